From an optimization exercise on the open Yosys and OpenROAD flow, aimed at small area, a short achievable clock period and few clock cycles per item; shortcuts taken in it are not production practice. Where RTL was checked, it was by simulation tests only, not by an equivalence proof against the original. Runs are listed by start time; runs that overlapped did not see each other's results, and the first one shown may already differ from the original design. Not every run is shown, and edits may drop behaviour that the tests do not exercise. The RTL of runs 4, 5, 7 to 10, 13 to 16, 18, 29 and 30 was laid out without a check of its function. Power and IR drop assume default switching activity.

[design/flow/run.sh]
#!/bin/bash
# synth_recipe.tcl (not shown) runs the flow's synth.tcl, then flattens the netlist and writes it again
# the make line also repeats each setting of config.mk as NAME=value (left out here)
make -C /OpenROAD-flow-scripts/flow DESIGN_CONFIG=/design/flow/config.mk WORK_HOME=/design/flow/orfs CLKGATE_MAP_FILE= SYNTH_SCRIPT=/design/flow/synth_recipe.tcl finish
[design/flow/config.mk]
export PLATFORM = sky130hd
export DESIGN_NAME = SME
export DESIGN_NICKNAME = SME
export VERILOG_FILES = /design/flow/design.v
export SDC_FILE = /design/flow/constraint.sdc
export NUM_CORES = 4
export LEC_CHECK = 0
export CAP_MARGIN = 20
export CORE_MARGIN = 2
export CORE_UTILIZATION = 40
export SLEW_MARGIN = 20
[design/flow/constraint.sdc]
create_clock -name core_clock -period 8.0 [get_ports {clk}]
set_input_delay 1.6000 -clock core_clock [delete_from_list [all_inputs] [get_ports {clk}]]
set_output_delay 1.6000 -clock core_clock [all_outputs]
set_load 0.01 [all_outputs]
[design/flow/design.v]
module SME ( clk, reset, chardata, isstring, ispattern, valid, match, match_index);
input clk;
input reset;
input [7:0] chardata;
input isstring;
input ispattern;
output valid;
output match;
output [4:0] match_index;
reg [7:0] strbuf[0:31];
reg [7:0] pattern[0:7];
reg match;
reg valid;
reg valid_temp;
reg match_temp;
reg match_done;
reg star_flag;
reg match_t;
reg [4:0] match_index;
reg [2:0] state;
reg [2:0] n_state;
reg [5:0] string_cnt;			 
reg [5:0] string_cnt_temp;
reg [3:0] pattern_cnt;			 
reg [5:0] star_index;			 
reg [3:0] star_pat;			 
reg [5:0] string_index_temp;		 
reg [5:0] string_index;			
reg [3:0] pattern_index;		
wire [5:0] str_len = string_cnt_temp + 6'd1;
wire [7:0] cur_pat = pattern[pattern_index[2:0]];
wire [7:0] cur_str = strbuf[string_index[4:0]];
wire [7:0] prev_str = strbuf[string_index[4:0] - 5'd1];
wire       in_str  = (string_index < str_len);
wire       pat_end = (pattern_index == pattern_cnt);
reg        step_ok;
parameter IDLE = 3'b000;
parameter STR  = 3'b001;
parameter PAT  = 3'b010;
parameter DEC  = 3'b011;
parameter OUT  = 3'b100;
integer i;
always@(posedge clk or posedge reset) begin
    if(reset) begin
       state <= IDLE; 
    end
    else begin
       state <= n_state;
    end
end
always@(*) begin
    case(state) 
         IDLE: begin
                  if(isstring) n_state = STR;
                  else if (ispattern) n_state = PAT;
                  else n_state = state;             
         end      
         STR: begin
                  if(ispattern) n_state = PAT;
                  else n_state = state;
         end      
         PAT: begin  
                  if(!ispattern) n_state = DEC; 
                  else n_state = state;
         end
         DEC: begin 
                 if(match_done) n_state = OUT;
                 else n_state = state;
         end
         OUT: begin
         		if(!valid_temp) n_state = IDLE;
                 else n_state = state;
         end
         default: n_state = state;
    endcase
end
always @(posedge clk or posedge reset) begin
	if (reset) begin
		string_cnt <= 0;
	end
	else begin
		case(n_state)
			STR: begin
				if (isstring) begin
					string_cnt <= string_cnt + 1;
				end
				else begin
					string_cnt <= string_cnt;
				end
			end
			OUT: begin
					string_cnt <= 0;
				 end 
			default: begin
				string_cnt <= string_cnt;
			end				
		endcase
	end
end
always @(posedge clk or posedge reset) begin
	if (reset) begin
		string_cnt_temp <= 0;
	end
	else if (isstring) begin
	    string_cnt_temp <= string_cnt;
	end
	else begin
		string_cnt_temp <= string_cnt_temp;
	end
end
always @(posedge clk or posedge reset) begin
	if (reset) begin
		pattern_cnt <= 0;
	end
	else begin
		case(n_state)
			PAT: begin
				if (ispattern) begin
					pattern_cnt <= pattern_cnt + 1;
				end
				else begin
					pattern_cnt <= pattern_cnt;
				end
			end
			OUT: pattern_cnt <= 0;
			default: pattern_cnt <= pattern_cnt;
		endcase
	end
end
always @(posedge clk or posedge reset) begin
	if (reset) begin
		for(i = 0; i <8; i=i+1) begin
			pattern[i] <= 8'b0;
		end		
    end
    else begin
    	case(n_state)
    		PAT: begin
    			if (ispattern) begin
    				pattern[pattern_cnt] <= chardata;
    			end
    			else begin
    				pattern[pattern_cnt] <= pattern[pattern_cnt];		
    			end
    		end
    		default: begin
    			for(i = 0; i < 8; i= i + 1) begin
					pattern[i] <= pattern[i];
				end
    		end
    	endcase
    end
end
always @(posedge clk or posedge reset) begin
	if (reset) begin
		for(i = 0; i <32; i=i+1)begin
			strbuf[i] <= 8'b0;
		end
	end
	else begin
		case(n_state)
			STR: begin
    			if (isstring) begin
    				strbuf[string_cnt] <= chardata; 
    			end
    			else begin
    				strbuf[string_cnt] <= strbuf[string_cnt];
    			end
    		end
    		default: begin
    			for(i = 0; i < 32; i = i + 1)begin
					strbuf[i] <= strbuf[i];
				end
    		end
		endcase
	end
end
always @(*) begin
	case (cur_pat)
		8'h5E:   step_ok = (string_index == 0) || (prev_str == 8'h20);
		8'h24:   step_ok = !in_str || (cur_str == 8'h20);
		8'h2E:   step_ok = in_str;
		default: step_ok = in_str && (cur_str == cur_pat);
	endcase
end
always @(posedge clk or posedge reset) begin
	if (reset) begin
		string_index <= 0;
		pattern_index <= 0;
		string_index_temp <= 0;
		star_flag <= 0;
		star_index <= 0;
		star_pat <= 0;
		match_done <= 0;
		match_temp <= 0;
		match_index <= 0;
	end
	else begin
		case(state)
			PAT: begin
				pattern_index <= 0;
				string_index <= 0;
				string_index_temp <= 0;
				star_flag <= 0;
				star_index <= 0;
				star_pat <= 0;
				match_done <= 0;
				match_temp <= 0;
				match_index <= 0;
			end
			DEC: begin
				if (match_done) begin
					pattern_index <= pattern_index;
				end
				else if (pat_end) begin
					match_done <= 1;
					match_temp <= 1;
					match_index <= string_index_temp[4:0];
				end
				else if (cur_pat == 8'h2A) begin
					star_flag <= 1;
					star_pat <= pattern_index;
					star_index <= string_index;
					pattern_index <= pattern_index + 1;
				end
				else if (step_ok) begin
					pattern_index <= pattern_index + 1;
					if (cur_pat != 8'h5E && cur_pat != 8'h24)
						string_index <= string_index + 1;
				end
				else if (star_flag && star_index < str_len) begin
					star_index <= star_index + 1;
					string_index <= star_index + 1;
					pattern_index <= star_pat + 1;
				end
				else if (string_index_temp + 1 >= str_len) begin
					match_done <= 1;
					match_temp <= 0;
				end
				else begin
					string_index_temp <= string_index_temp + 1;
					string_index <= string_index_temp + 1;
					pattern_index <= 0;
					star_flag <= 0;
				end
			end
			default: begin
				string_index <= string_index;
			end
		endcase
	end
end
always @(posedge clk or posedge reset) begin
	if (reset) begin
		match_t  <= 0;
		valid_temp <= 0;
	end
	else begin
		case(state)
			OUT: begin
				valid_temp <= 1;
				match_t <= match_temp;			
			end 
			default: begin
				valid_temp <= 0;
				match_t <= 0;
			end 
		endcase
	end
end
always @(posedge clk or posedge reset) begin
	if (reset) begin
		valid <= 0;
		match <= 0;
	end
	else  begin
		valid <= valid_temp;
		match <= match_t;
	end
end
endmodule
==> results of run 1 <==
==> worst max-delay path: cells and delay by family, from the launching register on <==
family                     cells  cell delay (ns)
and+or+nand+nor                4             1.87
buffers and inverters          2             0.56
DFF                            1             0.57
xor gates and xnor gates       1             0.09
muxes                          1             0.37
adders and majority gates      1             0.82
AOI/OAI and AO/OA              5             1.94
==> synthesized netlist by cell type, drive strengths merged (45+ instances only) <==
| cell | number |
|---|---|
| nand2 | 441 |
| dfrtp | 377 |
| o21ai | 355 |
| nor2 | 162 |
| clkbuf | 142 |
| a22oi | 96 |
| a21oi | 89 |
| nand3 | 74 |
| a221oi | 52 |
| buf | 52 |
| mux2i | 51 |
| a22o | 49 |
| ha | 45 |
==> metal layers <==
metal,track usage [%],vias up,wire length (um)
li1,-,9646,-
met1,60.8,11860,55300
met2,58.8,1764,50800
met3,18.0,408,17400
met4,20.4,10,7330
met5,0,-,98
==> sequential cells by signal, summed over array words and instances (netlist names) <==
register           flops
star_pat               4
strbuf               256
pattern_cnt            4
valid                  1
pattern               64
string_cnt_temp        6
star_index             6
pattern_index          4
match                  1
string_index           6
match_index            5
match_temp             1
match_t                1
match_done             1
star_flag              1
valid_temp             1
string_cnt             6
string_index_temp      6
state                  3
==> worst paths after layout <==
path	startpoint	endpoint	slack, ns	cells after the start
worst max-delay path	string_index[1]	pattern_index[2]	1.65	14
worst min-delay path	match_t	match	0.35	0
worst max register to register	string_index[1]	pattern_index[2]	1.65	14
worst min register to register	match_t	match	0.35	0
max in group asynchronous	reset	strbuf[20][2]	5.10	4
min in group asynchronous	reset	match_index[3]	1.34	2
==> through the flow <==
| step | hold slack, ns | util (%) | area [um2] | instances |
|---|---|---|---|---|
| after CTS | 0.350 | 44.6 | 25000 | 3333 |
| after global placement | 0.332 | 42.1 | 23600 | 3255 |
| after global routing | 0.351 | 44.6 | 25100 | 3334 |
| after floorplan | 0.331 | - | 22600 | 2599 |
| final | 0.348 | 44.7 | 25100 | 3344 |
| after detailed placement | 0.338 | 42.1 | 23600 | 3255 |
==> final cells by class <==
cell class                 instances  share of cell area [%]
timing repair buffer              95                    3.27
tap                              756                    3.77
multi-input combinational       1997                    49.2
clock buffer                      57                    4.70
sequential                       377                    37.6
antenna                           10                  0.0998
inverter                          31                   0.479
clock inverter                    21                   0.883
==> cell families after synthesis <==
| kind of cell | share of synthesized area [%] |
|---|---|
| flip-flops | 41.7 |
| AO/OA/AOI/OAI | 27.2 |
| XOR/XNOR | 1.23 |
| AND/OR/NAND/NOR | 19.0 |
| adder cells (fa/ha/maj) | 2.49 |
| multiplexers | 4.25 |
| buffers and inverters | 4.16 |
==> power by group <==
part	internal (mW)	total, mW	leakage, nW	switching, mW
Combinational	1.14	4.01	4.47	2.88
Clock	1.12	2.00	0.695	0.883
Sequential	2.23	2.85	5.15	0.615
==> summary.txt, run 1 <==
register bit count reported by yosys 377; Peak Freq 0.158 GHz; initial antenna violation count 12; Crit-path slowest cell o311ai_0; Power Dens Cells 353 mW/mm2; 1st-iter DRT viols 3,449; CTS tree yes; Remaining Overflow, GRT 0; Synth area leader dfrtp_1; Starting Density 40.3%; final antenna-violating net count 0; largest net degree at the start of global routing 176; dpl hpwl 97.5 mm; Post-Syn Nets 2,656; most common flop cell mapped by yosys dfrtp_1; share of post-route cells with drive strength above 1 9.39%; wire per inst 39.1 um; Max-Cap Viols 0; Cell variety after synth 98; fillers 5,513; static leakage 10.3 nW; sequential share of the synthesized area 41.7%; Post-route DRC 0; Clock Tree Root clkbuf_16; Least-Margin Pin Slew 1.26 ns; Critical Path End Type flop; Syn. warnings 3; commonest cells after routing, fill and taps aside nand2_1, dfrtp_1, o21ai_0; DR vias/cell 7.08; routed wire length 131 mm; P&R area growth vs syn 10.9%; VDD IR max 289 uV; Post-CTS Setup Bufs 0; worst-path fanout max 39; port bufs 18; worst-path cell chain inv_1 -> ha_1 -> nor3b_4 -> xnor2_2 -> buf_4 -> o311ai_0 -> a41oi_1 -> a221o_1 -> nor4_1 -> a32oi_2 -> nand3_4 -> or2_1 -> mux2_1 -> o22ai_1; Fin. Hold Viols 0; post-synthesis async set-or-reset flop share 100%; critical path type flop to flop; Synth top area share 41.7%; slowest stage delay, CP 1.03 ns; status complete, no violations; final setup fails 0; DIE WIDTH 242 um; Final Total Pwr 8.86 mW; Post-synth EDFFs 0; hold_buf cts 0; clock skew 0.0227 ns; Slew HR 16.0%; pre-CTS setup slack 1.94 ns; Nets 2,602; Cell Area, Synth 0.0226 mm2; row count 87; Final min period 6.35 ns; largest cells by area after synthesis dfrtp_1, o21ai_0, nand2_1, a22oi_1, nor2_1; total track usage 43.8%; # IOs 19; RD Place Congestion 1.13; most common cell after layout, fill and taps aside nand2_1; area of the multi-input gates 0.0123 mm2; Syn Inst Count 2,599; height of the chip 242 um; vias in the first global route 21,768; worst hold-check path type flop to flop; Register Area 0.00944 mm2; Core Area 0.0562 mm2; final worst setup slack 1.65 ns; setup_tns 0 ns; Worst EP arrival 6.85 ns; cts repair resizes 0; DR pass1 iterations 10; global-route wire length before repair 180 mm; RSZ-0062 raised after global routing no; Inserted Clock Buffers 43; Tcrit/Tclk final 79.3%; CTS clk-pin slew, worst paths 0.06 ns; Skew-Pair Late Insertion Delay 0.61 ns; WP data required 8.50 ns; Slew Viols, Final 0; Setup crit start kind flop; Sink Count 377; mean post-synth cell area 8.70 um2; via count 23,688; H-tree levels 2; clk buf depth 3; die area 0.0585 mm2
Testbench counts, summed over its fixed seeds: cycles 461,340, items 8,000.
==> run 2: changes to the inputs <==
==> design/flow/design.v (replaced) <==
module SME ( clk, reset, chardata, isstring, ispattern, valid, match, match_index);
input clk;
input reset;
input [7:0] chardata;
input isstring;
input ispattern;
output valid;
output match;
output [4:0] match_index;
reg valid;
reg match;
reg [4:0] match_index;
reg  [7:0] c_q;         
reg        lit_q, dot_q, car_q, dol_q, star_q;
reg        str_q, str_q2;
reg        pat_q, pat_q2;
wire in_car  = (chardata == 8'h5E);
wire in_dol  = (chardata == 8'h24);
wire in_dot  = (chardata == 8'h2E);
wire in_star = (chardata == 8'h2A);
always @(posedge clk) begin
	c_q    <= (in_car | in_dol) ? 8'h20 : chardata;
	lit_q  <= !(in_car | in_dol | in_dot | in_star);
	dot_q  <= in_dot;
	car_q  <= in_car;
	dol_q  <= in_dol;
	star_q <= in_star;
end
always @(posedge clk or posedge reset) begin
	if (reset) begin
		str_q  <= 1'b0;
		str_q2 <= 1'b0;
		pat_q  <= 1'b0;
		pat_q2 <= 1'b0;
	end else begin
		str_q  <= isstring;
		str_q2 <= str_q;
		pat_q  <= ispattern;
		pat_q2 <= pat_q;
	end
end
reg [7:0] s [0:31];
reg [5:0] len;           
integer n;
always @(posedge clk) begin
	if (str_q) begin
		for (n = 0; n < 31; n = n + 1)
			s[n] <= s[n+1];
		s[31] <= c_q;
		len <= str_q2 ? len + 6'd1 : 6'd1;
	end
end
wire [5:0] lo = 6'd32 - len;
reg  [31:0] v;
integer j;
always @(*) begin
	for (j = 0; j < 32; j = j + 1)
		v[j] = (j >= lo);
end
reg [31:0] eq;
always @(*) begin
	for (j = 0; j < 32; j = j + 1)
		eq[j] = (s[j] == c_q);
end
reg  [32:0] m;
reg  [4:0]  base;        
reg         starred;
wire        first  = !pat_q2;
wire [32:0] m_eff  = first ? {1'b0, v} : m;
wire [4:0]  b_eff  = first ? len[4:0] : base;
reg [32:0] pre;
always @(*) begin
	pre[0] = m_eff[0];
	for (j = 1; j < 33; j = j + 1)
		pre[j] = pre[j-1] | m_eff[j];
end
reg [4:0] fs;
always @(*) begin
	fs = 5'd0;
	for (j = 31; j >= 0; j = j - 1)
		if (m_eff[j]) fs = j;
end
wire [4:0] cand = fs + b_eff;
reg [32:0] m_nxt;
always @(*) begin
	m_nxt[0] = (car_q & v[0]) |
	           (dol_q & m_eff[0] & eq[0]) |
	           (star_q & pre[0]);
	for (j = 1; j < 32; j = j + 1)
		m_nxt[j] = ((lit_q | dot_q) & m_eff[j-1] & (dot_q | eq[j-1])) |
		           (car_q & v[j] & (!v[j-1] | eq[j-1])) |
		           (dol_q & m_eff[j] & eq[j]) |
		           (star_q & pre[j]);
	m_nxt[32] = ((lit_q | dot_q) & m_eff[31] & (dot_q | eq[31])) |
	            (dol_q & m_eff[32]) |
	            (star_q & pre[32]);
end
always @(posedge clk) begin
	if (pat_q) begin
		m    <= m_nxt;
		base <= (lit_q | dot_q) ? b_eff - 5'd1 : b_eff;
	end
end
always @(posedge clk or posedge reset) begin
	if (reset)
		starred <= 1'b0;
	else
		starred <= pat_q & (starred | star_q);
end
always @(posedge clk) begin
	if (!starred)
		match_index <= cand;
end
always @(posedge clk or posedge reset) begin
	if (reset) begin
		valid <= 1'b0;
	end else begin
		valid <= pat_q2 & !pat_q;
	end
end
always @(posedge clk) begin
	match <= |m;
end
endmodule
==> run 2 against run 1 <==
Clock-buffer cell count decreased by 5. Sequential power decreased by 28%. Highest routed layer unchanged. Critical path depth increased by 3. First-iteration DRC count decreased by 69%. Power decreased by 53%. Area after synthesis decreased by 28%. Global-route usage decreased by 25 points. Routed wire length decreased by 71%.
==> summary.txt, run 2 <==
final worst setup slack 2.56 ns; Worst Path Buf+Inv 3; hold_buf cts 0; Post-CTS Setup Bufs 0; largest registers s (256), m (33), c_q (8); status complete, no violations; dpl hpwl 25.9 mm; Slew HR 30.8%; Commonest cells post-synth edfxtp_1, xnor2_1, nor2_1; 1st-iter DRT viols 1,070; Min-Delay Startpoint s[10][4]; Post-route DRC 0; Syn. warnings 2; Tcrit/Tclk final 68.0%; critical path type flop to flop; worst-path cell chain inv_1 -> ha_1 -> and2b_1 -> nor3_1 -> o21ai_0 -> a211oi_1 -> o211ai_1 -> a21o_1 -> a21oi_1 -> ha_1 -> inv_1 -> fa_1 -> inv_1 -> a21o_1 -> a21oi_1 -> xnor2_1 -> xnor2_1; cts repair resizes 0; Cell variety after synth 89; RSZ-0062 raised after global routing no; wire per inst 20.3 um; worst hold-check path type flop to flop; # diodes 0; clk buf depth 3; Clock Tree Root clkbuf_16; Final min period 5.44 ns; commonest cells after routing, fill and taps aside edfxtp_1, xnor2_1, nor2_1; Crit-path slowest cell nor3_1; # IOs 19; height of the chip 206 um; routed wire length 38.6 mm; CTS tree yes; largest cells by area after synthesis edfxtp_1, xnor2_1, nand4_1, xor2_1, nor2_1; Synth top area share 56.0%; Starting Density 40.3%; post-synthesis async set-or-reset flop share 1.85%; Inserted Clock Buffers 37; Synth area leader edfxtp_1; H-tree levels 2; final setup fails 0; DR vias/cell 5.68; Nets 1,359; dominant cell by count in the synthesized netlist edfxtp_1; most common flop cell mapped by yosys edfxtp_1; initial antenna violation count 1; DR pass1 iterations 5; Power Dens Cells 228 mW/mm2; port bufs 18; pre-CTS setup slack 2.64 ns; most frequent CP cell inv_1; setup_tns 0 ns; Reg power frac 49.3%; Post-Syn Nets 1,358; Least-Margin Pin Slew 1.04 ns; Fin. Hold Viols 0; Clock Power Share 39.5%; Cell Area, Synth 0.0164 mm2; Crit path max-delay family compound AO/OA/AOI/OAI gates; Sink Count 325; mean post-synth cell area 12.3 um2; Final Total Pwr 4.17 mW; CTS clk-pin slew, worst paths 0.06 ns; Core Area 0.0406 mm2; Post-synth EDFFs 305; Int Power 3.14 mW; Remaining Overflow, GRT 0; vias in the first global route 10,969; Syn Inst Count 1,336; final antenna-violating net count 0; Combinational Power Share 11.3%; VDD IR max 125 uV; die area 0.0426 mm2; static leakage 6.01 nW; RD Place Congestion 0.915; Slew Viols, Final 0; via count 10,771; worst r2r src len[0]; Skew-Pair Late Insertion Delay 0.55 ns; share of post-route cells with drive strength above 1 8.13%; WP data required 8.27 ns; global-route wire length before repair 61.5 mm; P&R area growth vs syn 11.5%; sw power 1.03 mW; Biggest register s; CP Launch Point len[0]; row count 74; Largest register FFs 256; Critical Path End Type flop; Max-Cap Viols 0; Setup crit start kind flop; register bit count reported by yosys 325; clock skew 0.0223 ns; Worst EP arrival 5.71 ns; worst-path fanout max 25; Peak Freq 0.184 GHz; largest net degree at the start of global routing 192; sequential share of the synthesized area 58.6%; DIE WIDTH 206 um; slowest stage delay, CP 0.86 ns; Sw Ratio 24.7%; most common cell after layout, fill and taps aside edfxtp_1; total track usage 18.4%
[run 2: cell count changes in the layout (fill, tap and decap cells not counted), moves of 46 or more]
cell	delta
nor2_1	-69
a22o_1	-46
xnor2_1	+217
edfxtp_1	+305
dfrtp_1	-370
mux2i_1	-46
a22oi_1	-87
o21ai_0	-305
a221oi_1	-48
nand3_1	-58
buf_4	-51
nand2_1	-365
[run 2: path summary, 6_finish.rpt]
kind	end	slack, ns	cells past startpoint
hold / removal	s[9][4]	0.46	0
setup / recovery	match_index[4]	2.56	17
setup reg to reg	match_index[4]	2.56	17
hold reg to reg	s[9][4]	0.46	0
max in group asynchronous	str_q	6.51	2
min in group asynchronous	starred	1.27	2
[run 2: metal layers]
layer	vias up	global-route usage, %	routed length, um
li1	4994	-	-
met1	5342	24.0	16900
met2	353	31.0	18500
met3	80	3.23	2000
met4	2	6.22	1140
met5	-	0	13
[run 2: cell families (layout without fill, tap and decap cells)]
logic type | count (synthesis) | after routing | share of synthesized area (%)
multiplexers | 5 | 5 | 0.306
AND/OR/NAND/NOR | 339 | 339 | 11.0
buffers and inverters | 108 | 137 | 2.77
adder cells (fa/ha/maj) | 11 | 11 | 0.872
flip-flops | 325 | 325 | 58.6
AO/OA/AOI/OAI | 277 | 277 | 12.0
XOR/XNOR | 271 | 271 | 14.5
[run 2: per-stage QoR]
step	cells	cell area [um2]	utilization [%]	hold WS, ns
floorplan	1336	16400	-	0.406
global placement	1830	17100	42.0	0.450
detailed placement	1830	17100	42.0	0.454
CTS	1897	18200	44.9	0.465
global route	1897	18200	44.9	0.468
finish	1897	18200	44.9	0.462
[run 2: final cells by class]
type                            count  area (um2)
Clock buffer                       52        1020
Inverter                           30         113
Multi-Input combinational cell    903        6320
Clock inverter                     15         161
Sequential cell                   325        9600
Tap cell                          532         666
Timing Repair Buffer               40         358
Fill cell                        3690       22400
[run 2: power groups by stage]
| stage | sequential [mW] | combinational (mW) | clock [mW] |
|---|---|---|---|
| 6_report | 2.05 | 0.470 | 1.65 |
| 4_1_cts | 2.05 | 0.472 | 1.69 |
| 2_1_floorplan | 2.10 | 0.322 | 0 |
| 3_3_place_gp | 2.09 | 0.467 | 0 |
| 5_1_grt | 2.07 | 0.515 | 1.76 |
| 3_5_place_dp | 2.09 | 0.470 | 0 |
[run 2: worst register-to-register path: stages (launching register included)]
cell	delay, ns
edfxtp_1	0.71
inv_1	0.17
ha_1	0.54
and2b_1	0.44
nor3_1	0.86
o21ai_0	0.35
a211oi_1	0.33
o211ai_1	0.15
a21o_1	0.21
a21oi_1	0.23
ha_1	0.23
inv_1	0.06
fa_1	0.39
inv_1	0.07
a21o_1	0.10
a21oi_1	0.07
xnor2_1	0.14
xnor2_1	0.14
Testbench counts for the RTL of run 2, summed over its fixed seeds: cycles 114,566, items 8,000.
==> run 3: changes to the inputs <==
--- a/design/flow/design.v
+++ b/design/flow/design.v
@@ -52,3 +52,4 @@
 end
-wire [5:0] lo = 6'd32 - len;
+wire [5:0] len_nxt = str_q ? (str_q2 ? len + 6'd1 : 6'd1) : len;
+wire [5:0] lo = 6'd32 - len_nxt;
 reg  [31:0] v;
@@ -67,10 +68,7 @@
 reg         starred;
-wire        first  = !pat_q2;
-wire [32:0] m_eff  = first ? {1'b0, v} : m;
-wire [4:0]  b_eff  = first ? len[4:0] : base;
 reg [32:0] pre;
 always @(*) begin
-	pre[0] = m_eff[0];
+	pre[0] = m[0];
 	for (j = 1; j < 33; j = j + 1)
-		pre[j] = pre[j-1] | m_eff[j];
+		pre[j] = pre[j-1] | m[j];
 end
@@ -80,17 +78,17 @@
 	for (j = 31; j >= 0; j = j - 1)
-		if (m_eff[j]) fs = j;
+		if (m[j]) fs = j;
 end
-wire [4:0] cand = fs + b_eff;
+wire [4:0] cand = fs + base;
 reg [32:0] m_nxt;
 always @(*) begin
-	m_nxt[0] = (car_q & v[0]) |
-	           (dol_q & m_eff[0] & eq[0]) |
+	m_nxt[0] = (car_q & m[0]) |
+	           (dol_q & m[0] & eq[0]) |
 	           (star_q & pre[0]);
 	for (j = 1; j < 32; j = j + 1)
-		m_nxt[j] = ((lit_q | dot_q) & m_eff[j-1] & (dot_q | eq[j-1])) |
-		           (car_q & v[j] & (!v[j-1] | eq[j-1])) |
-		           (dol_q & m_eff[j] & eq[j]) |
+		m_nxt[j] = ((lit_q | dot_q) & m[j-1] & (dot_q | eq[j-1])) |
+		           (car_q & m[j] & (!m[j-1] | eq[j-1])) |
+		           (dol_q & m[j] & eq[j]) |
 		           (star_q & pre[j]);
-	m_nxt[32] = ((lit_q | dot_q) & m_eff[31] & (dot_q | eq[31])) |
-	            (dol_q & m_eff[32]) |
+	m_nxt[32] = ((lit_q | dot_q) & m[31] & (dot_q | eq[31])) |
+	            (dol_q & m[32]) |
 	            (star_q & pre[32]);
@@ -100,3 +98,6 @@
 		m    <= m_nxt;
-		base <= (lit_q | dot_q) ? b_eff - 5'd1 : b_eff;
+		base <= (lit_q | dot_q) ? base - 5'd1 : base;
+	end else begin
+		m    <= {1'b0, v};
+		base <= len_nxt[4:0];
 	end
--- a/design/flow/config.mk
+++ b/design/flow/config.mk
@@ -7,2 +7,3 @@
 export LEC_CHECK = 0
+export ABC_CLOCK_PERIOD_IN_PS = 3000
 export CAP_MARGIN = 20
@@ -10,2 +11,3 @@
 export CORE_UTILIZATION = 40
+export SETUP_SLACK_MARGIN = 5
 export SLEW_MARGIN = 20
==> run 3 against run 2 <==
Final cell count is 6.9% lower. Clock skew shrank 0.0047 ns. Setup slack better by 2.5 ns. Register-to-register slack better by 2.5 ns. Global-route usage down 1.5 points. Clock power down 7%. Non-clock buffer count rose by 2. Fmax up 88%. Synthesized cell count fell by 8.7%. Critical path depth is 2 lower. Critical path type unchanged. Highest routed layer is now met4.
==> summary.txt, run 3 <==
status complete, no violations; dominant cell by count in the synthesized netlist edfxtp_1; slowest stage delay, CP 0.36 ns; final core utilization 45.9%; pre-CTS setup slack 4.32 ns; worst hold-check path type flop to flop; Tcrit/Tclk final 36.1%; Reg2Reg Setup Slack 5.11 ns; height of the chip 199 um; initial antenna violation count 0; Worst Path Buf+Inv 2; most common flop cell mapped by yosys edfxtp_1; final worst setup slack 5.11 ns; global-route wire length before repair 52.5 mm; Largest register FFs 256; sequential share of the synthesized area 60.2%; Crit-path slowest cell fa_2; Max-Cap Viols 0; Least-Margin Pin Slew 1.15 ns; Clock Tree Root clkbuf_16; critical path type flop to flop; R2R depth 15; final antenna-violating net count 0; Critical Path End Type flop; 1st-iter DRT viols 640; Sink Count 325; RD Place Congestion 0.885; Post-synth EDFFs 266; register bit count reported by yosys 325; placed cell area 0.0160 mm2; largest net degree at the start of global routing 84; Post-Syn Nets 1,243; RSZ-0062 raised after global routing yes; dpl hpwl 21.4 mm; Synth area leader edfxtp_1; wire per inst 19.0 um; CTS clk-pin slew, worst paths 0.06 ns; vias in the first global route 9,425; Remaining Overflow, GRT 0; Min-Delay Startpoint s[16][6]; # IOs 19; design area 0.0173 mm2; Cell Area, Synth 0.0153 mm2; most common cell after layout, fill and taps aside edfxtp_1; total track usage 17.0%; row count 71; CTS tree yes; Cell variety after synth 77; die area 0.0398 mm2; mean post-synth cell area 12.5 um2; Inserted Clock Buffers 35; VDD IR max 164 uV; Slew HR 23.3%; hold path cells 0; worst-path cell chain nor2b_1 -> o21ai_1 -> a21oi_1 -> o21ai_1 -> a21oi_2 -> o221ai_2 -> a221oi_2 -> ha_2 -> inv_1 -> fa_2 -> inv_1 -> a21o_1 -> a21oi_2 -> xor2_1 -> xnor2_1; Power Dens Cells 244 mW/mm2; final setup fails 0; largest cells by area after synthesis edfxtp_1, xnor2_1, dfxtp_1, nand4_1, o21ai_0; clock skew 0.0176 ns; Starting Density 40.5%; Syn. warnings 2; Post-route DRC 0; commonest cells after routing, fill and taps aside edfxtp_1, xnor2_1, o21ai_0; Hold Path End s[15][6]; hold_buf cts 0; Setup crit start kind flop; fillers 3,394; reg2reg end match_index[4]; via count 9,529; Synth top area share 52.3%; worst-path fanout max 3; DR pass1 iterations 9; DR vias/cell 5.40; Core Area 0.0377 mm2; share of post-route cells with drive strength above 1 10.8%; worst r2r src m[31]; P&R area growth vs syn 13.2%; Syn Inst Count 1,220; Final min period 2.89 ns; post-synthesis async set-or-reset flop share 1.85%; Nets 1,253; setup_tns 0 ns; H-tree levels 2; Skew-Pair Late Insertion Delay 0.52 ns; Commonest cells post-synth edfxtp_1, xnor2_1, o21ai_0; Worst EP arrival 3.14 ns; Fin. Hold Viols 0; largest registers s (256), m (33), c_q (8); Peak Freq 0.346 GHz; # diodes 0; static leakage 5.52 nW; Biggest register s; Slew Viols, Final 0; Crit path max-delay family compound AO/OA/AOI/OAI gates; DIE WIDTH 199 um; WP data required 8.25 ns; clk buf depth 3; port bufs 18; routed wire length 33.6 mm
-- run 3: how the worst max path moves through the flow --
stage               start              to  cells after the start
CTS                 m[24]  match_index[4]                     10
detailed placement  str_q           m[14]                      9
finish              m[31]  match_index[4]                     15
global route        m[31]  match_index[4]                     15
floorplan           str_q           m[18]                      9
global placement    str_q            m[4]                      9
-- run 3: repair_timing --
action,CTS,global route
buffers inserted,1,8
gates cloned,0,1
resized for setup,22,13
setup endpoints to repair,40,11
pin swaps,4,11
-- run 3: through the flow --
step                      power (mW)  hold slack, ns  cells
after floorplan                 2.51           0.352   1220
after global placement          2.67           0.449   1694
after detailed placement        2.68           0.446   1694
after CTS                       4.23           0.465   1757
after global routing            4.40           0.473   1766
final                           4.21           0.460   1766
-- run 3: cell type report --
cell class	instances	area, um2	share of cell area, %
Multi-Input combinational cell	786	5770	33.4
Clock buffer	54	1050	6.07
Tap cell	511	639	3.70
Sequential cell	325	9220	53.3
Inverter	40	163	0.941
Clock inverter	8	35.0	0.203
Timing Repair Buffer	42	404	2.34
-- run 3: kinds of logic (layout without fill, tap and decap cells) --
| group | Yosys count | after routing | share of synthesized area (%) |
|---|---|---|---|
| AO/OA/AOI/OAI | 247 | 247 | 10.7 |
| buffers and inverters | 109 | 144 | 3.11 |
| XOR/XNOR | 266 | 266 | 15.4 |
| flip-flops | 325 | 325 | 60.2 |
| AND/OR/NAND/NOR | 259 | 259 | 9.45 |
| multiplexers | 3 | 3 | 0.197 |
| adder cells (fa/ha/maj) | 11 | 11 | 0.950 |
-- run 3: layer usage --
metal | vias up | GRT usage [%] | part of all wire, %
li1 | 4536 | - | -
met1 | 4703 | 22.8 | 45
met2 | 240 | 27.9 | 48
met3 | 50 | 3.21 | 4.8
met4 | 0 | 5.02 | 2.2
met5 | - | 0 | 0
-- run 3: report_power, final --
group	leakage, nW	switching, mW	internal [mW]
Sequential	3.12	0.108	1.97
Combinational	1.86	0.334	0.258
Clock	0.532	0.636	0.901
Testbench counts for the RTL of run 3, summed over its fixed seeds: cycles 114,566, items 8,000.
==> run 4: changes to the inputs <==
==> design/flow/design.v (replaced) <==
module SME ( clk, reset, chardata, isstring, ispattern, valid, match, match_index);
input clk;
input reset;
input [7:0] chardata;
input isstring;
input ispattern;
output valid;
output match;
output [4:0] match_index;
reg valid;
reg match;
reg [4:0] match_index;
reg str_q;               
reg pat_q;               
reg starred;             
wire is_car  = (chardata == 8'h5E);
wire is_dol  = (chardata == 8'h24);
wire is_dot  = (chardata == 8'h2E);
wire is_star = (chardata == 8'h2A);
wire is_lit  = !(is_car | is_dol | is_dot | is_star);
always @(posedge clk or posedge reset) begin
	if (reset) begin
		str_q   <= 1'b0;
		pat_q   <= 1'b0;
		starred <= 1'b0;
		valid   <= 1'b0;
	end else begin
		str_q   <= isstring;
		pat_q   <= ispattern;
		starred <= ispattern & (starred | is_star);
		valid   <= pat_q & !ispattern;
	end
end
reg [7:0] s [0:31];
reg [5:0] len;           
integer n;
wire [5:0] len_nxt = isstring ? (str_q ? len + 6'd1 : 6'd1) : len;
always @(posedge clk) begin
	if (isstring) begin
		for (n = 0; n < 31; n = n + 1)
			s[n] <= s[n+1];
		s[31] <= chardata;
	end
	len <= len_nxt;
end
wire [5:0] lo = 6'd32 - len_nxt;
reg  [31:0] v;
integer j;
always @(*) begin
	for (j = 0; j < 32; j = j + 1)
		v[j] = (j >= lo);
end
reg [31:0] eq, sp;
always @(*) begin
	for (j = 0; j < 32; j = j + 1) begin
		eq[j] = (s[j] == chardata);
		sp[j] = (s[j] == 8'h20);
	end
end
reg  [32:0] m;
reg  [4:0]  base;        
reg [32:0] pre;
always @(*) begin
	pre[0] = m[0];
	for (j = 1; j < 33; j = j + 1)
		pre[j] = pre[j-1] | m[j];
end
reg [4:0] fs;
always @(*) begin
	fs = 5'd0;
	for (j = 31; j >= 0; j = j - 1)
		if (m[j]) fs = j;
end
wire [4:0] cand = fs + base;
reg [32:0] m_nxt;
always @(*) begin
	m_nxt[0] = (is_car & m[0]) |
	           (is_dol & m[0] & sp[0]) |
	           (is_star & pre[0]);
	for (j = 1; j < 32; j = j + 1)
		m_nxt[j] = (is_dot & m[j-1]) |
		           (is_lit & m[j-1] & eq[j-1]) |
		           (is_car & m[j] & (!m[j-1] | sp[j-1])) |
		           (is_dol & m[j] & sp[j]) |
		           (is_star & pre[j]);
	m_nxt[32] = (is_dot & m[31]) |
	            (is_lit & m[31] & eq[31]) |
	            (is_dol & m[32]) |
	            (is_star & pre[32]);
end
always @(posedge clk) begin
	if (ispattern) begin
		m    <= m_nxt;
		base <= (is_lit | is_dot) ? base - 5'd1 : base;
	end else begin
		m    <= {1'b0, v};
		base <= len_nxt[4:0];
	end
end
always @(posedge clk) begin
	match <= |m;
	if (!starred)
		match_index <= cand;
end
endmodule
--- a/design/flow/config.mk
+++ b/design/flow/config.mk
@@ -7,3 +7,2 @@
 export LEC_CHECK = 0
-export ABC_CLOCK_PERIOD_IN_PS = 3000
 export CAP_MARGIN = 20
==> run 4 against run 3 <==
First-iteration DRC count rose by 98%. Final cell count up 8.3%. Setup slack worse by 0.19 ns. Power is 10% higher. Routed wire length grew 38%. Largest power group unchanged. Still clean. Utilization is 4.8 points higher. Fmax fell by 6.0%. Final area is 11% higher.
==> summary.txt, run 4 <==
DR pass1 iterations 8; fillers 3,229; reg2reg end match_index[4]; Post-Syn Nets 1,285; Power Dens Cells 243 mW/mm2; VDD IR max 159 uV; Tcrit/Tclk final 38.4%; Skew-Pair Late Insertion Delay 0.55 ns; RSZ-0062 raised after global routing yes; Clock Tree Root clkbuf_16; final worst setup slack 4.92 ns; WP data required 8.42 ns; Nets 1,399; CTS tree yes; clk buf depth 3; Syn. warnings 2; sequential share of the synthesized area 57.7%; clock skew 0.0311 ns; 1st-iter DRT viols 1,269; worst r2r src m[30]; Reg2Reg Setup Slack 5.02 ns; vias in the first global route 11,095; Slew HR 41.8%; worst hold-check path type flop to flop; wire per inst 24.2 um; Cell variety after synth 83; CTS clk-pin slew, worst paths 0.06 ns; row count 71; Int Power 3.33 mW; Fin. Hold Viols 0; R2R depth 14; Worst Path Buf+Inv 2; routed wire length 46.3 mm; Max-Cap Viols 0; H-tree levels 2; Register Area 0.00889 mm2; setup_tns 0 ns; DR vias/cell 5.98; Reg power frac 44.3%; Remaining Overflow, GRT 0; static leakage 6.29 nW; hold_buf cts 0; hold path cells 1; most common cell after layout, fill and taps aside edfxtp_1; port bufs 18; final setup fails 0; commonest cells after routing, fill and taps aside edfxtp_1, xnor2_1, buf_4; Peak Freq 0.325 GHz; most frequent CP cell buf_16; final antenna-violating net count 0; Inserted Clock Buffers 37; Final min period 3.08 ns; die area 0.0401 mm2; Final Total Pwr 4.65 mW; initial antenna violation count 0; Min-Delay Startpoint pat_q; Syn Inst Count 1,263; Cell Area, Synth 0.0154 mm2; placed cell area 0.0161 mm2; critical path type input port to flop; Starting Density 40.8%; Least-Margin Pin Slew 0.865 ns; Largest register FFs 256; Synth area leader edfxtp_1; Crit-path slowest cell or4b_4; # diodes 0; Core Area 0.0378 mm2; P&R area growth vs syn 24.1%; Worst EP arrival 3.49 ns; worst-path fanout max 6; # IOs 19; height of the chip 200 um; design area 0.0191 mm2; pre-CTS setup slack 3.40 ns; Sw Ratio 28.5%; Sink Count 310; most common flop cell mapped by yosys edfxtp_1; area of the multi-input gates 0.00677 mm2; via count 11,441; Slew Viols, Final 0; mean post-synth cell area 12.2 um2; dpl hpwl 27.5 mm; slowest stage delay, CP 0.63 ns; Clock Power Share 36.1%; Biggest register s; Hold Path End valid; dominant cell by count in the synthesized netlist edfxtp_1; total track usage 22.1%; Combinational Power Share 19.6%; register bit count reported by yosys 310; DIE WIDTH 200 um; Setup crit start kind input port; Post-synth EDFFs 266; global-route wire length before repair 68.0 mm; share of post-route cells with drive strength above 1 19.3%; worst-path cell chain buf_16 -> buf_16 -> or4b_4 -> a21oi_4 -> or2b_4 -> o31ai_1 -> a221oi_2 -> o21ai_1; status complete, no violations; largest registers s (256), m (33), len (6); sw power 1.33 mW; RD Place Congestion 0.910; Post-route DRC 0; largest net degree at the start of global routing 90; post-synthesis async set-or-reset flop share 1.29%; Synth top area share 51.9%; Critical Path End Type flop; largest cells by area after synthesis edfxtp_1, xnor2_1, dfxtp_1, nand4_1, nor4_1; Crit path max-delay family simple AND/OR/NAND/NOR gates; Commonest cells post-synth edfxtp_1, xnor2_1, nand4_1
[run 4: cell count changes in the layout (fill, tap and decap cells not counted), moves of 10 or more]
cell	change
a222oi_1	-10
buf_12	+12
buf_4	+60
inv_1	-12
nor4_1	+38
nor4b_1	+30
o21ai_0	-31
o21ai_1	+14
o31ai_1	-13
[run 4: cells by family (layout without fill, tap and decap cells)]
family,after synthesis,after routing,share of synthesized area (%)
buf+inv,80,213,2.49
simple gates,364,370,13.9
flops,310,310,57.7
fa+ha+maj,10,10,0.861
compound gates,227,227,9.51
xor+xnor,267,267,15.2
mux,5,5,0.333
[run 4: repair_timing]
action / CTS / global route
resized for setup: 102 / 71
endpoints found under the setup margin: 43 / 40
cloned: 10 / 5
pin swaps: 25 / 25
setup buffers: 37 / 49
[run 4: worst register-to-register path, delay by kind of cell, from the launching register on]
family / cells / cell delay, ns
flops: 1 / 0.36
simple gates: 1 / 0.15
xor+xnor: 2 / 0.28
buf+inv: 2 / 0.11
compound gates: 7 / 1.18
fa+ha+maj: 2 / 0.62
[run 4: per-layer routing]
| layer | part of all wire, % | GRT usage (%) | vias up |
|---|---|---|---|
| li1 | - | - | 5037 |
| met1 | 41 | 29.6 | 5693 |
| met2 | 46 | 35.4 | 576 |
| met3 | 9.6 | 5.30 | 135 |
| met4 | 3.3 | 6.88 | 0 |
| met5 | 0 | 0 | - |
[run 4: worst max path at each step]
stage / from / endpoint / slack, ns / cells after the start
3_3_place_gp: chardata[6] / m[11] / 3.45 / 9
2_1_floorplan: isstring / m[11] / 4.58 / 10
5_1_grt: chardata[6] / m[27] / 4.91 / 9
3_5_place_dp: chardata[6] / m[11] / 3.40 / 9
6_report: chardata[6] / m[16] / 4.92 / 8
4_1_cts: chardata[4] / m[23] / 5.00 / 10
[run 4: power groups by stage]
stage / Clock (mW) / Combinational [mW] / Sequential, mW
2_1_floorplan: 0 / 0.494 / 2.04
4_1_cts: 1.71 / 0.824 / 2.05
3_3_place_gp: 0 / 0.712 / 2.08
3_5_place_dp: 0 / 0.718 / 2.08
6_report: 1.68 / 0.913 / 2.06
5_1_grt: 1.77 / 0.969 / 2.08
[run 4: stage by stage]
step | instances | util, % | hold slack, ns
final | 1913 | 50.6 | 0.461
after global routing | 1913 | 50.6 | 0.497
after CTS | 1859 | 48.6 | 0.467
after detailed placement | 1748 | 42.7 | 0.453
after global placement | 1748 | 42.7 | 0.444
after floorplan | 1263 | - | 0.415
[run 4: final cells by class]
type / count / area share (%)
Clock buffer: 51 / 5.28
Clock inverter: 13 / 0.962
Inverter: 20 / 0.393
Multi-Input combinational cell: 879 / 35.4
Sequential cell: 310 / 46.5
Tap cell: 511 / 3.34
Timing Repair Buffer: 129 / 8.12
==> run 5: changes to the inputs <==
--- a/design/flow/config.mk
+++ b/design/flow/config.mk
@@ -9,3 +9,3 @@
 export CORE_MARGIN = 2
-export CORE_UTILIZATION = 40
+export CORE_UTILIZATION = 60
 export SETUP_SLACK_MARGIN = 5
==> run 5 against run 4 <==
First-iteration DRC count down 0.63%. Register-to-register slack better by 0.08 ns. Fmax up 0.25%. Largest cell class unchanged. Largest power group unchanged.
==> summary.txt, run 5 <==
status complete, no violations; Syn. warnings 2; # IOs 19; Fin. Hold Viols 0; H-tree levels 2; P&R area growth vs syn 21.2%; Starting Density 61.2%; placed cell area 0.0159 mm2; via count 11,442; port bufs 18; final core utilization 74.1%; Cell variety after synth 83; clk buf depth 3; Critical Path End Type flop; Clock Tree Root clkbuf_16; critical path type input port to flop; total track usage 33.1%; CTS tree yes; Post-Syn Nets 1,285; Slew Viols, Final 0; Register Area 0.00891 mm2; R2R depth 13; Peak Freq 0.326 GHz; Least-Margin Pin Slew 1.05 ns; hold path cells 1; # diodes 0; hold_buf cts 0; Final min period 3.07 ns; height of the chip 164 um; Setup crit start kind input port; commonest cells after routing, fill and taps aside edfxtp_1, xnor2_1, nand4_1; sequential share of the synthesized area 57.7%; VDD IR max 239 uV; Max-Cap Viols 0; most common cell after layout, fill and taps aside edfxtp_1; most common flop cell mapped by yosys edfxtp_1; Synth area leader edfxtp_1; Tcrit/Tclk final 38.3%; area of the multi-input gates 0.00680 mm2; RD Place Congestion 0.939; Cell Area, Synth 0.0154 mm2; CTS clk-pin slew, worst paths 0.06 ns; dpl hpwl 26.8 mm; Power Dens Cells 239 mW/mm2; worst-path fanout max 13; WP data required 8.40 ns; setup_tns 0 ns; dominant cell by count in the synthesized netlist edfxtp_1; row count 58; Post-route DRC 0; Skew-Pair Late Insertion Delay 0.53 ns; vias in the first global route 10,969; routed wire length 44.7 mm; Largest register FFs 256; final antenna-violating net count 0; DIE WIDTH 164 um; DR pass1 iterations 6; Nets 1,369; global-route wire length before repair 66.1 mm; Sink Count 310; 1st-iter DRT viols 1,261; wire per inst 26.3 um; Core Area 0.0252 mm2; design area 0.0187 mm2; Worst EP arrival 3.46 ns; post-synthesis async set-or-reset flop share 1.29%; largest net degree at the start of global routing 86; Syn Inst Count 1,263; clock skew 0.0157 ns; final setup fails 0; initial antenna violation count 4; largest cells by area after synthesis edfxtp_1, xnor2_1, dfxtp_1, nand4_1, nor4_1; worst hold-check path type flop to flop; Slew HR 29.8%; fillers 1,628; Commonest cells post-synth edfxtp_1, xnor2_1, nand4_1; RSZ-0062 raised after global routing yes; largest registers s (256), m (33), len (6); Synth top area share 51.9%; Post-synth EDFFs 266; Remaining Overflow, GRT 0; register bit count reported by yosys 310; Biggest register s; static leakage 6.12 nW; Inserted Clock Buffers 34; die area 0.0270 mm2; share of post-route cells with drive strength above 1 18.8%; DR vias/cell 6.73; mean post-synth cell area 12.2 um2
run 5: cell type report:
type                       count  area share (%)
sequential                   310            47.7
multi-input combinational    878            36.5
timing repair buffer         103            7.59
clock buffer                  48            5.24
tap                          330            2.21
inverter                      20           0.402
clock inverter                10           0.375
run 5: metrics by stage:
step	cells	power (mW)	hold slack, ns	setup slack, ns
floorplan	1263	2.54	0.415	4.58
global placement	1565	2.78	0.466	3.44
detailed placement	1565	2.79	0.476	3.34
CTS	1672	4.37	0.490	4.92
global route	1699	4.59	0.498	4.87
finish	1699	4.46	0.490	4.93
run 5: kinds of logic (layout without fill, tap and decap cells):
family / after synthesis / count (layout) / share of synthesized area (%)
AO/OA/AOI/OAI: 227 / 227 / 9.51
multiplexers: 5 / 5 / 0.333
adder cells (fa/ha/maj): 10 / 10 / 0.861
buffers and inverters: 80 / 181 / 2.49
flip-flops: 310 / 310 / 57.7
XOR/XNOR: 267 / 267 / 15.2
AND/OR/NAND/NOR: 364 / 369 / 13.9
run 5: power by group:
part / internal [mW] / switching [mW] / leakage, nW
Clock: 0.880 / 0.624 / 0.515
Sequential: 1.91 / 0.149 / 3.00
Combinational: 0.387 / 0.503 / 2.61
Total: 3.18 / 1.27 / 6.12
run 5: per-layer routing:
metal	wire [um]	track usage (%)	vias to the layer above	share of wire, %
met4	1810	12.2	2	4.0
met1	17600	45.7	5634	39
li1	-	-	4970	-
met3	4990	7.30	141	11
met2	20300	51.8	695	45
met5	13	0	-	0.029
run 5: worst max-delay path, cell delays in order:
cell and delay, ns:
buf_16 0.14, or4b_4 0.58, buf_12 0.16, a21oi_4 0.18, or2b_4 0.24, buf_12 0.13
o31ai_4 0.05, a221oi_2 0.28, o21ai_1 0.09
run 5: what timing repair did:
item	in CTS	in global routing
endpoints found under the setup margin	125	41
gates cloned	13	3
pin swaps	38	44
buffers inserted	36	23
endpoints found under the hold margin	0	0
gates resized for setup	126	66
run 5: path summary, 6_finish.rpt:
check | to | from | slack, ns
max in group asynchronous | str_q | reset | 6.57
min reg2reg | valid | pat_q | 0.49
min | valid | pat_q | 0.49
max | m[16] | chardata[6] | 4.93
max reg2reg | match_index[4] | m[24] | 5.10
min in group asynchronous | valid | reset | 1.27
==> run 6: changes to the inputs <==
==> design/flow/design.v: back to that of run 3 <==
--- a/design/flow/config.mk
+++ b/design/flow/config.mk
@@ -9,3 +9,3 @@
 export CORE_MARGIN = 2
-export CORE_UTILIZATION = 60
+export CORE_UTILIZATION = 40
 export SETUP_SLACK_MARGIN = 5
==> run 6 against run 5 <==
Still clean. Sequential cell count up 15. Clock power up 3%. Non-clock buffer count down 61. Critical path type is now flop to flop. Critical endpoint is now match_index[4].
==> summary.txt, run 6 <==
largest registers s (256), m (33), c_q (8); static leakage 5.52 nW; global-route wire length before repair 52.5 mm; Post-Syn Nets 1,243; Cell Area, Synth 0.0153 mm2; Min-Delay Startpoint s[16][6]; final setup fails 0; clock skew 0.0176 ns; # diodes 0; Core Area 0.0377 mm2; port bufs 18; 1st-iter DRT viols 640; initial antenna violation count 0; largest net degree at the start of global routing 84; Max-Cap Viols 0; Inserted Clock Buffers 35; VDD IR max 164 uV; slowest stage delay, CP 0.36 ns; final antenna-violating net count 0; total track usage 17.0%; Setup crit start kind flop; Syn. warnings 2; Fin. Hold Viols 0; Remaining Overflow, GRT 0; Commonest cells post-synth edfxtp_1, xnor2_1, o21ai_0; final worst setup slack 5.11 ns; worst-path cell chain nor2b_1 -> o21ai_1 -> a21oi_1 -> o21ai_1 -> a21oi_2 -> o221ai_2 -> a221oi_2 -> ha_2 -> inv_1 -> fa_2 -> inv_1 -> a21o_1 -> a21oi_2 -> xor2_1 -> xnor2_1; via count 9,529; DR vias/cell 5.40; P&R area growth vs syn 13.2%; CTS tree yes; design area 0.0173 mm2; Least-Margin Pin Slew 1.15 ns; R2R depth 15; CTS clk-pin slew, worst paths 0.06 ns; dpl hpwl 21.4 mm; Sink Count 325; Largest register FFs 256; sequential share of the synthesized area 60.2%; Cell variety after synth 77; DIE WIDTH 199 um; pre-CTS setup slack 4.32 ns; placed cell area 0.0160 mm2; Post-synth EDFFs 266; status complete, no violations; Syn Inst Count 1,220; most common flop cell mapped by yosys edfxtp_1; commonest cells after routing, fill and taps aside edfxtp_1, xnor2_1, o21ai_0; RSZ-0062 raised after global routing yes; Peak Freq 0.346 GHz; most common cell after layout, fill and taps aside edfxtp_1; share of post-route cells with drive strength above 1 10.8%; die area 0.0398 mm2; largest cells by area after synthesis edfxtp_1, xnor2_1, dfxtp_1, nand4_1, o21ai_0; register bit count reported by yosys 325; worst r2r src m[31]; hold path cells 0; Slew HR 23.3%; H-tree levels 2; Crit-path slowest cell fa_2; Synth area leader edfxtp_1; critical path type flop to flop; WP data required 8.25 ns; worst hold-check path type flop to flop; Starting Density 40.5%; fillers 3,394; reg2reg end match_index[4]; Biggest register s; clk buf depth 3; vias in the first global route 9,425; Synth top area share 52.3%; Reg2Reg Setup Slack 5.11 ns; # IOs 19; worst-path fanout max 3; DR pass1 iterations 9; post-synthesis async set-or-reset flop share 1.85%; Min Hold Slack 0.460 ns; RD Place Congestion 0.885; wire per inst 19.0 um; row count 71; Final Total Pwr 4.21 mW; Hold Path End s[15][6]; Tcrit/Tclk final 36.1%; Worst EP arrival 3.14 ns; Skew-Pair Late Insertion Delay 0.52 ns; Final min period 2.89 ns; Post-route DRC 0; routed wire length 33.6 mm; dominant cell by count in the synthesized netlist edfxtp_1; mean post-synth cell area 12.5 um2; Slew Viols, Final 0; height of the chip 199 um; Nets 1,253; Power Dens Cells 244 mW/mm2; Critical Path End Type flop; Clock Tree Root clkbuf_16; setup_tns 0 ns
==> run 6: cell count changes in the layout (fill, tap and decap cells not counted), sizes merged, moves of 10 or more <==
cell	previous run	this run
a31oi	19	8
nor3	29	16
o21ai	61	76
nor4	51	13
buf	83	23
dfxtp	40	53
inv	20	39
a222oi	0	10
nor4b	32	2
==> run 6: through the flow <==
| step | instances | utilization, % |
|---|---|---|
| 2_1_floorplan | 1220 | - |
| 3_3_place_gp | 1694 | 42.5 |
| 3_5_place_dp | 1694 | 42.5 |
| 4_1_cts | 1757 | 45.6 |
| 5_1_grt | 1766 | 45.9 |
| 6_report | 1766 | 45.9 |
==> run 6: cells by family after synthesis <==
kind of cell,count (synthesis),share of synthesized area (%)
adders and majority gates,11,0.950
buffers and inverters,109,3.11
xor gates and xnor gates,266,15.4
and+or+nand+nor,259,9.45
DFF,325,60.2
AOI/OAI and AO/OA,247,10.7
muxes,3,0.197
==> run 6: report_power, final <==
part | leakage [nW] | switching (mW) | internal (mW) | total, mW
Clock | 0.532 | 0.636 | 0.901 | 1.54
Sequential | 3.12 | 0.108 | 1.97 | 2.08
Combinational | 1.86 | 0.334 | 0.258 | 0.592
==> run 6: layout make-up <==
class | instances | area, um2 | area share, %
Tap cell | 511 | 639 | 3.70
Inverter | 40 | 163 | 0.941
Sequential cell | 325 | 9220 | 53.3
Clock inverter | 8 | 35.0 | 0.203
Timing Repair Buffer | 42 | 404 | 2.34
Clock buffer | 54 | 1050 | 6.07
Multi-Input combinational cell | 786 | 5770 | 33.4
==> run 6: how the worst max path moves through the flow <==
stage	start	depth (start not counted)	slack [ns]	endpoint
finish	m[31]	15	5.11	match_index[4]
global route	m[31]	15	4.98	match_index[4]
CTS	m[24]	10	5.00	match_index[4]
detailed placement	str_q	9	4.32	m[14]
global placement	str_q	9	4.40	m[4]
floorplan	str_q	9	4.07	m[18]
==> run 6: worst max-delay path: cells and delay by family (launching register included) <==
kind	cells	cell delay, ns
AOI/OAI and AO/OA	8	1.18
xor gates and xnor gates	2	0.28
adders and majority gates	2	0.58
buffers and inverters	2	0.12
DFF	1	0.34
and+or+nand+nor	1	0.13
==> run 6: what timing repair did <==
action                                  in CTS  in global routing
endpoints found under the hold margin        0                  0
cloned                                       0                  1
endpoints found under the setup margin      40                 11
hold buffers                                 0                  0
buffers inserted                             1                  8
gates resized for setup                     22                 13
pin swaps                                    4                 11
==> run 6: layer usage <==
layer  global-route usage, %  vias to the layer above  share of wire (%)
met3                    3.21                       50                4.8
met2                    27.9                      240                 48
met4                    5.02                        0                2.2
met1                    22.8                     4703                 45
li1                        -                     4536                  -
met5                       0                        -                  0
Testbench counts for the RTL of run 6, summed over its fixed seeds: cycles 114,566, items 8,000.
==> run 7: changes to the inputs <==
==> design/flow/design.v (replaced) <==
module SME ( clk, reset, chardata, isstring, ispattern, valid, match, match_index);
input clk;
input reset;
input [7:0] chardata;
input isstring;
input ispattern;
output valid;
output match;
output [4:0] match_index;
reg valid;
reg match;
reg [4:0] match_index;
reg [7:0] s [0:31];
reg [5:0] len;           
reg       str_q;         
integer n;
always @(posedge clk) begin
	if (isstring) begin
		for (n = 0; n < 31; n = n + 1)
			s[n] <= s[n+1];
		s[31] <= chardata;
		len <= str_q ? len + 6'd1 : 6'd1;
	end
end
wire in_car  = (chardata == 8'h5E);
wire in_dol  = (chardata == 8'h24);
wire in_dot  = (chardata == 8'h2E);
wire in_star = (chardata == 8'h2A);
wire [7:0] c_eff = (in_car | in_dol) ? 8'h20 : chardata;
reg [31:0] eq_q;         
reg        lit_q, dot_q, car_q, dol_q, star_q;
reg        pat_q;        
integer j;
always @(posedge clk) begin
	for (j = 0; j < 32; j = j + 1)
		eq_q[j] <= (s[j] == c_eff);
	lit_q  <= !(in_car | in_dol | in_dot | in_star);
	dot_q  <= in_dot;
	car_q  <= in_car;
	dol_q  <= in_dol;
	star_q <= in_star;
end
reg  [32:0] m;
reg  [4:0]  base;        
reg         starred;     
wire [5:0] lo = 6'd32 - len;
reg  [31:0] v;           
always @(*) begin
	for (j = 0; j < 32; j = j + 1)
		v[j] = (j >= lo);
end
reg [32:0] pre;
always @(*) begin
	pre[0] = m[0];
	for (j = 1; j < 33; j = j + 1)
		pre[j] = pre[j-1] | m[j];
end
reg [32:0] m_nxt;
always @(*) begin
	m_nxt[0] = (car_q & m[0]) |
	           (dol_q & m[0] & eq_q[0]) |
	           (star_q & pre[0]);
	for (j = 1; j < 32; j = j + 1)
		m_nxt[j] = (dot_q & m[j-1]) |
		           (lit_q & m[j-1] & eq_q[j-1]) |
		           (car_q & m[j] & (!m[j-1] | eq_q[j-1])) |
		           (dol_q & m[j] & eq_q[j]) |
		           (star_q & pre[j]);
	m_nxt[32] = (dot_q & m[31]) |
	            (lit_q & m[31] & eq_q[31]) |
	            (dol_q & m[32]) |
	            (star_q & pre[32]);
end
wire [4:0] base_nxt = (lit_q | dot_q) ? base - 5'd1 : base;
reg [4:0] fs;
always @(*) begin
	fs = 5'd0;
	for (j = 31; j >= 0; j = j - 1)
		if (m_nxt[j]) fs = j;
end
always @(posedge clk) begin
	if (pat_q) begin
		m    <= m_nxt;
		base <= base_nxt;
	end else begin
		m    <= {1'b0, v};
		base <= len[4:0];
	end
end
always @(posedge clk or posedge reset) begin
	if (reset) begin
		str_q   <= 1'b0;
		pat_q   <= 1'b0;
		starred <= 1'b0;
		valid   <= 1'b0;
	end else begin
		str_q   <= isstring;
		pat_q   <= ispattern;
		starred <= pat_q & (starred | star_q);
		valid   <= pat_q & !ispattern;
	end
end
always @(posedge clk) begin
	match <= |m_nxt;
	if (!starred)
		match_index <= fs + base_nxt;
end
endmodule
==> run 7 against run 6 <==
Still clean on timing, DRC and antenna. First-iteration DRC count grew 36%. Global-route usage is 1.8 points higher. Via count increased by 7.8%. Critical path depth rose by 1. Utilization rose by 3.6 points. Sequential power is 5% higher. Sequential cell count is 22 higher. Non-clock buffer count is 42 higher. Area after synthesis is 3.0% higher. Routed wire length is 18% higher. Final cell count increased by 6.5%. Final area rose by 11%. Largest cell class unchanged.
==> summary.txt, run 7 <==
die area 0.0409 mm2; H-tree levels 2; Remaining Overflow, GRT 0; main combinational cell family by area after synthesis XOR/XNOR gates; Nets 1,354; WP data required 8.27 ns; largest cells by area after synthesis edfxtp_1, xnor2_1, dfxtp_1, xor2_1, a21oi_1; critical path type flop to flop; Tcrit/Tclk final 52.5%; Min-Delay Startpoint s[19][7]; Reg2Reg Setup Slack 3.80 ns; 1st-iter DRT viols 870; status complete, no violations; port bufs 18; worst-path fanout max 6; Biggest register s; VDD IR max 228 uV; post-synthesis async set-or-reset flop share 1.15%; setup_tns 0 ns; Worst Path Buf+Inv 2; static leakage 6.76 nW; Commonest cells post-synth edfxtp_1, xnor2_1, dfxtp_1; hold path cells 0; Critical Path End Type flop; most common flop cell mapped by yosys edfxtp_1; sequential share of the synthesized area 61.3%; routed wire length 39.6 mm; Slew Viols, Final 0; CTS tree yes; Hold Path End s[18][7]; commonest cells after routing, fill and taps aside edfxtp_1, xnor2_1, dfxtp_1; Clock Tree Root clkbuf_16; slowest stage delay, CP 0.64 ns; Setup crit start kind flop; initial antenna violation count 0; Fin. Hold Viols 0; CTS clk-pin slew, worst paths 0.06 ns; # diodes 0; largest registers s (256), m (33), eq_q (32); simple-gate share of the synthesized area 10.4%; row count 72; Crit-path slowest cell or4_4; pre-CTS setup slack 3.46 ns; reg2reg end match_index[4]; Least-Margin Pin Slew 0.863 ns; R2R depth 16; most frequent CP cell a211oi_2; dpl hpwl 23.0 mm; wire per inst 21.0 um; Final min period 4.20 ns; most common cell after layout, fill and taps aside edfxtp_1; DR pass1 iterations 5; worst r2r src m[0]; Synth top area share 51.0%; Worst EP arrival 4.48 ns; clk buf depth 3; Min Hold Slack 0.464 ns; Slew HR 42.4%; final worst setup slack 3.80 ns; # IOs 19; largest net degree at the start of global routing 197; worst hold-check path type flop to flop; Cell variety after synth 67; vias in the first global route 10,048; height of the chip 202 um; dominant cell by count in the synthesized netlist edfxtp_1; adder-cell share of the synthesized area 0.843%; Post-route DRC 0; Post-Syn Nets 1,300; Cell Area, Synth 0.0157 mm2; Power Dens Cells 247 mW/mm2; Sink Count 347; hold_buf cts 0; placed insts 1,755; fin cells 1,880; RSZ-0062 raised after global routing yes; Syn Inst Count 1,278; via count 10,269; RD Place Congestion 0.897; fillers 3,376; Syn. warnings 2; design area 0.0192 mm2; Compound-Gate Fraction of Synth Area 9.61%; Core Area 0.0387 mm2; Final Total Pwr 4.74 mW; placed cell area 0.0167 mm2; Post-synth EDFFs 267; Largest register FFs 256; final antenna-violating net count 0; Inserted Clock Buffers 38; total track usage 18.8%; DIE WIDTH 202 um; Max-Cap Viols 0; Skew-Pair Late Insertion Delay 0.55 ns; mean post-synth cell area 12.3 um2; final core utilization 49.5%; Crit path max-delay family simple AND/OR/NAND/NOR gates; register bit count reported by yosys 347; share of post-route cells with drive strength above 1 17.8%; P&R area growth vs syn 21.9%; multiplexer share of the synthesized area 0.0636%; final setup fails 0; Peak Freq 0.238 GHz; clock skew 0.0246 ns; Post-Synth XOR/XNOR Area 15.3%; Synth area leader edfxtp_1; DR vias/cell 5.46; global-route wire length before repair 59.7 mm; Starting Density 40.6%; worst-path cell chain or3_4 -> or4_4 -> o31ai_4 -> or3b_4 -> a311o_1 -> a211oi_2 -> nor4_2 -> a211oi_2 -> ha_2 -> inv_2 -> fa_2 -> inv_1 -> a21o_1 -> a21oi_2 -> xor2_1 -> xnor2_1
run 7: changes by cell type after synthesis, moves of 16 or more:
cell / delta
nand3_1: +31
xor2_1: +52
xnor2_1: -41
buf_2: -35
a21oi_1: +17
o21ai_0: -27
nor2_1: -17
dfxtp_1: +23
nand4_1: -31
a21o_1: +22
clkbuf_1: +27
nor3_1: +32
buf_1: +16
run 7: kinds of logic (layout without fill, tap and decap cells):
family | Yosys count | after routing
fa+ha+maj | 10 | 10
compound gates | 231 | 231
xor+xnor | 275 | 275
simple gates | 314 | 316
flops | 347 | 347
mux | 1 | 1
buf+inv | 100 | 182
run 7: final cells by class:
type | count | area, um2 | share of cell area (%)
multi-input combinational | 833 | 6390 | 33.3
clock buffer | 54 | 1130 | 5.91
timing repair buffer | 84 | 1040 | 5.40
sequential | 347 | 9650 | 50.4
inverter | 28 | 105 | 0.548
tap | 518 | 648 | 3.38
clock inverter | 16 | 203 | 1.06
run 7: power breakdown:
part           switching, mW  internal [mW]  total, mW
sequential             0.103           2.08       2.18
combinational          0.382          0.336      0.717
clock                  0.721           1.12       1.84
run 7: per-layer routing:
| layer | up-vias | track usage, % | part of all wire (%) |
|---|---|---|---|
| li1 | 4755 | - | - |
| met1 | 5151 | 25.7 | 45 |
| met2 | 303 | 31.5 | 49 |
| met3 | 60 | 2.64 | 4.7 |
| met4 | 0 | 4.87 | 2.0 |
| met5 | - | 0 | 0 |
run 7: worst max path at each step:
stage | startpoint | endpoint | slack, ns | cells after the start
floorplan | m[2] | match_index[4] | 4.03 | 18
global placement | chardata[7] | eq_q[24] | 3.50 | 7
detailed placement | chardata[7] | eq_q[19] | 3.46 | 7
CTS | m[5] | match_index[4] | 3.82 | 16
global route | m[5] | match_index[4] | 3.66 | 16
finish | m[0] | match_index[4] | 3.80 | 16
run 7: timing repair:
action                     CTS  global route
setup endpoints to repair   40            51
gates cloned                 6             3
resized for setup           95            50
buffers inserted            29            16
pin swaps                   29            25
run 7: worst register-to-register path, stage by stage (launching register included):
cell and delay, ns:
dfxtp_2 0.32, or3_4 0.39, or4_4 0.64, o31ai_4 0.23
or3b_4 0.41, a311o_1 0.29, a211oi_2 0.29, nor4_2 0.07
a211oi_2 0.17, ha_2 0.22, inv_2 0.04, fa_2 0.36
inv_1 0.07, a21o_1 0.12, a21oi_2 0.05, xor2_1 0.14
xnor2_1 0.13
==> run 8: changes to the inputs <==
--- a/design/flow/design.v
+++ b/design/flow/design.v
@@ -74,2 +74,3 @@
 wire [4:0] base_nxt = (lit_q | dot_q) ? base - 5'd1 : base;
+wire [32:0] m_res = star_q ? m : m_nxt;
 reg [4:0] fs;
@@ -78,3 +79,3 @@
 	for (j = 31; j >= 0; j = j - 1)
-		if (m_nxt[j]) fs = j;
+		if (m_res[j]) fs = j;
 end
@@ -103,3 +104,3 @@
 always @(posedge clk) begin
-	match <= |m_nxt;
+	match <= |m_res;
 	if (!starred)
==> run 8 against run 7 <==
Fmax increased by 18%. Combinational power decreased by 8.2%. First-iteration DRC count increased by 19%. Via count increased by 13%. Register-to-register slack improved by 0.65 ns. Highest routed layer unchanged. Final cell count increased by 8.7%. Final area increased by 3.8%. Setup slack improved by 0.65 ns. Still clean. Power decreased by 3.5%. Die area increased by 6.1%. Area after synthesis increased by 6.2%.
==> summary.txt, run 8 <==
Reg2Reg Setup Slack 4.45 ns; DR vias/cell 5.65; Final Total Pwr 4.58 mW; worst-path fanout max 4; Slew Viols, Final 0; Synth area leader edfxtp_1; Largest register FFs 256; hold_buf cts 0; Remaining Overflow, GRT 0; sequential share of the synthesized area 57.7%; Syn Inst Count 1,442; via count 11,557; Commonest cells post-synth edfxtp_1, xnor2_1, nand2_1; largest net degree at the start of global routing 157; DIE WIDTH 208 um; # diodes 0; Critical Path End Type flop; Biggest register s; fillers 3,627; pre-CTS setup slack 3.33 ns; VDD IR max 151 uV; final antenna-violating net count 0; status complete, no violations; post-synthesis async set-or-reset flop share 1.15%; mean post-synth cell area 11.6 um2; worst hold-check path type flop to flop; RD Place Congestion 0.920; # IOs 19; Sink Count 347; Nets 1,503; Tcrit/Tclk final 44.4%; static leakage 6.94 nW; Power Dens Cells 230 mW/mm2; Syn. warnings 2; fin cells 2,044; Core Area 0.0410 mm2; most common flop cell mapped by yosys edfxtp_1; final setup fails 0; placed insts 1,912; final core utilization 48.5%; routed wire length 44.1 mm; row count 74; critical path type flop to flop; initial antenna violation count 0; WP data required 8.31 ns; Setup crit start kind flop; commonest cells after routing, fill and taps aside edfxtp_1, xnor2_1, nand2_1; Post-Syn Nets 1,464; vias in the first global route 11,269; Peak Freq 0.282 GHz; RSZ-0062 raised after global routing yes; dominant cell by count in the synthesized netlist edfxtp_1; Cell Area, Synth 0.0167 mm2; Synth top area share 48.0%; Final min period 3.55 ns; Crit path max-delay family compound AO/OA/AOI/OAI gates; Clock Tree Root clkbuf_16; global-route wire length before repair 65.5 mm; slowest stage delay, CP 0.42 ns; total track usage 19.5%; Slew HR 39.5%; height of the chip 208 um; clock skew 0.0370 ns; Least-Margin Pin Slew 0.908 ns; Fin. Hold Viols 0; most common cell after layout, fill and taps aside edfxtp_1; design area 0.0199 mm2; wire per inst 21.6 um; Starting Density 40.7%; worst-path cell chain buf_16 -> or3b_1 -> a222oi_1 -> nor2b_1 -> o311a_1 -> o32a_1 -> nand2_2 -> ha_4 -> inv_2 -> fa_2 -> inv_1 -> a21o_1 -> a21oi_2 -> xor2_1 -> xnor2_1; final worst setup slack 4.45 ns; Inserted Clock Buffers 39; clk buf depth 3; H-tree levels 2; DR pass1 iterations 5; Cell variety after synth 73; register bit count reported by yosys 347; Skew-Pair Late Insertion Delay 0.58 ns; Post-synth EDFFs 267; Max-Cap Viols 0; largest cells by area after synthesis edfxtp_1, xnor2_1, dfxtp_1, xor2_1, a21oi_1; setup_tns 0 ns; CTS tree yes; 1st-iter DRT viols 1,034; Post-route DRC 0; placed cell area 0.0174 mm2; die area 0.0434 mm2; largest registers s (256), m (33), eq_q (32); Crit-path slowest cell a222oi_1; port bufs 18; Worst Path Buf+Inv 3; Min Hold Slack 0.452 ns; P&R area growth vs syn 19.1%; share of post-route cells with drive strength above 1 14.7%; dpl hpwl 25.5 mm; CTS clk-pin slew, worst paths 0.06 ns; Worst EP arrival 3.86 ns
-- run 8: changes by cell type in the layout (fill, tap and decap cells not counted), sizes merged, moves of 7 or more --
cell	previous run	this run
nor2	38	54
a211oi	6	14
nand2	61	91
nand3	49	58
or3	11	4
buf	69	76
a21oi	68	81
nor2b	5	25
nand2b	16	9
a31oi	7	16
-- run 8: routing by layer --
metal | global-route usage, % | up-vias | part of all wire (%) | routed length (um)
met5 | 0 | - | 0 | 0
li1 | - | 5342 | - | -
met4 | 6.03 | 0 | 2.8 | 1240
met3 | 3.62 | 98 | 6.4 | 2810
met2 | 31.9 | 430 | 47 | 20800
met1 | 26.4 | 5687 | 44 | 19200
-- run 8: logic make-up (layout without fill, tap and decap cells) --
group / after synthesis / in the layout / synth area share [%]
AND/OR/NAND/NOR: 385 / 385 / 12.0
flip-flops: 347 / 347 / 57.7
AO/OA/AOI/OAI: 294 / 294 / 11.7
XOR/XNOR: 275 / 275 / 14.4
buffers and inverters: 128 / 198 / 3.18
adder cells (fa/ha/maj): 10 / 10 / 0.794
multiplexers: 3 / 3 / 0.195
-- run 8: area by class of cell --
| class | count | area, um2 | area share, % |
|---|---|---|---|
| Multi-Input combinational cell | 967 | 7000 | 35.2 |
| Clock buffer | 59 | 1070 | 5.39 |
| Inverter | 33 | 135 | 0.679 |
| Sequential cell | 347 | 9650 | 48.5 |
| Timing Repair inverter | 1 | 7.51 | 0.0377 |
| Clock inverter | 13 | 146 | 0.736 |
| Tap cell | 532 | 666 | 3.35 |
| Timing Repair Buffer | 92 | 1210 | 6.07 |
-- run 8: where the power goes --
part           switching [mW]  internal [mW]  total (mW)
registers               0.110           2.08        2.19
clock network           0.733          0.996        1.73
logic                   0.349          0.309       0.658
-- run 8: worst paths after layout --
path,from,to,cells after the start
worst max-delay path,dot_q,match_index[4],15
worst min-delay path,s[9][6],s[8][6],0
worst max register to register,dot_q,match_index[4],15
worst min register to register,s[9][6],s[8][6],0
max in group asynchronous,reset,pat_q,2
min in group asynchronous,reset,starred,2
-- run 8: timing repair --
item | 4_1_cts | 5_1_grt
endpoints found under the hold margin | 0 | 0
pin swaps | 39 | 36
buffers inserted | 35 | 13
endpoints found under the setup margin | 53 | 45
cloned | 8 | 4
resized for setup | 100 | 63
==> run 9: changes to the inputs <==
--- a/design/flow/design.v
+++ b/design/flow/design.v
@@ -28,3 +28,2 @@
 wire in_star = (chardata == 8'h2A);
-wire [7:0] c_eff = (in_car | in_dol) ? 8'h20 : chardata;
 reg [31:0] eq_q;         
@@ -35,3 +34,3 @@
 	for (j = 0; j < 32; j = j + 1)
-		eq_q[j] <= (s[j] == c_eff);
+		eq_q[j] <= (s[j] == chardata);
 	lit_q  <= !(in_car | in_dol | in_dot | in_star);
@@ -51,2 +50,7 @@
 end
+reg [31:0] sp;
+always @(*) begin
+	for (j = 0; j < 32; j = j + 1)
+		sp[j] = (s[j] == 8'h20);
+end
 reg [32:0] pre;
@@ -60,3 +64,3 @@
 	m_nxt[0] = (car_q & m[0]) |
-	           (dol_q & m[0] & eq_q[0]) |
+	           (dol_q & m[0] & sp[0]) |
 	           (star_q & pre[0]);
@@ -65,4 +69,4 @@
 		           (lit_q & m[j-1] & eq_q[j-1]) |
-		           (car_q & m[j] & (!m[j-1] | eq_q[j-1])) |
-		           (dol_q & m[j] & eq_q[j]) |
+		           (car_q & m[j] & (!m[j-1] | sp[j-1])) |
+		           (dol_q & m[j] & sp[j]) |
 		           (star_q & pre[j]);
==> run 9 against run 8 <==
Via count fell by 3.5%. Utilization shrank 2.3 points. Clock power fell by 5%. Die area decreased by 0.26%. Power shrank 8.0%. Sequential cell count unchanged. Register-to-register slack got worse by 0.20 ns. Synthesized cell count shrank 2.4%. Global-route usage shrank 1.4 points. Fmax fell by 5.3%. Routed wire length shrank 9.2%. Area after synthesis fell by 0.26%. Critical endpoint is now match_index[3]. Largest cell class unchanged.
==> summary.txt, run 9 <==
Remaining Overflow, GRT 0; Post-route DRC 0; area of the multi-input gates 0.00682 mm2; Biggest register s; Post-Syn Nets 1,429; share of post-route cells with drive strength above 1 12.3%; status complete, no violations; clock skew 0.0153 ns; pre-CTS setup slack 3.70 ns; most frequent CP cell buf_4; Setup crit start kind flop; hold path cells 0; design area 0.0189 mm2; P&R area growth vs syn 13.6%; Peak Freq 0.267 GHz; placed insts 1,905; R2R depth 14; Syn Inst Count 1,407; Power Dens Cells 223 mW/mm2; DIE WIDTH 208 um; RD Place Congestion 0.859; Syn. warnings 2; routed wl met2 18.9 mm; die area 0.0433 mm2; largest cells by area after synthesis edfxtp_1, xnor2_1, dfxtp_1, nand4_1, a21oi_1; largest net degree at the start of global routing 140; final worst setup slack 4.25 ns; CTS tree yes; via count 11,158; fin cells 1,993; dominant cell by count in the synthesized netlist xnor2_1; Register Area 0.00965 mm2; Least-Margin Pin Slew 0.995 ns; initial antenna violation count 0; height of the chip 208 um; DR vias/cell 5.60; Fin. Hold Viols 0; largest registers s (256), m (33), eq_q (32); critical path type flop to flop; met3 routed WL 1.99 mm; highest metal used met4; most common flop cell mapped by yosys edfxtp_1; # diodes 0; final antenna-violating net count 0; Final min period 3.75 ns; setup_tns 0 ns; global-route wire length before repair 63.1 mm; placed cell area 0.0174 mm2; sequential share of the synthesized area 57.9%; post-synthesis async set-or-reset flop share 1.15%; Starting Density 40.7%; Commonest cells post-synth xnor2_1, edfxtp_1, nor2_1; Sink Count 347; VDD IR max 145 uV; DR pass1 iterations 5; Core Area 0.0409 mm2; row count 74; Worst EP arrival 4.02 ns; Tcrit/Tclk final 46.8%; worst hold-check path type flop to flop; register bit count reported by yosys 347; worst-path cell chain or4_4 -> or3b_4 -> o31ai_4 -> a32o_2 -> o211ai_2 -> a221o_1 -> a211oi_2 -> buf_4 -> buf_4 -> o21ai_1 -> ha_1 -> a21o_1 -> a21oi_2 -> xnor2_1; WP data required 8.27 ns; Slew HR 33.7%; static leakage 6.35 nW; final setup fails 0; commonest cells after routing, fill and taps aside xnor2_1, edfxtp_1, nor2_1; CTS clk-pin slew, worst paths 0.06 ns; 1st-iter DRT viols 803; Post-synth EDFFs 267; mean post-synth cell area 11.8 um2; vias in the first global route 11,345; Inserted Clock Buffers 37; Slew Viols, Final 0; total track usage 18.1%; Skew-Pair Late Insertion Delay 0.52 ns; fillers 3,709; Critical Path End Type flop; Cell variety after synth 80; port bufs 18; Synth area leader edfxtp_1; routed wire length 40.0 mm; worst-path fanout max 4; Max-Cap Viols 0; Met1 Wirelength 18.3 mm; Largest register FFs 256; Clock Tree Root clkbuf_16; Synth top area share 48.1%; most common cell after layout, fill and taps aside xnor2_1; Nets 1,457; slowest stage delay, CP 0.56 ns; H-tree levels 2; Crit-path slowest cell or4_4; dpl hpwl 25.4 mm; Cell Area, Synth 0.0167 mm2; wire per inst 20.1 um; RSZ-0062 raised after global routing yes; # IOs 19; clk buf depth 3
[run 9: layout make-up]
type,count,share of cell area (%)
flip-flops and latches,347,51.0
multi-input cells,955,36.1
clock buffers,48,5.38
well taps,532,3.52
repair buffers,57,2.49
inverters,36,0.754
clock inverters,17,0.721
repair inverters,1,0.0397
[run 9: logic make-up (layout without fill, tap and decap cells)]
logic type / Yosys count / count (layout) / synth area share [%]
DFF: 347 / 347 / 57.9
muxes: 2 / 2 / 0.120
xor gates and xnor gates: 275 / 275 / 14.5
adders and majority gates: 10 / 10 / 0.796
and+or+nand+nor: 384 / 384 / 12.7
AOI/OAI and AO/OA: 284 / 284 / 11.6
buffers and inverters: 105 / 159 / 2.49
[run 9: through the flow]
step,hold WS (ns),total power [mW],util (%)
final,0.488,4.21,46.2
after global routing,0.502,4.37,46.2
after CTS,0.491,4.23,45.7
after detailed placement,0.476,2.60,42.4
after global placement,0.472,2.59,42.4
after floorplan,0.463,2.44,-
[run 9: path summary, 6_finish.rpt]
path / endpoint / startpoint / slack (ns)
setup / recovery: match_index[3] / m[9] / 4.25
hold / removal: s[21][0] / s[22][0] / 0.49
setup reg to reg: match_index[3] / m[9] / 4.25
hold reg to reg: s[21][0] / s[22][0] / 0.49
max in group asynchronous: starred / reset / 6.56
min in group asynchronous: str_q / reset / 1.28
[run 9: where the power goes]
group | switching [mW] | internal, mW
Combinational | 0.224 | 0.177
Sequential | 0.104 | 2.07
Clock | 0.681 | 0.959
[run 9: timing repair]
item / 4_1_cts / 5_1_grt
gates resized for setup: 30 / 35
pin swaps: 14 / 16
buffers inserted: 14 / 8
hold buffers: 0 / 0
endpoints found under the setup margin: 12 / 9
endpoints found under the hold margin: 0 / 0
cloned: 1 / 0
[run 9: worst max-delay path: cells and delay by family, from the launching register on]
family	cells	cell delay, ns
AND/OR/NAND/NOR	2	0.99
buffers and inverters	2	0.24
adder cells (fa/ha/maj)	1	0.27
XOR/XNOR	1	0.09
AO/OA/AOI/OAI	8	1.60
flip-flops	1	0.32
[run 9: metal layers]
layer	up-vias	global-route usage (%)
li1	5297	-
met1	5547	25.1
met2	249	29.7
met3	65	3.08
met4	0	4.48
met5	-	0
==> run 10: changes to the inputs <==
--- a/design/flow/design.v
+++ b/design/flow/design.v
@@ -56,6 +56,9 @@
 reg [32:0] pre;
+integer d;
 always @(*) begin
-	pre[0] = m[0];
-	for (j = 1; j < 33; j = j + 1)
-		pre[j] = pre[j-1] | m[j];
+	pre = m;
+	for (d = 0; d < 6; d = d + 1)
+		for (j = 0; j < 33; j = j + 1)
+			if ((j >> d) & 1)
+				pre[j] = pre[j] | pre[((j >> d) << d) - 1];
 end
@@ -78,8 +81,26 @@
 wire [4:0] base_nxt = (lit_q | dot_q) ? base - 5'd1 : base;
-wire [32:0] m_res = star_q ? m : m_nxt;
-reg [4:0] fs;
+reg [32:0] x;
 always @(*) begin
-	fs = 5'd0;
-	for (j = 31; j >= 0; j = j - 1)
-		if (m_res[j]) fs = j;
+	for (j = 0; j < 32; j = j + 1)
+		x[j] = m[j] & ((lit_q & eq_q[j]) | dot_q | (dol_q & sp[j]) | star_q |
+		               (car_q & (j == 0 || !m[j-1] || sp[j-1])));
+	x[32] = m[32] & (dol_q | star_q);
+end
+reg [31:0] px, first;
+reg [4:0]  fs;
+always @(*) begin
+	px = x[31:0];
+	for (d = 0; d < 5; d = d + 1)
+		for (j = 0; j < 32; j = j + 1)
+			if ((j >> d) & 1)
+				px[j] = px[j] | px[((j >> d) << d) - 1];
+	first[0] = x[0];
+	for (j = 1; j < 32; j = j + 1)
+		first[j] = x[j] & !px[j-1];
+	for (d = 0; d < 5; d = d + 1) begin
+		fs[d] = 1'b0;
+		for (j = 0; j < 32; j = j + 1)
+			if ((j >> d) & 1)
+				fs[d] = fs[d] | first[j];
+	end
 end
@@ -108,5 +129,5 @@
 always @(posedge clk) begin
-	match <= |m_res;
+	match <= |x;
 	if (!starred)
-		match_index <= fs + base_nxt;
+		match_index <= fs + base;
 end
==> run 10 against run 9 <==
Still clean on timing, DRC and antenna. Clock power increased by 14%. Die area increased by 0.54%. Routed wire length increased by 9.6%. Register-to-register slack about the same. Synthesized cell count increased by 0.14%. Setup slack about the same. Final cell count increased by 1.6%. Largest power group unchanged.
==> summary.txt, run 10 <==
setup_tns 0 ns; Commonest cells post-synth edfxtp_1, xnor2_1, nand2_1; clk buf depth 3; DR pass1 iterations 8; Slew Viols, Final 0; Least-Margin Pin Slew 0.905 ns; routed wire length 43.9 mm; static leakage 6.75 nW; DR vias/cell 5.83; Inserted Clock Buffers 38; most common flop cell mapped by yosys edfxtp_1; status complete, no violations; Min-Delay Startpoint s[8][5]; Peak Freq 0.267 GHz; register bit count reported by yosys 347; Nets 1,486; Cell Area, Synth 0.0167 mm2; Max-Cap Viols 0; Core Area 0.0411 mm2; # IOs 19; mean post-synth cell area 11.9 um2; height of the chip 209 um; vias in the first global route 11,674; worst-path fanout max 3; CTS clk-pin slew, worst paths 0.06 ns; port bufs 18; P&R area growth vs syn 20.1%; hold_buf cts 0; Crit path max-delay family compound AO/OA/AOI/OAI gates; Biggest register s; global-route wire length before repair 66.4 mm; Post-synth EDFFs 272; worst r2r src s[26][3]; VDD IR max 182 uV; Cell variety after synth 77; fillers 3,644; initial antenna violation count 1; total track usage 19.5%; Synth top area share 48.8%; worst hold-check path type flop to flop; Clock Tree Root clkbuf_16; Largest register FFs 256; sequential share of the synthesized area 57.9%; Worst EP arrival 4.01 ns; die area 0.0435 mm2; largest registers s (256), m (33), eq_q (32); Post-Syn Nets 1,432; Critical Path End Type flop; critical path type flop to flop; RSZ-0062 raised after global routing yes; wire per inst 21.7 um; Remaining Overflow, GRT 0; H-tree levels 2; Tcrit/Tclk final 46.8%; CTS tree yes; Worst Path Buf+Inv 1; slowest stage delay, CP 0.44 ns; clock skew 0.0115 ns; Setup crit start kind flop; most common cell after layout, fill and taps aside edfxtp_1; DIE WIDTH 209 um; WP data required 8.26 ns; Sink Count 347; final setup fails 0; share of post-route cells with drive strength above 1 17.3%; 1st-iter DRT viols 1,185; row count 74; Post-route DRC 0; Power Dens Cells 222 mW/mm2; largest cells by area after synthesis edfxtp_1, xnor2_1, dfxtp_1, nand4_1, a21oi_1; RD Place Congestion 0.956; post-synthesis async set-or-reset flop share 1.15%; final antenna-violating net count 0; Syn. warnings 4; via count 11,809; worst-path cell chain nor4_4 -> buf_4 -> and4_1 -> a311oi_2 -> a22o_1 -> a31o_2 -> a32o_1 -> a221o_1 -> ha_2 -> fa_2 -> a21o_1 -> a21oi_2 -> xor2_1 -> xnor2_1; Slew HR 39.7%; commonest cells after routing, fill and taps aside edfxtp_1, xnor2_1, nand2_1; Crit-path slowest cell edfxtp_1; Fin. Hold Viols 0; largest net degree at the start of global routing 155; Starting Density 40.7%; # diodes 0; CP Launch Point s[26][3]; dominant cell by count in the synthesized netlist edfxtp_1; Synth area leader edfxtp_1; Final Total Pwr 4.47 mW; Skew-Pair Late Insertion Delay 0.54 ns; Final min period 3.75 ns; Syn Inst Count 1,409; final core utilization 48.9%; dpl hpwl 26.7 mm
[run 10: cell count changes after synthesis, sizes merged, moves of 6 or more]
cell | previous run | this run
a21o | 27 | 11
nor2 | 93 | 77
inv | 36 | 23
a21boi | 3 | 15
nor4b | 18 | 27
a211o | 6 | 14
buf | 17 | 25
a221o | 8 | 1
a31oi | 20 | 27
o22ai | 3 | 10
clkbuf | 52 | 46
[run 10: path summary, 6_finish.rpt]
path,end,slack (ns),depth (start not counted)
min in group asynchronous,valid,1.27,2
max,match_index[4],4.25,14
min reg2reg,s[7][5],0.49,0
max reg2reg,match_index[4],4.25,14
max in group asynchronous,str_q,6.55,2
min,s[7][5],0.49,0
[run 10: worst register-to-register path, delay by kind of cell (launching register included)]
kind / cells / cell delay [ns]
AOI/OAI and AO/OA: 7 / 1.43
xor gates and xnor gates: 2 / 0.27
adders and majority gates: 2 / 0.55
buffers and inverters: 1 / 0.18
DFF: 1 / 0.44
and+or+nand+nor: 2 / 0.60
[run 10: kinds of logic (layout without fill, tap and decap cells)]
| family | count (synthesis) | after routing | synth area share (%) |
|---|---|---|---|
| and+or+nand+nor | 390 | 390 | 13.0 |
| DFF | 347 | 347 | 57.9 |
| AOI/OAI and AO/OA | 291 | 291 | 11.7 |
| xor gates and xnor gates | 273 | 273 | 14.3 |
| buffers and inverters | 96 | 180 | 2.20 |
| adders and majority gates | 11 | 11 | 0.867 |
| muxes | 1 | 1 | 0.0598 |
[run 10: repair_timing]
item,in CTS,in global routing
gates resized for setup,83,56
setup buffers,24,22
pin swaps,15,23
cloned,1,2
setup endpoints to repair,10,10
hold endpoints to repair,0,0
[run 10: layout make-up]
cell class	count	area (um2)	area share, %
inverter	25	98.8	0.492
tap	532	666	3.31
clock buffer	48	1080	5.38
clock inverter	22	260	1.29
timing repair buffer	85	772	3.84
multi-input combinational	966	7540	37.5
sequential	347	9690	48.2
[run 10: stage by stage]
stage	hold WS, ns	area (um2)	setup WS [ns]	cells
finish	0.486	20100	4.25	2025
global route	0.510	20100	4.10	2025
CTS	0.491	19600	4.28	2001
detailed placement	0.478	17600	3.85	1906
global placement	0.479	17600	3.93	1906
floorplan	0.460	16900	4.50	1409
[run 10: where the power goes]
| group | leakage (nW) | internal, mW | switching (mW) |
|---|---|---|---|
| clock network | 0.665 | 1.15 | 0.722 |
| registers | 3.30 | 2.07 | 0.119 |
| logic | 2.78 | 0.184 | 0.224 |
| total | 6.75 | 3.41 | 1.06 |
[run 10: per-layer routing]
| layer | routed length, um | vias up | part of all wire, % | track usage, % |
|---|---|---|---|---|
| met5 | 0 | - | 0 | 0 |
| met4 | 816 | 0 | 1.9 | 5.20 |
| met3 | 2800 | 76 | 6.4 | 3.68 |
| met2 | 20400 | 393 | 47 | 31.4 |
| met1 | 19800 | 5925 | 45 | 27.1 |
| li1 | - | 5415 | - | - |
==> run 11: changes to the inputs <==
==> design/flow/design.v: back to that of run 3 <==
==> design/flow/flow/run.sh (new file) <==
#!/bin/bash
set -euo pipefail
bash standard.sh SETUP_SLACK_MARGIN=5.4 finish > make_finish.log 2>&1
==> design/flow/standard.sh (new file) <==
#!/bin/bash
# synth_recipe.tcl (not shown) runs the flow's synth.tcl, then flattens the netlist and writes it again
# the make line also repeats each setting of config.mk as NAME=value (left out here)
make -C /OpenROAD-flow-scripts/flow DESIGN_CONFIG=/design/flow/config.mk WORK_HOME=/design/flow/orfs CLKGATE_MAP_FILE= SYNTH_SCRIPT=/design/flow/synth_recipe.tcl "${@:-finish}"
--- a/design/flow/config.mk
+++ b/design/flow/config.mk
@@ -10,3 +10,4 @@
 export CORE_UTILIZATION = 40
-export SETUP_SLACK_MARGIN = 5
+export CTS_CLUSTER_DIAMETER = 120
+export CTS_CLUSTER_SIZE = 24
 export SLEW_MARGIN = 20
removed: design/flow/run.sh
==> run 11 against run 10 <==
Still clean. Global-route usage shrank 2.7 points. Final area is 16% lower. Clock-buffer cell count fell by 20. Synthesized cell count shrank 13%. Via count is 19% lower. Non-clock buffer count down 40. Fmax rose by 32%. Power fell by 19%. Area after synthesis decreased by 8.8%. Sequential power down 5%. Clock skew rose by 0.014 ns. Critical path type unchanged. Largest power group unchanged.
==> summary.txt, run 11 <==
Skew-Pair Late Insertion Delay 0.53 ns; dominant cell by count in the synthesized netlist edfxtp_1; CTS tree yes; Syn Inst Count 1,220; row count 71; Critical Path End Type flop; Max-Cap Viols 0; RD Place Congestion 0.865; Biggest register s; share of post-route cells with drive strength above 1 11.7%; clock skew 0.0258 ns; Nets 1,239; reg2reg end match_index[4]; pre-CTS setup slack 4.79 ns; Commonest cells post-synth edfxtp_1, xnor2_1, o21ai_0; initial antenna violation count 0; critical path type flop to flop; clk buf depth 3; placed cell area 0.0160 mm2; largest net degree at the start of global routing 72; placed insts 1,694; VDD IR max 134 uV; design area 0.0168 mm2; Setup crit start kind flop; H-tree levels 1; register bit count reported by yosys 325; Clock Tree Root clkbuf_16; most frequent CP cell a21oi_2; Min-Delay Startpoint s[23][0]; Inserted Clock Buffers 17; final setup fails 0; Cell variety after synth 77; final antenna-violating net count 0; most common cell after layout, fill and taps aside edfxtp_1; worst-path cell chain nor2b_4 -> o21ai_2 -> a21oi_2 -> o21ai_2 -> a21oi_2 -> o221ai_2 -> a221oi_2 -> ha_2 -> inv_2 -> fa_2 -> inv_2 -> a21o_1 -> a21oi_2 -> xor2_1 -> xnor2_1; Remaining Overflow, GRT 0; largest cells by area after synthesis edfxtp_1, xnor2_1, dfxtp_1, nand4_1, o21ai_0; Peak Freq 0.353 GHz; Post-synth EDFFs 266; slowest stage delay, CP 0.37 ns; hold path cells 0; # IOs 19; Fin. Hold Viols 0; Post-route DRC 0; RSZ-0062 raised after global routing yes; R2R depth 15; Power Dens Cells 216 mW/mm2; global-route wire length before repair 52.5 mm; DR vias/cell 5.50; port bufs 18; # diodes 0; post-synthesis async set-or-reset flop share 1.85%; Slew HR 37.4%; P&R area growth vs syn 10.1%; DIE WIDTH 199 um; Tcrit/Tclk final 35.5%; Syn. warnings 2; worst hold-check path type flop to flop; DR pass1 iterations 5; worst r2r src m[31]; largest registers s (256), m (33), c_q (8); dpl hpwl 21.6 mm; wire per inst 19.4 um; Sink Count 325; static leakage 5.27 nW; Largest register FFs 256; final worst setup slack 5.16 ns; Starting Density 40.5%; WP data required 8.25 ns; total track usage 16.8%; vias in the first global route 9,411; height of the chip 199 um; Slew Viols, Final 0; status complete, no violations; CTS clk-pin slew, worst paths 0.11 ns; Crit-path slowest cell dfxtp_2; fin cells 1,738; mean post-synth cell area 12.5 um2; Final min period 2.84 ns; fillers 3,517; via count 9,554; Min Hold Slack 0.460 ns; commonest cells after routing, fill and taps aside edfxtp_1, xnor2_1, o21ai_0; Reg2Reg Setup Slack 5.16 ns; worst-path fanout max 3; routed wire length 33.7 mm; Synth area leader edfxtp_1; setup_tns 0 ns; Worst EP arrival 3.09 ns; Synth top area share 52.3%; die area 0.0398 mm2; final core utilization 44.6%; Cell Area, Synth 0.0153 mm2; 1st-iter DRT viols 728; Final Total Pwr 3.64 mW; hold_buf cts 0; Core Area 0.0377 mm2; most common flop cell mapped by yosys edfxtp_1; Least-Margin Pin Slew 0.937 ns; sequential share of the synthesized area 60.2%; Hold Path End s[22][0]; Post-Syn Nets 1,243
run 11: changes by cell type in the layout (fill, tap and decap cells not counted), sizes merged, moves of 14 or more:
cell	change
inv	+16
dfxtp	-18
xnor2	-18
clkbuf	-22
nand2	-27
nor4	-14
a31oi	-19
nor2	-19
o21ai	+21
nor4b	-25
clkinv	-15
buf	-39
a21oi	-16
a21boi	-14
run 11: worst max path at each step:
stage / cells after the start / to / start / slack (ns)
2_1_floorplan: 9 / m[18] / str_q / 4.07
3_3_place_gp: 6 / c_q[2] / chardata[4] / 4.85
3_5_place_dp: 8 / m[4] / str_q / 4.79
4_1_cts: 15 / match_index[4] / m[31] / 5.16
5_1_grt: 15 / match_index[4] / m[31] / 5.00
6_report: 15 / match_index[4] / m[31] / 5.16
run 11: metal layers:
metal | share of wire, % | track usage (%) | wire [um] | vias to the layer above
met1 | 46 | 23.2 | 15500 | 4836
met5 | 0 | 0 | 0 | -
li1 | - | - | - | 4495
met3 | 3.3 | 1.79 | 1100 | 42
met4 | 2.0 | 4.22 | 671 | 0
met2 | 49 | 28.5 | 16400 | 181
run 11: cell families (layout without fill, tap and decap cells):
logic type               Yosys count  after routing  synth area share [%]
AND/OR/NAND/NOR                  259            260                  9.45
adder cells (fa/ha/maj)           11             11                 0.950
buffers and inverters            109            115                  3.11
AO/OA/AOI/OAI                    247            247                  10.7
multiplexers                       3              3                 0.197
flip-flops                       325            325                  60.2
XOR/XNOR                         266            266                  15.4
run 11: worst max-delay path: cells and delay by family, from the launching register on:
family	cells	cell delay (ns)
adder cells (fa/ha/maj)	2	0.57
AND/OR/NAND/NOR	1	0.15
flip-flops	1	0.37
AO/OA/AOI/OAI	8	1.09
buffers and inverters	2	0.09
XOR/XNOR	2	0.28
run 11: area by class of cell:
| type | instances | area [um2] | share of cell area, % |
|---|---|---|---|
| Multi-Input combinational cell | 787 | 5880 | 35.0 |
| Sequential cell | 325 | 9230 | 54.9 |
| Clock inverter | 2 | 25.0 | 0.149 |
| Clock buffer | 28 | 467 | 2.78 |
| Tap cell | 511 | 639 | 3.80 |
| Timing Repair Buffer | 45 | 403 | 2.40 |
| Inverter | 40 | 163 | 0.968 |
run 11: what timing repair did:
action	in CTS	in global routing
setup buffers	8	5
gates cloned	1	0
setup endpoints to repair	118	39
endpoints found under the hold margin	0	0
pin swaps	15	19
resized for setup	54	28
run 11: where the power goes:
part           switching [mW]  internal (mW)
combinational           0.346          0.263
clock                   0.536          0.411
sequential              0.109           1.97
total                   0.990           2.65
Testbench counts for the RTL of run 11, summed over its fixed seeds: cycles 114,566, items 8,000.
==> run 12: changes to the inputs <==
==> design/flow/run.sh (new file) <==
#!/bin/bash
# synth_recipe.tcl (not shown) runs the flow's synth.tcl, then flattens the netlist and writes it again
# the make line also repeats each setting of config.mk as NAME=value (left out here)
make -C /OpenROAD-flow-scripts/flow DESIGN_CONFIG=/design/flow/config.mk WORK_HOME=/design/flow/orfs CLKGATE_MAP_FILE= SYNTH_SCRIPT=/design/flow/synth_recipe.tcl finish
--- a/design/flow/config.mk
+++ b/design/flow/config.mk
@@ -9,5 +9,6 @@
 export CORE_MARGIN = 2
-export CORE_UTILIZATION = 40
+export CORE_UTILIZATION = 60
 export CTS_CLUSTER_DIAMETER = 120
 export CTS_CLUSTER_SIZE = 24
+export SETUP_SLACK_MARGIN = 5
 export SLEW_MARGIN = 20
removed: design/flow/flow/run.sh
removed: design/flow/standard.sh
==> run 12 against run 11 <==
Still clean. Area after synthesis stayed put. Sequential power is essentially flat. Clock skew decreased by 0.0016 ns. Die area fell by 33%. Final area down 2.4%. Register-to-register slack got worse by 0.12 ns. Power down 1.3%. Largest power group unchanged.
==> summary.txt, run 12 <==
P&R area growth vs syn 7.46%; row count 58; share of post-route cells with drive strength above 1 8.44%; wire per inst 21.1 um; Synth area leader edfxtp_1; Synth top area share 52.3%; Inserted Clock Buffers 17; Reg2Reg Setup Slack 5.04 ns; routed wire length 32.7 mm; Least-Margin Pin Slew 1.05 ns; Min-Delay Startpoint s[19][3]; DR pass1 iterations 6; most common cell after layout, fill and taps aside edfxtp_1; Peak Freq 0.338 GHz; Post-synth EDFFs 266; 1st-iter DRT viols 1,027; hold path cells 0; Hold Path End s[18][3]; # IOs 19; Final min period 2.96 ns; worst hold-check path type flop to flop; WP data required 8.26 ns; sequential share of the synthesized area 60.2%; Setup crit start kind flop; static leakage 5.20 nW; R2R depth 10; Syn. warnings 2; # diodes 0; via count 9,424; critical path type flop to flop; commonest cells after routing, fill and taps aside edfxtp_1, xnor2_1, o21ai_0; initial antenna violation count 0; Syn Inst Count 1,220; status complete, no violations; largest cells by area after synthesis edfxtp_1, xnor2_1, dfxtp_1, nand4_1, o21ai_0; DR vias/cell 6.08; final core utilization 65.4%; Slew HR 30.0%; final setup fails 0; VDD IR max 175 uV; global-route wire length before repair 51.3 mm; Skew-Pair Late Insertion Delay 0.52 ns; Cell variety after synth 77; register bit count reported by yosys 325; pre-CTS setup slack 4.71 ns; post-synthesis async set-or-reset flop share 1.85%; RD Place Congestion 0.904; Starting Density 60.8%; total track usage 24.7%; mean post-synth cell area 12.5 um2; Critical Path End Type flop; H-tree levels 1; Clock Tree Root clkbuf_16; largest registers s (256), m (33), c_q (8); Fin. Hold Viols 0; Post-Syn Nets 1,243; placed cell area 0.0158 mm2; CTS tree yes; Slew Viols, Final 0; worst r2r src m[24]; Commonest cells post-synth edfxtp_1, xnor2_1, o21ai_0; fillers 1,871; clock skew 0.0242 ns; hold_buf cts 0; Post-route DRC 0; design area 0.0164 mm2; Core Area 0.0251 mm2; worst-path fanout max 5; clk buf depth 3; Power Dens Cells 219 mW/mm2; height of the chip 164 um; setup_tns 0 ns; Cell Area, Synth 0.0153 mm2; reg2reg end match_index[4]; largest net degree at the start of global routing 85; Remaining Overflow, GRT 0; most common flop cell mapped by yosys edfxtp_1; Final Total Pwr 3.59 mW; port bufs 18; Sink Count 325; Worst EP arrival 3.22 ns; DIE WIDTH 164 um; vias in the first global route 9,160; Tcrit/Tclk final 36.9%; Max-Cap Viols 0; RSZ-0062 raised after global routing yes; die area 0.0267 mm2; CTS clk-pin slew, worst paths 0.10 ns; Biggest register s; dpl hpwl 20.9 mm; Largest register FFs 256; final worst setup slack 5.04 ns; Nets 1,233; dominant cell by count in the synthesized netlist edfxtp_1; final antenna-violating net count 0
==> run 12: changes by cell type in the layout (fill, tap and decap cells not counted), moves of 4 or more <==
| cell | previous run | this run |
|---|---|---|
| dlygate4sd2_1 | 0 | 6 |
| a21oi_2 | 5 | 1 |
| dfxtp_2 | 16 | 12 |
| a21oi_1 | 45 | 49 |
| buf_2 | 6 | 0 |
| dfxtp_1 | 35 | 41 |
| buf_6 | 4 | 0 |
==> run 12: cell type report <==
class | count | area, um2 | share of cell area, %
Timing Repair Buffer | 40 | 373 | 2.27
Sequential cell | 325 | 9220 | 56.2
Clock inverter | 2 | 25.0 | 0.152
Multi-Input combinational cell | 786 | 5750 | 35.1
Clock buffer | 28 | 467 | 2.84
Tap cell | 330 | 413 | 2.52
Inverter | 40 | 163 | 0.991
==> run 12: kinds of logic after synthesis <==
family	count (synthesis)	share of synthesized area [%]
AND/OR/NAND/NOR	259	9.45
buffers and inverters	109	3.11
AO/OA/AOI/OAI	247	10.7
flip-flops	325	60.2
multiplexers	3	0.197
adder cells (fa/ha/maj)	11	0.950
XOR/XNOR	266	15.4
==> run 12: critical path, cell delays in order (launching register included) <==
cell and delay, ns:
dfxtp_1 0.37, nor4_1 0.54, a2111oi_0 0.22, o21ai_0 0.34, nand2_1 0.11, a21oi_1 0.23, ha_1 0.30, a21o_1 0.17
a21oi_1 0.16, xor2_1 0.18, xnor2_1 0.09
==> run 12: report_power, final <==
part           total [mW]  switching (mW)  internal (mW)
Sequential           2.07           0.104           1.97
Clock               0.937           0.526          0.411
Combinational       0.577           0.330          0.246
==> run 12: metal layers <==
| layer | wire, um | up-vias | track usage (%) | part of all wire [%] |
|---|---|---|---|---|
| met1 | 14500 | 4642 | 34.5 | 44 |
| met5 | 0 | - | 0 | 0 |
| li1 | - | 4480 | - | - |
| met3 | 1740 | 37 | 3.53 | 5.3 |
| met2 | 16000 | 265 | 41.8 | 49 |
| met4 | 482 | 0 | 4.90 | 1.5 |
==> run 12: how the worst max path moves through the flow <==
stage                 from        endpoint  slack, ns  cells past startpoint
2_1_floorplan        str_q           m[18]       4.07                      9
3_3_place_gp   chardata[4]          c_q[2]       4.76                      6
3_5_place_dp   chardata[4]          c_q[2]       4.71                      6
4_1_cts              m[31]  match_index[4]       4.84                     15
5_1_grt              m[31]  match_index[4]       4.98                     15
6_report             m[24]  match_index[4]       5.04                     10
==> run 12: repair_timing <==
item / CTS / global route
setup endpoints to repair: 31 / 13
cloned: 0 / 0
gates resized for setup: 7 / 16
buffers inserted: 1 / 4
pin swaps: 0 / 6
==> run 12: per-stage QoR <==
| stage | cells | hold slack, ns |
|---|---|---|
| floorplan | 1220 | 0.352 |
| detailed placement | 1516 | 0.455 |
| global placement | 1516 | 0.450 |
| global route | 1551 | 0.474 |
| finish | 1551 | 0.469 |
| CTS | 1547 | 0.466 |
==> run 13: changes to the inputs <==
--- a/design/flow/design.v
+++ b/design/flow/design.v
@@ -74,9 +74,38 @@
 end
-reg [4:0] fs;
+reg [15:0] a2; reg [7:0] a4; reg [3:0] a8; reg [1:0] a16;
+reg [31:0] i1;  reg [31:0] i2; reg [31:0] i4; reg [31:0] i8; reg [4:0] fs;
 always @(*) begin
-	fs = 5'd0;
-	for (j = 31; j >= 0; j = j - 1)
-		if (m[j]) fs = j;
+	i1 = 32'd0; i2 = 32'd0; i4 = 32'd0; i8 = 32'd0;
+	for (j = 0; j < 16; j = j + 1) begin             
+		a2[j] = m[2*j] | m[2*j+1];
+		i1[j] = !m[2*j] & m[2*j+1];
+	end
+	for (j = 0; j < 8; j = j + 1) begin              
+		a4[j] = a2[2*j] | a2[2*j+1];
+		i2[2*j]   = a2[2*j] ? i1[2*j] : i1[2*j+1];
+		i2[2*j+1] = !a2[2*j] & a2[2*j+1];
+	end
+	for (j = 0; j < 4; j = j + 1) begin              
+		a8[j] = a4[2*j] | a4[2*j+1];
+		i4[3*j]   = a4[2*j] ? i2[4*j]   : i2[4*j+2];
+		i4[3*j+1] = a4[2*j] ? i2[4*j+1] : i2[4*j+3];
+		i4[3*j+2] = !a4[2*j] & a4[2*j+1];
+	end
+	for (j = 0; j < 2; j = j + 1) begin              
+		a16[j] = a8[2*j] | a8[2*j+1];
+		i8[4*j]   = a8[2*j] ? i4[6*j]   : i4[6*j+3];
+		i8[4*j+1] = a8[2*j] ? i4[6*j+1] : i4[6*j+4];
+		i8[4*j+2] = a8[2*j] ? i4[6*j+2] : i4[6*j+5];
+		i8[4*j+3] = !a8[2*j] & a8[2*j+1];
+	end
+	fs[0] = a16[0] ? i8[0] : i8[4];
+	fs[1] = a16[0] ? i8[1] : i8[5];
+	fs[2] = a16[0] ? i8[2] : i8[6];
+	fs[3] = a16[0] ? i8[3] : i8[7];
+	fs[4] = !a16[0] & a16[1];
 end
-wire [4:0] cand = fs + base;
+wire [2:0] lo_sum = {1'b0, fs[1:0]} + {1'b0, base[1:0]};
+wire [2:0] hi0 = fs[4:2] + base[4:2];
+wire [2:0] hi1 = fs[4:2] + base[4:2] + 3'd1;
+wire [4:0] cand = {lo_sum[2] ? hi1 : hi0, lo_sum[1:0]};
 reg [32:0] m_nxt;
==> design/flow/flow/run.sh (new file) <==
#!/bin/bash
set -euo pipefail
bash standard.sh SETUP_SLACK_MARGIN=5.4 finish > make_finish.log 2>&1
==> design/flow/standard.sh (new file) <==
#!/bin/bash
# synth_recipe.tcl (not shown) runs the flow's synth.tcl, then flattens the netlist and writes it again
# the make line also repeats each setting of config.mk as NAME=value (left out here)
make -C /OpenROAD-flow-scripts/flow DESIGN_CONFIG=/design/flow/config.mk WORK_HOME=/design/flow/orfs CLKGATE_MAP_FILE= SYNTH_SCRIPT=/design/flow/synth_recipe.tcl "${@:-finish}"
--- a/design/flow/config.mk
+++ b/design/flow/config.mk
@@ -9,6 +9,5 @@
 export CORE_MARGIN = 2
-export CORE_UTILIZATION = 60
+export CORE_UTILIZATION = 40
 export CTS_CLUSTER_DIAMETER = 120
 export CTS_CLUSTER_SIZE = 24
-export SETUP_SLACK_MARGIN = 5
 export SLEW_MARGIN = 20
removed: design/flow/run.sh
==> run 13 against run 12 <==
Still clean on timing, DRC and antenna. Via count increased by 0.35%. Clock-buffer cell count unchanged. Non-clock buffer count increased by 26. Critical path type unchanged. Largest cell class unchanged.
==> summary.txt, run 13 <==
static leakage 5.51 nW; Reg2Reg Setup Slack 4.97 ns; largest registers s (256), m (33), c_q (8); critical path type flop to flop; WP data required 8.27 ns; P&R area growth vs syn 12.3%; Fin. Hold Viols 0; commonest cells after routing, fill and taps aside edfxtp_1, xnor2_1, nand2_1; Sw Ratio 29.5%; via count 9,457; hold_buf cts 0; mean post-synth cell area 12.5 um2; routed wire length 33.0 mm; Largest register FFs 256; Min-Delay Startpoint s[11][0]; Peak Freq 0.330 GHz; Worst EP arrival 3.30 ns; CTS tree yes; # diodes 0; RD Place Congestion 0.881; Tcrit/Tclk final 37.8%; initial antenna violation count 0; largest net degree at the start of global routing 82; Post-Syn Nets 1,227; total track usage 16.5%; Least-Margin Pin Slew 1.02 ns; status complete, no violations; dpl hpwl 21.0 mm; worst r2r src m[24]; vias in the first global route 8,919; dominant cell by count in the synthesized netlist edfxtp_1; Nets 1,248; Commonest cells post-synth edfxtp_1, xnor2_1, nand2_1; register bit count reported by yosys 325; clock skew 0.0202 ns; Final min period 3.03 ns; Reg power frac 54.3%; Sink Count 325; final antenna-violating net count 0; worst hold-check path type flop to flop; Cell variety after synth 68; Core Area 0.0368 mm2; Setup crit start kind flop; Post-route DRC 0; DIE WIDTH 198 um; worst-path fanout max 2; Max-Cap Viols 0; post-synthesis async set-or-reset flop share 1.85%; Combinational Power Share 21.9%; Power Dens Cells 235 mW/mm2; share of post-route cells with drive strength above 1 12.7%; global-route wire length before repair 50.5 mm; height of the chip 198 um; sequential share of the synthesized area 61.2%; Remaining Overflow, GRT 0; wire per inst 19.4 um; RSZ-0062 raised after global routing yes; final setup fails 0; Inserted Clock Buffers 17; DR pass1 iterations 6; Skew-Pair Late Insertion Delay 0.52 ns; Hold Path End s[10][0]; Synth top area share 53.2%; Syn Inst Count 1,205; port bufs 18; Starting Density 40.9%; largest cells by area after synthesis edfxtp_1, xnor2_1, dfxtp_1, nand4_1, nand2_1; 1st-iter DRT viols 814; reg2reg end match_index[4]; Syn. warnings 2; CTS clk-pin slew, worst paths 0.10 ns; Clock Tree Root clkbuf_16; Post-synth EDFFs 266; sw power 1.17 mW; Critical Path End Type flop; Int Power 2.79 mW; most common flop cell mapped by yosys edfxtp_1; most common cell after layout, fill and taps aside edfxtp_1; Cell Area, Synth 0.0150 mm2; hold path cells 0; R2R depth 14; Slew HR 31.8%; VDD IR max 130 uV; die area 0.0391 mm2; H-tree levels 1; row count 70; Synth area leader edfxtp_1; Slew Viols, Final 0; # IOs 19; setup_tns 0 ns; DR vias/cell 5.55; Final Total Pwr 3.96 mW; clk buf depth 3; Biggest register s; Clock Power Share 23.8%
[run 13: area by class of cell]
cell class              count  area [um2]
clock buffers              28         467
repair inverters            1        5.00
repair buffers             66         574
well taps                 468         586
flip-flops and latches    325        9250
clock inverters             2        25.0
multi-input cells         782        5840
fillers                  3285       19900
inverters                  33         133
[run 13: cells by family after synthesis]
kind of cell,Yosys count,share of synthesized area [%]
buffers and inverters,99,2.51
AO/OA/AOI/OAI,202,9.24
adder cells (fa/ha/maj),10,0.933
multiplexers,6,0.408
flip-flops,325,61.2
AND/OR/NAND/NOR,294,10.0
XOR/XNOR,269,15.7
[run 13: worst max-delay path: stages (launching register included)]
cell and delay (ns):
dfxtp_4 0.37, or4_4 0.53, o21ai_2 0.15, nand2_1 0.07
nand2_1 0.08, nand2_1 0.06, a21oi_2 0.24, ha_2 0.21
inv_1 0.04, fa_1 0.49, inv_1 0.05, ha_1 0.18
nand2_1 0.07, xnor2_1 0.13, xnor2_1 0.09
[run 13: worst max path at each step]
| stage | startpoint | to | slack (ns) | depth (start not counted) |
|---|---|---|---|---|
| floorplan | str_q | m[5] | 3.73 | 12 |
| global placement | str_q | m[18] | 4.60 | 8 |
| detailed placement | str_q | m[18] | 4.53 | 8 |
| CTS | m[24] | match_index[4] | 5.02 | 14 |
| global route | m[27] | match_index[4] | 4.90 | 14 |
| finish | m[24] | match_index[4] | 4.97 | 14 |
[run 13: power by group through the flow]
stage,Sequential [mW],Combinational [mW],Clock (mW)
global route,2.17,0.942,1.03
floorplan,2.15,0.542,0
global placement,2.17,0.724,0
CTS,2.14,0.807,0.978
finish,2.15,0.866,0.944
detailed placement,2.18,0.733,0
[run 13: routing by layer]
metal	track usage (%)	vias to the layer above	share of wire, %
met3	2.57	24	5.8
li1	-	4461	-
met5	0	-	0
met2	25.6	230	45
met4	2.62	0	0.94
met1	25.0	4742	48
[run 13: stage by stage]
| stage | util [%] | instance area [um2] | setup slack (ns) | cells | hold WS, ns |
|---|---|---|---|---|---|
| after floorplan | - | 15200 | 3.73 | 1205 | 0.352 |
| after global placement | 42.9 | 15800 | 4.60 | 1641 | 0.444 |
| after detailed placement | 42.9 | 15800 | 4.53 | 1641 | 0.452 |
| after CTS | 45.0 | 16600 | 5.02 | 1683 | 0.467 |
| after global routing | 45.9 | 16900 | 4.90 | 1705 | 0.475 |
| final | 45.9 | 16900 | 4.97 | 1705 | 0.462 |
[run 13: what timing repair did]
action | in CTS | in global routing
endpoints found under the setup margin | 132 | 46
pin swaps | 10 | 19
setup buffers | 12 | 19
gates resized for setup | 69 | 33
gates cloned | 0 | 3
==> run 14: changes to the inputs <==
==> design/flow/run.sh (new file) <==
#!/bin/bash
# synth_recipe.tcl (not shown) runs the flow's synth.tcl, then flattens the netlist and writes it again
# the make line also repeats each setting of config.mk as NAME=value (left out here)
make -C /OpenROAD-flow-scripts/flow DESIGN_CONFIG=/design/flow/config.mk WORK_HOME=/design/flow/orfs CLKGATE_MAP_FILE= SYNTH_SCRIPT=/design/flow/synth_recipe.tcl finish
--- a/design/flow/config.mk
+++ b/design/flow/config.mk
@@ -12,2 +12,3 @@
 export CTS_CLUSTER_SIZE = 24
+export SETUP_SLACK_MARGIN = 5
 export SLEW_MARGIN = 20
removed: design/flow/flow/run.sh
removed: design/flow/standard.sh
==> run 14 against run 13 <==
Largest cell class unchanged. Setup slack improved by 0.081 ns. Final cell count decreased by 1.9%. Die area unchanged. Global-route usage decreased by 0.22 points. Non-clock buffer count decreased by 29. Clock skew about the same.
==> summary.txt, run 14 <==
status complete, no violations; Met1 Wirelength 15.3 mm; highest metal used met4; P&R area growth vs syn 9.28%; Cell Area, Synth 0.0150 mm2; post-synthesis async set-or-reset flop share 1.85%; share of post-route cells with drive strength above 1 7.30%; Skew-Pair Late Insertion Delay 0.52 ns; final antenna-violating net count 0; DIE WIDTH 198 um; # IOs 19; Post-route DRC 0; pre-CTS setup slack 4.68 ns; area of the multi-input gates 0.00565 mm2; Sink Count 325; final core utilization 44.6%; Critical Path End Type flop; die area 0.0391 mm2; 1st-iter DRT viols 907; worst-path fanout max 5; Tcrit/Tclk final 36.8%; static leakage 5.30 nW; Least-Margin Pin Slew 1.07 ns; most common flop cell mapped by yosys edfxtp_1; Syn. warnings 2; Biggest register s; mean post-synth cell area 12.5 um2; setup_tns 0 ns; final setup fails 0; final worst setup slack 5.05 ns; CTS clk-pin slew, worst paths 0.10 ns; routed wire length 31.9 mm; largest registers s (256), m (33), c_q (8); worst hold-check path type flop to flop; Fin. Hold Viols 0; Max-Cap Viols 0; RSZ-0062 raised after global routing yes; design area 0.0164 mm2; most frequent CP cell nand2_1; initial antenna violation count 0; placed cell area 0.0158 mm2; Remaining Overflow, GRT 0; vias in the first global route 8,950; slowest stage delay, CP 0.55 ns; register bit count reported by yosys 325; Clock Tree Root clkbuf_16; largest net degree at the start of global routing 89; Syn Inst Count 1,205; Slew HR 28.5%; via count 9,231; DR vias/cell 5.52; dominant cell by count in the synthesized netlist edfxtp_1; H-tree levels 1; Starting Density 40.9%; WP data required 8.27 ns; Post-synth EDFFs 266; Cell variety after synth 68; most common cell after layout, fill and taps aside edfxtp_1; DR pass1 iterations 5; critical path type flop to flop; Worst EP arrival 3.22 ns; met3 routed WL 1.82 mm; sequential share of the synthesized area 61.2%; CTS tree yes; Register Area 0.00923 mm2; Core Area 0.0368 mm2; Setup crit start kind flop; RD Place Congestion 0.890; height of the chip 198 um; clk buf depth 3; Largest register FFs 256; global-route wire length before repair 50.1 mm; Inserted Clock Buffers 17; Min-Delay Startpoint s[11][7]; hold path cells 0; Final min period 2.95 ns; # diodes 0; Slew Viols, Final 0; hold_buf cts 0; CP Launch Point m[25]; VDD IR max 121 uV; Synth area leader edfxtp_1; worst-path cell chain or4_4 -> o21ai_2 -> nand2_1 -> nand2_1 -> nand2_1 -> a21oi_2 -> ha_2 -> inv_1 -> fa_1 -> inv_1 -> ha_1 -> nand2_1 -> xnor2_1 -> xnor2_1; routed wl met2 14.4 mm; commonest cells after routing, fill and taps aside edfxtp_1, xnor2_1, nand2_1; dpl hpwl 20.8 mm; worst r2r src m[25]; Peak Freq 0.339 GHz; R2R depth 14; largest cells by area after synthesis edfxtp_1, xnor2_1, dfxtp_1, nand4_1, nand2_1; Commonest cells post-synth edfxtp_1, xnor2_1, nand2_1; Final Total Pwr 3.85 mW; port bufs 18; total track usage 16.3%; Post-Syn Nets 1,227; Nets 1,217; fillers 3,318; row count 70; Crit-path slowest cell or4_4; clock skew 0.0200 ns; wire per inst 19.1 um; Synth top area share 53.2%; Power Dens Cells 234 mW/mm2
[run 14: cell types whose count changed in the layout (fill, tap and decap cells not counted), sizes merged]
cell           delta
clkinvlp          -2
xor2              -1
dlygate4sd2       +5
clkdlybuf4s50     +3
dlymetal6s2s      -1
buf              -36
[run 14: final cells by class]
class	count	area share, %
Clock buffer	28	2.84
Clock inverter	1	0.0991
Inverter	33	0.785
Multi-Input combinational cell	781	34.4
Sequential cell	325	56.2
Tap cell	468	3.57
Timing Repair Buffer	37	2.12
[run 14: power by group]
part	switching [mW]	leakage (nW)	internal (mW)
registers	0.153	3.12	2.00
clock network	0.529	0.229	0.408
logic	0.440	1.95	0.319
total	1.12	5.30	2.73
[run 14: metrics by stage]
stage	hold WS, ns	instances
floorplan	0.352	1205
global route	0.477	1673
detailed placement	0.456	1640
global placement	0.444	1640
CTS	0.469	1670
finish	0.470	1673
[run 14: critical path: cells and delay by family, from the launching register on]
| family | cells | cell delay, ns |
|---|---|---|
| adder cells (fa/ha/maj) | 3 | 0.86 |
| AND/OR/NAND/NOR | 5 | 0.84 |
| flip-flops | 1 | 0.38 |
| AO/OA/AOI/OAI | 2 | 0.33 |
| XOR/XNOR | 2 | 0.22 |
| buffers and inverters | 2 | 0.09 |
[run 14: path summary, 6_finish.rpt]
check / to / slack (ns)
min: s[10][7] / 0.47
max reg2reg: match_index[4] / 5.05
min in group asynchronous: str_q2 / 1.30
max: match_index[4] / 5.05
min reg2reg: s[10][7] / 0.47
max in group asynchronous: str_q / 6.49
[run 14: routing by layer]
metal	global-route usage, %	vias up
li1	-	4384
met1	24.1	4587
met2	25.5	234
met3	2.71	26
met4	3.20	0
met5	0	-
[run 14: cells by family after synthesis]
logic type	share of synthesized area [%]
muxes	0.408
buffers and inverters	2.51
DFF	61.2
AOI/OAI and AO/OA	9.24
xor gates and xnor gates	15.7
and+or+nand+nor	10.0
adders and majority gates	0.933
[run 14: timing repair]
item                                    in CTS  in global routing
setup buffers                                1                  3
pin swaps                                    3                  3
endpoints found under the setup margin      35                 22
resized for setup                           20                 14
gates cloned                                 0                  0
==> run 15: changes to the inputs <==
--- a/design/flow/design.v
+++ b/design/flow/design.v
@@ -74,2 +74,9 @@
 end
+reg [32:0] x;
+always @(*) begin
+	for (j = 0; j < 32; j = j + 1)
+		x[j] = m[j] & ((lit_q & eq[j]) | dot_q | (dol_q & eq[j]) | star_q |
+		               (car_q & (j == 0 || !m[j-1] || eq[j-1])));
+	x[32] = m[32] & (dol_q | star_q);
+end
 reg [15:0] a2; reg [7:0] a4; reg [3:0] a8; reg [1:0] a16;
@@ -79,4 +86,4 @@
 	for (j = 0; j < 16; j = j + 1) begin             
-		a2[j] = m[2*j] | m[2*j+1];
-		i1[j] = !m[2*j] & m[2*j+1];
+		a2[j] = x[2*j] | x[2*j+1];
+		i1[j] = !x[2*j] & x[2*j+1];
 	end
@@ -106,6 +113,2 @@
 end
-wire [2:0] lo_sum = {1'b0, fs[1:0]} + {1'b0, base[1:0]};
-wire [2:0] hi0 = fs[4:2] + base[4:2];
-wire [2:0] hi1 = fs[4:2] + base[4:2] + 3'd1;
-wire [4:0] cand = {lo_sum[2] ? hi1 : hi0, lo_sum[1:0]};
 reg [32:0] m_nxt;
@@ -133,10 +136,23 @@
 end
+reg [4:0] fsq, bq;
+reg       starred2;
+always @(posedge clk) begin
+	fsq <= fs;
+	bq  <= base;
+end
+wire [2:0] lo_sum = {1'b0, fsq[1:0]} + {1'b0, bq[1:0]};
+wire [2:0] hi0 = fsq[4:2] + bq[4:2];
+wire [2:0] hi1 = fsq[4:2] + bq[4:2] + 3'd1;
+wire [4:0] cand = {lo_sum[2] ? hi1 : hi0, lo_sum[1:0]};
 always @(posedge clk or posedge reset) begin
-	if (reset)
-		starred <= 1'b0;
-	else
-		starred <= pat_q & (starred | star_q);
+	if (reset) begin
+		starred  <= 1'b0;
+		starred2 <= 1'b0;
+	end else begin
+		starred  <= pat_q & (starred | star_q);
+		starred2 <= starred;
+	end
 end
 always @(posedge clk) begin
-	if (!starred)
+	if (!starred2)
 		match_index <= cand;
==> design/flow/flow/run.sh (new file) <==
#!/bin/bash
set -euo pipefail
bash standard.sh SETUP_SLACK_MARGIN=5.4 finish > make_finish.log 2>&1
==> design/flow/standard.sh (new file) <==
#!/bin/bash
# synth_recipe.tcl (not shown) runs the flow's synth.tcl, then flattens the netlist and writes it again
# the make line also repeats each setting of config.mk as NAME=value (left out here)
make -C /OpenROAD-flow-scripts/flow DESIGN_CONFIG=/design/flow/config.mk WORK_HOME=/design/flow/orfs CLKGATE_MAP_FILE= SYNTH_SCRIPT=/design/flow/synth_recipe.tcl "${@:-finish}"
--- a/design/flow/config.mk
+++ b/design/flow/config.mk
@@ -12,3 +12,2 @@
 export CTS_CLUSTER_SIZE = 24
-export SETUP_SLACK_MARGIN = 5
 export SLEW_MARGIN = 20
removed: design/flow/run.sh
==> run 15 against run 14 <==
Final area increased by 17%. Clock-buffer cell count increased by 1. Global-route usage increased by 3.5 points. Critical endpoint is now fsq[1]. Still clean on timing, DRC and antenna. Final cell count increased by 15%. Critical path type unchanged. Largest cell class unchanged. Sequential share of layout area decreased by 6.7 points.
==> summary.txt, run 15 <==
row count 73; Skew-Pair Late Insertion Delay 0.53 ns; Syn Inst Count 1,289; via count 10,693; clk buf depth 3; Post-route DRC 0; largest registers s (256), m (33), c_q (8); final setup fails 0; initial antenna violation count 0; routed wire length 42.3 mm; Inserted Clock Buffers 17; Synth area leader edfxtp_1; RSZ-0062 raised after global routing yes; Combinational Power Share 17.9%; Peak Freq 0.371 GHz; Biggest register s; vias in the first global route 10,333; Slew HR 31.1%; Commonest cells post-synth edfxtp_1, xor2_1, xnor2_1; DR vias/cell 5.57; Core Area 0.0397 mm2; Cell Area, Synth 0.0161 mm2; Post-synth EDFFs 266; most common cell after layout, fill and taps aside edfxtp_1; RD Place Congestion 0.875; Fin. Hold Viols 0; Int Power 2.74 mW; Clock Tree Root clkbuf_16; post-synthesis async set-or-reset flop share 2.08%; Slew Viols, Final 0; share of post-route cells with drive strength above 1 21.0%; wire per inst 22.0 um; placed insts 1,790; setup_tns 0 ns; Setup crit start kind flop; Power Dens Cells 198 mW/mm2; P&R area growth vs syn 18.9%; final worst setup slack 5.31 ns; sw power 1.05 mW; Final min period 2.69 ns; most common flop cell mapped by yosys edfxtp_1; clock skew 0.0199 ns; Reg power frac 56.8%; WP data required 8.45 ns; DIE WIDTH 205 um; port bufs 18; die area 0.0418 mm2; sequential share of the synthesized area 58.6%; design area 0.0191 mm2; dominant cell by count in the synthesized netlist edfxtp_1; largest cells by area after synthesis edfxtp_1, xor2_1, dfxtp_1, xnor2_1, o21ai_0; # diodes 0; Clock Power Share 25.4%; Post-Syn Nets 1,311; Syn. warnings 4; static leakage 6.70 nW; H-tree levels 1; Critical Path End Type flop; fin cells 1,920; pre-CTS setup slack 4.31 ns; Min Hold Slack 0.392 ns; Sw Ratio 27.7%; Worst EP arrival 3.14 ns; VDD IR max 147 uV; Cell variety after synth 89; total track usage 19.8%; placed cell area 0.0167 mm2; CTS clk-pin slew, worst paths 0.10 ns; final antenna-violating net count 0; # IOs 19; 1st-iter DRT viols 833; Largest register FFs 256; largest net degree at the start of global routing 83; Starting Density 40.5%; worst hold-check path type flop to flop; Sink Count 336; height of the chip 205 um; Tcrit/Tclk final 33.7%; register bit count reported by yosys 336; status complete, no violations; worst-path fanout max 8; Synth top area share 49.6%; commonest cells after routing, fill and taps aside edfxtp_1, xor2_1, xnor2_1; critical path type flop to flop; CTS tree yes; global-route wire length before repair 63.2 mm; Least-Margin Pin Slew 1.03 ns; fillers 3,495; Max-Cap Viols 0; dpl hpwl 23.3 mm; Nets 1,407; mean post-synth cell area 12.5 um2; Remaining Overflow, GRT 0; DR pass1 iterations 5
run 15: layout make-up:
type / count / area [um2] / area share (%)
flip-flops and latches: 336 / 9470 / 49.5
multi-input cells: 853 / 6710 / 35.1
repair buffers: 138 / 1660 / 8.70
well taps: 525 / 657 / 3.43
clock buffers: 29 / 470 / 2.46
inverters: 38 / 158 / 0.824
repair inverters: 1 / 7.51 / 0.0392
run 15: per-stage QoR:
step                power (mW)  utilization, %
floorplan                 2.56               -
global placement          2.70            42.0
detailed placement        2.71            42.0
CTS                       3.74            46.4
global route              3.93            48.2
finish                    3.79            48.2
run 15: worst max-delay path, cell delays in order, from the launching register on:
cell and delay (ns):
dfxtp_4 0.38, buf_12 0.14, buf_8 0.13, xor2_2 0.16
nor4_2 0.09, a31oi_1 0.24, o2111ai_2 0.16, a22o_1 0.29
or4b_4 0.59, a211oi_2 0.27, o21ai_2 0.10, o31ai_1 0.06
run 15: worst paths after layout:
path                          from  endpoint  slack [ns]  depth (start not counted)
max in group asynchronous    reset     str_q        6.38                          2
min                        starred  starred2        0.39                          0
max reg2reg                 c_q[4]    fsq[1]        5.31                         11
min in group asynchronous    reset     str_q        1.33                          2
max                         c_q[4]    fsq[1]        5.31                         11
min reg2reg                starred  starred2        0.39                          0
run 15: power groups by stage:
| stage | registers [mW] | logic [mW] | clock network [mW] |
|---|---|---|---|
| 2_1_floorplan | 2.17 | 0.388 | 0 |
| 3_3_place_gp | 2.19 | 0.512 | 0 |
| 3_5_place_dp | 2.19 | 0.518 | 0 |
| 4_1_cts | 2.15 | 0.615 | 0.980 |
| 5_1_grt | 2.17 | 0.729 | 1.04 |
| 6_report | 2.15 | 0.677 | 0.961 |
run 15: kinds of logic after synthesis:
group	after synthesis	share of synthesized area, %
flip-flops	336	58.6
multiplexers	2	0.132
adder cells (fa/ha/maj)	10	0.871
buffers and inverters	100	4.05
AO/OA/AOI/OAI	291	12.2
XOR/XNOR	272	14.9
AND/OR/NAND/NOR	278	9.32
run 15: what timing repair did:
action | CTS | global route
endpoints found under the setup margin | 135 | 79
setup buffers | 54 | 37
pin swaps | 22 | 37
cloned | 10 | 0
hold buffers | 0 | 0
gates resized for setup | 121 | 87
run 15: per-layer routing:
metal	global-route usage [%]	wire length (um)	vias up
li1	-	-	4936
met1	26.3	18200	5298
met2	34.0	20600	378
met3	2.37	2110	81
met4	5.95	1300	0
met5	0	0	-
==> run 16: changes to the inputs <==
==> design/flow/run.sh (new file) <==
#!/bin/bash
# synth_recipe.tcl (not shown) runs the flow's synth.tcl, then flattens the netlist and writes it again
# the make line also repeats each setting of config.mk as NAME=value (left out here)
make -C /OpenROAD-flow-scripts/flow DESIGN_CONFIG=/design/flow/config.mk WORK_HOME=/design/flow/orfs CLKGATE_MAP_FILE= SYNTH_SCRIPT=/design/flow/synth_recipe.tcl finish
--- a/design/flow/config.mk
+++ b/design/flow/config.mk
@@ -12,2 +12,3 @@
 export CTS_CLUSTER_SIZE = 24
+export SETUP_SLACK_MARGIN = 5
 export SLEW_MARGIN = 20
removed: design/flow/flow/run.sh
removed: design/flow/standard.sh
==> run 16 against run 15 <==
Power down 3.8%. Clock-buffer cell count unchanged. Clock skew grew 0.012 ns. Critical endpoint is now m[29]. Critical path depth down 2. Critical path type unchanged. Hold slack improved by 0.0078 ns. Area after synthesis stayed put. First-iteration DRC count shrank 5.3%. Still clean on timing, DRC and antenna. Non-clock buffer count down 98. Fmax shrank 7.4%.
==> summary.txt, run 16 <==
status complete, no violations; Cell variety after synth 89; Inserted Clock Buffers 17; wire per inst 19.5 um; Biggest register s; most common flop cell mapped by yosys edfxtp_1; DIE WIDTH 205 um; CTS tree yes; vias in the first global route 9,877; Slew Viols, Final 0; Final Total Pwr 3.65 mW; setup_tns 0 ns; Clock Tree Root clkbuf_16; worst r2r src m[8]; Skew-Pair Late Insertion Delay 0.53 ns; Largest register FFs 256; worst-path fanout max 6; Starting Density 40.5%; Register Area 0.00944 mm2; Least-Margin Pin Slew 0.988 ns; sequential share of the synthesized area 58.6%; CP Launch Point m[8]; CTS clk-pin slew, worst paths 0.10 ns; Tcrit/Tclk final 36.4%; Synth area leader edfxtp_1; row count 73; final setup fails 0; 1st-iter DRT viols 789; Syn. warnings 4; die area 0.0418 mm2; critical path type flop to flop; R2R depth 9; Worst EP arrival 3.30 ns; post-synthesis async set-or-reset flop share 2.08%; H-tree levels 1; global-route wire length before repair 56.5 mm; commonest cells after routing, fill and taps aside edfxtp_1, xor2_1, xnor2_1; Post-synth EDFFs 266; Peak Freq 0.344 GHz; VDD IR max 123 uV; Setup crit start kind flop; DR pass1 iterations 5; port bufs 18; P&R area growth vs syn 7.95%; Nets 1,308; Final min period 2.91 ns; dpl hpwl 23.2 mm; Fin. Hold Viols 0; Critical Path End Type flop; via count 9,981; dominant cell by count in the synthesized netlist edfxtp_1; largest cells by area after synthesis edfxtp_1, xor2_1, dfxtp_1, xnor2_1, o21ai_0; largest registers s (256), m (33), c_q (8); Post-route DRC 0; # diodes 0; Core Area 0.0397 mm2; RD Place Congestion 0.894; total track usage 17.1%; routed wire length 35.5 mm; RSZ-0062 raised after global routing yes; fillers 3,669; largest net degree at the start of global routing 85; mean post-synth cell area 12.5 um2; final antenna-violating net count 0; register bit count reported by yosys 336; # IOs 19; Synth top area share 49.6%; DR vias/cell 5.48; area of the multi-input gates 0.00620 mm2; Sink Count 336; Commonest cells post-synth edfxtp_1, xor2_1, xnor2_1; Cell Area, Synth 0.0161 mm2; worst hold-check path type flop to flop; Reg2Reg Setup Slack 5.09 ns; reg2reg end m[29]; Syn Inst Count 1,289; Power Dens Cells 210 mW/mm2; height of the chip 205 um; crit path to m[29]; Max-Cap Viols 0; Remaining Overflow, GRT 0; Post-Syn Nets 1,311; Slew HR 34.1%; share of post-route cells with drive strength above 1 9.18%; clk buf depth 3; WP data required 8.39 ns; hold_buf cts 0; initial antenna violation count 0; clock skew 0.0322 ns; static leakage 5.93 nW; most common cell after layout, fill and taps aside edfxtp_1
==> run 16: critical path, cell delays in order, from the launching register on <==
cell	delay (ns)
dfxtp_1	0.38
nor4_2	0.36
nand4b_1	0.30
nand4b_4	0.27
nand4b_1	0.34
nor4_4	0.37
nand3_2	0.12
or3_4	0.37
a21oi_4	0.18
a221oi_1	0.10
==> run 16: cells by family (layout without fill, tap and decap cells) <==
logic type / count (synthesis) / in the layout / share of synthesized area, %
multiplexers: 2 / 2 / 0.132
AO/OA/AOI/OAI: 291 / 291 / 12.2
flip-flops: 336 / 336 / 58.6
XOR/XNOR: 272 / 272 / 14.9
adder cells (fa/ha/maj): 10 / 10 / 0.871
buffers and inverters: 100 / 107 / 4.05
AND/OR/NAND/NOR: 278 / 278 / 9.32
==> run 16: stage by stage <==
stage | worst slack [ns] | hold slack [ns] | utilization (%) | instance area [um2] | instances
floorplan | 3.90 | 0.352 | - | 16200 | 1289
global placement | 4.65 | 0.374 | 42.0 | 16700 | 1788
detailed placement | 4.66 | 0.375 | 42.0 | 16700 | 1788
CTS | 5.00 | 0.402 | 43.3 | 17200 | 1818
global route | 4.95 | 0.408 | 43.7 | 17400 | 1821
finish | 5.09 | 0.400 | 43.7 | 17400 | 1821
==> run 16: final cells by class <==
cell class,instances,area share (%)
Tap cell,525,3.78
Multi-Input combinational cell,853,35.7
Inverter,38,0.929
Sequential cell,336,54.4
Timing Repair Buffer,40,2.50
Clock buffer,29,2.71
==> run 16: report_power, final <==
group / switching [mW] / leakage [nW] / internal (mW)
registers: 0.109 / 3.22 / 2.04
logic: 0.331 / 2.48 / 0.222
clock network: 0.543 / 0.224 / 0.406
total: 0.982 / 5.93 / 2.66
==> run 16: timing repair <==
action,in CTS,in global routing
buffers inserted,1,3
endpoints found under the setup margin,94,19
resized for setup,15,39
pin swaps,0,4
==> run 16: worst min-delay path by stage <==
stage	depth (start not counted)	from	to	slack (ns)
floorplan	0	pat_q	pat_q2	0.35
global placement	0	base[4]	bq[4]	0.37
finish	0	starred	starred2	0.40
detailed placement	0	starred	starred2	0.38
CTS	0	starred	starred2	0.40
global route	0	starred	starred2	0.41
==> run 16: metal layers <==
layer	vias to the layer above	share of wire (%)	track usage (%)
li1	4712	-	-
met1	4967	45	23.4
met2	254	48	29.1
met3	48	4.1	1.61
met4	0	2.6	4.63
met5	-	0	0
==> run 17: changes to the inputs <==
--- a/design/flow/design.v
+++ b/design/flow/design.v
@@ -74,41 +74,9 @@
 end
-reg [32:0] x;
+reg [4:0] fs;
 always @(*) begin
-	for (j = 0; j < 32; j = j + 1)
-		x[j] = m[j] & ((lit_q & eq[j]) | dot_q | (dol_q & eq[j]) | star_q |
-		               (car_q & (j == 0 || !m[j-1] || eq[j-1])));
-	x[32] = m[32] & (dol_q | star_q);
+	fs = 5'd0;
+	for (j = 31; j >= 0; j = j - 1)
+		if (m[j]) fs = j;
 end
-reg [15:0] a2; reg [7:0] a4; reg [3:0] a8; reg [1:0] a16;
-reg [31:0] i1;  reg [31:0] i2; reg [31:0] i4; reg [31:0] i8; reg [4:0] fs;
-always @(*) begin
-	i1 = 32'd0; i2 = 32'd0; i4 = 32'd0; i8 = 32'd0;
-	for (j = 0; j < 16; j = j + 1) begin             
-		a2[j] = x[2*j] | x[2*j+1];
-		i1[j] = !x[2*j] & x[2*j+1];
-	end
-	for (j = 0; j < 8; j = j + 1) begin              
-		a4[j] = a2[2*j] | a2[2*j+1];
-		i2[2*j]   = a2[2*j] ? i1[2*j] : i1[2*j+1];
-		i2[2*j+1] = !a2[2*j] & a2[2*j+1];
-	end
-	for (j = 0; j < 4; j = j + 1) begin              
-		a8[j] = a4[2*j] | a4[2*j+1];
-		i4[3*j]   = a4[2*j] ? i2[4*j]   : i2[4*j+2];
-		i4[3*j+1] = a4[2*j] ? i2[4*j+1] : i2[4*j+3];
-		i4[3*j+2] = !a4[2*j] & a4[2*j+1];
-	end
-	for (j = 0; j < 2; j = j + 1) begin              
-		a16[j] = a8[2*j] | a8[2*j+1];
-		i8[4*j]   = a8[2*j] ? i4[6*j]   : i4[6*j+3];
-		i8[4*j+1] = a8[2*j] ? i4[6*j+1] : i4[6*j+4];
-		i8[4*j+2] = a8[2*j] ? i4[6*j+2] : i4[6*j+5];
-		i8[4*j+3] = !a8[2*j] & a8[2*j+1];
-	end
-	fs[0] = a16[0] ? i8[0] : i8[4];
-	fs[1] = a16[0] ? i8[1] : i8[5];
-	fs[2] = a16[0] ? i8[2] : i8[6];
-	fs[3] = a16[0] ? i8[3] : i8[7];
-	fs[4] = !a16[0] & a16[1];
-end
+wire [4:0] cand = fs + base;
 reg [32:0] m_nxt;
@@ -136,23 +104,10 @@
 end
-reg [4:0] fsq, bq;
-reg       starred2;
-always @(posedge clk) begin
-	fsq <= fs;
-	bq  <= base;
-end
-wire [2:0] lo_sum = {1'b0, fsq[1:0]} + {1'b0, bq[1:0]};
-wire [2:0] hi0 = fsq[4:2] + bq[4:2];
-wire [2:0] hi1 = fsq[4:2] + bq[4:2] + 3'd1;
-wire [4:0] cand = {lo_sum[2] ? hi1 : hi0, lo_sum[1:0]};
 always @(posedge clk or posedge reset) begin
-	if (reset) begin
-		starred  <= 1'b0;
-		starred2 <= 1'b0;
-	end else begin
-		starred  <= pat_q & (starred | star_q);
-		starred2 <= starred;
-	end
+	if (reset)
+		starred <= 1'b0;
+	else
+		starred <= pat_q & (starred | star_q);
 end
 always @(posedge clk) begin
-	if (!starred2)
+	if (!starred)
 		match_index <= cand;
==> run 17 against run 16 <==
Area after synthesis is 5.1% lower. Global-route usage shrank 0.65 points. Hold slack gained 0.068 ns. Highest routed layer unchanged.
==> summary.txt, run 17 <==
CTS clk-pin slew, worst paths 0.10 ns; Cell Area, Synth 0.0153 mm2; row count 71; global-route wire length before repair 51.5 mm; routed wire length 33.0 mm; largest registers s (256), m (33), c_q (8); Post-route DRC 0; clk buf depth 3; vias in the first global route 9,197; Starting Density 40.5%; largest cells by area after synthesis edfxtp_1, xnor2_1, dfxtp_1, nand4_1, o21ai_0; P&R area growth vs syn 8.88%; Remaining Overflow, GRT 0; Commonest cells post-synth edfxtp_1, xnor2_1, o21ai_0; Cell variety after synth 77; setup_tns 0 ns; Least-Margin Pin Slew 1.14 ns; DIE WIDTH 199 um; Nets 1,229; largest net degree at the start of global routing 84; DR pass1 iterations 6; VDD IR max 145 uV; Critical Path End Type flop; Max-Cap Viols 0; critical path type flop to flop; dpl hpwl 21.4 mm; status complete, no violations; Final min period 2.90 ns; Min Hold Slack 0.468 ns; worst-path fanout max 3; worst hold-check path type flop to flop; fillers 3,455; Largest register FFs 256; Post-synth EDFFs 266; final setup fails 0; share of post-route cells with drive strength above 1 8.22%; Synth area leader edfxtp_1; die area 0.0398 mm2; RD Place Congestion 0.885; CTS tree yes; port bufs 18; most common cell after layout, fill and taps aside edfxtp_1; clock skew 0.0180 ns; final antenna-violating net count 0; RSZ-0062 raised after global routing yes; mean post-synth cell area 12.5 um2; static leakage 5.18 nW; total track usage 16.5%; Slew Viols, Final 0; Post-Syn Nets 1,243; Final Total Pwr 3.59 mW; Inserted Clock Buffers 17; Core Area 0.0377 mm2; WP data required 8.26 ns; via count 9,437; 1st-iter DRT viols 776; dominant cell by count in the synthesized netlist edfxtp_1; Slew HR 24.1%; post-synthesis async set-or-reset flop share 1.85%; Biggest register s; hold_buf cts 0; Fin. Hold Viols 0; Skew-Pair Late Insertion Delay 0.51 ns; sequential share of the synthesized area 60.2%; H-tree levels 1; height of the chip 199 um; Synth top area share 52.3%; DR vias/cell 5.46; Tcrit/Tclk final 36.2%; wire per inst 19.1 um; Peak Freq 0.345 GHz; Power Dens Cells 216 mW/mm2; Clock Tree Root clkbuf_16; register bit count reported by yosys 325; # diodes 0; most common flop cell mapped by yosys edfxtp_1; Syn. warnings 2; Setup crit start kind flop; Syn Inst Count 1,220; Worst EP arrival 3.15 ns; initial antenna violation count 0; commonest cells after routing, fill and taps aside edfxtp_1, xnor2_1, o21ai_0; Sink Count 325; # IOs 19
run 17: cell types whose count changed after synthesis, moves of 10 or more:
| cell | change |
|---|---|
| xor2_1 | -131 |
| xnor2_1 | +124 |
| nand4_1 | +38 |
| buf_2 | +35 |
| nor4_1 | -27 |
| nand2_1 | -26 |
| buf_6 | -18 |
| a21oi_1 | -11 |
| a31oi_1 | -10 |
| dfxtp_1 | -10 |
run 17: area by class of cell:
| type | instances | area (um2) | area share, % |
|---|---|---|---|
| clock buffer | 28 | 467 | 2.81 |
| clock inverter | 1 | 16.3 | 0.0978 |
| inverter | 40 | 163 | 0.978 |
| multi-input combinational | 786 | 5770 | 34.7 |
| sequential | 325 | 9220 | 55.4 |
| tap | 511 | 639 | 3.85 |
| timing repair buffer | 36 | 355 | 2.14 |
run 17: power by group:
group	switching (mW)	total, mW	internal [mW]	leakage (nW)
combinational	0.329	0.578	0.249	1.83
clock	0.528	0.937	0.408	0.229
sequential	0.108	2.08	1.97	3.12
run 17: stage by stage:
stage          utilization [%]  setup WS [ns]  instance area (um2)  cells
5_1_grt                   44.1           4.95                16600   1727
4_1_cts                   44.0           5.01                16600   1724
3_5_place_dp              42.5           4.32                16000   1694
2_1_floorplan                -           4.07                15400   1220
6_report                  44.1           5.10                16600   1727
3_3_place_gp              42.5           4.40                16000   1694
run 17: worst paths after layout:
| path | start | endpoint | slack (ns) | depth (start not counted) |
|---|---|---|---|---|
| worst max-delay path | m[31] | match_index[4] | 5.10 | 15 |
| worst min-delay path | pat_q2 | valid | 0.47 | 1 |
| worst max register to register | m[31] | match_index[4] | 5.10 | 15 |
| worst min register to register | pat_q2 | valid | 0.47 | 1 |
| max in group asynchronous | reset | str_q | 6.51 | 2 |
| min in group asynchronous | reset | str_q | 1.29 | 2 |
run 17: kinds of logic (layout without fill, tap and decap cells):
family                     after synthesis  after routing  synth area share, %
buffers and inverters                  109            105                 3.11
and+or+nand+nor                        259            259                 9.45
DFF                                    325            325                 60.2
muxes                                    3              3                0.197
xor gates and xnor gates               266            266                 15.4
AOI/OAI and AO/OA                      247            247                 10.7
adders and majority gates               11             11                0.950
run 17: worst max-delay path: stages, from the launching register on:
cell and delay, ns:
dfxtp_2 0.35, nor2b_1 0.12, o21ai_0 0.08, a21oi_1 0.16, o21ai_1 0.10, a21oi_2 0.22
o221ai_2 0.17, a221oi_2 0.29, ha_2 0.22, inv_1 0.05, fa_2 0.35, inv_1 0.06
a21o_1 0.11, a21oi_1 0.07, xor2_1 0.15, xnor2_1 0.13
run 17: repair_timing:
action	in CTS	in global routing
setup endpoints to repair	41	11
buffers inserted	1	2
cloned	0	1
gates resized for setup	21	10
pin swaps	2	5
run 17: per-layer routing:
metal	track usage, %	up-vias	part of all wire [%]
met5	0	-	0
li1	-	4474	-
met2	27.6	236	48
met4	4.06	0	2.2
met1	22.6	4691	45
met3	2.14	36	4.2
Testbench counts for the RTL of run 17, summed over its fixed seeds: cycles 114,566, items 8,000.
==> run 18: changes to the inputs <==
==> design/flow/design.v (replaced) <==
module SME ( clk, reset, chardata, isstring, ispattern, valid, match, match_index);
input clk;
input reset;
input [7:0] chardata;
input isstring;
input ispattern;
output valid;
output match;
output [4:0] match_index;
reg valid;
reg match;
reg [4:0] match_index;
reg [7:0] s [0:31];
reg [5:0] len;           
reg       str_q;         
integer n;
always @(posedge clk) begin
	if (isstring) begin
		for (n = 0; n < 31; n = n + 1)
			s[n] <= s[n+1];
		s[31] <= chardata;
		len <= str_q ? len + 6'd1 : 6'd1;
	end
end
wire in_car  = (chardata == 8'h5E);
wire in_dol  = (chardata == 8'h24);
wire in_dot  = (chardata == 8'h2E);
wire in_star = (chardata == 8'h2A);
wire [7:0] c_eff = (in_car | in_dol) ? 8'h20 : chardata;
reg [31:0] eq_q;         
reg        lit_q, dot_q, car_q, dol_q, star_q;
reg        pat_q;        
integer j;
always @(posedge clk) begin
	for (j = 0; j < 32; j = j + 1)
		eq_q[j] <= (s[j] == c_eff);
	lit_q  <= !(in_car | in_dol | in_dot | in_star);
	dot_q  <= in_dot;
	car_q  <= in_car;
	dol_q  <= in_dol;
	star_q <= in_star;
end
reg  [32:0] m;
reg  [4:0]  base;        
reg         starred;     
wire [5:0] lo = 6'd32 - len;
reg  [31:0] v;           
always @(*) begin
	for (j = 0; j < 32; j = j + 1)
		v[j] = (j >= lo);
end
reg [32:0] pre;
always @(*) begin
	pre[0] = m[0];
	for (j = 1; j < 33; j = j + 1)
		pre[j] = pre[j-1] | m[j];
end
wire [4:0] base_nxt = (lit_q | dot_q) ? base - 5'd1 : base;
reg [32:0] x;
always @(*) begin
	for (j = 0; j < 32; j = j + 1)
		x[j] = m[j] & ((lit_q & eq_q[j]) | dot_q | (dol_q & eq_q[j]) | star_q |
		               (car_q & (j == 0 || !m[j-1] || eq_q[j-1])));
	x[32] = m[32] & (dol_q | star_q);
end
wire        cons  = lit_q | dot_q;
wire [32:0] m_nxt = cons ? {x[31:0], 1'b0} : star_q ? pre : x;
reg [15:0] a2; reg [7:0] a4; reg [3:0] a8; reg [1:0] a16;
reg [31:0] i1;  reg [31:0] i2; reg [31:0] i4; reg [31:0] i8; reg [4:0] fs;
always @(*) begin
	i1 = 32'd0; i2 = 32'd0; i4 = 32'd0; i8 = 32'd0;
	for (j = 0; j < 16; j = j + 1) begin             
		a2[j] = x[2*j] | x[2*j+1];
		i1[j] = !x[2*j] & x[2*j+1];
	end
	for (j = 0; j < 8; j = j + 1) begin              
		a4[j] = a2[2*j] | a2[2*j+1];
		i2[2*j]   = a2[2*j] ? i1[2*j] : i1[2*j+1];
		i2[2*j+1] = !a2[2*j] & a2[2*j+1];
	end
	for (j = 0; j < 4; j = j + 1) begin              
		a8[j] = a4[2*j] | a4[2*j+1];
		i4[3*j]   = a4[2*j] ? i2[4*j]   : i2[4*j+2];
		i4[3*j+1] = a4[2*j] ? i2[4*j+1] : i2[4*j+3];
		i4[3*j+2] = !a4[2*j] & a4[2*j+1];
	end
	for (j = 0; j < 2; j = j + 1) begin              
		a16[j] = a8[2*j] | a8[2*j+1];
		i8[4*j]   = a8[2*j] ? i4[6*j]   : i4[6*j+3];
		i8[4*j+1] = a8[2*j] ? i4[6*j+1] : i4[6*j+4];
		i8[4*j+2] = a8[2*j] ? i4[6*j+2] : i4[6*j+5];
		i8[4*j+3] = !a8[2*j] & a8[2*j+1];
	end
	fs[0] = a16[0] ? i8[0] : i8[4];
	fs[1] = a16[0] ? i8[1] : i8[5];
	fs[2] = a16[0] ? i8[2] : i8[6];
	fs[3] = a16[0] ? i8[3] : i8[7];
	fs[4] = !a16[0] & a16[1];
end
wire [2:0] lo_sum = {1'b0, fs[1:0]} + {1'b0, base[1:0]};
wire [2:0] hi0 = fs[4:2] + base[4:2];
wire [2:0] hi1 = fs[4:2] + base[4:2] + 3'd1;
wire [4:0] cand = {lo_sum[2] ? hi1 : hi0, lo_sum[1:0]};
always @(posedge clk) begin
	if (pat_q) begin
		m    <= m_nxt;
		base <= base_nxt;
	end else begin
		m    <= {1'b0, v};
		base <= len[4:0];
	end
end
always @(posedge clk or posedge reset) begin
	if (reset) begin
		str_q   <= 1'b0;
		pat_q   <= 1'b0;
		starred <= 1'b0;
		valid   <= 1'b0;
	end else begin
		str_q   <= isstring;
		pat_q   <= ispattern;
		starred <= pat_q & (starred | star_q);
		valid   <= pat_q & !ispattern;
	end
end
always @(posedge clk) begin
	match <= |x;
	if (!starred)
		match_index <= cand;
end
endmodule
==> run 18 against run 17 <==
Area after synthesis is 2.7% higher. Global-route usage up 1.2 points. Final cell count is 6.6% higher.
==> summary.txt, run 18 <==
fin cells 1,841; VDD IR max 132 uV; highest metal used met4; commonest cells after routing, fill and taps aside edfxtp_1, xnor2_1, nand2_1; Final min period 3.52 ns; critical path type flop to flop; DR vias/cell 5.54; DIE WIDTH 202 um; Synth area leader edfxtp_1; status complete, no violations; register bit count reported by yosys 347; Power Dens Cells 193 mW/mm2; clock skew 0.0348 ns; Max-Cap Viols 0; CTS tree yes; final setup fails 0; Core Area 0.0386 mm2; Synth top area share 52.3%; WP data required 8.30 ns; wire per inst 20.4 um; mean post-synth cell area 12.6 um2; routed wire length 37.5 mm; 1st-iter DRT viols 1,076; Worst EP arrival 3.82 ns; global-route wire length before repair 56.1 mm; Slew Viols, Final 0; initial antenna violation count 0; Reg2Reg Setup Slack 4.48 ns; port bufs 18; Sink Count 347; pre-CTS setup slack 3.24 ns; Post-Syn Nets 1,270; Syn. warnings 4; vias in the first global route 9,639; Cell variety after synth 67; Critical Path End Type flop; largest cells by area after synthesis edfxtp_1, xnor2_1, dfxtp_1, xor2_1, o211ai_1; # diodes 0; RD Place Congestion 0.905; height of the chip 202 um; CTS clk-pin slew, worst paths 0.11 ns; Fin. Hold Viols 0; Syn Inst Count 1,248; worst-path fanout max 5; reg2reg end match_index[3]; met3 routed WL 2.33 mm; largest net degree at the start of global routing 178; Skew-Pair Late Insertion Delay 0.53 ns; setup_tns 0 ns; Largest register FFs 256; H-tree levels 1; sequential share of the synthesized area 61.8%; hold_buf cts 0; Least-Margin Pin Slew 1.02 ns; Post-synth EDFFs 273; post-synthesis async set-or-reset flop share 1.15%; fillers 3,384; worst r2r src lit_q; Biggest register s; hold path cells 0; P&R area growth vs syn 18.2%; Hold Path End s[1][5]; Met1 Wirelength 17.1 mm; Min-Delay Startpoint s[2][5]; DR pass1 iterations 8; Clock Tree Root clkbuf_16; largest registers s (256), m (33), eq_q (32); dominant cell by count in the synthesized netlist edfxtp_1; Inserted Clock Buffers 18; total track usage 17.6%; R2R depth 15; Nets 1,333; most common flop cell mapped by yosys edfxtp_1; Cell Area, Synth 0.0157 mm2; Tcrit/Tclk final 44.0%; clk buf depth 3; Starting Density 40.6%; # IOs 19; routed wl met2 17.3 mm; dpl hpwl 21.8 mm; die area 0.0408 mm2; share of post-route cells with drive strength above 1 17.2%; placed insts 1,733; worst hold-check path type flop to flop; static leakage 6.34 nW; most common cell after layout, fill and taps aside edfxtp_1; Post-route DRC 0; final worst setup slack 4.48 ns; Peak Freq 0.284 GHz; Commonest cells post-synth edfxtp_1, xnor2_1, nand2_1; RSZ-0062 raised after global routing yes; Setup crit start kind flop; row count 72; via count 10,204; Remaining Overflow, GRT 0; Slew HR 31.8%; final antenna-violating net count 0
-- run 18: layout make-up --
cell class                 instances  area (um2)  share of cell area [%]
clock inverter                     2        15.0                  0.0810
timing repair buffer             102        1230                    6.64
multi-input combinational        823        6340                    34.2
tap                              518         648                    3.50
sequential                       347        9710                    52.4
clock buffer                      30         517                    2.79
inverter                          19        71.3                   0.385
-- run 18: repair_timing --
item / 4_1_cts / 5_1_grt
cloned: 8 / 7
buffers inserted: 32 / 29
pin swaps: 43 / 51
setup endpoints to repair: 45 / 41
resized for setup: 94 / 61
-- run 18: how the worst max path moves through the flow --
stage / slack (ns) / endpoint / startpoint / cells past startpoint
2_1_floorplan: 4.39 / match_index[3] / dol_q / 14
3_3_place_gp: 3.38 / eq_q[0] / chardata[5] / 8
3_5_place_dp: 3.24 / eq_q[1] / chardata[5] / 8
4_1_cts: 4.30 / match_index[3] / lit_q / 14
5_1_grt: 4.34 / match_index[4] / star_q / 17
6_report: 4.48 / match_index[3] / lit_q / 15
-- run 18: logic make-up (layout without fill, tap and decap cells) --
family          after synthesis  count (layout)  share of synthesized area [%]
xor+xnor                    275             275                           15.4
compound gates              212             212                           9.02
simple gates                321             325                           10.8
fa+ha+maj                    10              10                          0.893
buf+inv                      82             153                           2.07
mux                           1               1                         0.0718
flops                       347             347                           61.8
-- run 18: critical path: stages, from the launching register on --
cell	delay, ns
dfxtp_4	0.36
buf_12	0.12
or2_4	0.25
buf_6	0.14
a21oi_4	0.14
a21boi_2	0.09
or4_4	0.56
nor4_4	0.19
a21oi_2	0.09
o21a_1	0.20
ha_2	0.18
inv_2	0.05
fa_1	0.39
inv_2	0.09
ha_4	0.19
mux2_4	0.24
-- run 18: metal layers --
metal	vias up	global-route usage, %
met2	364	28.1
met5	-	0
met1	5107	25.8
met4	0	3.73
li1	4675	-
met3	58	2.35
-- run 18: where the power goes --
group	leakage, nW	switching (mW)	internal, mW
Sequential	3.30	0.0841	2.06
Clock	0.256	0.570	0.452
Combinational	2.78	0.218	0.193
-- run 18: metrics by stage --
stage	instance area, um2	hold slack (ns)	utilization, %	power [mW]
6_report	18500	0.466	48.0	3.58
5_1_grt	18500	0.483	48.0	3.72
4_1_cts	17900	0.468	46.4	3.59
3_5_place_dp	16600	0.454	43.0	2.54
3_3_place_gp	16600	0.448	43.0	2.53
2_1_floorplan	16100	0.448	-	2.42
==> run 19: changes to the inputs <==
==> design/flow/design.v: back to that of run 3 <==
--- a/design/flow/config.mk
+++ b/design/flow/config.mk
@@ -10,4 +10,5 @@
 export CORE_UTILIZATION = 40
-export CTS_CLUSTER_DIAMETER = 120
-export CTS_CLUSTER_SIZE = 24
+export CTS_BUF_LIST = sky130_fd_sc_hd__clkbuf_8
+export CTS_CLUSTER_DIAMETER = 100
+export CTS_CLUSTER_SIZE = 16
 export SETUP_SLACK_MARGIN = 5
==> run 19 against run 18 <==
First-iteration DRC count fell by 32%. Sequential power is 3% lower. Critical path type is now flop to output pin. Highest routed layer unchanged. Still clean on timing, DRC and antenna. Clock-buffer cell count is 5 lower. Register-to-register slack better by 0.62 ns.
==> summary.txt, run 19 <==
worst-path fanout max 1; commonest cells after routing, fill and taps aside edfxtp_1, xnor2_1, o21ai_0; row count 71; fillers 3,462; via count 9,420; height of the chip 199 um; Least-Margin Pin Slew 1.12 ns; H-tree levels 1; DR vias/cell 5.41; routed wire length 32.9 mm; Core Area 0.0377 mm2; Commonest cells post-synth edfxtp_1, xnor2_1, o21ai_0; Cell Area, Synth 0.0153 mm2; Slew HR 25.3%; RD Place Congestion 0.885; Peak Freq 0.343 GHz; Inserted Clock Buffers 24; vias in the first global route 9,287; largest registers s (256), m (33), c_q (8); Slew Viols, Final 0; Synth area leader edfxtp_1; 1st-iter DRT viols 731; dpl hpwl 21.4 mm; Combinational Power Share 16.5%; VDD IR max 145 uV; dominant cell by count in the synthesized netlist edfxtp_1; share of post-route cells with drive strength above 1 8.77%; CTS tree yes; post-synthesis async set-or-reset flop share 1.85%; main combinational cell family by area after synthesis XOR/XNOR gates; setup_tns 0 ns; Reg power frac 59.7%; Crit-path slowest cell edfxtp_1; Syn. warnings 2; Sw Ratio 27.8%; P&R area growth vs syn 8.50%; Post-Syn Nets 1,243; clock skew 0.0226 ns; global-route wire length before repair 51.8 mm; Final min period 2.91 ns; final setup fails 0; worst-path cell chain dlygate4sd2_1; final antenna-violating net count 0; Setup crit start kind flop; Post-route DRC 0; DR pass1 iterations 7; Worst EP arrival 1.31 ns; clk buf depth 3; Int Power 2.52 mW; register bit count reported by yosys 325; mean post-synth cell area 12.5 um2; die area 0.0398 mm2; Sink Count 325; Cell variety after synth 77; Worst Path Buf+Inv 1; DIE WIDTH 199 um; Clock Power Share 23.8%; RSZ-0062 raised after global routing yes; Syn Inst Count 1,220; simple-gate share of the synthesized area 9.45%; fin cells 1,742; Remaining Overflow, GRT 0; placed insts 1,694; Post-synth EDFFs 266; Compound-Gate Fraction of Synth Area 10.7%; Tcrit/Tclk final 36.4%; Largest register FFs 256; initial antenna violation count 0; Biggest register s; # diodes 0; Synth top area share 52.3%; Skew-Pair Late Insertion Delay 0.59 ns; most common flop cell mapped by yosys edfxtp_1; WP data required 6.40 ns; Critical Path End Type output pin; Register Area 0.00922 mm2; CTS clk-pin slew, worst paths 0.10 ns; port bufs 18; Crit path max-delay family flip-flops; Fin. Hold Viols 0; Starting Density 40.5%; largest net degree at the start of global routing 84; adder-cell share of the synthesized area 0.950%; sequential share of the synthesized area 60.2%; sw power 969 uW; area of the multi-input gates 0.00577 mm2; most common cell after layout, fill and taps aside edfxtp_1; Clock Tree Root clkbuf_8; Nets 1,236; critical path type flop to output pin; # IOs 19; Post-Synth XOR/XNOR Area 15.4%; Power Dens Cells 210 mW/mm2; total track usage 16.6%; multiplexer share of the synthesized area 0.197%; status complete, no violations; wire per inst 18.9 um; largest cells by area after synthesis edfxtp_1, xnor2_1, dfxtp_1, nand4_1, o21ai_0; slowest stage delay, CP 0.43 ns; worst hold-check path type flop to flop; Max-Cap Viols 0; static leakage 5.23 nW
[run 19: changes by cell type after synthesis, sizes merged, moves of 23 or more]
| cell | change |
|---|---|
| buf | +25 |
| nand2 | -23 |
| nand3 | -27 |
| nand4 | +35 |
| nor2 | +24 |
| nor2b | -28 |
| nor3 | -26 |
| o211ai | -45 |
| xnor2 | +42 |
| xor2 | -51 |
[run 19: path summary, 6_finish.rpt]
| path | start | to | slack, ns | depth (start not counted) |
|---|---|---|---|---|
| max | match_index[1] | match_index[1] | 5.09 | 1 |
| min | s[21][3] | s[20][3] | 0.46 | 0 |
| max reg2reg | m[31] | match_index[4] | 5.10 | 15 |
| min reg2reg | s[21][3] | s[20][3] | 0.46 | 0 |
| max in group asynchronous | reset | str_q | 6.57 | 2 |
| min in group asynchronous | reset | pat_q2 | 1.22 | 2 |
[run 19: power by group through the flow]
stage                     registers [mW]  clock network [mW]  logic (mW)
after floorplan                     2.10                   0       0.410
after CTS                           2.08               0.865       0.571
after global routing                2.09               0.925       0.639
after global placement              2.11                   0       0.558
final                               2.08               0.829       0.577
after detailed placement            2.11                   0       0.563
[run 19: timing repair]
item	4_1_cts	5_1_grt
setup endpoints to repair	42	10
resized for setup	22	9
endpoints found under the hold margin	0	0
gates cloned	0	1
setup buffers	1	2
hold buffers	0	0
pin swaps	2	6
[run 19: layout make-up]
type / count / share of cell area, %
clock inverter: 19 / 0.506
multi-input combinational: 786 / 34.8
timing repair buffer: 36 / 2.12
tap: 511 / 3.86
inverter: 40 / 0.982
sequential: 325 / 55.6
clock buffer: 25 / 2.08
[run 19: logic make-up (layout without fill, tap and decap cells)]
family | count (synthesis) | in the layout
and+or+nand+nor | 259 | 259
adders and majority gates | 11 | 11
AOI/OAI and AO/OA | 247 | 247
muxes | 3 | 3
xor gates and xnor gates | 266 | 266
buffers and inverters | 109 | 120
DFF | 325 | 325
[run 19: layer usage]
layer | vias to the layer above | wire length (um) | track usage (%)
li1 | 4487 | - | -
met1 | 4687 | 15100 | 22.8
met2 | 209 | 15900 | 27.7
met3 | 37 | 1350 | 2.72
met4 | 0 | 516 | 3.18
met5 | - | 0 | 0
[run 19: stage by stage]
step	cell area, um2	hold WS, ns	setup WS, ns	power, mW	util, %
floorplan	15400	0.352	4.07	2.51	-
global placement	16000	0.449	4.40	2.67	42.5
detailed placement	16000	0.446	4.32	2.68	42.5
CTS	16500	0.460	5.03	3.51	43.8
global route	16600	0.454	4.96	3.66	44.0
finish	16600	0.455	5.09	3.48	44.0
Testbench counts for the RTL of run 19, summed over its fixed seeds: cycles 114,566, items 8,000.
==> run 20: changes to the inputs <==
==> design/flow/flow/run.sh (new file) <==
#!/bin/bash
set -euo pipefail
bash standard.sh SETUP_SLACK_MARGIN=5.3 finish > make_finish.log 2>&1
==> design/flow/standard.sh (new file) <==
#!/bin/bash
# synth_recipe.tcl (not shown) runs the flow's synth.tcl, then flattens the netlist and writes it again
# the make line also repeats each setting of config.mk as NAME=value (left out here)
make -C /OpenROAD-flow-scripts/flow DESIGN_CONFIG=/design/flow/config.mk WORK_HOME=/design/flow/orfs CLKGATE_MAP_FILE= SYNTH_SCRIPT=/design/flow/synth_recipe.tcl "${@:-finish}"
--- a/design/flow/config.mk
+++ b/design/flow/config.mk
@@ -10,6 +10,4 @@
 export CORE_UTILIZATION = 40
-export CTS_BUF_LIST = sky130_fd_sc_hd__clkbuf_8
-export CTS_CLUSTER_DIAMETER = 100
-export CTS_CLUSTER_SIZE = 16
-export SETUP_SLACK_MARGIN = 5
+export CTS_CLUSTER_DIAMETER = 120
+export CTS_CLUSTER_SIZE = 24
 export SLEW_MARGIN = 20
removed: design/flow/run.sh
==> run 20 against run 19 <==
Via count up 0.84%. Register-to-register slack about the same. Area after synthesis stayed put. Routed wire length grew 1.5%. Utilization is 0.57 points higher. First-iteration DRC count down 0.55%. Sequential share of layout area is 0.69 points lower. Highest routed layer unchanged. Clock power increased by 13%. Largest cell class unchanged. Final area rose by 1.3%.
==> summary.txt, run 20 <==
status complete, no violations; Post-route DRC 0; Starting Density 40.5%; commonest cells after routing, fill and taps aside edfxtp_1, xnor2_1, o21ai_0; Inserted Clock Buffers 17; fillers 3,455; setup_tns 0 ns; routed wire length 33.4 mm; # diodes 0; Crit path max-delay family compound AO/OA/AOI/OAI gates; share of post-route cells with drive strength above 1 10.9%; DR pass1 iterations 7; DIE WIDTH 199 um; Remaining Overflow, GRT 0; Nets 1,243; most common cell after layout, fill and taps aside edfxtp_1; Clock Tree Root clkbuf_16; clk buf depth 3; height of the chip 199 um; worst hold-check path type flop to flop; Largest register FFs 256; Post-synth EDFFs 266; via count 9,499; slowest stage delay, CP 0.37 ns; total track usage 16.7%; design area 0.0168 mm2; Biggest register s; critical path type flop to flop; worst r2r src m[31]; 1st-iter DRT viols 727; clock skew 0.0195 ns; Least-Margin Pin Slew 1.14 ns; Crit-path slowest cell dfxtp_2; global-route wire length before repair 52.1 mm; placed insts 1,694; register bit count reported by yosys 325; fin cells 1,741; worst-path fanout max 3; R2R depth 15; RD Place Congestion 0.885; Worst Path Buf+Inv 2; Final Total Pwr 3.62 mW; CTS clk-pin slew, worst paths 0.10 ns; H-tree levels 1; Commonest cells post-synth edfxtp_1, xnor2_1, o21ai_0; sequential share of the synthesized area 60.2%; worst-path cell chain nor2b_1 -> o21ai_1 -> a21oi_1 -> o21ai_1 -> a21oi_2 -> o221ai_2 -> a221oi_2 -> ha_2 -> inv_2 -> fa_2 -> inv_2 -> a21o_1 -> a21oi_2 -> xor2_1 -> xnor2_1; static leakage 5.26 nW; Cell Area, Synth 0.0153 mm2; WP data required 8.26 ns; Syn. warnings 2; P&R area growth vs syn 9.90%; Worst EP arrival 3.16 ns; # IOs 19; row count 71; Cell variety after synth 77; Synth top area share 52.3%; Skew-Pair Late Insertion Delay 0.52 ns; final core utilization 44.6%; VDD IR max 146 uV; vias in the first global route 9,235; RSZ-0062 raised after global routing yes; Max-Cap Viols 0; Reg2Reg Setup Slack 5.10 ns; largest cells by area after synthesis edfxtp_1, xnor2_1, dfxtp_1, nand4_1, o21ai_0; dominant cell by count in the synthesized netlist edfxtp_1; Peak Freq 0.344 GHz; Post-Syn Nets 1,243; Syn Inst Count 1,220; hold path cells 0; port bufs 18; dpl hpwl 21.4 mm; Fin. Hold Viols 0; placed cell area 0.0160 mm2; initial antenna violation count 0; CP Launch Point m[31]; Synth area leader edfxtp_1; Min-Delay Startpoint s[16][6]; Sink Count 325; final setup fails 0; Critical Path End Type flop; die area 0.0398 mm2; DR vias/cell 5.46; Tcrit/Tclk final 36.3%; Crit. path cell count 15; post-synthesis async set-or-reset flop share 1.85%; wire per inst 19.2 um; Slew Viols, Final 0; CTS tree yes; Core Area 0.0377 mm2; Slew HR 23.8%; Final min period 2.90 ns; most common flop cell mapped by yosys edfxtp_1; largest registers s (256), m (33), c_q (8); final antenna-violating net count 0; largest net degree at the start of global routing 84; Setup crit start kind flop; mean post-synth cell area 12.5 um2; Power Dens Cells 216 mW/mm2
## run 20: cell counts after synthesis
Identical to the previous run, type by type.
## run 20: area by class of cell
type                    instances  area [um2]  area share [%]
flip-flops and latches        325        9220            54.9
inverters                      40         163           0.969
multi-input cells             786        5820            34.7
clock inverters                 1        16.3          0.0969
repair buffers                 50         458            2.73
clock buffers                  28         467            2.78
well taps                     511         639            3.81
## run 20: repair_timing
item,in CTS,in global routing
gates cloned,1,0
pin swaps,15,16
gates resized for setup,62,6
setup buffers,7,10
hold buffers,0,0
endpoints found under the setup margin,116,17
## run 20: logic make-up (layout without fill, tap and decap cells)
kind of cell	Yosys count	in the layout	share of synthesized area, %
fa+ha+maj	11	11	0.950
buf+inv	109	119	3.11
xor+xnor	266	266	15.4
flops	325	325	60.2
simple gates	259	259	9.45
mux	3	3	0.197
compound gates	247	247	10.7
## run 20: worst reg2reg max path, delay by kind of cell (launching register included)
| family | cells | cell delay [ns] |
|---|---|---|
| AO/OA/AOI/OAI | 8 | 1.21 |
| XOR/XNOR | 2 | 0.27 |
| adder cells (fa/ha/maj) | 2 | 0.57 |
| buffers and inverters | 2 | 0.09 |
| flip-flops | 1 | 0.37 |
| AND/OR/NAND/NOR | 1 | 0.13 |
## run 20: per-layer routing
layer | up-vias | wire length, um | GRT usage, %
li1 | 4500 | - | -
met3 | 37 | 1390 | 1.97
met5 | - | 0 | 0
met4 | 0 | 631 | 3.57
met2 | 215 | 16200 | 28.4
met1 | 4747 | 15100 | 23.0
## run 20: final timing paths
kind,to
setup / recovery,match_index[4]
hold / removal,s[15][6]
setup reg to reg,match_index[4]
hold reg to reg,s[15][6]
max in group asynchronous,str_q
min in group asynchronous,str_q
## run 20: where the power goes
part / internal (mW) / switching, mW / leakage [nW]
sequential: 1.97 / 0.106 / 3.12
combinational: 0.263 / 0.340 / 1.91
clock: 0.408 / 0.530 / 0.229
## run 20: stage by stage
| stage | setup slack (ns) | hold WS [ns] |
|---|---|---|
| final | 5.10 | 0.466 |
| after global routing | 4.98 | 0.473 |
| after CTS | 5.11 | 0.468 |
| after detailed placement | 4.32 | 0.446 |
| after global placement | 4.40 | 0.449 |
| after floorplan | 4.07 | 0.352 |
==> run 21: changes to the inputs <==
--- a/design/flow/design.v
+++ b/design/flow/design.v
@@ -13,3 +13,3 @@
 reg  [7:0] c_q;         
-reg        lit_q, dot_q, car_q, dol_q, star_q;
+reg        dot_q, car_q, dol_q, star_q;
 reg        str_q, str_q2;
@@ -22,3 +22,2 @@
 	c_q    <= (in_car | in_dol) ? 8'h20 : chardata;
-	lit_q  <= !(in_car | in_dol | in_dot | in_star);
 	dot_q  <= in_dot;
@@ -41,4 +40,5 @@
 end
+wire lit_q = !(dot_q | car_q | dol_q | star_q);
 reg [7:0] s [0:31];
-reg [5:0] len;           
+reg [4:0] len;           
 integer n;
@@ -49,7 +49,7 @@
 		s[31] <= c_q;
-		len <= str_q2 ? len + 6'd1 : 6'd1;
+		len <= str_q2 ? len + 5'd1 : 5'd1;
 	end
 end
-wire [5:0] len_nxt = str_q ? (str_q2 ? len + 6'd1 : 6'd1) : len;
-wire [5:0] lo = 6'd32 - len_nxt;
+wire [4:0] len_nxt = str_q ? (str_q2 ? len + 5'd1 : 5'd1) : len;
+wire [4:0] lo = 5'd0 - len_nxt;      
 reg  [31:0] v;
@@ -101,3 +101,3 @@
 		m    <= {1'b0, v};
-		base <= len_nxt[4:0];
+		base <= len_nxt;
 	end
==> design/flow/run.sh (new file) <==
#!/bin/bash
# synth_recipe.tcl (not shown) runs the flow's synth.tcl, then flattens the netlist and writes it again
# the make line also repeats each setting of config.mk as NAME=value (left out here)
make -C /OpenROAD-flow-scripts/flow DESIGN_CONFIG=/design/flow/config.mk WORK_HOME=/design/flow/orfs CLKGATE_MAP_FILE= SYNTH_SCRIPT=/design/flow/synth_recipe.tcl finish
--- a/design/flow/config.mk
+++ b/design/flow/config.mk
@@ -12,2 +12,3 @@
 export CTS_CLUSTER_SIZE = 24
+export SETUP_SLACK_MARGIN = 5
 export SLEW_MARGIN = 20
removed: design/flow/flow/run.sh
removed: design/flow/standard.sh
==> run 21 against run 20 <==
Fmax fell by 2.5%. Die area decreased by 2.4%. Register-to-register slack worse by 0.08 ns. Critical endpoint unchanged. Largest cell class unchanged. Utilization is 0.30 points lower. Non-clock buffer count fell by 14.
==> summary.txt, run 21 <==
mean post-synth cell area 12.8 um2; Worst EP arrival 3.25 ns; area of the multi-input gates 0.00549 mm2; Power Dens Cells 224 mW/mm2; Tcrit/Tclk final 37.2%; critical path type flop to flop; design area 0.0162 mm2; final worst setup slack 5.02 ns; Core Area 0.0366 mm2; DIE WIDTH 197 um; H-tree levels 1; Cell Area, Synth 0.0149 mm2; Worst Path Buf+Inv 1; Slew HR 38.2%; Hold Path End s[20][3]; RSZ-0062 raised after global routing yes; VDD IR max 111 uV; Final Total Pwr 3.63 mW; Post-route DRC 0; most frequent CP cell a21oi_1; Crit-path slowest cell or4_4; Fin. Hold Viols 0; worst hold-check path type flop to flop; Syn. warnings 2; Nets 1,176; post-synthesis async set-or-reset flop share 1.86%; 1st-iter DRT viols 620; Sink Count 323; Least-Margin Pin Slew 0.927 ns; WP data required 8.27 ns; largest cells by area after synthesis edfxtp_1, xnor2_1, dfxtp_1, nand4_1, nand2_1; CTS clk-pin slew, worst paths 0.10 ns; port bufs 18; largest registers s (256), m (33), c_q (8); die area 0.0388 mm2; # IOs 19; Inserted Clock Buffers 17; # diodes 0; static leakage 5.24 nW; Final min period 2.98 ns; Peak Freq 0.336 GHz; fillers 3,332; Post-Syn Nets 1,186; Synth top area share 53.6%; Synth area leader edfxtp_1; via count 8,816; Skew-Pair Late Insertion Delay 0.53 ns; dominant cell by count in the synthesized netlist edfxtp_1; largest net degree at the start of global routing 86; Post-synth EDFFs 266; slowest stage delay, CP 0.52 ns; row count 70; reg2reg end match_index[4]; final core utilization 44.3%; DR vias/cell 5.40; commonest cells after routing, fill and taps aside edfxtp_1, xnor2_1, nand4_1; worst-path cell chain nor2_1 -> o311ai_2 -> a311oi_1 -> o31ai_1 -> a21oi_1 -> or4_4 -> fa_2 -> inv_1 -> a21o_1 -> a21oi_1 -> xor2_1 -> xnor2_1; hold path cells 0; Setup crit start kind flop; worst r2r src m[30]; clock skew 0.0167 ns; final setup fails 0; total track usage 16.0%; setup_tns 0 ns; final antenna-violating net count 0; R2R depth 12; share of post-route cells with drive strength above 1 7.64%; global-route wire length before repair 49.6 mm; Biggest register s; Reg2Reg Setup Slack 5.02 ns; Starting Density 40.7%; register bit count reported by yosys 323; Cell variety after synth 71; Syn Inst Count 1,164; clk buf depth 3; most common flop cell mapped by yosys edfxtp_1; Clock Tree Root clkbuf_16; most common cell after layout, fill and taps aside edfxtp_1; CTS tree yes; sequential share of the synthesized area 61.5%; pre-CTS setup slack 4.90 ns; Min-Delay Startpoint s[21][3]; worst-path fanout max 5; hold_buf cts 0; P&R area growth vs syn 8.71%; height of the chip 197 um; Max-Cap Viols 0; routed wire length 30.9 mm; placed cell area 0.0157 mm2; DR pass1 iterations 5; Register Area 0.00918 mm2; initial antenna violation count 0; status complete, no violations; vias in the first global route 8,917; RD Place Congestion 0.815; Commonest cells post-synth edfxtp_1, xnor2_1, nand4_1; dpl hpwl 19.9 mm; Largest register FFs 256; wire per inst 18.9 um; Slew Viols, Final 0; Crit path max-delay family compound AO/OA/AOI/OAI gates; Remaining Overflow, GRT 0; Critical Path End Type flop
[run 21: cell types whose count changed after synthesis, sizes merged, moves of 9 or more]
| cell | previous run | this run |
|---|---|---|
| xor2 | 19 | 4 |
| a222oi | 10 | 0 |
| o22ai | 14 | 2 |
| o211ai | 7 | 22 |
| o31ai | 20 | 2 |
| xnor2 | 247 | 263 |
| o32a | 0 | 10 |
| o21ai | 76 | 51 |
| a21oi | 51 | 42 |
| o211a | 0 | 14 |
[run 21: stage by stage]
| step | cells | hold slack, ns |
|---|---|---|
| 3_3_place_gp | 1601 | 0.450 |
| 5_1_grt | 1633 | 0.480 |
| 2_1_floorplan | 1164 | 0.349 |
| 6_report | 1633 | 0.464 |
| 3_5_place_dp | 1601 | 0.450 |
| 4_1_cts | 1632 | 0.465 |
[run 21: logic make-up after synthesis]
logic type	after synthesis	synth area share, %
AO/OA/AOI/OAI	199	9.17
XOR/XNOR	267	15.7
adder cells (fa/ha/maj)	10	0.890
buffers and inverters	103	2.85
flip-flops	323	61.5
multiplexers	4	0.277
AND/OR/NAND/NOR	258	9.61
[run 21: worst max path at each step]
stage / start / end / slack [ns] / cells after the start
2_1_floorplan: str_q / m[12] / 3.99 / 9
3_3_place_gp: m[30] / match_index[4] / 4.91 / 12
3_5_place_dp: m[30] / match_index[4] / 4.90 / 12
4_1_cts: m[30] / match_index[4] / 4.95 / 12
5_1_grt: m[30] / match_index[4] / 4.86 / 12
6_report: m[30] / match_index[4] / 5.02 / 12
[run 21: what timing repair did]
| action | 4_1_cts | 5_1_grt |
|---|---|---|
| endpoints found under the setup margin | 8 | 87 |
| gates resized for setup | 11 | 3 |
| pin swaps | 3 | 3 |
| setup buffers | 1 | 1 |
[run 21: final cells by class]
cell class / count / share of cell area [%]
Sequential cell: 323 / 56.6
Multi-Input combinational cell: 738 / 33.9
Tap cell: 468 / 3.61
Clock buffer: 28 / 2.88
Timing Repair Buffer: 36 / 1.94
Inverter: 38 / 0.911
Clock inverter: 2 / 0.154
[run 21: layer usage]
metal,wire length (um),vias up,track usage [%]
met2,15100,168,27.6
met1,14000,4383,21.3
met5,0,-,0
met3,1090,42,2.24
met4,706,0,4.26
li1,-,4223,-
[run 21: report_power, final]
part	switching [mW]	leakage (nW)	total, mW	internal, mW
logic	0.345	1.89	0.604	0.259
registers	0.108	3.11	2.08	1.97
clock network	0.536	0.234	0.948	0.412
total	0.989	5.24	3.63	2.64
Testbench counts for the RTL of run 21, summed over its fixed seeds: cycles 114,566, items 8,000.
==> run 22: changes to the inputs <==
--- a/design/flow/config.mk
+++ b/design/flow/config.mk
@@ -14 +14,2 @@
 export SLEW_MARGIN = 20
+export TNS_END_PERCENT = 5
==> run 22 against run 21 <==
Critical endpoint is now match_index[4]. Sequential cell count unchanged. Die area stayed put. Routed wire length barely moved. Hold slack lost 0.0076 ns. Power down 0.10%. Final cell count increased by 0.31%. Clock skew rose by 0.0094 ns. Non-clock buffer count rose by 5. Global-route usage barely moved. Combinational power barely moved. Highest routed layer unchanged. Final area up 0.28%. Setup slack got worse by 0.011 ns.
==> summary.txt, run 22 <==
final worst setup slack 5.01 ns; Inserted Clock Buffers 17; clk buf depth 3; hold_buf cts 0; Final min period 2.99 ns; most common flop cell mapped by yosys edfxtp_1; Least-Margin Pin Slew 1.05 ns; most common cell after layout, fill and taps aside edfxtp_1; Post-Syn Nets 1,186; Remaining Overflow, GRT 0; worst-path fanout max 1; DIE WIDTH 197 um; Largest register FFs 256; Setup crit start kind flop; CTS tree yes; Biggest register s; Syn Inst Count 1,164; P&R area growth vs syn 9.02%; Worst EP arrival 1.39 ns; Syn. warnings 2; worst hold-check path type flop to flop; Reg2Reg Setup Slack 5.05 ns; routed wire length 30.8 mm; clock skew 0.0260 ns; dominant cell by count in the synthesized netlist edfxtp_1; Slew Viols, Final 0; register bit count reported by yosys 323; 1st-iter DRT viols 531; # IOs 19; dpl hpwl 20.0 mm; WP data required 6.40 ns; Synth top area share 53.6%; Nets 1,181; RSZ-0062 raised after global routing yes; final core utilization 44.4%; Peak Freq 0.334 GHz; setup_tns 0 ns; fin cells 1,638; post-synthesis async set-or-reset flop share 1.86%; share of post-route cells with drive strength above 1 7.95%; global-route wire length before repair 49.8 mm; Post-route DRC 0; Fin. Hold Viols 0; H-tree levels 1; worst-path cell chain clkdlybuf4s50_1; placed cell area 0.0156 mm2; via count 8,798; slowest stage delay, CP 0.53 ns; row count 70; Tcrit/Tclk final 37.4%; # diodes 0; Worst Path Buf+Inv 1; critical path type flop to output pin; Starting Density 40.7%; Commonest cells post-synth edfxtp_1, xnor2_1, nand4_1; largest net degree at the start of global routing 84; sequential share of the synthesized area 61.5%; Skew-Pair Late Insertion Delay 0.53 ns; Core Area 0.0366 mm2; wire per inst 18.8 um; Crit-path slowest cell clkdlybuf4s50_1; Slew HR 30.2%; Min Hold Slack 0.457 ns; placed insts 1,601; Final Total Pwr 3.62 mW; R2R depth 7; static leakage 5.25 nW; commonest cells after routing, fill and taps aside edfxtp_1, xnor2_1, nand4_1; RD Place Congestion 0.877; Crit. path cell count 1; DR pass1 iterations 8; initial antenna violation count 0; design area 0.0162 mm2; Post-synth EDFFs 266; VDD IR max 106 uV; largest registers s (256), m (33), c_q (8); final antenna-violating net count 0; vias in the first global route 8,909; hold path cells 0; Cell Area, Synth 0.0149 mm2; CTS clk-pin slew, worst paths 0.10 ns; port bufs 18; Power Dens Cells 223 mW/mm2; Synth area leader edfxtp_1; height of the chip 197 um; mean post-synth cell area 12.8 um2; DR vias/cell 5.37; die area 0.0388 mm2; final setup fails 0; Max-Cap Viols 0; Clock Tree Root clkbuf_16; Cell variety after synth 71; Critical Path End Type output pin; largest cells by area after synthesis edfxtp_1, xnor2_1, dfxtp_1, nand4_1, nand2_1; Crit path max-delay family buffers and inverters; pre-CTS setup slack 4.32 ns; total track usage 16.1%; Sink Count 323; status complete, no violations
## run 22: worst register-to-register path, cell delays in order (launching register included)
cell	delay, ns
dfrtp_4	0.63
buf_16	0.36
nand2b_1	0.16
and3_1	0.38
nand2_1	0.30
nor4b_1	0.40
o21ai_1	0.27
o311ai_1	0.36
## run 22: kinds of logic (layout without fill, tap and decap cells)
| family | count (synthesis) | after routing | share of synthesized area (%) |
|---|---|---|---|
| DFF | 323 | 323 | 61.5 |
| buffers and inverters | 103 | 109 | 2.85 |
| muxes | 4 | 4 | 0.277 |
| AOI/OAI and AO/OA | 199 | 199 | 9.17 |
| and+or+nand+nor | 258 | 258 | 9.61 |
| adders and majority gates | 10 | 10 | 0.890 |
| xor gates and xnor gates | 267 | 267 | 15.7 |
## run 22: final timing paths
path	start	endpoint
max in group asynchronous	reset	str_q
min in group asynchronous	reset	str_q2
worst min register to register	s[20][4]	s[19][4]
worst max register to register	str_q	m[2]
worst min-delay path	s[20][4]	s[19][4]
worst max-delay path	match_index[4]	match_index[4]
## run 22: per-layer routing
metal  part of all wire, %  routed length (um)  track usage [%]
met2                    51               15600             28.8
met5                     0                   0                0
met3                   3.0                 929             1.88
met1                    45               13800             21.1
met4                   1.8                 556             3.26
## run 22: repair_timing
action / CTS / global route
hold endpoints to repair: 0 / 0
buffers inserted: 3 / 4
gates resized for setup: 9 / 12
endpoints found under the setup margin: 38 / 28
pin swaps: 3 / 5
## run 22: power by group
part	internal [mW]	switching (mW)
combinational	0.277	0.327
sequential	1.97	0.111
clock	0.410	0.532
total	2.65	0.969
## run 22: layout make-up
cell class              instances  area [um2]
clock buffers                  28         467
clock inverters                 2        25.0
fillers                      3314       20400
inverters                      38         145
multi-input cells             738        5460
flip-flops and latches        323        9180
well taps                     468         586
repair buffers                 41         380
==> run 23: changes to the inputs <==
==> design/flow/flow/run.sh (new file) <==
#!/bin/bash
set -euo pipefail
bash standard.sh SETUP_SLACK_MARGIN=5.4 finish > make_finish.log 2>&1
==> design/flow/standard.sh (new file) <==
#!/bin/bash
# synth_recipe.tcl (not shown) runs the flow's synth.tcl, then flattens the netlist and writes it again
# the make line also repeats each setting of config.mk as NAME=value (left out here)
make -C /OpenROAD-flow-scripts/flow DESIGN_CONFIG=/design/flow/config.mk WORK_HOME=/design/flow/orfs CLKGATE_MAP_FILE= SYNTH_SCRIPT=/design/flow/synth_recipe.tcl "${@:-finish}"
--- a/design/flow/config.mk
+++ b/design/flow/config.mk
@@ -12,3 +12,2 @@
 export CTS_CLUSTER_SIZE = 24
-export SETUP_SLACK_MARGIN = 5
 export SLEW_MARGIN = 20
removed: design/flow/run.sh
==> run 23 against run 22 <==
Sequential cell count is the same. Non-clock buffer count grew 7. Power grew 0.46%. Clock power is essentially flat. Synthesized cell count is the same. Hold slack is essentially flat. Routed wire length grew 1.8%. Clock-buffer cell count is the same. Fmax grew 4.3%. Clock skew is essentially flat. Area after synthesis is the same. Largest cell class unchanged. Largest power group unchanged.
==> summary.txt, run 23 <==
wire per inst 19.1 um; RSZ-0062 raised after global routing yes; Power Dens Cells 222 mW/mm2; Sink Count 323; largest cells by area after synthesis edfxtp_1, xnor2_1, dfxtp_1, nand4_1, nand2_1; critical path type flop to flop; Skew-Pair Late Insertion Delay 0.53 ns; CTS clk-pin slew, worst paths 0.10 ns; Syn. warnings 2; Min Hold Slack 0.456 ns; via count 8,892; largest registers s (256), m (33), c_q (8); Starting Density 40.7%; Int Power 2.66 mW; VDD IR max 107 uV; clock skew 0.0261 ns; RD Place Congestion 0.877; Post-route DRC 0; dominant cell by count in the synthesized netlist edfxtp_1; static leakage 5.32 nW; Reg2Reg Setup Slack 5.13 ns; die area 0.0388 mm2; Biggest register s; fillers 3,307; Clock Tree Root clkbuf_16; routed wire length 31.4 mm; Post-synth EDFFs 266; worst-path fanout max 6; Combinational Power Share 17.0%; sequential share of the synthesized area 61.5%; DR pass1 iterations 5; Nets 1,188; Remaining Overflow, GRT 0; port bufs 18; Peak Freq 0.349 GHz; placed cell area 0.0156 mm2; vias in the first global route 8,980; height of the chip 197 um; hold_buf cts 0; # IOs 19; total track usage 16.3%; Largest register FFs 256; share of post-route cells with drive strength above 1 9.69%; Setup crit start kind flop; 1st-iter DRT viols 471; Slew HR 30.0%; status complete, no violations; Inserted Clock Buffers 17; Cell variety after synth 71; DR vias/cell 5.41; Clock Power Share 25.9%; final antenna-violating net count 0; Least-Margin Pin Slew 1.05 ns; DIE WIDTH 197 um; setup_tns 0 ns; clk buf depth 3; Commonest cells post-synth edfxtp_1, xnor2_1, nand4_1; design area 0.0164 mm2; commonest cells after routing, fill and taps aside edfxtp_1, xnor2_1, nand4_1; WP data required 8.26 ns; Synth area leader edfxtp_1; row count 70; worst hold-check path type flop to flop; final setup fails 0; initial antenna violation count 0; mean post-synth cell area 12.8 um2; Max-Cap Viols 0; R2R depth 11; Register Area 0.00919 mm2; Post-Syn Nets 1,186; Core Area 0.0366 mm2; Reg power frac 57.1%; Worst EP arrival 3.13 ns; Fin. Hold Viols 0; most common flop cell mapped by yosys edfxtp_1; global-route wire length before repair 50.3 mm; dpl hpwl 20.0 mm; Tcrit/Tclk final 35.9%; Cell Area, Synth 0.0149 mm2; # diodes 0; largest net degree at the start of global routing 84; Syn Inst Count 1,164; CTS tree yes; most common cell after layout, fill and taps aside edfxtp_1; post-synthesis async set-or-reset flop share 1.86%; hold path cells 0; sw power 983 uW; Synth top area share 53.6%; Sw Ratio 27.0%; final core utilization 44.8%; Final min period 2.87 ns; H-tree levels 1; P&R area growth vs syn 10.1%; area of the multi-input gates 0.00554 mm2; Slew Viols, Final 0; Critical Path End Type flop; register bit count reported by yosys 323
## run 23: cell count changes in the layout (fill, tap and decap cells not counted), moves of 2 or more
| cell | change |
|---|---|
| buf_4 | +5 |
| a21oi_2 | +3 |
| a21oi_1 | -3 |
| nor4_1 | -3 |
| dfxtp_1 | -2 |
| nor4_2 | +2 |
| dlygate4sd2_1 | +6 |
| clkdlybuf4s50_1 | -7 |
## run 23: kinds of logic after synthesis
group                      after synthesis  synth area share [%]
AOI/OAI and AO/OA                      199                  9.17
adders and majority gates               10                 0.890
DFF                                    323                  61.5
buffers and inverters                  103                  2.85
muxes                                    4                 0.277
and+or+nand+nor                        258                  9.61
xor gates and xnor gates               267                  15.7
## run 23: final timing paths
check	endpoint	from
hold / removal	s[19][4]	s[20][4]
hold reg to reg	s[19][4]	s[20][4]
setup / recovery	match_index[4]	m[29]
setup reg to reg	match_index[4]	m[29]
max in group asynchronous	str_q	reset
min in group asynchronous	str_q	reset
## run 23: final cells by class
type | instances | share of cell area [%]
inverter | 38 | 0.885
multi-input combinational | 738 | 33.7
clock buffer | 28 | 2.85
sequential | 323 | 56.0
timing repair buffer | 48 | 2.78
clock inverter | 2 | 0.153
tap | 468 | 3.57
## run 23: routing by layer
metal,vias up,part of all wire (%),global-route usage (%)
met3,34,3.2,1.86
met1,4471,44,21.4
li1,4241,-,-
met2,146,51,29.3
met4,0,1.7,3.15
met5,-,0,0
## run 23: what timing repair did
item                                    4_1_cts  5_1_grt
endpoints found under the setup margin      207       40
buffers inserted                              7        6
pin swaps                                     6       17
hold endpoints to repair                      0        0
resized for setup                            23       26
cloned                                        1        0
## run 23: per-stage QoR
step           instances  worst slack [ns]  power [mW]
5_1_grt             1645              5.02        3.80
6_report            1645              5.13        3.64
2_1_floorplan       1164              3.99        2.52
3_3_place_gp        1601              4.41        2.67
4_1_cts             1639              4.99        3.64
3_5_place_dp        1601              4.32        2.68
## run 23: worst max-delay path, cell delays in order, from the launching register on
cell      delay, ns
dfxtp_4        0.39
o311ai_4       0.26
a311oi_2       0.15
o31ai_2        0.28
a21oi_2        0.13
or4_4          0.51
fa_2           0.39
inv_2          0.05
a21o_1         0.11
a21oi_2        0.05
xor2_1         0.16
xnor2_1        0.12
## run 23: power by group through the flow
| stage | Clock [mW] | Combinational (mW) | Sequential [mW] |
|---|---|---|---|
| 6_report | 0.943 | 0.620 | 2.08 |
| 5_1_grt | 1.03 | 0.682 | 2.10 |
| 4_1_cts | 0.977 | 0.591 | 2.08 |
| 3_5_place_dp | 0 | 0.565 | 2.12 |
| 3_3_place_gp | 0 | 0.556 | 2.11 |
| 2_1_floorplan | 0 | 0.415 | 2.10 |
==> run 24: changes to the inputs <==
==> design/flow/flow/run.sh (replaced) <==
#!/bin/bash
set -euo pipefail
bash standard.sh SETUP_SLACK_MARGIN=6.0 finish > make_finish.log 2>&1
==> run 24 against run 23 <==
Largest cell class unchanged. Setup slack improved by 0.13 ns. Still clean. Final area increased by 1.3%. Power increased by 1.8%. Hold slack improved by 0.0076 ns. First-iteration DRC count increased by 28%. Largest power group unchanged.
==> summary.txt, run 24 <==
port bufs 18; final core utilization 45.4%; Combinational Power Share 18.8%; Sw Ratio 27.2%; H-tree levels 1; R2R depth 10; largest registers s (256), m (33), c_q (8); Tcrit/Tclk final 34.3%; DIE WIDTH 197 um; Min Hold Slack 0.464 ns; Cell variety after synth 71; DR pass1 iterations 5; worst r2r src m[8]; Int Power 2.70 mW; Hold Path End s[17][6]; worst-path fanout max 6; P&R area growth vs syn 11.5%; Min-Delay Startpoint s[18][6]; critical path type flop to flop; clk buf depth 3; Syn. warnings 2; VDD IR max 125 uV; Sink Count 323; largest cells by area after synthesis edfxtp_1, xnor2_1, dfxtp_1, nand4_1, nand2_1; hold_buf cts 0; # IOs 19; global-route wire length before repair 50.4 mm; Peak Freq 0.365 GHz; Post-route DRC 0; status complete, no violations; Least-Margin Pin Slew 1.06 ns; dpl hpwl 19.8 mm; WP data required 8.27 ns; sw power 1.01 mW; Syn Inst Count 1,164; Nets 1,205; height of the chip 197 um; Post-synth EDFFs 266; sequential share of the synthesized area 61.5%; # diodes 0; RSZ-0062 raised after global routing yes; Critical Path End Type flop; Clock Power Share 25.2%; setup_tns 0 ns; most common flop cell mapped by yosys edfxtp_1; commonest cells after routing, fill and taps aside edfxtp_1, xnor2_1, nand4_1; Worst EP arrival 3.01 ns; final antenna-violating net count 0; Reg2Reg Setup Slack 5.26 ns; share of post-route cells with drive strength above 1 13.1%; Biggest register s; most common cell after layout, fill and taps aside edfxtp_1; Skew-Pair Late Insertion Delay 0.52 ns; fillers 3,262; wire per inst 18.9 um; Reg power frac 56.0%; mean post-synth cell area 12.8 um2; Cell Area, Synth 0.0149 mm2; via count 9,059; Largest register FFs 256; dominant cell by count in the synthesized netlist edfxtp_1; CTS tree yes; Fin. Hold Viols 0; final setup fails 0; Slew Viols, Final 0; Final min period 2.74 ns; Core Area 0.0366 mm2; Max-Cap Viols 0; DR vias/cell 5.45; largest net degree at the start of global routing 85; Synth area leader edfxtp_1; Commonest cells post-synth edfxtp_1, xnor2_1, nand4_1; row count 70; RD Place Congestion 0.825; Clock Tree Root clkbuf_16; Starting Density 40.7%; Synth top area share 53.6%; Remaining Overflow, GRT 0; Post-Syn Nets 1,186; initial antenna violation count 0; worst hold-check path type flop to flop; register bit count reported by yosys 323; die area 0.0388 mm2; Inserted Clock Buffers 17; hold path cells 0; 1st-iter DRT viols 603; post-synthesis async set-or-reset flop share 1.86%; reg2reg end match_index[4]; Setup crit start kind flop; static leakage 5.41 nW; total track usage 16.3%; Power Dens Cells 223 mW/mm2; Slew HR 29.3%; clock skew 0.0279 ns; routed wire length 31.4 mm; CTS clk-pin slew, worst paths 0.10 ns; vias in the first global route 9,164
==> run 24: cell count changes in the layout (fill, tap and decap cells not counted), moves of 4 or more <==
cell | before | now
buf_4 | 26 | 36
buf_6 | 1 | 8
buf_2 | 0 | 6
dlygate4sd2_1 | 6 | 0
dfxtp_1 | 36 | 31
dfxtp_2 | 12 | 17
a21oi_2 | 5 | 1
==> run 24: how the worst max path moves through the flow <==
stage                     startpoint              to  slack [ns]  cells after the start
after CTS                      m[31]  match_index[4]        5.23                     12
after global routing           m[28]  match_index[4]        5.14                     11
final                           m[8]  match_index[4]        5.26                     10
after detailed placement       str_q           m[12]        4.76                      8
after floorplan                str_q           m[12]        3.99                      9
after global placement         str_q           m[12]        4.84                      8
==> run 24: cell type report <==
cell class / instances / area [um2] / share of cell area (%)
clock buffers: 28 / 467 / 2.81
clock inverters: 1 / 16.3 / 0.0979
repair buffers: 65 / 566 / 3.40
multi-input cells: 738 / 5640 / 33.9
flip-flops and latches: 323 / 9200 / 55.3
inverters: 38 / 150 / 0.903
well taps: 468 / 586 / 3.52
==> run 24: logic make-up after synthesis <==
group | after synthesis | synth area share, %
flops | 323 | 61.5
compound gates | 199 | 9.17
simple gates | 258 | 9.61
mux | 4 | 0.277
fa+ha+maj | 10 | 0.890
xor+xnor | 267 | 15.7
buf+inv | 103 | 2.85
==> run 24: what timing repair did <==
item / in CTS / in global routing
setup buffers: 30 / 1
cloned: 0 / 0
pin swaps: 24 / 6
setup endpoints to repair: 229 / 229
gates resized for setup: 87 / 21
endpoints found under the hold margin: 0 / 0
==> run 24: per-stage QoR <==
stage               area [um2]  setup slack [ns]  cells  power, mW
floorplan                15000              3.99   1164       2.52
global placement         15600              4.84   1601       2.69
detailed placement       15600              4.76   1601       2.70
CTS                      16600              5.23   1660       3.73
global route             16600              5.14   1661       3.87
finish                   16600              5.26   1661       3.71
==> run 24: power groups by stage <==
stage          clock network (mW)  logic, mW  registers, mW
6_report                    0.934      0.696           2.08
5_1_grt                      1.02      0.757           2.10
2_1_floorplan                   0      0.415           2.10
4_1_cts                     0.966      0.686           2.08
3_5_place_dp                    0      0.581           2.12
3_3_place_gp                    0      0.577           2.11
==> run 24: routing by layer <==
metal  global-route usage, %  vias to the layer above  routed length [um]
met5                       0                        -                   0
met4                    4.51                        0                 780
met3                    2.17                       53                1120
met2                    28.6                      162               15600
met1                    21.1                     4566               13900
li1                        -                     4278                   -
==> run 24: worst max-delay path, stage by stage, from the launching register on <==
cell and delay [ns]:
dfxtp_1 0.39, or2_2 0.36, a211oi_2 0.23, nor3_1 0.09
or4_4 0.51, fa_2 0.39, inv_2 0.06, a21o_1 0.11
a21oi_1 0.07, xor2_1 0.17, xnor2_1 0.12
==> run 25: changes to the inputs <==
==> design/flow/flow/run.sh (replaced) <==
#!/bin/bash
set -euo pipefail
bash standard.sh SETUP_SLACK_MARGIN=6.3 finish > make_finish.log 2>&1
==> run 25 against run 24 <==
Still clean on timing, DRC and antenna. Global-route usage up 0.31 points. Clock-buffer cell count is the same. Area after synthesis stayed put. Die area is the same. Hold slack worse by 0.0068 ns. Sequential power about the same. Via count up 0.36%. Critical path depth is 9 lower. Utilization increased by 0.35 points. Register-to-register slack worse by 0.08 ns. Sequential share of layout area fell by 0.41 points.
==> summary.txt, run 25 <==
share of post-route cells with drive strength above 1 12.1%; wire per inst 19.7 um; WP data required 6.40 ns; row count 70; status complete, no violations; VDD IR max 106 uV; H-tree levels 1; Setup crit start kind flop; dpl hpwl 20.3 mm; DIE WIDTH 197 um; largest cells by area after synthesis edfxtp_1, xnor2_1, dfxtp_1, nand4_1, nand2_1; Peak Freq 0.354 GHz; Worst Path Buf+Inv 1; commonest cells after routing, fill and taps aside edfxtp_1, xnor2_1, nand4_1; Final min period 2.83 ns; Worst EP arrival 1.23 ns; CTS clk-pin slew, worst paths 0.10 ns; RSZ-0062 raised after global routing yes; worst-path cell chain dlygate4sd2_1; routed wl met2 16.1 mm; mean post-synth cell area 12.8 um2; hold_buf cts 0; CTS tree yes; 1st-iter DRT viols 701; die area 0.0388 mm2; clk buf depth 3; slowest stage delay, CP 0.41 ns; most common cell after layout, fill and taps aside edfxtp_1; critical path type flop to output pin; Post-synth EDFFs 266; Cell variety after synth 71; DR vias/cell 5.45; # IOs 19; clock skew 0.0300 ns; port bufs 18; Starting Density 40.7%; fillers 3,264; Remaining Overflow, GRT 0; Min Hold Slack 0.457 ns; DR pass1 iterations 5; Critical Path End Type output pin; register bit count reported by yosys 323; worst-path fanout max 1; Met1 Wirelength 14.9 mm; Syn Inst Count 1,164; RD Place Congestion 0.810; Reg power frac 55.4%; routed wire length 32.8 mm; Least-Margin Pin Slew 0.734 ns; via count 9,092; Combinational Power Share 19.0%; Commonest cells post-synth edfxtp_1, xnor2_1, nand4_1; R2R depth 10; setup_tns 0 ns; Sw Ratio 27.4%; Skew-Pair Late Insertion Delay 0.53 ns; largest registers s (256), m (33), c_q (8); Crit. path cell count 1; Inserted Clock Buffers 17; Post-Syn Nets 1,186; highest metal used met4; final setup fails 0; Clock Power Share 25.6%; total track usage 16.6%; worst hold-check path type flop to flop; Largest register FFs 256; Synth top area share 53.6%; final antenna-violating net count 0; Clock Tree Root clkbuf_16; Int Power 2.72 mW; Sink Count 323; Synth area leader edfxtp_1; Core Area 0.0366 mm2; Max-Cap Viols 0; most common flop cell mapped by yosys edfxtp_1; initial antenna violation count 0; vias in the first global route 8,871; Power Dens Cells 224 mW/mm2; global-route wire length before repair 50.6 mm; sw power 1.03 mW; Slew Viols, Final 0; Tcrit/Tclk final 35.3%; dominant cell by count in the synthesized netlist edfxtp_1; Post-route DRC 0; Biggest register s; static leakage 5.47 nW; # diodes 0; largest net degree at the start of global routing 81; Crit path max-delay family flip-flops; met3 routed WL 1.14 mm; sequential share of the synthesized area 61.5%; Cell Area, Synth 0.0149 mm2; post-synthesis async set-or-reset flop share 1.86%; P&R area growth vs syn 12.4%; Syn. warnings 2; Crit-path slowest cell edfxtp_1; height of the chip 197 um; Fin. Hold Viols 0; hold path cells 0; Slew HR 51.0%; Nets 1,210
-- run 25: cell families (layout without fill, tap and decap cells) --
family                   after synthesis  in the layout  share of synthesized area [%]
AND/OR/NAND/NOR                      258            258                           9.61
buffers and inverters                103            137                           2.85
flip-flops                           323            323                           61.5
adder cells (fa/ha/maj)               10             10                          0.890
AO/OA/AOI/OAI                        199            199                           9.17
multiplexers                           4              4                          0.277
XOR/XNOR                             267            268                           15.7
-- run 25: worst reg2reg max path, cell delays in order (launching register included) --
cell      delay (ns)
dfxtp_1         0.40
or2_2           0.36
a211oi_1        0.33
nor3_1          0.11
or4_4           0.44
fa_2            0.37
inv_1           0.06
a21o_1          0.11
a21oi_2         0.05
xor2_1          0.16
xnor2_1         0.13
-- run 25: area by class of cell --
type	count	area, um2	share of cell area, %
Clock buffer	28	477	2.85
Clock inverter	2	25.0	0.149
Inverter	38	150	0.896
Multi-Input combinational cell	739	5630	33.6
Sequential cell	323	9200	54.9
Tap cell	468	586	3.50
Timing Repair Buffer	69	684	4.09
-- run 25: worst paths after layout --
check                                     from        endpoint  slack (ns)
worst max-delay path            match_index[4]  match_index[4]        5.17
worst min-delay path                  s[22][7]        s[21][7]        0.46
worst max register to register            m[8]  match_index[4]        5.18
worst min register to register        s[22][7]        s[21][7]        0.46
max in group asynchronous                reset           str_q        6.46
min in group asynchronous                reset          str_q2        1.28
-- run 25: repair_timing --
| item | in CTS | in global routing |
|---|---|---|
| buffers inserted | 5 | 29 |
| resized for setup | 24 | 63 |
| gates cloned | 1 | 1 |
| setup endpoints to repair | 281 | 141 |
| pin swaps | 11 | 20 |
-- run 25: layer usage --
| layer | vias up | global-route usage, % |
|---|---|---|
| met5 | - | 0 |
| met4 | 0 | 3.37 |
| met3 | 44 | 1.67 |
| met2 | 197 | 28.8 |
| met1 | 4562 | 22.6 |
| li1 | 4289 | - |
-- run 25: power groups by stage --
stage	registers, mW	clock network (mW)	logic [mW]
2_1_floorplan	2.10	0	0.415
6_report	2.08	0.959	0.710
3_5_place_dp	2.11	0	0.583
5_1_grt	2.09	1.04	0.769
3_3_place_gp	2.11	0	0.580
4_1_cts	2.07	0.985	0.600
-- run 25: stage by stage --
| stage | instance area (um2) | util [%] | total power, mW | worst slack [ns] | instances |
|---|---|---|---|---|---|
| after floorplan | 15000 | - | 2.52 | 3.99 | 1164 |
| after global placement | 15600 | 42.6 | 2.69 | 4.85 | 1601 |
| after detailed placement | 15600 | 42.6 | 2.70 | 4.82 | 1601 |
| after CTS | 16200 | 44.4 | 3.66 | 5.03 | 1637 |
| after global routing | 16700 | 45.7 | 3.90 | 5.09 | 1667 |
| final | 16700 | 45.7 | 3.75 | 5.17 | 1667 |
==> run 26: changes to the inputs <==
==> design/flow/flow/run.sh (replaced) <==
#!/bin/bash
set -euo pipefail
bash standard.sh SETUP_SLACK_MARGIN=5.7 finish > make_finish.log 2>&1
==> run 26 against run 25 <==
Routed wire length fell by 5.0%. Still clean on timing, DRC and antenna. Global-route usage fell by 0.48 points. Fmax rose by 2.8%. Power fell by 2.2%. Final area fell by 2.3%. Setup slack improved by 0.077 ns. Clock skew fell by 0.0012 ns. Critical path depth rose by 9. Utilization fell by 1.0 points. Clock-buffer cell count did not move. Critical path type is now flop to flop.
==> summary.txt, run 26 <==
static leakage 5.32 nW; final setup fails 0; WP data required 8.27 ns; Cell variety after synth 71; Syn. warnings 2; CTS clk-pin slew, worst paths 0.10 ns; Worst EP arrival 3.02 ns; VDD IR max 124 uV; clk buf depth 3; DR vias/cell 5.48; via count 9,048; Max-Cap Viols 0; global-route wire length before repair 49.8 mm; design area 0.0164 mm2; Final min period 2.75 ns; wire per inst 18.9 um; dominant cell by count in the synthesized netlist edfxtp_1; Setup crit start kind flop; sequential share of the synthesized area 61.5%; Tcrit/Tclk final 34.4%; worst-path cell chain or2_2 -> a211oi_2 -> nor3_1 -> or4_4 -> fa_2 -> inv_2 -> a21o_1 -> a21oi_1 -> xor2_1 -> xnor2_1; row count 70; Skew-Pair Late Insertion Delay 0.52 ns; total track usage 16.1%; dpl hpwl 19.8 mm; worst-path fanout max 6; Reg2Reg Setup Slack 5.25 ns; Nets 1,194; largest net degree at the start of global routing 85; setup_tns 0 ns; initial antenna violation count 0; Critical Path End Type flop; Clock Tree Root clkbuf_16; largest cells by area after synthesis edfxtp_1, xnor2_1, dfxtp_1, nand4_1, nand2_1; Post-synth EDFFs 266; Slew HR 30.0%; DR pass1 iterations 4; RSZ-0062 raised after global routing yes; final antenna-violating net count 0; # IOs 19; routed wire length 31.2 mm; CTS tree yes; Post-route DRC 0; Slew Viols, Final 0; Syn Inst Count 1,164; Peak Freq 0.364 GHz; critical path type flop to flop; Crit-path slowest cell or4_4; P&R area growth vs syn 9.84%; hold_buf cts 0; # diodes 0; 1st-iter DRT viols 615; Post-Syn Nets 1,186; mean post-synth cell area 12.8 um2; multiplexer share of the synthesized area 0.277%; Synth top area share 53.6%; die area 0.0388 mm2; placed cell area 0.0156 mm2; Starting Density 40.7%; adder-cell share of the synthesized area 0.890%; height of the chip 197 um; Least-Margin Pin Slew 1.05 ns; Post-Synth XOR/XNOR Area 15.7%; Cell Area, Synth 0.0149 mm2; Compound-Gate Fraction of Synth Area 9.17%; Power Dens Cells 224 mW/mm2; Inserted Clock Buffers 17; most common cell after layout, fill and taps aside edfxtp_1; H-tree levels 1; vias in the first global route 9,115; status complete, no violations; register bit count reported by yosys 323; Biggest register s; Commonest cells post-synth edfxtp_1, xnor2_1, nand4_1; port bufs 18; Synth area leader edfxtp_1; post-synthesis async set-or-reset flop share 1.86%; Sink Count 323; fillers 3,280; worst hold-check path type flop to flop; Fin. Hold Viols 0; largest registers s (256), m (33), c_q (8); Core Area 0.0366 mm2; Remaining Overflow, GRT 0; RD Place Congestion 0.825; clock skew 0.0288 ns; commonest cells after routing, fill and taps aside edfxtp_1, xnor2_1, nand4_1; slowest stage delay, CP 0.51 ns; simple-gate share of the synthesized area 9.61%; most common flop cell mapped by yosys edfxtp_1; main combinational cell family by area after synthesis XOR/XNOR gates; Min Hold Slack 0.463 ns; share of post-route cells with drive strength above 1 10.5%; Largest register FFs 256; DIE WIDTH 197 um
==> run 26: cell count changes in the layout (fill, tap and decap cells not counted), moves of 3 or more <==
cell           previous run  this run
buf_6                    10         1
dlygate4sd2_1             7         0
buf_2                     0         6
dfxtp_2                  11        14
dfxtp_4                   5         2
==> run 26: timing repair <==
action	in CTS	in global routing
buffers inserted	18	2
pin swaps	10	7
setup endpoints to repair	134	137
resized for setup	48	17
==> run 26: critical path, delay by kind of cell, from the launching register on <==
| family | cells | cell delay (ns) |
|---|---|---|
| and+or+nand+nor | 3 | 0.96 |
| AOI/OAI and AO/OA | 3 | 0.41 |
| DFF | 1 | 0.40 |
| adders and majority gates | 1 | 0.39 |
| xor gates and xnor gates | 2 | 0.29 |
| buffers and inverters | 1 | 0.06 |
==> run 26: routing by layer <==
metal,wire (um),global-route usage [%],vias up,share of wire [%]
met3,1230,2.22,56,3.9
met2,15400,28.2,203,50
met1,13700,20.9,4530,44
li1,-,-,4259,-
met5,0,0,-,0
met4,808,4.71,0,2.6
==> run 26: worst paths after layout <==
path | start | to | depth (start not counted)
setup / recovery | m[8] | match_index[4] | 10
hold / removal | s[18][6] | s[17][6] | 0
setup reg to reg | m[8] | match_index[4] | 10
hold reg to reg | s[18][6] | s[17][6] | 0
max in group asynchronous | reset | str_q | 2
min in group asynchronous | reset | pat_q | 2
==> run 26: report_power, final <==
| part | total [mW] | switching [mW] | internal, mW |
|---|---|---|---|
| Sequential | 2.08 | 0.108 | 1.97 |
| Combinational | 0.654 | 0.358 | 0.296 |
| Clock | 0.932 | 0.524 | 0.408 |
==> run 26: kinds of logic (layout without fill, tap and decap cells) <==
kind of cell / Yosys count / count (layout)
fa+ha+maj: 10 / 10
mux: 4 / 4
buf+inv: 103 / 121
simple gates: 258 / 258
xor+xnor: 267 / 267
compound gates: 199 / 199
flops: 323 / 323
==> run 26: area by class of cell <==
class / instances / area (um2) / area share, %
Sequential cell: 323 / 9190 / 56.1
Multi-Input combinational cell: 738 / 5520 / 33.7
Tap cell: 468 / 586 / 3.58
Clock buffer: 28 / 467 / 2.85
Timing Repair Buffer: 54 / 444 / 2.71
Inverter: 38 / 145 / 0.887
Clock inverter: 1 / 16.3 / 0.0994
==> run 26: through the flow <==
| stage | total power, mW | util [%] | setup slack [ns] | std cells |
|---|---|---|---|---|
| floorplan | 2.52 | - | 3.99 | 1164 |
| CTS | 3.69 | 44.5 | 5.23 | 1648 |
| finish | 3.66 | 44.7 | 5.25 | 1650 |
| detailed placement | 2.70 | 42.6 | 4.76 | 1601 |
| global placement | 2.69 | 42.6 | 4.84 | 1601 |
| global route | 3.82 | 44.7 | 5.13 | 1650 |
==> run 27: changes to the inputs <==
--- a/design/flow/config.mk
+++ b/design/flow/config.mk
@@ -13,2 +13,2 @@
 export SLEW_MARGIN = 20
-export TNS_END_PERCENT = 5
+export TNS_END_PERCENT = 0
==> run 27 against run 26 <==
Critical path depth shrank 9. Die area is the same. Fmax shrank 1.9%. Sequential cell count is the same. Clock skew shrank 0.013 ns. Clock-buffer cell count is the same. First-iteration DRC count grew 15%. Hold slack lost 0.0018 ns. Register-to-register slack lost 0.04 ns. Via count shrank 1.5%. Non-clock buffer count shrank 13.
==> summary.txt, run 27 <==
status complete, no violations; Post-Synth XOR/XNOR Area 15.7%; Final Total Pwr 3.62 mW; Cell Area, Synth 0.0149 mm2; # IOs 19; Tcrit/Tclk final 35.0%; fin cells 1,638; vias in the first global route 9,005; largest cells by area after synthesis edfxtp_1, xnor2_1, dfxtp_1, nand4_1, nand2_1; RD Place Congestion 0.828; Post-Syn Nets 1,186; Inserted Clock Buffers 17; Cell variety after synth 71; DR vias/cell 5.44; Slew Viols, Final 0; initial antenna violation count 0; CTS clk-pin slew, worst paths 0.09 ns; largest net degree at the start of global routing 85; 1st-iter DRT viols 705; Sink Count 323; DR pass1 iterations 5; Slew HR 30.0%; # diodes 0; adder-cell share of the synthesized area 0.890%; Synth area leader edfxtp_1; Max-Cap Viols 0; Post-route DRC 0; Power Dens Cells 223 mW/mm2; Skew-Pair Late Insertion Delay 0.52 ns; die area 0.0388 mm2; most common flop cell mapped by yosys edfxtp_1; multiplexer share of the synthesized area 0.277%; main combinational cell family by area after synthesis XOR/XNOR gates; worst hold-check path type flop to flop; height of the chip 197 um; Worst EP arrival 1.20 ns; mean post-synth cell area 12.8 um2; simple-gate share of the synthesized area 9.61%; commonest cells after routing, fill and taps aside edfxtp_1, xnor2_1, nand4_1; critical path type flop to output pin; Remaining Overflow, GRT 0; static leakage 5.26 nW; Clock Tree Root clkbuf_16; Commonest cells post-synth edfxtp_1, xnor2_1, nand4_1; largest registers s (256), m (33), c_q (8); Least-Margin Pin Slew 1.05 ns; row count 70; via count 8,915; H-tree levels 1; sequential share of the synthesized area 61.5%; total track usage 16.1%; clk buf depth 3; fillers 3,333; Crit path max-delay family flip-flops; post-synthesis async set-or-reset flop share 1.86%; slowest stage delay, CP 0.39 ns; Syn. warnings 2; routed wire length 30.8 mm; Nets 1,181; Final min period 2.80 ns; Setup crit start kind flop; Post-synth EDFFs 266; Starting Density 40.7%; worst-path fanout max 1; Synth top area share 53.6%; port bufs 18; Largest register FFs 256; share of post-route cells with drive strength above 1 8.89%; final setup fails 0; DIE WIDTH 197 um; P&R area growth vs syn 9.03%; worst-path cell chain dlygate4sd2_1; dpl hpwl 19.8 mm; Critical Path End Type output pin; clock skew 0.0153 ns; WP data required 6.40 ns; setup_tns 0 ns; placed insts 1,601; Worst Path Buf+Inv 1; Crit-path slowest cell edfxtp_1; most common cell after layout, fill and taps aside edfxtp_1; Fin. Hold Viols 0; Compound-Gate Fraction of Synth Area 9.17%; wire per inst 18.8 um; VDD IR max 116 uV; global-route wire length before repair 49.8 mm; Core Area 0.0366 mm2; register bit count reported by yosys 323; Syn Inst Count 1,164; Peak Freq 0.357 GHz; RSZ-0062 raised after global routing yes; CTS tree yes; dominant cell by count in the synthesized netlist edfxtp_1; Biggest register s; final antenna-violating net count 0
## run 27: area by class of cell
type                       instances  area, um2  area share [%]
sequential                       323       9190            56.5
tap                              468        586            3.60
clock buffer                      28        467            2.87
timing repair buffer              41        357            2.19
clock inverter                     2       25.0           0.154
inverter                          38        143           0.878
multi-input combinational        738       5480            33.7
## run 27: logic make-up after synthesis
family | count (synthesis)
multiplexers | 4
buffers and inverters | 103
AND/OR/NAND/NOR | 258
XOR/XNOR | 267
flip-flops | 323
adder cells (fa/ha/maj) | 10
AO/OA/AOI/OAI | 199
## run 27: where the power goes
part / leakage (nW) / switching [mW] / total (mW) / internal (mW)
clock: 0.234 / 0.534 / 0.947 / 0.412
combinational: 1.92 / 0.337 / 0.599 / 0.262
sequential: 3.11 / 0.110 / 2.08 / 1.97
## run 27: routing by layer
layer | GRT usage [%] | share of wire, %
met1 | 21.5 | 46
met2 | 27.9 | 49
met3 | 1.93 | 3.1
met4 | 3.93 | 2.0
met5 | 0 | 0
## run 27: repair_timing
action / in CTS / in global routing
resized for setup: 17 / 28
cloned: 0 / 0
pin swaps: 11 / 14
endpoints found under the setup margin: 127 / 130
setup buffers: 5 / 2
hold buffers: 0 / 0
## run 27: path summary, 6_finish.rpt
| check | slack [ns] | cells after the start | start | endpoint |
|---|---|---|---|---|
| setup / recovery | 5.20 | 1 | match_index[1] | match_index[1] |
| hold / removal | 0.46 | 0 | s[19][3] | s[18][3] |
| setup reg to reg | 5.21 | 10 | m[8] | match_index[4] |
| hold reg to reg | 0.46 | 0 | s[19][3] | s[18][3] |
| max in group asynchronous | 6.49 | 2 | reset | str_q |
| min in group asynchronous | 1.29 | 2 | reset | str_q2 |
## run 27: metrics by stage
stage | area, um2 | hold WS, ns | setup WS, ns | utilization, %
2_1_floorplan | 14900 | 0.349 | 3.99 | -
3_3_place_gp | 15600 | 0.442 | 4.93 | 42.5
3_5_place_dp | 15600 | 0.456 | 4.86 | 42.5
4_1_cts | 16100 | 0.463 | 5.05 | 44.1
5_1_grt | 16200 | 0.477 | 5.05 | 44.4
6_report | 16200 | 0.462 | 5.20 | 44.4
==> run 28: changes to the inputs <==
--- a/design/flow/config.mk
+++ b/design/flow/config.mk
@@ -9,3 +9,3 @@
 export CORE_MARGIN = 2
-export CORE_UTILIZATION = 40
+export CORE_UTILIZATION = 50
 export CTS_CLUSTER_DIAMETER = 120
@@ -13,2 +13,2 @@
 export SLEW_MARGIN = 20
-export TNS_END_PERCENT = 0
+export TNS_END_PERCENT = 5
==> run 28 against run 27 <==
Global-route usage up 4.2 points. Still clean. Hold slack better by 0.0089 ns. Synthesized cell count unchanged. Critical path type is now flop to flop. Register-to-register slack worse by 0.09 ns. Fmax down 2.8%. Clock power down 2%.
==> summary.txt, run 28 <==
Post-synth EDFFs 266; Synth top area share 53.6%; Commonest cells post-synth edfxtp_1, xnor2_1, nand4_1; DR vias/cell 5.65; static leakage 5.42 nW; height of the chip 177 um; commonest cells after routing, fill and taps aside edfxtp_1, xnor2_1, nand4_1; Combinational Power Share 18.4%; sequential share of the synthesized area 61.5%; Starting Density 50.6%; hold_buf cts 0; Setup crit start kind flop; Reg2Reg Setup Slack 5.12 ns; Fin. Hold Viols 0; area of the multi-input gates 0.00558 mm2; Slew HR 47.1%; H-tree levels 1; Clock Power Share 25.2%; global-route wire length before repair 49.6 mm; via count 8,942; sw power 993 uW; Int Power 2.69 mW; mean post-synth cell area 12.8 um2; row count 63; largest registers s (256), m (33), c_q (8); Reg power frac 56.4%; final worst setup slack 5.12 ns; Max-Cap Viols 0; P&R area growth vs syn 10.9%; clock skew 0.0205 ns; Post-Syn Nets 1,186; setup_tns 0 ns; post-synthesis async set-or-reset flop share 1.86%; Synth area leader edfxtp_1; Sink Count 323; most common flop cell mapped by yosys edfxtp_1; worst-path fanout max 4; final antenna-violating net count 0; die area 0.0312 mm2; Final min period 2.88 ns; wire per inst 20.0 um; pre-CTS setup slack 4.14 ns; initial antenna violation count 0; worst hold-check path type flop to flop; final setup fails 0; CTS clk-pin slew, worst paths 0.11 ns; largest net degree at the start of global routing 80; fillers 2,436; DIE WIDTH 177 um; total track usage 20.3%; critical path type flop to flop; # diodes 0; Biggest register s; clk buf depth 3; dpl hpwl 19.7 mm; Peak Freq 0.347 GHz; Syn Inst Count 1,164; Nets 1,206; RSZ-0062 raised after global routing yes; # IOs 19; RD Place Congestion 0.835; Cell variety after synth 71; Inserted Clock Buffers 17; dominant cell by count in the synthesized netlist edfxtp_1; Clock Tree Root clkbuf_16; register bit count reported by yosys 323; VDD IR max 166 uV; Skew-Pair Late Insertion Delay 0.52 ns; Power Dens Cells 223 mW/mm2; Remaining Overflow, GRT 0; Core Area 0.0295 mm2; CTS tree yes; Syn. warnings 2; Final Total Pwr 3.68 mW; Register Area 0.00918 mm2; largest cells by area after synthesis edfxtp_1, xnor2_1, dfxtp_1, nand4_1, nand2_1; vias in the first global route 8,865; Least-Margin Pin Slew 0.793 ns; Post-route DRC 0; share of post-route cells with drive strength above 1 11.5%; WP data required 8.26 ns; Sw Ratio 27.0%; Critical Path End Type flop; Tcrit/Tclk final 36.0%; port bufs 18; Largest register FFs 256; Cell Area, Synth 0.0149 mm2; Worst EP arrival 3.14 ns; Slew Viols, Final 0; DR pass1 iterations 7; routed wire length 31.7 mm; most common cell after layout, fill and taps aside edfxtp_1; status complete, no violations; 1st-iter DRT viols 656
run 28: cell counts after synthesis:
No cell type changed its count.
run 28: metal layers:
| layer | GRT usage (%) | part of all wire [%] | vias up | wire length (um) |
|---|---|---|---|---|
| met5 | 0 | 0 | - | 0 |
| met3 | 2.26 | 3.4 | 37 | 1090 |
| met4 | 4.44 | 2.2 | 0 | 686 |
| met2 | 34.6 | 48 | 181 | 15400 |
| met1 | 28.2 | 46 | 4433 | 14600 |
| li1 | - | - | 4291 | - |
run 28: cell type report:
class                           count  share of cell area [%]
Tap cell                          390                    2.95
Clock inverter                      1                  0.0984
Timing Repair Buffer               66                    3.86
Clock buffer                       28                    2.82
Sequential cell                   323                    55.6
Multi-Input combinational cell    738                    33.8
Inverter                           38                   0.931
run 28: final timing paths:
| check | end | from | depth (start not counted) |
|---|---|---|---|
| worst min register to register | s[22][5] | s[23][5] | 0 |
| min in group asynchronous | starred | reset | 2 |
| worst max-delay path | match_index[4] | m[28] | 11 |
| worst max register to register | match_index[4] | m[28] | 11 |
| worst min-delay path | s[22][5] | s[23][5] | 0 |
| max in group asynchronous | str_q | reset | 2 |
run 28: cell families (layout without fill, tap and decap cells):
logic type	after synthesis	after routing	share of synthesized area [%]
flops	323	323	61.5
simple gates	258	258	9.61
mux	4	4	0.277
buf+inv	103	133	2.85
compound gates	199	199	9.17
xor+xnor	267	267	15.7
fa+ha+maj	10	10	0.890
run 28: timing repair:
item,CTS,global route
setup buffers,6,24
resized for setup,26,45
cloned,1,0
pin swaps,8,16
setup endpoints to repair,247,104
run 28: stage by stage:
| step | util (%) | hold WS (ns) | area (um2) | instances |
|---|---|---|---|---|
| 2_1_floorplan | - | 0.349 | 15000 | 1164 |
| 3_3_place_gp | 52.6 | 0.449 | 15500 | 1524 |
| 3_5_place_dp | 52.6 | 0.453 | 15500 | 1524 |
| 4_1_cts | 54.9 | 0.468 | 16200 | 1560 |
| 5_1_grt | 56.1 | 0.475 | 16500 | 1584 |
| 6_report | 56.1 | 0.471 | 16500 | 1584 |
run 28: power by group through the flow:
stage | logic [mW] | clock network [mW] | registers (mW)
4_1_cts | 0.595 | 0.960 | 2.08
6_report | 0.679 | 0.928 | 2.08
2_1_floorplan | 0.415 | 0 | 2.10
5_1_grt | 0.741 | 1.01 | 2.09
3_5_place_dp | 0.572 | 0 | 2.12
3_3_place_gp | 0.570 | 0 | 2.11
run 28: critical path, cell delays in order (launching register included):
cell and delay (ns):
dfxtp_4 0.38, o311ai_4 0.30, a311oi_2 0.15, o31ai_2 0.28
a21oi_2 0.13, or4_4 0.51, fa_2 0.38, inv_2 0.06
a21o_1 0.12, a21oi_2 0.06, xor2_1 0.14, xnor2_1 0.13
==> run 29: changes to the inputs <==
--- a/design/flow/design.v
+++ b/design/flow/design.v
@@ -74,9 +74,38 @@
 end
-reg [4:0] fs;
+reg [15:0] a2; reg [7:0] a4; reg [3:0] a8; reg [1:0] a16;
+reg [31:0] i1;  reg [31:0] i2; reg [31:0] i4; reg [31:0] i8; reg [4:0] fs;
 always @(*) begin
-	fs = 5'd0;
-	for (j = 31; j >= 0; j = j - 1)
-		if (m[j]) fs = j;
+	i1 = 32'd0; i2 = 32'd0; i4 = 32'd0; i8 = 32'd0;
+	for (j = 0; j < 16; j = j + 1) begin             
+		a2[j] = m[2*j] | m[2*j+1];
+		i1[j] = !m[2*j] & m[2*j+1];
+	end
+	for (j = 0; j < 8; j = j + 1) begin              
+		a4[j] = a2[2*j] | a2[2*j+1];
+		i2[2*j]   = a2[2*j] ? i1[2*j] : i1[2*j+1];
+		i2[2*j+1] = !a2[2*j] & a2[2*j+1];
+	end
+	for (j = 0; j < 4; j = j + 1) begin              
+		a8[j] = a4[2*j] | a4[2*j+1];
+		i4[3*j]   = a4[2*j] ? i2[4*j]   : i2[4*j+2];
+		i4[3*j+1] = a4[2*j] ? i2[4*j+1] : i2[4*j+3];
+		i4[3*j+2] = !a4[2*j] & a4[2*j+1];
+	end
+	for (j = 0; j < 2; j = j + 1) begin              
+		a16[j] = a8[2*j] | a8[2*j+1];
+		i8[4*j]   = a8[2*j] ? i4[6*j]   : i4[6*j+3];
+		i8[4*j+1] = a8[2*j] ? i4[6*j+1] : i4[6*j+4];
+		i8[4*j+2] = a8[2*j] ? i4[6*j+2] : i4[6*j+5];
+		i8[4*j+3] = !a8[2*j] & a8[2*j+1];
+	end
+	fs[0] = a16[0] ? i8[0] : i8[4];
+	fs[1] = a16[0] ? i8[1] : i8[5];
+	fs[2] = a16[0] ? i8[2] : i8[6];
+	fs[3] = a16[0] ? i8[3] : i8[7];
+	fs[4] = !a16[0] & a16[1];
 end
-wire [4:0] cand = fs + base;
+wire [2:0] lo_sum = {1'b0, fs[1:0]} + {1'b0, base[1:0]};
+wire [2:0] hi0 = fs[4:2] + base[4:2];
+wire [2:0] hi1 = fs[4:2] + base[4:2] + 3'd1;
+wire [4:0] cand = {lo_sum[2] ? hi1 : hi0, lo_sum[1:0]};
 reg [32:0] m_nxt;
--- a/design/flow/config.mk
+++ b/design/flow/config.mk
@@ -9,3 +9,3 @@
 export CORE_MARGIN = 2
-export CORE_UTILIZATION = 50
+export CORE_UTILIZATION = 40
 export CTS_CLUSTER_DIAMETER = 120
==> run 29 against run 28 <==
Largest power group unchanged. Register-to-register slack better by 0.08 ns. Combinational power decreased by 9.3%. Final area decreased by 0.25%. Hold slack worse by 0.017 ns. Sequential share of layout area grew 0.14 points.
==> summary.txt, run 29 <==
Final min period 2.80 ns; placed insts 1,604; initial antenna violation count 0; setup_tns 0 ns; largest net degree at the start of global routing 93; Remaining Overflow, GRT 0; fin cells 1,658; H-tree levels 1; Inserted Clock Buffers 17; die area 0.0388 mm2; Cell variety after synth 74; Slew Viols, Final 0; Post-route DRC 0; Min Hold Slack 0.453 ns; Skew-Pair Late Insertion Delay 0.53 ns; Largest register FFs 256; Core Area 0.0366 mm2; post-synthesis async set-or-reset flop share 1.86%; largest registers s (256), m (33), c_q (8); most common cell after layout, fill and taps aside edfxtp_1; worst-path fanout max 3; WP data required 8.26 ns; total track usage 16.3%; Reg power frac 57.0%; Slew HR 40.8%; clk buf depth 3; VDD IR max 182 uV; final core utilization 45.0%; Synth area leader edfxtp_1; 1st-iter DRT viols 594; Synth top area share 53.6%; static leakage 5.30 nW; # diodes 0; Syn Inst Count 1,169; DR vias/cell 5.44; Fin. Hold Viols 0; fillers 3,346; DR pass1 iterations 5; dominant cell by count in the synthesized netlist edfxtp_1; Register Area 0.00918 mm2; placed cell area 0.0155 mm2; Nets 1,202; largest cells by area after synthesis edfxtp_1, xnor2_1, dfxtp_1, nand4_1, o21ai_0; design area 0.0165 mm2; final worst setup slack 5.20 ns; Worst EP arrival 3.06 ns; final antenna-violating net count 0; CTS tree yes; Peak Freq 0.357 GHz; Sw Ratio 26.4%; Setup crit start kind flop; vias in the first global route 8,870; status complete, no violations; Final Total Pwr 3.61 mW; most common flop cell mapped by yosys edfxtp_1; Starting Density 40.7%; P&R area growth vs syn 10.6%; Post-Syn Nets 1,191; critical path type flop to flop; clock skew 0.0300 ns; final setup fails 0; Tcrit/Tclk final 35.0%; Max-Cap Viols 0; RD Place Congestion 0.862; pre-CTS setup slack 4.91 ns; Critical Path End Type flop; Power Dens Cells 219 mW/mm2; Biggest register s; height of the chip 197 um; Sink Count 323; register bit count reported by yosys 323; Syn. warnings 2; Clock Power Share 26.0%; sw power 954 uW; dpl hpwl 20.0 mm; Cell Area, Synth 0.0149 mm2; CTS clk-pin slew, worst paths 0.11 ns; Post-synth EDFFs 266; worst hold-check path type flop to flop; mean post-synth cell area 12.7 um2; RSZ-0062 raised after global routing yes; sequential share of the synthesized area 61.5%; area of the multi-input gates 0.00551 mm2; global-route wire length before repair 50.2 mm; via count 9,019; routed wire length 31.4 mm; port bufs 18; # IOs 19; Combinational Power Share 17.1%; Commonest cells post-synth edfxtp_1, xnor2_1, nand4_1; wire per inst 18.9 um; Clock Tree Root clkbuf_16; DIE WIDTH 197 um; Int Power 2.65 mW; share of post-route cells with drive strength above 1 10.7%; Least-Margin Pin Slew 0.889 ns; row count 70; commonest cells after routing, fill and taps aside edfxtp_1, xnor2_1, nand4_1
## run 29: cell count changes in the layout (fill, tap and decap cells not counted), moves of 7 or more
cell,previous run,this run
a21oi_1,37,27
a221oi_1,3,11
a2bb2oi_1,0,7
buf_4,37,28
nand2_1,53,44
nand3_1,11,18
nor2_1,52,59
o211ai_1,22,29
o21ai_0,39,46
o21ai_1,12,2
o32a_1,10,2
xnor2_1,261,251
xor2_1,3,12
## run 29: what timing repair did
action | CTS | global route
pin swaps | 8 | 6
setup endpoints to repair | 144 | 145
gates resized for setup | 48 | 22
setup buffers | 7 | 18
hold buffers | 0 | 0
## run 29: cell type report
class | instances | share of cell area, %
flip-flops and latches | 323 | 55.7
multi-input cells | 742 | 33.4
well taps | 468 | 3.55
repair buffers | 59 | 3.49
clock buffers | 28 | 2.83
inverters | 37 | 0.880
clock inverters | 1 | 0.0987
## run 29: kinds of logic after synthesis
| group | synth area share (%) |
|---|---|
| muxes | 0.210 |
| DFF | 61.5 |
| buffers and inverters | 2.94 |
| and+or+nand+nor | 8.75 |
| xor gates and xnor gates | 15.7 |
| AOI/OAI and AO/OA | 10.0 |
| adders and majority gates | 0.940 |
## run 29: per-layer routing
layer / up-vias / track usage [%] / routed length (um)
li1: 4311 / - / -
met1: 4492 / 22.8 / 14500
met2: 178 / 26.8 / 14900
met3: 38 / 2.00 / 1150
met4: 0 / 4.37 / 767
met5: - / 0 / 0
## run 29: final timing paths
kind	start	to	slack, ns	cells past startpoint
worst max-delay path	m[20]	match_index[4]	5.20	13
worst max register to register	m[20]	match_index[4]	5.20	13
worst min-delay path	s[23][6]	s[22][6]	0.45	0
min in group asynchronous	reset	pat_q	1.30	2
max in group asynchronous	reset	str_q	6.45	2
worst min register to register	s[23][6]	s[22][6]	0.45	0
## run 29: power groups by stage
stage | sequential [mW] | clock (mW) | combinational (mW)
4_1_cts | 2.06 | 0.969 | 0.544
3_3_place_gp | 2.09 | 0 | 0.518
3_5_place_dp | 2.09 | 0 | 0.521
6_report | 2.05 | 0.936 | 0.616
5_1_grt | 2.07 | 1.02 | 0.672
2_1_floorplan | 2.09 | 0 | 0.366
## run 29: worst max-delay path, cell delays in order (launching register included)
cell     delay (ns)
dfxtp_2        0.34
or4_4          0.55
a21oi_2        0.17
o21ai_2        0.08
nand2_1        0.11
a21oi_2        0.06
ha_2           0.19
inv_2          0.05
fa_1           0.42
inv_1          0.07
ha_2           0.17
nand2_2        0.07
xnor2_2        0.15
xnor2_1        0.12
==> run 30: changes to the inputs <==
--- a/design/flow/design.v
+++ b/design/flow/design.v
@@ -106,6 +106,21 @@
 end
-wire [2:0] lo_sum = {1'b0, fs[1:0]} + {1'b0, base[1:0]};
-wire [2:0] hi0 = fs[4:2] + base[4:2];
-wire [2:0] hi1 = fs[4:2] + base[4:2] + 3'd1;
-wire [4:0] cand = {lo_sum[2] ? hi1 : hi0, lo_sum[1:0]};
+reg [1:0] lo_sum;
+reg       lo_cy;
+always @(*) begin
+	case (fs[1:0])
+	2'd0: begin lo_sum = base[1:0];         lo_cy = 1'b0;              end
+	2'd1: begin lo_sum = base[1:0] + 2'd1;  lo_cy = &base[1:0];        end
+	2'd2: begin lo_sum = base[1:0] + 2'd2;  lo_cy = base[1];           end
+	default: begin lo_sum = base[1:0] + 2'd3; lo_cy = |base[1:0];      end
+	endcase
+end
+reg [2:0] up0 [0:7];     
+reg [2:0] up1 [0:7];     
+always @(*) begin
+	for (j = 0; j < 8; j = j + 1) begin
+		up0[j] = base[4:2] + j;
+		up1[j] = base[4:2] + j + 1;
+	end
+end
+wire [4:0] cand = {lo_cy ? up1[fs[4:2]] : up0[fs[4:2]], lo_sum};
 reg [32:0] m_nxt;
==> run 30 against run 29 <==
Still clean on timing, DRC and antenna. Area after synthesis grew 0.65%. Via count shrank 0.11%. Clock-buffer cell count is the same. Combinational power grew 41%. Final cell count grew 0.84%. Register-to-register slack gained 0.08 ns. Die area grew 0.64%. Power grew 9.0%. Clock power grew 0.5%.
==> summary.txt, run 30 <==
status complete, no violations; Skew-Pair Late Insertion Delay 0.53 ns; Syn Inst Count 1,188; Max-Cap Viols 0; DR pass1 iterations 5; dominant cell by count in the synthesized netlist xnor2_1; Setup crit start kind flop; Biggest register s; final setup fails 0; RSZ-0062 raised after global routing yes; Tcrit/Tclk final 34.0%; Slew HR 29.7%; Worst EP arrival 2.99 ns; Fin. Hold Viols 0; die area 0.0391 mm2; vias in the first global route 8,957; mean post-synth cell area 12.6 um2; initial antenna violation count 0; setup_tns 0 ns; WP data required 8.28 ns; share of post-route cells with drive strength above 1 11.3%; Syn. warnings 4; worst hold-check path type flop to flop; total track usage 16.1%; fillers 3,349; adder-cell share of the synthesized area 0.918%; Cell Area, Synth 0.0150 mm2; simple-gate share of the synthesized area 8.87%; RD Place Congestion 0.851; dpl hpwl 19.8 mm; Post-route DRC 0; worst-path fanout max 5; register bit count reported by yosys 323; Inserted Clock Buffers 17; placed cell area 0.0157 mm2; H-tree levels 1; Sink Count 323; port bufs 18; Final min period 2.72 ns; VDD IR max 128 uV; clk buf depth 3; P&R area growth vs syn 10.9%; wire per inst 18.7 um; multiplexer share of the synthesized area 0.634%; final antenna-violating net count 0; Post-synth EDFFs 266; most common cell after layout, fill and taps aside xnor2_1; Compound-Gate Fraction of Synth Area 10.0%; DR vias/cell 5.39; largest registers s (256), m (33), c_q (8); CTS tree yes; sequential share of the synthesized area 61.1%; routed wire length 31.3 mm; clock skew 0.0306 ns; largest net degree at the start of global routing 85; Commonest cells post-synth xnor2_1, edfxtp_1, o21ai_0; largest cells by area after synthesis edfxtp_1, xnor2_1, dfxtp_1, nand4_1, o21ai_0; Critical Path End Type flop; Cell variety after synth 72; placed insts 1,618; most common flop cell mapped by yosys edfxtp_1; Nets 1,216; Post-Synth XOR/XNOR Area 15.9%; Synth area leader edfxtp_1; Least-Margin Pin Slew 1.05 ns; CTS clk-pin slew, worst paths 0.11 ns; Largest register FFs 256; via count 9,009; row count 70; global-route wire length before repair 49.9 mm; height of the chip 198 um; critical path type flop to flop; Remaining Overflow, GRT 0; Core Area 0.0368 mm2; design area 0.0166 mm2; Power Dens Cells 236 mW/mm2; fin cells 1,672; # IOs 19; static leakage 5.21 nW; Synth top area share 53.2%; # diodes 0; DIE WIDTH 198 um; hold_buf cts 0; Peak Freq 0.368 GHz; main combinational cell family by area after synthesis XOR/XNOR gates; Slew Viols, Final 0; commonest cells after routing, fill and taps aside xnor2_1, edfxtp_1, nand4_1; Starting Density 40.8%; Post-Syn Nets 1,211; 1st-iter DRT viols 631; Clock Tree Root clkbuf_16; post-synthesis async set-or-reset flop share 1.86%
==> run 30: worst max-delay path, cell delays in order, from the launching register on <==
cell and delay (ns):
dfxtp_4 0.36, or4_4 0.62, or2_4 0.32, o31ai_4 0.27, or2b_1 0.16, xnor2_1 0.12, ha_2 0.19, o31ai_2 0.06
xnor2_1 0.13, mux2_4 0.25
==> run 30: worst paths after layout <==
path / startpoint / cells past startpoint / to / slack (ns)
worst max register to register: m[20] / 9 / match_index[4] / 5.28
min in group asynchronous: reset / 2 / str_q2 / 1.28
worst max-delay path: m[20] / 9 / match_index[4] / 5.28
worst min-delay path: s[26][6] / 0 / s[25][6] / 0.46
max in group asynchronous: reset / 2 / str_q / 6.46
worst min register to register: s[26][6] / 0 / s[25][6] / 0.46
==> run 30: layout make-up <==
type / instances / area, um2 / area share [%]
Timing Repair Buffer: 52 / 473 / 2.84
Clock inverter: 2 / 25.0 / 0.150
Sequential cell: 323 / 9220 / 55.4
Inverter: 34 / 128 / 0.767
Multi-Input combinational cell: 765 / 5740 / 34.5
Clock buffer: 28 / 467 / 2.80
Tap cell: 468 / 586 / 3.52
==> run 30: cell families after synthesis <==
family | count (synthesis)
muxes | 9
DFF | 323
xor gates and xnor gates | 273
adders and majority gates | 11
and+or+nand+nor | 253
buffers and inverters | 100
AOI/OAI and AO/OA | 219
==> run 30: per-layer routing <==
layer / share of wire [%] / wire, um / track usage (%)
met1: 47 / 14600 / 21.9
met2: 49 / 15500 / 28.1
met3: 2.6 / 809 / 1.90
met4: 1.5 / 464 / 2.81
met5: 0 / 0 / 0
==> run 30: through the flow <==
step | hold WS (ns) | total power [mW] | util (%) | setup WS [ns]
floorplan | 0.406 | 2.70 | - | 4.06
global placement | 0.450 | 2.90 | 42.5 | 4.79
detailed placement | 0.456 | 2.91 | 42.5 | 4.78
CTS | 0.464 | 3.96 | 45.1 | 5.29
global route | 0.470 | 4.13 | 45.2 | 5.16
finish | 0.460 | 3.93 | 45.2 | 5.28
==> run 30: timing repair <==
item	CTS	global route
pin swaps	18	6
gates cloned	1	0
gates resized for setup	91	11
setup endpoints to repair	135	52
setup buffers	20	3
==> run 30: report_power, final <==
part	switching (mW)	total [mW]	internal, mW	leakage (nW)
clock	0.529	0.941	0.412	0.234
sequential	0.143	2.12	1.98	3.11
combinational	0.464	0.868	0.404	1.86
==> run 31: changes to the inputs <==
--- a/design/flow/design.v
+++ b/design/flow/design.v
@@ -74,53 +74,9 @@
 end
-reg [15:0] a2; reg [7:0] a4; reg [3:0] a8; reg [1:0] a16;
-reg [31:0] i1;  reg [31:0] i2; reg [31:0] i4; reg [31:0] i8; reg [4:0] fs;
+reg [4:0] fs;
 always @(*) begin
-	i1 = 32'd0; i2 = 32'd0; i4 = 32'd0; i8 = 32'd0;
-	for (j = 0; j < 16; j = j + 1) begin             
-		a2[j] = m[2*j] | m[2*j+1];
-		i1[j] = !m[2*j] & m[2*j+1];
-	end
-	for (j = 0; j < 8; j = j + 1) begin              
-		a4[j] = a2[2*j] | a2[2*j+1];
-		i2[2*j]   = a2[2*j] ? i1[2*j] : i1[2*j+1];
-		i2[2*j+1] = !a2[2*j] & a2[2*j+1];
-	end
-	for (j = 0; j < 4; j = j + 1) begin              
-		a8[j] = a4[2*j] | a4[2*j+1];
-		i4[3*j]   = a4[2*j] ? i2[4*j]   : i2[4*j+2];
-		i4[3*j+1] = a4[2*j] ? i2[4*j+1] : i2[4*j+3];
-		i4[3*j+2] = !a4[2*j] & a4[2*j+1];
-	end
-	for (j = 0; j < 2; j = j + 1) begin              
-		a16[j] = a8[2*j] | a8[2*j+1];
-		i8[4*j]   = a8[2*j] ? i4[6*j]   : i4[6*j+3];
-		i8[4*j+1] = a8[2*j] ? i4[6*j+1] : i4[6*j+4];
-		i8[4*j+2] = a8[2*j] ? i4[6*j+2] : i4[6*j+5];
-		i8[4*j+3] = !a8[2*j] & a8[2*j+1];
-	end
-	fs[0] = a16[0] ? i8[0] : i8[4];
-	fs[1] = a16[0] ? i8[1] : i8[5];
-	fs[2] = a16[0] ? i8[2] : i8[6];
-	fs[3] = a16[0] ? i8[3] : i8[7];
-	fs[4] = !a16[0] & a16[1];
+	fs = 5'd0;
+	for (j = 31; j >= 0; j = j - 1)
+		if (m[j]) fs = j;
 end
-reg [1:0] lo_sum;
-reg       lo_cy;
-always @(*) begin
-	case (fs[1:0])
-	2'd0: begin lo_sum = base[1:0];         lo_cy = 1'b0;              end
-	2'd1: begin lo_sum = base[1:0] + 2'd1;  lo_cy = &base[1:0];        end
-	2'd2: begin lo_sum = base[1:0] + 2'd2;  lo_cy = base[1];           end
-	default: begin lo_sum = base[1:0] + 2'd3; lo_cy = |base[1:0];      end
-	endcase
-end
-reg [2:0] up0 [0:7];     
-reg [2:0] up1 [0:7];     
-always @(*) begin
-	for (j = 0; j < 8; j = j + 1) begin
-		up0[j] = base[4:2] + j;
-		up1[j] = base[4:2] + j + 1;
-	end
-end
-wire [4:0] cand = {lo_cy ? up1[fs[4:2]] : up0[fs[4:2]], lo_sum};
+wire [4:0] cand = fs + base;
 reg [32:0] m_nxt;
==> design/flow/flow/run.sh (replaced) <==
#!/bin/bash
set -euo pipefail
bash standard.sh SETUP_SLACK_MARGIN=5.7 \
  "CTS_ARGS=-sink_clustering_enable -repair_clock_nets -sink_clustering_size 24 -sink_clustering_max_diameter 120 -sink_clustering_levels 1" \
  finish > make_finish.log 2>&1
==> run 31 against run 30 <==
Utilization fell by 0.52 points. Largest power group unchanged. Final cell count is 1.3% lower. Sequential share of layout area increased by 0.73 points. Global-route usage about the same. Still clean. Non-clock buffer count is 2 higher. Register-to-register slack worse by 0.03 ns. Sequential cell count did not move. Sequential power down 2%.
==> summary.txt, run 31 <==
post-synthesis async set-or-reset flop share 1.86%; Slew HR 30.0%; final core utilization 44.7%; CTS tree yes; fillers 3,280; global-route wire length before repair 49.8 mm; final antenna-violating net count 0; Fin. Hold Viols 0; P&R area growth vs syn 9.84%; Tcrit/Tclk final 34.4%; port bufs 18; wire per inst 18.9 um; DIE WIDTH 197 um; commonest cells after routing, fill and taps aside edfxtp_1, xnor2_1, nand4_1; status complete, no violations; Final Total Pwr 3.66 mW; mean post-synth cell area 12.8 um2; Power Dens Cells 224 mW/mm2; Slew Viols, Final 0; Sink Count 323; Biggest register s; register bit count reported by yosys 323; Inserted Clock Buffers 17; total track usage 16.1%; WP data required 8.27 ns; Worst EP arrival 3.02 ns; Commonest cells post-synth edfxtp_1, xnor2_1, nand4_1; Critical Path End Type flop; worst hold-check path type flop to flop; critical path type flop to flop; worst-path fanout max 6; DR vias/cell 5.48; clock skew 0.0288 ns; Nets 1,194; 1st-iter DRT viols 615; Syn Inst Count 1,164; H-tree levels 1; routed wire length 31.2 mm; Reg2Reg Setup Slack 5.25 ns; initial antenna violation count 0; placed insts 1,601; CTS clk-pin slew, worst paths 0.10 ns; Largest register FFs 256; Synth top area share 53.6%; Least-Margin Pin Slew 1.05 ns; DR pass1 iterations 4; Post-Syn Nets 1,186; largest registers s (256), m (33), c_q (8); Core Area 0.0366 mm2; Skew-Pair Late Insertion Delay 0.52 ns; most common flop cell mapped by yosys edfxtp_1; Starting Density 40.7%; static leakage 5.32 nW; placed cell area 0.0156 mm2; via count 9,048; RSZ-0062 raised after global routing yes; dpl hpwl 19.8 mm; Synth area leader edfxtp_1; row count 70; largest net degree at the start of global routing 85; # diodes 0; share of post-route cells with drive strength above 1 10.5%; Peak Freq 0.364 GHz; vias in the first global route 9,115; Remaining Overflow, GRT 0; final worst setup slack 5.25 ns; largest cells by area after synthesis edfxtp_1, xnor2_1, dfxtp_1, nand4_1, nand2_1; Cell variety after synth 71; fin cells 1,650; pre-CTS setup slack 4.76 ns; most common cell after layout, fill and taps aside edfxtp_1; Post-synth EDFFs 266; setup_tns 0 ns; Cell Area, Synth 0.0149 mm2; Syn. warnings 2; Setup crit start kind flop; design area 0.0164 mm2; # IOs 19; Min Hold Slack 0.463 ns; dominant cell by count in the synthesized netlist edfxtp_1; VDD IR max 124 uV; RD Place Congestion 0.825; Max-Cap Viols 0; height of the chip 197 um; clk buf depth 3; Final min period 2.75 ns; die area 0.0388 mm2; Clock Tree Root clkbuf_16; Post-route DRC 0; sequential share of the synthesized area 61.5%; final setup fails 0
run 31: logic make-up (layout without fill, tap and decap cells):
kind of cell / count (synthesis) / count (layout) / synth area share, %
xor+xnor: 267 / 267 / 15.7
compound gates: 199 / 199 / 9.17
mux: 4 / 4 / 0.277
buf+inv: 103 / 121 / 2.85
flops: 323 / 323 / 61.5
fa+ha+maj: 10 / 10 / 0.890
simple gates: 258 / 258 / 9.61
run 31: timing repair:
item                                    CTS  global route
pin swaps                                10             7
endpoints found under the setup margin  134           137
resized for setup                        48            17
hold buffers                              0             0
buffers inserted                         18             2
run 31: area by class of cell:
type	instances	area (um2)	area share [%]
Clock buffer	28	467	2.85
Clock inverter	1	16.3	0.0994
Inverter	38	145	0.887
Multi-Input combinational cell	738	5520	33.7
Sequential cell	323	9190	56.1
Tap cell	468	586	3.58
Timing Repair Buffer	54	444	2.71
run 31: power by group:
group / leakage [nW] / switching, mW / total (mW) / internal [mW]
Clock: 0.229 / 0.524 / 0.932 / 0.408
Sequential: 3.11 / 0.108 / 2.08 / 1.97
Combinational: 1.98 / 0.358 / 0.654 / 0.296
Total: 5.32 / 0.989 / 3.66 / 2.67
run 31: layer usage:
metal	up-vias	track usage, %	routed length (um)
met2	203	28.2	15400
li1	4259	-	-
met1	4530	20.9	13700
met5	-	0	0
met4	0	4.71	808
met3	56	2.22	1230
run 31: path summary, 6_finish.rpt:
check | from | end | depth (start not counted)
max reg2reg | m[8] | match_index[4] | 10
max in group asynchronous | reset | str_q | 2
min | s[18][6] | s[17][6] | 0
min reg2reg | s[18][6] | s[17][6] | 0
max | m[8] | match_index[4] | 10
min in group asynchronous | reset | pat_q | 2
run 31: worst max-delay path, stage by stage, from the launching register on:
cell,delay (ns)
dfxtp_1,0.40
or2_2,0.36
a211oi_2,0.23
nor3_1,0.09
or4_4,0.51
fa_2,0.39
inv_2,0.06
a21o_1,0.11
a21oi_1,0.07
xor2_1,0.17
xnor2_1,0.12
Testbench counts for the RTL of run 31, summed over its fixed seeds: cycles 114,566, items 8,000.
==> run 32: changes to the inputs <==
==> design/flow/flow/run.sh (replaced) <==
#!/bin/bash
set -euo pipefail
bash standard.sh SETUP_SLACK_MARGIN=5.7 \
  "CTS_ARGS=-sink_clustering_enable -repair_clock_nets -sink_clustering_size 24 -sink_clustering_max_diameter 120 -distance_between_buffers 1000 -branching_point_buffers_distance 1000" \
  finish > make_finish.log 2>&1
==> run 32 against run 31 <==
Final area is the same. Setup slack is the same. Clock-buffer cell count is the same. Synthesized cell count is the same. Sequential cell count is the same. Critical path type unchanged. Largest cell class unchanged.
==> summary.txt, run 32 <==
dpl hpwl 19.8 mm; Crit-path slowest cell or4_4; P&R area growth vs syn 9.84%; Starting Density 40.7%; Syn Inst Count 1,164; commonest cells after routing, fill and taps aside edfxtp_1, xnor2_1, nand4_1; 1st-iter DRT viols 615; Clock Tree Root clkbuf_16; design area 0.0164 mm2; Biggest register s; Commonest cells post-synth edfxtp_1, xnor2_1, nand4_1; share of post-route cells with drive strength above 1 10.5%; critical path type flop to flop; status complete, no violations; worst-path fanout max 6; Power Dens Cells 224 mW/mm2; DR pass1 iterations 4; Synth top area share 53.6%; # IOs 19; worst r2r src m[8]; Critical Path End Type flop; vias in the first global route 9,115; Cell variety after synth 71; total track usage 16.1%; Setup crit start kind flop; Crit path max-delay family simple AND/OR/NAND/NOR gates; sw power 989 uW; Worst EP arrival 3.02 ns; clk buf depth 3; die area 0.0388 mm2; H-tree levels 1; Cell Area, Synth 0.0149 mm2; CTS clk-pin slew, worst paths 0.10 ns; sequential share of the synthesized area 61.5%; Reg power frac 56.7%; CTS tree yes; wire per inst 18.9 um; largest cells by area after synthesis edfxtp_1, xnor2_1, dfxtp_1, nand4_1, nand2_1; Post-route DRC 0; Sw Ratio 27.0%; Syn. warnings 2; Sink Count 323; Slew HR 30.0%; Least-Margin Pin Slew 1.05 ns; Slew Viols, Final 0; Post-Syn Nets 1,186; DIE WIDTH 197 um; Max-Cap Viols 0; Inserted Clock Buffers 17; pre-CTS setup slack 4.76 ns; Post-synth EDFFs 266; fillers 3,280; RD Place Congestion 0.825; setup_tns 0 ns; height of the chip 197 um; DR vias/cell 5.48; Remaining Overflow, GRT 0; static leakage 5.32 nW; Final min period 2.75 ns; placed cell area 0.0156 mm2; global-route wire length before repair 49.8 mm; area of the multi-input gates 0.00552 mm2; Register Area 0.00919 mm2; most common cell after layout, fill and taps aside edfxtp_1; VDD IR max 124 uV; Combinational Power Share 17.9%; routed wire length 31.2 mm; WP data required 8.27 ns; most common flop cell mapped by yosys edfxtp_1; largest net degree at the start of global routing 85; Worst Path Buf+Inv 1; port bufs 18; Largest register FFs 256; Skew-Pair Late Insertion Delay 0.52 ns; Nets 1,194; Int Power 2.67 mW; final worst setup slack 5.25 ns; row count 70; post-synthesis async set-or-reset flop share 1.86%; worst hold-check path type flop to flop; mean post-synth cell area 12.8 um2; largest registers s (256), m (33), c_q (8); register bit count reported by yosys 323; Core Area 0.0366 mm2; Peak Freq 0.364 GHz; final antenna-violating net count 0; Clock Power Share 25.4%; worst-path cell chain or2_2 -> a211oi_2 -> nor3_1 -> or4_4 -> fa_2 -> inv_2 -> a21o_1 -> a21oi_1 -> xor2_1 -> xnor2_1; dominant cell by count in the synthesized netlist edfxtp_1; final setup fails 0; slowest stage delay, CP 0.51 ns; Tcrit/Tclk final 34.4%; Min-Delay Startpoint s[18][6]; initial antenna violation count 0; Final Total Pwr 3.66 mW; Synth area leader edfxtp_1; RSZ-0062 raised after global routing yes; via count 9,048; Fin. Hold Viols 0; CP Launch Point m[8]; clock skew 0.0288 ns; # diodes 0
run 32: cell counts in the layout (fill, tap and decap cells not counted):
No cell type changed its count.
run 32: area by class of cell:
cell class                      count  share of cell area [%]
Multi-Input combinational cell    738                    33.7
Tap cell                          468                    3.58
Timing Repair Buffer               54                    2.71
Inverter                           38                   0.887
Clock inverter                      1                  0.0994
Sequential cell                   323                    56.1
Clock buffer                       28                    2.85
run 32: worst register-to-register path: cells and delay by family (launching register included):
family | cells | cell delay [ns]
AOI/OAI and AO/OA | 3 | 0.41
adders and majority gates | 1 | 0.39
buffers and inverters | 1 | 0.06
and+or+nand+nor | 3 | 0.96
DFF | 1 | 0.40
xor gates and xnor gates | 2 | 0.30
run 32: logic make-up after synthesis:
kind of cell	Yosys count	share of synthesized area [%]
AO/OA/AOI/OAI	199	9.17
XOR/XNOR	267	15.7
adder cells (fa/ha/maj)	10	0.890
buffers and inverters	103	2.85
flip-flops	323	61.5
multiplexers	4	0.277
AND/OR/NAND/NOR	258	9.61
run 32: routing by layer:
layer	vias up	global-route usage, %	part of all wire, %
met1	4530	20.9	44
li1	4259	-	-
met3	56	2.22	3.9
met2	203	28.2	50
met4	0	4.71	2.6
met5	-	0	0
run 32: metrics by stage:
step                      cells  utilization (%)  hold WS [ns]
final                      1650             44.7         0.463
after global routing       1650             44.7         0.477
after CTS                  1648             44.5         0.462
after detailed placement   1601             42.6         0.456
after global placement     1601             42.6         0.450
after floorplan            1164                -         0.349
run 32: final timing paths:
kind	end	slack (ns)	depth (start not counted)
setup reg to reg	match_index[4]	5.25	10
hold reg to reg	s[17][6]	0.46	0
setup / recovery	match_index[4]	5.25	10
min in group asynchronous	pat_q	1.28	2
max in group asynchronous	str_q	6.51	2
hold / removal	s[17][6]	0.46	0
run 32: what timing repair did:
action                                  in CTS  in global routing
pin swaps                                   10                  7
resized for setup                           48                 17
endpoints found under the setup margin     134                137
cloned                                       0                  0
hold buffers                                 0                  0
endpoints found under the hold margin        0                  0
setup buffers                               18                  2
run 32: power by group through the flow:
stage          clock network, mW  registers (mW)  logic, mW
6_report                   0.932            2.08      0.654
5_1_grt                     1.02            2.09      0.714
4_1_cts                    0.966            2.08      0.643
3_5_place_dp                   0            2.12      0.581
3_3_place_gp                   0            2.11      0.577
2_1_floorplan                  0            2.10      0.415
==> run 33: changes to the inputs <==
==> design/flow/flow/run.sh (replaced) <==
#!/bin/bash
set -euo pipefail
bash standard.sh SETUP_SLACK_MARGIN=5.5 finish > make_finish.log 2>&1
==> run 33 against run 32 <==
Still clean. Die area stayed put. Clock skew decreased by 0.0032 ns. Register-to-register slack lost 0.12 ns. Combinational power decreased by 4.7%. Sequential power is essentially flat. Clock-buffer cell count is the same. Critical path depth increased by 1. Clock power is 1% higher. Utilization increased by 0.12 points. Hold slack worse by 0.0064 ns. Final cell count is 0.24% lower. Critical endpoint unchanged.
==> summary.txt, run 33 <==
Final min period 2.87 ns; most common cell after layout, fill and taps aside edfxtp_1; register bit count reported by yosys 323; final setup fails 0; routed wire length 31.4 mm; Reg2Reg Setup Slack 5.13 ns; slowest stage delay, CP 0.51 ns; highest metal used met4; Slew Viols, Final 0; Hold Path End s[19][4]; Remaining Overflow, GRT 0; Biggest register s; routed wl met2 16.0 mm; wire per inst 19.1 um; RSZ-0062 raised after global routing yes; Post-route DRC 0; Post-Syn Nets 1,186; Slew HR 29.6%; VDD IR max 106 uV; final antenna-violating net count 0; Reg power frac 57.0%; post-synthesis async set-or-reset flop share 1.86%; Combinational Power Share 17.1%; Least-Margin Pin Slew 1.06 ns; Power Dens Cells 222 mW/mm2; die area 0.0388 mm2; port bufs 18; setup_tns 0 ns; CTS clk-pin slew, worst paths 0.10 ns; Tcrit/Tclk final 35.8%; Synth area leader edfxtp_1; R2R depth 11; share of post-route cells with drive strength above 1 9.85%; Syn. warnings 2; sw power 983 uW; height of the chip 197 um; Starting Density 40.7%; Met1 Wirelength 13.9 mm; CTS tree yes; vias in the first global route 8,992; mean post-synth cell area 12.8 um2; Commonest cells post-synth edfxtp_1, xnor2_1, nand4_1; RD Place Congestion 0.877; Fin. Hold Viols 0; clock skew 0.0256 ns; final worst setup slack 5.13 ns; sequential share of the synthesized area 61.5%; most common flop cell mapped by yosys edfxtp_1; Cell variety after synth 71; # IOs 19; Critical Path End Type flop; worst-path cell chain o311ai_4 -> a311oi_2 -> o31ai_2 -> a21oi_2 -> or4_4 -> fa_2 -> inv_2 -> a21o_1 -> a21oi_2 -> xor2_1 -> xnor2_1; dpl hpwl 20.0 mm; reg2reg end match_index[4]; Worst EP arrival 3.13 ns; Setup crit start kind flop; Clock Tree Root clkbuf_16; clk buf depth 3; status complete, no violations; row count 70; Inserted Clock Buffers 17; pre-CTS setup slack 4.32 ns; P&R area growth vs syn 10.1%; Synth top area share 53.6%; total track usage 16.3%; Cell Area, Synth 0.0149 mm2; most frequent CP cell a21oi_2; Sink Count 323; DIE WIDTH 197 um; Clock Power Share 25.9%; Nets 1,189; Min-Delay Startpoint s[20][4]; hold_buf cts 0; hold path cells 0; commonest cells after routing, fill and taps aside edfxtp_1, xnor2_1, nand4_1; H-tree levels 1; largest net degree at the start of global routing 84; worst r2r src m[29]; global-route wire length before repair 50.4 mm; dominant cell by count in the synthesized netlist edfxtp_1; 1st-iter DRT viols 524; Syn Inst Count 1,164; DR vias/cell 5.41; DR pass1 iterations 5; static leakage 5.32 nW; Post-synth EDFFs 266; Peak Freq 0.349 GHz; Largest register FFs 256; Core Area 0.0366 mm2; largest cells by area after synthesis edfxtp_1, xnor2_1, dfxtp_1, nand4_1, nand2_1; met3 routed WL 994 um; worst hold-check path type flop to flop; # diodes 0; Int Power 2.66 mW; Sw Ratio 27.0%; initial antenna violation count 0; critical path type flop to flop; Crit-path slowest cell or4_4; worst-path fanout max 6; largest registers s (256), m (33), c_q (8); via count 8,912; WP data required 8.26 ns; Skew-Pair Late Insertion Delay 0.53 ns; Max-Cap Viols 0
==> run 33: cell count changes in the layout (fill, tap and decap cells not counted), moves of 3 or more <==
cell / delta
buf_2: -6
buf_4: -6
dlygate4sd2_1: +6
a21oi_2: +4
a21oi_1: -3
==> run 33: logic make-up after synthesis <==
| family | count (synthesis) | share of synthesized area, % |
|---|---|---|
| DFF | 323 | 61.5 |
| xor gates and xnor gates | 267 | 15.7 |
| and+or+nand+nor | 258 | 9.61 |
| AOI/OAI and AO/OA | 199 | 9.17 |
| buffers and inverters | 103 | 2.85 |
| adders and majority gates | 10 | 0.890 |
| muxes | 4 | 0.277 |
==> run 33: worst max path at each step <==
| stage | from | to | slack [ns] |
|---|---|---|---|
| detailed placement | str_q | m[12] | 4.32 |
| global placement | str_q | m[12] | 4.41 |
| CTS | m[31] | match_index[4] | 4.99 |
| floorplan | str_q | m[12] | 3.99 |
| global route | m[28] | match_index[4] | 5.02 |
| finish | m[29] | match_index[4] | 5.13 |
==> run 33: power groups by stage <==
stage               Combinational, mW  Clock, mW  Sequential, mW
floorplan                       0.415          0            2.10
global placement                0.556          0            2.11
detailed placement              0.565          0            2.12
CTS                             0.593      0.977            2.07
global route                    0.685       1.02            2.10
finish                          0.623      0.942            2.08
==> run 33: what timing repair did <==
item / CTS / global route
resized for setup: 24 / 26
cloned: 1 / 0
buffers inserted: 8 / 6
endpoints found under the setup margin: 209 / 42
pin swaps: 6 / 17
==> run 33: metal layers <==
metal  GRT usage [%]  vias up
met4            3.15        0
met1            21.4     4492
met5               0        -
met2            29.3      147
met3            1.86       30
li1                -     4243
==> run 33: layout make-up <==
type | count | area, um2
clock buffer | 28 | 467
clock inverter | 2 | 25.0
fill | 3307 | 20200
inverter | 38 | 145
multi-input combinational | 738 | 5540
sequential | 323 | 9190
tap | 468 | 586
timing repair buffer | 49 | 464
==> run 33: critical path, delay by kind of cell, from the launching register on <==
| kind | cells | cell delay, ns |
|---|---|---|
| adder cells (fa/ha/maj) | 1 | 0.39 |
| flip-flops | 1 | 0.39 |
| AO/OA/AOI/OAI | 6 | 0.98 |
| AND/OR/NAND/NOR | 1 | 0.51 |
| XOR/XNOR | 2 | 0.28 |
| buffers and inverters | 1 | 0.05 |
==> run 33: through the flow <==
step | utilization, % | instance area [um2] | instances | total power, mW | hold WS (ns)
after global placement | 42.6 | 15600 | 1601 | 2.67 | 0.448
final | 44.8 | 16400 | 1646 | 3.64 | 0.457
after floorplan | - | 15000 | 1164 | 2.52 | 0.349
after detailed placement | 42.6 | 15600 | 1601 | 2.68 | 0.454
after global routing | 44.8 | 16400 | 1646 | 3.81 | 0.476
after CTS | 44.4 | 16300 | 1640 | 3.65 | 0.460
==> run 34: changes to the inputs <==
==> design/flow/flow/run.sh (replaced) <==
#!/bin/bash
set -euo pipefail
bash standard.sh SETUP_SLACK_MARGIN=5.8 finish > make_finish.log 2>&1
==> run 34 against run 33 <==
Highest routed layer unchanged. Largest cell class unchanged. Die area stayed put. Critical endpoint unchanged. Largest power group unchanged. Area after synthesis stayed put. Sequential share of layout area is 0.14 points lower. Clock skew is 0.0033 ns higher. Setup slack better by 0.13 ns. Power is 0.74% higher. Still clean on timing, DRC and antenna. Critical path type unchanged. Sequential power hardly changed.
==> summary.txt, run 34 <==
# diodes 0; most common flop cell mapped by yosys edfxtp_1; Post-Syn Nets 1,186; worst-path fanout max 3; clock skew 0.0289 ns; Cell variety after synth 71; Sink Count 323; Biggest register s; Max-Cap Viols 0; RSZ-0062 raised after global routing yes; WP data required 8.27 ns; Clock Tree Root clkbuf_16; Skew-Pair Late Insertion Delay 0.52 ns; height of the chip 197 um; Final min period 2.74 ns; global-route wire length before repair 49.9 mm; largest net degree at the start of global routing 85; Crit-path slowest cell or4_4; Peak Freq 0.365 GHz; Commonest cells post-synth edfxtp_1, xnor2_1, nand4_1; 1st-iter DRT viols 641; vias in the first global route 9,086; share of post-route cells with drive strength above 1 11.1%; final core utilization 45.0%; Slew Viols, Final 0; P&R area growth vs syn 10.4%; placed cell area 0.0156 mm2; worst-path cell chain o311ai_4 -> a311oi_1 -> o31ai_1 -> a21oi_1 -> or4_4 -> fa_2 -> inv_2 -> a21o_1 -> a21oi_1 -> xor2_1 -> xnor2_1; Least-Margin Pin Slew 1.04 ns; register bit count reported by yosys 323; Largest register FFs 256; Slew HR 30.7%; design area 0.0165 mm2; Syn Inst Count 1,164; H-tree levels 1; area of the multi-input gates 0.00558 mm2; initial antenna violation count 0; VDD IR max 124 uV; most frequent CP cell a21oi_1; Power Dens Cells 223 mW/mm2; largest cells by area after synthesis edfxtp_1, xnor2_1, dfxtp_1, nand4_1, nand2_1; final antenna-violating net count 0; Core Area 0.0366 mm2; Crit path max-delay family compound AO/OA/AOI/OAI gates; DR vias/cell 5.42; Register Area 0.00919 mm2; static leakage 5.33 nW; Post-synth EDFFs 266; Nets 1,194; status complete, no violations; post-synthesis async set-or-reset flop share 1.86%; dominant cell by count in the synthesized netlist edfxtp_1; RD Place Congestion 0.825; Critical Path End Type flop; total track usage 16.1%; mean post-synth cell area 12.8 um2; placed insts 1,601; via count 8,936; row count 70; dpl hpwl 19.8 mm; Cell Area, Synth 0.0149 mm2; die area 0.0388 mm2; slowest stage delay, CP 0.44 ns; routed wire length 31.1 mm; commonest cells after routing, fill and taps aside edfxtp_1, xnor2_1, nand4_1; DR pass1 iterations 5; final setup fails 0; Worst EP arrival 3.01 ns; Setup crit start kind flop; Synth top area share 53.6%; largest registers s (256), m (33), c_q (8); Starting Density 40.7%; critical path type flop to flop; Synth area leader edfxtp_1; sequential share of the synthesized area 61.5%; Worst Path Buf+Inv 1; CTS clk-pin slew, worst paths 0.09 ns; port bufs 18; Inserted Clock Buffers 17; setup_tns 0 ns; wire per inst 18.9 um; fin cells 1,650; Syn. warnings 2; clk buf depth 3; Tcrit/Tclk final 34.3%; # IOs 19; Fin. Hold Viols 0; most common cell after layout, fill and taps aside edfxtp_1; DIE WIDTH 197 um; CTS tree yes; Post-route DRC 0; worst hold-check path type flop to flop; Remaining Overflow, GRT 0; fillers 3,264
-- run 34: cell counts after synthesis --
No cell type changed its count.
-- run 34: cells by family (layout without fill, tap and decap cells) --
group,count (synthesis),in the layout,share of synthesized area (%)
flip-flops,323,323,61.5
XOR/XNOR,267,267,15.7
AND/OR/NAND/NOR,258,258,9.61
AO/OA/AOI/OAI,199,199,9.17
buffers and inverters,103,121,2.85
adder cells (fa/ha/maj),10,10,0.890
multiplexers,4,4,0.277
-- run 34: worst paths after layout --
kind	start	to	slack [ns]	cells after the start
setup / recovery	m[28]	match_index[4]	5.26	11
hold / removal	s[18][6]	s[17][6]	0.46	0
setup reg to reg	m[28]	match_index[4]	5.26	11
hold reg to reg	s[18][6]	s[17][6]	0.46	0
max in group asynchronous	reset	str_q	6.52	2
min in group asynchronous	reset	pat_q	1.27	2
-- run 34: metrics by stage --
stage / setup WS, ns / hold slack, ns / power (mW)
floorplan: 3.99 / 0.349 / 2.52
global placement: 4.84 / 0.450 / 2.69
detailed placement: 4.76 / 0.456 / 2.70
CTS: 5.23 / 0.462 / 3.70
global route: 5.14 / 0.477 / 3.83
finish: 5.26 / 0.463 / 3.67
-- run 34: repair_timing --
action                     CTS  global route
pin swaps                   13             6
hold buffers                 0             0
resized for setup           63            17
setup endpoints to repair  216           135
setup buffers               19             1
-- run 34: per-layer routing --
metal / GRT usage [%] / wire length (um) / up-vias
met4: 4.46 / 746 / 0
met2: 28.4 / 15500 / 150
met1: 20.9 / 13800 / 4476
li1: - / - / 4259
met5: 0 / 0 / -
met3: 2.17 / 1070 / 51
-- run 34: cell type report --
type                            instances  share of cell area (%)
Multi-Input combinational cell        738                    33.9
Clock buffer                           28                    2.84
Tap cell                              468                    3.56
Clock inverter                          1                  0.0988
Sequential cell                       323                    55.8
Timing Repair Buffer                   54                    2.87
Inverter                               38                   0.897
-- run 34: where the power goes --
part	leakage, nW	switching (mW)	total, mW	internal, mW
clock network	0.229	0.523	0.931	0.408
logic	1.99	0.361	0.661	0.301
registers	3.11	0.108	2.08	1.97
total	5.33	0.992	3.67	2.68

-- afterwards: timing with drivers on the ports --
Ports are ideal in the flow. The routed layouts listed here were re-timed in OpenROAD.
Step 1 sets driving cells, clkbuf_16 on the clock port and buf_2 on the other inputs (assumed; they add their load-dependent delay and slew).
Step 2 moves the port delays by t, midway between the first and last clock arrival at a register: inputs arrive t later, outputs are due t later. That takes back most of the time a late clock gives input paths.
Three values: ideal ports, drivers, drivers and shift; two values: the first two.
run | t (ns) | slack for setup (ns) | worst setup path at the end
run 1 | 0.651 | 1.654 / 1.654 / 1.654 | register to register
run 2 | 0.591 | 2.563 / 2.563 / 2.563 | register to register
run 3 | 0.571 | 5.110 / 5.110 / 4.698 | input to register
run 4 | 0.591 | 4.924 / 4.701 / 4.110 | input to register
run 5 | 0.569 | 4.932 / 4.757 / 4.188 | input to register
run 6 | 0.571 | 5.110 / 5.110 / 4.698 | input to register
run 7 | 0.581 | 3.797 / 3.797 / 3.797 | register to register
run 8 | 0.608 | 4.450 / 4.450 / 4.389 | input to register
run 9 | 0.567 | 4.252 / 4.252 / 4.252 | register to register
run 10 | 0.589 | 4.252 / 4.252 / 4.252 | register to register
run 11 | 0.568 | 5.163 / 5.163 / 4.927 | input to register
run 12 | 0.563 | 5.044 / 5.044 / 4.688 | input to register
run 13 | 0.565 | 4.972 / 4.972 / 4.926 | input to register
run 14 | 0.555 | 5.053 / 5.053 / 4.665 | input to register
run 15 | 0.571 | 5.306 / 5.283 / 5.120 | input to register
run 16 | 0.565 | 5.090 / 5.090 / 4.773 | input to register
run 17 | 0.559 | 5.105 / 5.100 / 4.701 | input to register
run 18 | 0.563 | 4.476 / 4.476 / 4.476 | register to register
run 19 | 0.628 | 5.087 / 5.038 / 4.700 | input to register
run 20 | 0.560 | 5.096 / 5.096 / 4.849 | input to register
run 21 | 0.573 | 5.021 / 5.021 / 4.950 | input to register
run 22 | 0.568 | 5.010 / 4.959 / 4.890 | input to register
run 23 | 0.574 | 5.132 / 5.132 / 4.889 | input to register
run 24 | 0.565 | 5.257 / 5.256 / 4.959 | input to register
run 25 | 0.567 | 5.174 / 5.122 / 4.875 | input to register
run 26 | 0.561 | 5.251 / 5.251 / 4.958 | input to register
run 27 | 0.567 | 5.198 / 5.145 / 4.971 | input to register
run 28 | 0.557 | 5.118 / 5.118 / 4.901 | input to register
run 29 | 0.564 | 5.200 / 5.178 / 4.937 | input to register
run 30 | 0.571 | 5.283 / 5.268 / 4.904 | input to register
run 31 | 0.561 | 5.251 / 5.251 / 4.958 | input to register
run 32 | 0.561 | 5.251 / 5.251 / 4.958 | input to register
run 33 | 0.573 | 5.133 / 5.133 / 4.890 | input to register
run 34 | 0.564 | 5.258 / 5.225 / 4.958 | input to register
After both steps every run listed still meets setup and hold. For run 4, which loses most, drivers alone change the setup slack by -0.223 ns; drivers and shift together by -0.814 ns.
